From an optimization exercise on the open Yosys and OpenROAD flow, aimed at small area and a short achievable clock period; shortcuts taken in it are not production practice. At most, simulation tests tie the RTL to the original design; equivalence was not proved. The runs stand in the order in which they began. Some may have run side by side, so a run need not build on the results above it, and the first need not be the original design. Not every run is shown, and edits may drop behaviour that the tests do not exercise. Only the layout flow was run in runs 1 to 4; the RTL was not checked for function there.

==> flow/design.v <==
module PPU (
    input clk,
    input rst,
    input i_en,
    input [32-1:0] data_in,
    input [11:0] scaling_factor,
    output logic[6:0] data_out,
    output logic valid,
    output logic [31:0] data_in_out
);
logic [32 - 1:0] relu_out;
logic [32:0] data_shift;
logic [7:0] data_quant;
logic [8:0] data_temp;
always @(*) begin
    relu_out = (data_in[32 - 1])? 32'd0 : data_in;
    /*verilator lint_off WIDTHEXPAND*/
    /*verilator lint_off WIDTHTRUNC*/
    data_shift = ({relu_out, 1'b0} / scaling_factor);
    /*verilator lint_on WIDTHTRUNC*/
    /*verilator lint_on WIDTHEXPAND*/
    data_temp = (data_shift > 127)? 254 : data_shift[8:0] + {8'b0, data_shift[0]};
end
always @(posedge clk) begin
    if(rst) begin
        valid <= 1'd0;
        data_out <= 7'd0;
        data_in_out <= 32'd0;
    end
    else begin
        valid <= i_en;
        data_out <= (i_en)? data_temp[7:1] : 7'd0;
        data_in_out <= data_in;
    end
end
endmodule
==> flow/run.sh <==
#!/bin/bash
# synth_recipe.tcl (not shown) runs the flow's synth.tcl, then flattens the netlist and writes it again
# the make line also repeats each setting of config.mk as NAME=value (left out here)
make -C /OpenROAD-flow-scripts/flow DESIGN_CONFIG=/design/flow/config.mk WORK_HOME=/design/flow/orfs CLKGATE_MAP_FILE= SYNTH_SCRIPT=/design/flow/synth_recipe.tcl finish
==> flow/config.mk <==
export PLATFORM = sky130hd
export DESIGN_NAME = PPU
export DESIGN_NICKNAME = PPU
export VERILOG_FILES = /design/flow/design.v
export SDC_FILE = /design/flow/constraint.sdc
export NUM_CORES = 4
export LEC_CHECK = 0
export CAP_MARGIN = 20
export CORE_MARGIN = 2
export CORE_UTILIZATION = 40
export SLEW_MARGIN = 20
==> flow/constraint.sdc <==
create_clock -name core_clock -period 120.0 [get_ports {clk}]
set_input_delay 24.0000 -clock core_clock [delete_from_list [all_inputs] [get_ports {clk}]]
set_output_delay 24.0000 -clock core_clock [all_outputs]
set_load 0.01 [all_outputs]
==> results of run 1 <==
-- cells in the final DEF (no fill, tap or decap), types with 53 or more instances in the layout --
cell             netlist  routed
clkdlybuf4s50_1        0      84
ha_1                 331     331
nand2_1              281     279
nor2b_1               94      91
buf_4                 13     130
xor2_1                77      77
o21a_1               206     205
nand4_1               53      53
nand3_1               69      69
xnor2_1              109     109
o21ai_0              157     149
o31ai_1               93      87
nor3_1               238     233
mux2_2                60      60
inv_1                 80      79
or2_2                 54      54
a21oi_1              201     184
nor2_1               324     314
a21o_1                91      90
-- what timing repair did --
action,CTS,global route
setup endpoints to repair,0,7
resized for setup,0,114
setup buffers,0,14
hold buffers,0,0
-- worst max-delay path, delay by kind of cell --
kind | cells | cell delay (ns)
and+or+nand+nor | 128 | 23.58
AOI/OAI and AO/OA | 254 | 48.96
muxes | 6 | 1.78
buffers and inverters | 31 | 5.41
adders and majority gates | 32 | 9.93
-- state kept, by name, indices dropped and copies added (netlist names) --
register     flops
data_in_out     32
valid            1
data_out         7
-- worst max-delay path by stage --
stage / to / depth (start not counted) / from / slack [ns]
5_1_grt: data_out[0] / 454 / data_in[30] / -0.21
6_report: data_out[1] / 451 / scaling_factor[11] / 6.29
3_3_place_gp: data_out[1] / 444 / scaling_factor[11] / 1.02
3_5_place_dp: data_out[1] / 447 / scaling_factor[0] / 0.31
4_1_cts: data_out[1] / 445 / scaling_factor[0] / 0.26
2_1_floorplan: data_out[0] / 474 / scaling_factor[0] / 1.26
-- routing by layer --
layer / up-vias / part of all wire, %
met5: - / 0
met4: 0 / 2.7
met3: 122 / 3.5
met2: 595 / 45
met1: 11900 / 49
li1: 13200 / -
-- layout make-up --
| class | instances | area, um^2 |
|---|---|---|
| fillers | 6071 | 32000 |
| multi-input cells | 3155 | 22700 |
| repair buffers | 222 | 1950 |
| well taps | 773 | 967 |
| flip-flops and latches | 40 | 801 |
| inverters | 82 | 308 |
| clock buffers | 5 | 125 |
| clock inverters | 2 | 60.1 |
-- stage by stage --
step                cells  setup WS (ns)  util (%)  cell area, um^2  hold WS, ns
floorplan            3358           1.26         -            23700        24.07
global placement     4258           1.02      44.3            26100        24.59
detailed placement   4258          0.308      44.3            26100        24.60
CTS                  4265          0.260      44.6            26300        24.28
global route         4279         -0.208      45.7            26900        24.29
finish               4279           6.29      45.7            26900        24.29
-- kinds of logic (layout without fill, tap and decap cells) --
family                     count (synthesis)  in the layout  synth area share, %
and+or+nand+nor                         1397           1397                 30.3
muxes                                     90             90                 4.15
DFF                                       40             40                 3.37
buffers and inverters                    163            311                 3.20
xor gates and xnor gates                 188            188                 7.00
other                                      1              1               0.0158
AOI/OAI and AO/OA                       1147           1147                 34.5
adders and majority gates                332            332                 17.5
==> flow_metrics.py, run 1 <==
metrics = {
    "drt": {
        "wl_um": 75100,
        "wl_per_cell_um": 17.5,
        "num_vias": 25900,
        "avgViaCountPerCell": 6.04,
        "ant_nets": 0,
        "drt_iter0_drc": 1389,
        "firstDrtPassIters": 5,
        "drcViolationCount": 0,
    },
    "cts": {
        "path_clk_slew_ns": 0.06,
        "numCtsBuffers": 5,
        "cts.htree.levels": 2,
        "cts_buffer_depth": 2,
        "cts_tree": "yes",
        "cts.sinks": 40,
        "clockRootBuffer": "clkbuf_16",
    },
    "synth": {
        "syn_avg_cell_area_um2": 7.07,
        "synth_top_cell_by_area": "ha_1",
        "ys_seq_elements": 40,
        "synth.most_common_cell": "ha_1",
        "synth-main-ff-cell": "dfxtp_1",
        "synth_edf_count": 0,
        "synth_area_um2": 23700,
        "syn_inst": 3358,
        "yosys.area.top_type_share_pct": 17.4,
        "yosysWarnings": 1,
        "synth_commonest_cells": "ha_1 (331), nor2_1 (324), nand2_1 (281), nor3_1 (238), o21a_1 (206)",
        "syn_nets": 3736,
        "synth_cell_types": 138,
        "async_flop_share_pct": 0,
        "yosysSeqAreaShare_pct": 3.37,
        "synth_area_leaders": "ha_1 (17%), o21a_1 (6.5%), nor2_1 (5.1%)",
    },
    "floorplan": {
        "boundaryPins": 87,
        "die_y_um": 248,
        "start_util_pct": 40.3,
        "die_area_um2": 61300,
        "rows": 89,
        "core_region_area_um2": 58900,
        "die_w_um": 248,
    },
    "min_path": {
        "hold_end": "data_in_out[23]",
        "hold_path_depth": 2,
        "min_path_type": "in -> reg",
        "hp-start": "data_in[23]",
    },
    "critical_path": {
        "worst-setup-path-type": "in -> reg",
        "cp_slowest_stage_delay_ns": 0.63,
        "critPathArrivalTime_ns": 113.93,
        "crit_required_ns": 120.22,
        "critPathSlowestCell": "clkdlybuf4s50_1",
        "worstPathMaxFanout": 30,
        "startpoint_type": "input pin",
        "crit_top_cell": "o21a_1",
        "endpoint_kind": "register",
    },
    "global_routing": {
        "antenna_found_initial": 0,
        "grt_usage_pct": 23.7,
        "first_global_vias": 23800,
        "grt_pass1_wl_um": 122000,
        "use_met3_pct": 1.51,
        "busiest_layer": "met2",
        "grt_max_degree": 34,
        "overflow": 0,
        "grtUsageMet2_pct": 39.9,
        "use_met1_pct": 32.6,
    },
    "sta": {
        "min_period_over_period_pct": 94.8,
        "hold_viol_final": 0,
        "tightest_slew_ns": 1.03,
        "layout_min_cycle_time_ns": 113.71,
        "max-slew-margin-rel_pct": 30.7,
        "setup_viol": 0,
        "max_freq_mhz": 8.79,
        "fin_tns_setup_ns": 0,
        "slew_violations": 0,
    },
    "finish": {
        "final_layout_size_suffix_gt1_share_pct": 12.9,
        "antennaDiodeCount": 0,
        "nNetsFinal": 3884,
        "area_growth_pct": 13.4,
    },
    "placement": {
        "dp_hpwl_um": 60200,
        "port_buffers": 86,
        "globalplace.congestion": 0.909,
    },
    "job": {
        "cap_violations": 0,
    },
    "status": {
        "status": "complete, no violations",
    },
}
Power of run 1 is left out: the tool's default activity adds up to more than one toggle a clock period on the data nets, which glitch-free logic cannot reach.
==> run 2: changes to the inputs <==
==> flow/design.v (replaced) <==
module PPU (
    input clk,
    input rst,
    input i_en,
    input [31:0] data_in,
    input [11:0] scaling_factor,
    output logic [6:0] data_out,
    output logic valid,
    output logic [31:0] data_in_out
);
logic        ovf;
logic [5:0]  qq;
logic        rnd;
logic [6:0]  fval;
logic [11:0] rem [0:6];
logic [12:0] diff [0:5];
always @(*) begin
    ovf = (|data_in[30:18]) | (data_in[17:6] >= scaling_factor);
    rem[6] = data_in[17:6];
    for (int k = 5; k >= 0; k--) begin
        diff[k] = {rem[k+1], data_in[k]} - {1'b0, scaling_factor};
        qq[k] = ~diff[k][12];
        rem[k] = qq[k] ? diff[k][11:0] : {rem[k+1][10:0], data_in[k]};
    end
    rnd = {rem[0], 1'b0} >= {1'b0, scaling_factor};
    fval = ovf ? 7'd127 : ({1'b0, qq} + {6'd0, rnd});
end
always @(posedge clk) begin
    if (rst) begin
        valid <= 1'b0;
        data_out <= 7'd0;
        data_in_out <= 32'd0;
    end else begin
        valid <= i_en;
        data_out <= (i_en & ~data_in[31]) ? fval : 7'd0;
        data_in_out <= data_in;
    end
end
endmodule
==> flow_metrics.py, run 2 <==
metrics = {
    "global_routing": {
        "grt_usage_pct": 20.8,
        "grt_pass1_wl_um": 25700,
        "overflow": 0,
        "grt_max_degree": 34,
        "antenna_found_initial": 0,
        "first_global_vias": 5407,
    },
    "synth": {
        "syn_nets": 876,
        "yosys.area.top_type_share_pct": 21.1,
        "synth_area_leaders": "ha_1 (21%), dfxtp_1 (14%), a21oi_1 (5.2%)",
        "synth_top_cell_by_area": "ha_1",
        "synth_edf_count": 0,
        "syn_avg_cell_area_um2": 7.91,
        "synth-main-ff-cell": "dfxtp_1",
        "synth.most_common_cell": "ha_1",
        "synth_cell_types": 70,
        "synth_commonest_cells": "ha_1 (97), nor2_1 (63), a21oi_1 (60), inv_1 (50), o21ai_0 (50)",
        "synth_area_um2": 5740,
        "syn_inst": 726,
        "yosysWarnings": 3,
        "async_flop_share_pct": 0,
        "ys_seq_elements": 40,
        "yosysSeqAreaShare_pct": 13.9,
    },
    "floorplan": {
        "die_y_um": 124,
        "die_w_um": 124,
        "die_area_um2": 15300,
        "boundaryPins": 87,
        "start_util_pct": 41.2,
        "core_region_area_um2": 13900,
        "rows": 43,
    },
    "cts": {
        "path_clk_slew_ns": 0.06,
        "clockRootBuffer": "clkbuf_16",
        "cts-hold-fix-buffers": 0,
        "cts.htree.levels": 2,
        "post-cts-setup-buffers": 0,
        "numCtsBuffers": 5,
        "cts_buffer_depth": 2,
        "cts_tree": "yes",
        "cts.sinks": 40,
        "cts_resized": 0,
    },
    "critical_path": {
        "critical_path.endpoint": "data_out[4]",
        "critPathArrivalTime_ns": 45.14,
        "critPathSlowestCell": "a21oi_1",
        "cp_slowest_stage_delay_ns": 0.83,
        "crit_cells": 92,
        "crit_top_cell": "a21oi_1",
        "endpoint_kind": "register",
        "crit_required_ns": 120.13,
        "startpoint_type": "input pin",
        "cp_top_family": "compound AO/OA/AOI/OAI gates",
        "worst-setup-path-type": "in -> reg",
        "worstPathMaxFanout": 22,
        "path_buf_inv": 4,
        "worstSetupStartpoint": "scaling_factor[0]",
    },
    "finish": {
        "regMostFlops": "data_in_out",
        "final_cells": 989,
        "top_regs": "data_in_out: 32 flops, data_out: 7 flops, valid: 1 flops",
        "nFillCells": 1320,
        "nNetsFinal": 958,
        "final_cell_mix": "ha_1 (97), clkdlybuf4s50_1 (86), nor2_1 (63), a21oi_1 (60)",
        "final_layout_size_suffix_gt1_share_pct": 8.41,
        "layout_commonest_cell": "ha_1",
        "area_growth_pct": 21.2,
        "stdcell_area_um2": 6960,
        "largest_reg_flops": 32,
        "antennaDiodeCount": 0,
    },
    "min_path": {
        "hp-start": "i_en",
        "min_path_type": "in -> reg",
    },
    "drt": {
        "avgViaCountPerCell": 5.58,
        "drt_iter0_drc": 331,
        "drcViolationCount": 0,
        "wl_per_cell_um": 15.9,
        "wl_um": 15800,
        "ant_nets": 0,
        "num_vias": 5521,
        "firstDrtPassIters": 5,
    },
    "sta": {
        "layout_min_cycle_time_ns": 45.00,
        "fin_tns_setup_ns": 0,
        "fin_ws_ns": 75.00,
        "setup_viol": 0,
        "max_freq_mhz": 22.2,
        "min_period_over_period_pct": 37.5,
        "hold_viol_final": 0,
        "tightest_slew_ns": 1.01,
        "max-slew-margin-rel_pct": 32.7,
        "slew_violations": 0,
        "rsz0062_at_grt": "no",
    },
    "job": {
        "cap_violations": 0,
    },
    "placement": {
        "globalplace.congestion": 0.923,
        "dp_hpwl_um": 13000,
        "placed_area_um2": 6790,
        "post-place-cells": 981,
        "port_buffers": 86,
        "post-place-ws_ns": 74.87,
    },
    "status": {
        "status": "complete, no violations",
    },
}
-- run 2: changes by cell type in the layout (fill, tap and decap cells not counted), moves of 61 or more --
cell,delta
o31ai_1,-85
a21o_1,-70
o21ai_0,-99
a21oi_1,-124
xor2_1,-61
xnor2_1,-76
ha_1,-234
nand2_1,-239
buf_4,-127
nor3_1,-217
nor2_1,-251
o21a_1,-191
-- run 2: worst min-delay path by stage --
stage,endpoint,slack [ns],depth (start not counted)
after floorplan,data_in_out[7],24.07,1
after global placement,valid,24.59,2
after detailed placement,valid,24.60,2
after CTS,valid,24.30,2
after global routing,data_in_out[31],24.31,2
final,valid,24.29,2
-- run 2: layer usage --
layer	vias up	share of wire, %	track usage [%]
met5	-	0	0
met4	0	1.8	5.61
met3	23	5.0	1.92
met2	151	48	37.6
met1	2596	45	26.3
li1	2751	-	-
-- run 2: cell families (layout without fill, tap and decap cells) --
group | Yosys count | count (layout) | synth area share (%)
AO/OA/AOI/OAI | 200 | 200 | 22.5
AND/OR/NAND/NOR | 231 | 231 | 20.3
XOR/XNOR | 49 | 49 | 7.47
multiplexers | 38 | 38 | 7.89
adder cells (fa/ha/maj) | 103 | 103 | 23.2
buffers and inverters | 65 | 148 | 4.60
flip-flops | 40 | 40 | 13.9
-- run 2: cell type report --
cell class / instances / area (um^2) / area share, %
Multi-Input combinational cell: 621 / 4680 / 67.3
Sequential cell: 40 / 801 / 11.5
Clock inverter: 2 / 38.8 / 0.557
Clock buffer: 6 / 139 / 1.99
Inverter: 51 / 191 / 2.75
Tap cell: 180 / 225 / 3.23
Timing Repair Buffer: 89 / 883 / 12.7
-- run 2: through the flow --
stage          utilization [%]  hold WS, ns
2_1_floorplan                -        24.07
3_3_place_gp              48.7        24.59
3_5_place_dp              48.7        24.60
4_1_cts                   50.0        24.30
5_1_grt                   50.0        24.31
6_report                  50.0        24.29
Power of run 2 is left out for the same reason.
==> run 3: changes to the inputs <==
==> flow/design.v (replaced) <==
module PPU (
    input clk,
    input rst,
    input i_en,
    input [31:0] data_in,
    input [11:0] scaling_factor,
    output logic [6:0] data_out,
    output logic valid,
    output logic [31:0] data_in_out
);
wire [11:0] s  = scaling_factor;
wire [11:0] sn = ~scaling_factor;
wire [12:0] oc;
assign oc[0] = 1'b1;
genvar i, k;
generate
    for (i = 0; i < 12; i = i + 1) begin : g_ov
        assign oc[i+1] = (data_in[6+i] & sn[i]) | (data_in[6+i] & oc[i]) | (sn[i] & oc[i]);
    end
endgenerate
wire ovf = (|data_in[30:18]) | oc[12];
wire [11:0] rem [0:6];
wire [5:0]  qq;
assign rem[6] = data_in[17:6];
generate
    for (k = 5; k >= 0; k = k - 1) begin : g_st
        wire [12:0] a = {rem[k+1], data_in[k]};
        wire [12:0] c;
        wire [11:0] d;
        assign c[0] = 1'b1;
        for (i = 0; i < 12; i = i + 1) begin : g_b
            assign d[i]   = a[i] ^ sn[i] ^ c[i];
            assign c[i+1] = (a[i] & sn[i]) | (a[i] & c[i]) | (sn[i] & c[i]);
        end
        assign qq[k] = a[12] | c[12];
        assign rem[k] = qq[k] ? d : a[11:0];
    end
endgenerate
wire [12:0] rc;
wire [12:0] a2 = {rem[0], 1'b0};
assign rc[0] = 1'b1;
generate
    for (i = 0; i < 12; i = i + 1) begin : g_rn
        assign rc[i+1] = (a2[i] & sn[i]) | (a2[i] & rc[i]) | (sn[i] & rc[i]);
    end
endgenerate
wire rnd = a2[12] | rc[12];
wire [6:0] fval = ovf ? 7'd127 : ({1'b0, qq} + {6'd0, rnd});
always @(posedge clk) begin
    if (rst) begin
        valid <= 1'b0;
        data_out <= 7'd0;
        data_in_out <= 32'd0;
    end else begin
        valid <= i_en;
        data_out <= (i_en & ~data_in[31]) ? fval : 7'd0;
        data_in_out <= data_in;
    end
end
endmodule
==> flow_metrics.py, run 3 <==
metrics = {
    "drt": {
        "drcViolationCount": 0,
        "ant_nets": 0,
        "drt_iter0_drc": 127,
        "num_vias": 3167,
        "wl_per_cell_um": 16.0,
        "firstDrtPassIters": 4,
        "wl_um": 9910,
        "avgViaCountPerCell": 5.12,
    },
    "floorplan": {
        "die_w_um": 106,
        "boundaryPins": 87,
        "die_y_um": 106,
        "rows": 37,
        "die_area_um2": 11300,
        "start_util_pct": 40.8,
        "core_region_area_um2": 10200,
    },
    "cts": {
        "path_clk_slew_ns": 0.09,
        "post-cts-setup-buffers": 0,
        "numCtsBuffers": 5,
        "cts-hold-fix-buffers": 0,
        "cts_buffer_depth": 2,
        "cts.sinks": 40,
        "cts.htree.levels": 2,
        "cts_tree": "yes",
        "cts_resized": 0,
        "clockRootBuffer": "clkbuf_8",
    },
    "critical_path": {
        "worst-setup-path-type": "in -> reg",
        "endpoint_kind": "register",
        "startpoint_type": "input pin",
        "cp_slowest_stage_delay_ns": 0.71,
        "critPathSlowestCell": "clkdlybuf4s50_1",
        "worstPathMaxFanout": 17,
        "crit_top_cell": "fa_1",
        "crit_required_ns": 120.24,
        "critPathArrivalTime_ns": 58.21,
    },
    "placement": {
        "dp_hpwl_um": 8550,
        "placed_area_um2": 5150,
        "globalplace.congestion": 0.857,
        "port_buffers": 86,
        "post-place-cells": 610,
    },
    "finish": {
        "regMostFlops": "data_in_out",
        "nNetsFinal": 604,
        "largest_reg_flops": 32,
        "area_growth_pct": 26.3,
        "final_cells": 619,
        "top_regs": "data_in_out: 32 flops, data_out: 7 flops, valid: 1 flops",
        "stdcell_area_um2": 5280,
        "final_cell_mix": "clkdlybuf4s50_1 (86), fa_1 (65), dfxtp_1 (40), inv_1 (37), nand2_1 (32)",
        "antennaDiodeCount": 0,
        "finalCoreUtilization_pct": 51.6,
        "layout_commonest_cell": "clkdlybuf4s50_1",
        "final_layout_size_suffix_gt1_share_pct": 12.0,
    },
    "synth": {
        "synth_top_family_by_area": "adder cells",
        "async_flop_share_pct": 0,
        "syn_inst": 395,
        "yosysWarnings": 1,
        "synth_xor_area_share_pct": 1.05,
        "synth_area_um2": 4180,
        "synth_commonest_cells": "fa_1 (65), dfxtp_1 (40), inv_1 (37), nand2_1 (32), nor2b_1 (27)",
        "synth_mux_area_share_pct": 12.2,
        "syn_avg_cell_area_um2": 10.6,
        "synth_cell_types": 64,
        "syn_nets": 517,
        "yosys.area.top_type_share_pct": 31.2,
        "synth_edf_count": 0,
        "ys_seq_elements": 40,
        "synth_compound_area_share_pct": 12.9,
        "yosysSeqAreaShare_pct": 19.2,
        "synth_area_leaders": "fa_1 (31%), dfxtp_1 (19%), mux2_2 (6.5%)",
        "synth_top_cell_by_area": "fa_1",
        "synth.most_common_cell": "fa_1",
        "synthAdderAreaFrac_pct": 36.1,
        "synth-main-ff-cell": "dfxtp_1",
        "synth_simple_gate_area_share_pct": 13.1,
    },
    "sta": {
        "layout_min_cycle_time_ns": 57.97,
        "min_period_over_period_pct": 48.3,
        "max_freq_mhz": 17.3,
        "slew_violations": 0,
        "rsz0062_at_grt": "no",
        "hold_viol_final": 0,
        "setup_viol": 0,
        "max-slew-margin-rel_pct": 43.1,
        "tightest_slew_ns": 0.854,
        "fin_tns_setup_ns": 0,
    },
    "global_routing": {
        "antenna_found_initial": 0,
        "overflow": 0,
        "first_global_vias": 3301,
        "grt_pass1_wl_um": 16900,
        "grt_usage_pct": 18.9,
        "grt_max_degree": 34,
    },
    "min_path": {
        "min_path_type": "in -> reg",
    },
    "status": {
        "status": "complete, no violations",
    },
    "job": {
        "cap_violations": 0,
    },
}
## run 3: cell types whose count changed after synthesis, moves of 14 or more
| cell | previous run | this run |
|---|---|---|
| a21o_1 | 20 | 4 |
| a21oi_1 | 60 | 13 |
| fa_1 | 6 | 65 |
| ha_1 | 97 | 10 |
| nand3_1 | 16 | 2 |
| nor2_1 | 63 | 23 |
| o21ai_0 | 50 | 7 |
| xnor2_1 | 33 | 4 |
| xor2_1 | 16 | 1 |
## run 3: path summary, 6_finish.rpt
check  cells after the start           to              start
min                        2        valid               i_en
max                      107  data_out[6]  scaling_factor[1]
## run 3: cell families (layout without fill, tap and decap cells)
group | Yosys count | count (layout)
simple gates | 107 | 107
fa+ha+maj | 83 | 83
compound gates | 67 | 67
buf+inv | 49 | 137
mux | 44 | 44
flops | 40 | 40
xor+xnor | 5 | 5
## run 3: cell type report
class,instances,area (um^2)
flip-flops and latches,40,801
inverters,37,139
clock buffers,5,68.8
repair buffers,92,906
clock inverters,3,46.3
fillers,968,4960
well taps,136,170
multi-input cells,306,3140
## run 3: metrics by stage
stage,hold slack (ns),setup slack [ns]
final,24.27,62.03
after global routing,24.27,60.38
after CTS,24.26,61.89
after detailed placement,24.58,61.62
after global placement,24.58,61.99
after floorplan,24.07,64.22
## run 3: routing by layer
| metal | part of all wire [%] | up-vias | wire (um) | GRT usage [%] |
|---|---|---|---|---|
| met5 | 0 | - | 0 | 0 |
| met4 | 2.1 | 0 | 206 | 5.08 |
| met3 | 4.1 | 15 | 410 | 2.51 |
| met2 | 49 | 72 | 4890 | 31.3 |
| met1 | 44 | 1553 | 4410 | 26.2 |
| li1 | - | 1527 | - | - |
## run 3: worst max-delay path, delay by kind of cell
kind	cells	cell delay [ns]
AO/OA/AOI/OAI	16	3.23
adder cells (fa/ha/maj)	68	26.13
AND/OR/NAND/NOR	6	0.94
buffers and inverters	12	2.13
multiplexers	5	1.70
Power of run 3 is left out for the same reason.
==> run 4: changes to the inputs <==
==> flow/flow/run.sh (new file) <==
#!/bin/bash
# Standard ORFS layout, with the port buffers made from the smallest buffer cell.
set -o pipefail
bash standard.sh BUFFER_PORTS_ARGS="-buffer_cell sky130_fd_sc_hd__buf_1" finish > standard_flow.log 2>&1
==> flow/standard.sh (new file) <==
#!/bin/bash
# synth_recipe.tcl (not shown) runs the flow's synth.tcl, then flattens the netlist and writes it again
# the make line also repeats each setting of config.mk as NAME=value (left out here)
make -C /OpenROAD-flow-scripts/flow DESIGN_CONFIG=/design/flow/config.mk WORK_HOME=/design/flow/orfs CLKGATE_MAP_FILE= SYNTH_SCRIPT=/design/flow/synth_recipe.tcl "${@:-finish}"
removed: flow/run.sh
==> flow_metrics.py, run 4 <==
metrics = {
    "status": {
        "status": "complete, no violations",
    },
    "critical_path": {
        "worst-setup-path-type": "in -> reg",
        "endpoint_kind": "register",
        "startpoint_type": "input pin",
        "critPathSlowestCell": "a21o_1",
        "crit_top_cell": "fa_1",
        "worstSetupStartpoint": "scaling_factor[1]",
        "cp_slowest_stage_delay_ns": 0.47,
        "crit_required_ns": 120.22,
        "cp_top_family": "adder cells",
        "worstPathMaxFanout": 17,
        "path_buf_inv": 10,
        "critPathArrivalTime_ns": 57.91,
    },
    "synth": {
        "synth-main-ff-cell": "dfxtp_1",
        "ys_seq_elements": 40,
        "synth.most_common_cell": "fa_1",
        "synth_cell_types": 64,
        "yosys.area.top_type_share_pct": 31.2,
        "synth_edf_count": 0,
        "yosysSeqAreaShare_pct": 19.2,
        "synth_top_cell_by_area": "fa_1",
        "yosysWarnings": 1,
        "syn_inst": 395,
        "async_flop_share_pct": 0,
        "syn_avg_cell_area_um2": 10.6,
        "syn_nets": 517,
        "synth_area_leaders": "fa_1 (31%), dfxtp_1 (19%), mux2_2 (6.5%)",
        "synth_area_um2": 4180,
        "synth_commonest_cells": "fa_1 (65), dfxtp_1 (40), inv_1 (37), nand2_1 (32), nor2b_1 (27)",
    },
    "drt": {
        "wl_per_cell_um": 15.7,
        "drcViolationCount": 0,
        "num_vias": 3231,
        "wl_um": 9690,
        "drt_iter0_drc": 100,
        "avgViaCountPerCell": 5.23,
        "ant_nets": 0,
        "firstDrtPassIters": 4,
    },
    "sta": {
        "rsz0062_at_grt": "no",
        "max-slew-margin-rel_pct": 34.0,
        "min_period_over_period_pct": 48.1,
        "layout_min_cycle_time_ns": 57.68,
        "max_freq_mhz": 17.3,
        "tightest_slew_ns": 0.989,
        "setup_viol": 0,
        "slew_violations": 0,
        "fin_tns_setup_ns": 0,
        "fin_ws_ns": 62.32,
        "hold_viol_final": 0,
    },
    "finish": {
        "stdcell_area_um2": 4730,
        "largest_reg_flops": 32,
        "regMostFlops": "data_in_out",
        "antennaDiodeCount": 0,
        "area_growth_pct": 13.2,
        "layout_commonest_cell": "buf_1",
        "final_layout_size_suffix_gt1_share_pct": 11.8,
        "nNetsFinal": 603,
        "final_cell_mix": "buf_1 (86), fa_1 (65), dfxtp_1 (40), inv_1 (37), nand2_1 (32)",
        "top_regs": "data_in_out: 32 flops, data_out: 7 flops, valid: 1 flops",
    },
    "min_path": {
        "hp-start": "data_in[31]",
        "min_path_type": "in -> reg",
    },
    "floorplan": {
        "die_w_um": 106,
        "start_util_pct": 40.8,
        "rows": 37,
        "core_region_area_um2": 10200,
        "die_y_um": 106,
        "die_area_um2": 11300,
        "boundaryPins": 87,
    },
    "cts": {
        "numCtsBuffers": 5,
        "clockRootBuffer": "clkbuf_8",
        "cts.htree.levels": 2,
        "cts_buffer_depth": 2,
        "cts-hold-fix-buffers": 0,
        "post-cts-setup-buffers": 0,
        "cts_tree": "yes",
        "path_clk_slew_ns": 0.08,
        "cts_resized": 0,
        "cts.sinks": 40,
    },
    "global_routing": {
        "grt_usage_pct": 18.2,
        "grt_max_degree": 34,
        "antenna_found_initial": 0,
        "grt_pass1_wl_um": 16400,
        "overflow": 0,
        "first_global_vias": 3300,
    },
    "placement": {
        "dp_hpwl_um": 8350,
        "port_buffers": 86,
        "placed_area_um2": 4610,
        "post-place-ws_ns": 61.90,
        "globalplace.congestion": 0.930,
    },
    "job": {
        "cap_violations": 0,
    },
}
==> run 4: changes by cell type in the layout (fill, tap and decap cells not counted), sizes merged <==
cell,delta
clkdlybuf4s50,-86
buf,+85
clkinv,+1
inv,-1
==> run 4: layout make-up <==
cell class                 instances  area (um^2)
timing repair buffer              91          360
inverter                          37          139
tap                              136          170
sequential                        40          801
clock buffer                       5         68.8
multi-input combinational        306         3140
fill                            1007         5510
clock inverter                     3         42.5
==> run 4: cells by family after synthesis <==
family / share of synthesized area, %
buffers and inverters: 5.54
XOR/XNOR: 1.05
adder cells (fa/ha/maj): 36.1
AND/OR/NAND/NOR: 13.1
AO/OA/AOI/OAI: 12.9
flip-flops: 19.2
multiplexers: 12.2
==> run 4: per-stage QoR <==
step	cells	utilization, %	hold WS, ns
floorplan	395	-	24.07
global placement	610	45.1	24.23
detailed placement	610	45.1	24.24
CTS	618	46.2	23.93
global route	618	46.2	23.94
finish	618	46.2	23.93
==> run 4: final timing paths <==
check | to | slack (ns) | cells after the start
max | data_out[6] | 62.32 | 105
min | data_in_out[31] | 23.93 | 2
==> run 4: per-layer routing <==
layer  vias up  GRT usage [%]  routed length, um
met5         -              0                  0
met4         0           4.61                139
met3         8           2.51                414
met2        89           31.2               4910
met1      1607           24.3               4230
li1       1527              -                  -
Power of run 4 is left out for the same reason.
==> run 5: changes to the inputs <==
--- a/flow/design.v
+++ b/flow/design.v
@@ -16,5 +16,5 @@
 generate
     for (i = 0; i < 12; i = i + 1) begin : g_ov
-        assign oc[i+1] = (data_in[6+i] & sn[i]) | (data_in[6+i] & oc[i]) | (sn[i] & oc[i]);
+        assign oc[i+1] = (data_in[6+i] & sn[i]) | ((data_in[6+i] | sn[i]) & oc[i]);
     end
 endgenerate
@@ -27,12 +27,13 @@
         wire [12:0] a = {rem[k+1], data_in[k]};
         wire [12:0] c;
-        wire [11:0] d;
+        wire [11:0] g = a[11:0] & sn;
+        wire [11:0] p = a[11:0] | sn;
+        wire [11:0] x = a[11:0] ^ sn;
         assign c[0] = 1'b1;
         for (i = 0; i < 12; i = i + 1) begin : g_b
-            assign d[i]   = a[i] ^ sn[i] ^ c[i];
-            assign c[i+1] = (a[i] & sn[i]) | (a[i] & c[i]) | (sn[i] & c[i]);
+            assign c[i+1] = g[i] | (p[i] & c[i]);
         end
         assign qq[k] = a[12] | c[12];
-        assign rem[k] = qq[k] ? d : a[11:0];
+        assign rem[k] = a[11:0] ^ ({12{qq[k]}} & ~(s ^ c[11:0]));
     end
 endgenerate
@@ -42,5 +43,5 @@
 generate
     for (i = 0; i < 12; i = i + 1) begin : g_rn
-        assign rc[i+1] = (a2[i] & sn[i]) | (a2[i] & rc[i]) | (sn[i] & rc[i]);
+        assign rc[i+1] = (a2[i] & sn[i]) | ((a2[i] | sn[i]) & rc[i]);
     end
 endgenerate
--- a/flow/config.mk
+++ b/flow/config.mk
@@ -6,4 +6,5 @@
 export NUM_CORES = 4
 export LEC_CHECK = 0
+export ABC_AREA = 1
 export CAP_MARGIN = 20
 export CORE_MARGIN = 2
==> flow_metrics.py, run 5 <==
metrics = {
    "critical_path": {
        "critPathSlowestCell": "buf_1",
        "cp_slowest_stage_delay_ns": 0.55,
        "crit_top_cell": "nand3_2",
        "startpoint_type": "input pin",
        "endpoint_kind": "register",
        "critPathArrivalTime_ns": 35.07,
        "crit_required_ns": 120.18,
        "worst-setup-path-type": "in -> reg",
        "worstPathMaxFanout": 21,
    },
    "finish": {
        "final_cells": 1097,
        "final_layout_size_suffix_gt1_share_pct": 10.2,
        "antennaDiodeCount": 0,
        "nNetsFinal": 973,
        "largest_reg_flops": 32,
        "area_growth_pct": 10.6,
        "layout_commonest_cell": "nand2_1",
        "final_cell_mix": "nand2_1 (255), inv_1 (132), nand3_1 (108), buf_1 (86), nor2_1 (70)",
        "regMostFlops": "data_in_out",
        "finalCoreUtilization_pct": 45.0,
        "top_regs": "data_in_out: 32 flops, data_out: 7 flops, valid: 1 flops",
    },
    "cts": {
        "cts_resized": 0,
        "cts_tree": "yes",
        "post-cts-setup-buffers": 0,
        "cts-hold-fix-buffers": 0,
        "clockRootBuffer": "clkbuf_16",
        "cts.htree.levels": 2,
        "cts_buffer_depth": 2,
        "cts.sinks": 40,
        "numCtsBuffers": 5,
        "path_clk_slew_ns": 0.06,
    },
    "global_routing": {
        "grt_max_degree": 34,
        "grt_pass1_wl_um": 20600,
        "antenna_found_initial": 0,
        "grt_usage_pct": 18.1,
        "first_global_vias": 4722,
        "overflow": 0,
    },
    "synth": {
        "syn_inst": 863,
        "yosysSeqAreaShare_pct": 15.7,
        "synth_top_cell_by_area": "nand2_1",
        "syn_nets": 912,
        "yosys.area.top_type_share_pct": 18.8,
        "synth_edf_count": 0,
        "synth_area_leaders": "nand2_1 (19%), dfxtp_1 (16%), xor2_1 (11%)",
        "async_flop_share_pct": 0,
        "ys_seq_elements": 40,
        "synth_cell_types": 36,
        "synth-main-ff-cell": "dfxtp_1",
        "synth_commonest_cells": "nand2_1 (255), inv_1 (132), nand3_1 (108), nor2_1 (70), xor2_1 (62)",
        "syn_avg_cell_area_um2": 5.89,
        "synth.most_common_cell": "nand2_1",
        "synth_area_um2": 5090,
        "yosysWarnings": 1,
    },
    "sta": {
        "slew_violations": 0,
        "rsz0062_at_grt": "no",
        "fin_tns_setup_ns": 0,
        "setup_viol": 0,
        "layout_min_cycle_time_ns": 34.88,
        "tightest_slew_ns": 0.953,
        "fin_ws_ns": 85.12,
        "max_freq_mhz": 28.7,
        "max-slew-margin-rel_pct": 36.4,
        "hold_viol_final": 0,
        "min_period_over_period_pct": 29.1,
    },
    "drt": {
        "num_vias": 4999,
        "ant_nets": 0,
        "avgViaCountPerCell": 4.56,
        "wl_per_cell_um": 10.2,
        "drt_iter0_drc": 163,
        "drcViolationCount": 0,
        "wl_um": 11200,
        "firstDrtPassIters": 4,
    },
    "floorplan": {
        "start_util_pct": 40.6,
        "boundaryPins": 87,
        "die_area_um2": 13600,
        "rows": 41,
        "die_w_um": 117,
        "die_y_um": 117,
        "core_region_area_um2": 12500,
    },
    "placement": {
        "post-place-cells": 1089,
        "port_buffers": 86,
        "dp_hpwl_um": 9350,
        "post-place-ws_ns": 84.74,
        "globalplace.congestion": 0.798,
    },
    "status": {
        "status": "complete, no violations",
    },
    "job": {
        "cap_violations": 0,
    },
    "min_path": {
        "min_path_type": "in -> reg",
    },
}
==> run 5: cell count changes after synthesis, sizes merged, moves of 27 or more <==
| cell | before | now |
|---|---|---|
| mux2 | 32 | 0 |
| nor2 | 23 | 70 |
| nor2b | 27 | 0 |
| fa | 65 | 0 |
| nand3 | 2 | 160 |
| nand2 | 32 | 275 |
| inv | 37 | 138 |
| xor2 | 1 | 65 |
==> run 5: worst max-delay path: cells and delay by family <==
| family | cells | cell delay, ns |
|---|---|---|
| compound gates | 1 | 0.14 |
| xor+xnor | 5 | 0.96 |
| fa+ha+maj | 2 | 0.43 |
| buf+inv | 2 | 0.60 |
| simple gates | 90 | 8.87 |
==> run 5: final timing paths <==
path	start	end	slack, ns	cells after the start
setup / recovery	scaling_factor[0]	data_out[4]	85.12	100
hold / removal	i_en	valid	23.90	3
==> run 5: final cells by class <==
type	instances	area, um^2
clock inverter	3	46.3
inverter	142	533
tap	172	215
clock buffer	5	125
sequential	40	801
fill	1416	6890
multi-input combinational	647	3570
timing repair buffer	88	338
==> run 5: metrics by stage <==
step / hold slack, ns / instance area, um^2
2_1_floorplan: 24.12 / 5090
3_3_place_gp: 24.21 / 5460
3_5_place_dp: 24.20 / 5460
4_1_cts: 23.90 / 5630
5_1_grt: 23.92 / 5630
6_report: 23.90 / 5630
==> run 5: kinds of logic (layout without fill, tap and decap cells) <==
kind of cell / after synthesis / count (layout) / synth area share [%]
fa+ha+maj: 2 / 2 / 0.492
xor+xnor: 85 / 85 / 15.2
buf+inv: 176 / 238 / 14.1
compound gates: 37 / 37 / 4.43
flops: 40 / 40 / 15.7
simple gates: 522 / 522 / 49.9
mux: 1 / 1 / 0.197
==> run 5: routing by layer <==
| metal | GRT usage (%) | routed length, um |
|---|---|---|
| met1 | 21.8 | 5330 |
| met5 | 0 | 0 |
| met2 | 34.2 | 5520 |
| met4 | 2.98 | 83 |
| met3 | 2.78 | 292 |
Power of run 5 is left out for the same reason.
==> run 6: changes to the inputs <==
==> flow/design.v (replaced) <==
module ppu_pg_n (input na, input s, output g, output p);
    assign g = ~(na | s);
    assign p = ~(na & s);
endmodule
module ppu_pg_t (input a, input sn, output g, output p);
    assign g = a & sn;
    assign p = a | sn;
endmodule
module ppu_ngp_t (input a, input sn, output ng, output np);
    assign ng = ~(a & sn);
    assign np = ~(a | sn);
endmodule
module ppu_cy_ti (input g, input p, input c, output nco);
    assign nco = ~(g | (p & c));
endmodule
module ppu_cy_it (input ng, input np, input nc, output co);
    assign co = ~((ng & nc) | np);
endmodule
module ppu_rem_iti (input na, input s, input c, input q, output nr);
    assign nr = ~(~na ^ (q & ~(s ^ c)));
endmodule
module ppu_rem_itt (input na, input s, input c, input q, output r);
    assign r = ~na ^ (q & ~(s ^ c));
endmodule
module ppu_rem_tii (input a, input s, input nc, input q, output nr);
    assign nr = ~(a ^ (q & (s ^ nc)));
endmodule
module ppu_rem_tti (input a, input s, input c, input q, output nr);
    assign nr = ~(a ^ (q & ~(s ^ c)));
endmodule
module ppu_rem_ttt (input a, input s, input c, input q, output r);
    assign r = a ^ (q & ~(s ^ c));
endmodule
module ppu_q (input a12, input nc12, output q);
    assign q = a12 | ~nc12;
endmodule
module ppu_maj (input a, input b, input c, output y);
    assign y = (a & b) | (a & c) | (b & c);
endmodule
module ppu_ge12 (input [11:0] a, input [11:0] sn, output ge);
    wire [12:0] c;
    assign c[1] = a[0] | sn[0];
    genvar i;
    generate
        for (i = 1; i < 12; i = i + 1) begin : g_b
            ppu_maj u_m (.a(a[i]), .b(sn[i]), .c(c[i]), .y(c[i+1]));
        end
    endgenerate
    assign ge = c[12];
endmodule
module ppu_rem0 (input a, input s, input q, output nr);
    assign nr = ~(a ^ (q & s));
endmodule
module ppu_stage_first (input [12:0] a, input [11:0] s, input [11:0] sn, output q, output [11:0] r);
    wire [12:0] cy;   
    assign cy[1] = a[0] | sn[0];
    ppu_rem0 u_r0 (.a(a[0]), .s(s[0]), .q(q), .nr(r[0]));
    wire g1, p1;
    ppu_pg_t u_pg1 (.a(a[1]), .sn(sn[1]), .g(g1), .p(p1));
    ppu_cy_ti u_cy1 (.g(g1), .p(p1), .c(cy[1]), .nco(cy[2]));
    ppu_rem_ttt u_r1 (.a(a[1]), .s(s[1]), .c(cy[1]), .q(q), .r(r[1]));
    wire ng2, np2;
    ppu_ngp_t u_pg2 (.a(a[2]), .sn(sn[2]), .ng(ng2), .np(np2));
    ppu_cy_it u_cy2 (.ng(ng2), .np(np2), .nc(cy[2]), .co(cy[3]));
    ppu_rem_tii u_r2 (.a(a[2]), .s(s[2]), .nc(cy[2]), .q(q), .nr(r[2]));
    wire g3, p3;
    ppu_pg_t u_pg3 (.a(a[3]), .sn(sn[3]), .g(g3), .p(p3));
    ppu_cy_ti u_cy3 (.g(g3), .p(p3), .c(cy[3]), .nco(cy[4]));
    ppu_rem_ttt u_r3 (.a(a[3]), .s(s[3]), .c(cy[3]), .q(q), .r(r[3]));
    wire ng4, np4;
    ppu_ngp_t u_pg4 (.a(a[4]), .sn(sn[4]), .ng(ng4), .np(np4));
    ppu_cy_it u_cy4 (.ng(ng4), .np(np4), .nc(cy[4]), .co(cy[5]));
    ppu_rem_tii u_r4 (.a(a[4]), .s(s[4]), .nc(cy[4]), .q(q), .nr(r[4]));
    wire g5, p5;
    ppu_pg_t u_pg5 (.a(a[5]), .sn(sn[5]), .g(g5), .p(p5));
    ppu_cy_ti u_cy5 (.g(g5), .p(p5), .c(cy[5]), .nco(cy[6]));
    ppu_rem_ttt u_r5 (.a(a[5]), .s(s[5]), .c(cy[5]), .q(q), .r(r[5]));
    wire ng6, np6;
    ppu_ngp_t u_pg6 (.a(a[6]), .sn(sn[6]), .ng(ng6), .np(np6));
    ppu_cy_it u_cy6 (.ng(ng6), .np(np6), .nc(cy[6]), .co(cy[7]));
    ppu_rem_tii u_r6 (.a(a[6]), .s(s[6]), .nc(cy[6]), .q(q), .nr(r[6]));
    wire g7, p7;
    ppu_pg_t u_pg7 (.a(a[7]), .sn(sn[7]), .g(g7), .p(p7));
    ppu_cy_ti u_cy7 (.g(g7), .p(p7), .c(cy[7]), .nco(cy[8]));
    ppu_rem_ttt u_r7 (.a(a[7]), .s(s[7]), .c(cy[7]), .q(q), .r(r[7]));
    wire ng8, np8;
    ppu_ngp_t u_pg8 (.a(a[8]), .sn(sn[8]), .ng(ng8), .np(np8));
    ppu_cy_it u_cy8 (.ng(ng8), .np(np8), .nc(cy[8]), .co(cy[9]));
    ppu_rem_tii u_r8 (.a(a[8]), .s(s[8]), .nc(cy[8]), .q(q), .nr(r[8]));
    wire g9, p9;
    ppu_pg_t u_pg9 (.a(a[9]), .sn(sn[9]), .g(g9), .p(p9));
    ppu_cy_ti u_cy9 (.g(g9), .p(p9), .c(cy[9]), .nco(cy[10]));
    ppu_rem_ttt u_r9 (.a(a[9]), .s(s[9]), .c(cy[9]), .q(q), .r(r[9]));
    wire ng10, np10;
    ppu_ngp_t u_pg10 (.a(a[10]), .sn(sn[10]), .ng(ng10), .np(np10));
    ppu_cy_it u_cy10 (.ng(ng10), .np(np10), .nc(cy[10]), .co(cy[11]));
    ppu_rem_tii u_r10 (.a(a[10]), .s(s[10]), .nc(cy[10]), .q(q), .nr(r[10]));
    wire g11, p11;
    ppu_pg_t u_pg11 (.a(a[11]), .sn(sn[11]), .g(g11), .p(p11));
    ppu_cy_ti u_cy11 (.g(g11), .p(p11), .c(cy[11]), .nco(cy[12]));
    ppu_rem_ttt u_r11 (.a(a[11]), .s(s[11]), .c(cy[11]), .q(q), .r(r[11]));
    ppu_q u_q (.a12(a[12]), .nc12(cy[12]), .q(q));
endmodule
module ppu_stage (input [12:0] a, input [11:0] s, input [11:0] sn, output q, output [11:0] r);
    wire [12:0] cy;   
    assign cy[1] = a[0] | sn[0];
    ppu_rem0 u_r0 (.a(a[0]), .s(s[0]), .q(q), .nr(r[0]));
    wire g1, p1;
    ppu_pg_n u_pg1 (.na(a[1]), .s(s[1]), .g(g1), .p(p1));
    ppu_cy_ti u_cy1 (.g(g1), .p(p1), .c(cy[1]), .nco(cy[2]));
    ppu_rem_itt u_r1 (.na(a[1]), .s(s[1]), .c(cy[1]), .q(q), .r(r[1]));
    wire ng2, np2;
    ppu_ngp_t u_pg2 (.a(a[2]), .sn(sn[2]), .ng(ng2), .np(np2));
    ppu_cy_it u_cy2 (.ng(ng2), .np(np2), .nc(cy[2]), .co(cy[3]));
    ppu_rem_tii u_r2 (.a(a[2]), .s(s[2]), .nc(cy[2]), .q(q), .nr(r[2]));
    wire g3, p3;
    ppu_pg_n u_pg3 (.na(a[3]), .s(s[3]), .g(g3), .p(p3));
    ppu_cy_ti u_cy3 (.g(g3), .p(p3), .c(cy[3]), .nco(cy[4]));
    ppu_rem_itt u_r3 (.na(a[3]), .s(s[3]), .c(cy[3]), .q(q), .r(r[3]));
    wire ng4, np4;
    ppu_ngp_t u_pg4 (.a(a[4]), .sn(sn[4]), .ng(ng4), .np(np4));
    ppu_cy_it u_cy4 (.ng(ng4), .np(np4), .nc(cy[4]), .co(cy[5]));
    ppu_rem_tii u_r4 (.a(a[4]), .s(s[4]), .nc(cy[4]), .q(q), .nr(r[4]));
    wire g5, p5;
    ppu_pg_n u_pg5 (.na(a[5]), .s(s[5]), .g(g5), .p(p5));
    ppu_cy_ti u_cy5 (.g(g5), .p(p5), .c(cy[5]), .nco(cy[6]));
    ppu_rem_itt u_r5 (.na(a[5]), .s(s[5]), .c(cy[5]), .q(q), .r(r[5]));
    wire ng6, np6;
    ppu_ngp_t u_pg6 (.a(a[6]), .sn(sn[6]), .ng(ng6), .np(np6));
    ppu_cy_it u_cy6 (.ng(ng6), .np(np6), .nc(cy[6]), .co(cy[7]));
    ppu_rem_tii u_r6 (.a(a[6]), .s(s[6]), .nc(cy[6]), .q(q), .nr(r[6]));
    wire g7, p7;
    ppu_pg_n u_pg7 (.na(a[7]), .s(s[7]), .g(g7), .p(p7));
    ppu_cy_ti u_cy7 (.g(g7), .p(p7), .c(cy[7]), .nco(cy[8]));
    ppu_rem_itt u_r7 (.na(a[7]), .s(s[7]), .c(cy[7]), .q(q), .r(r[7]));
    wire ng8, np8;
    ppu_ngp_t u_pg8 (.a(a[8]), .sn(sn[8]), .ng(ng8), .np(np8));
    ppu_cy_it u_cy8 (.ng(ng8), .np(np8), .nc(cy[8]), .co(cy[9]));
    ppu_rem_tii u_r8 (.a(a[8]), .s(s[8]), .nc(cy[8]), .q(q), .nr(r[8]));
    wire g9, p9;
    ppu_pg_n u_pg9 (.na(a[9]), .s(s[9]), .g(g9), .p(p9));
    ppu_cy_ti u_cy9 (.g(g9), .p(p9), .c(cy[9]), .nco(cy[10]));
    ppu_rem_itt u_r9 (.na(a[9]), .s(s[9]), .c(cy[9]), .q(q), .r(r[9]));
    wire ng10, np10;
    ppu_ngp_t u_pg10 (.a(a[10]), .sn(sn[10]), .ng(ng10), .np(np10));
    ppu_cy_it u_cy10 (.ng(ng10), .np(np10), .nc(cy[10]), .co(cy[11]));
    ppu_rem_tii u_r10 (.a(a[10]), .s(s[10]), .nc(cy[10]), .q(q), .nr(r[10]));
    wire g11, p11;
    ppu_pg_n u_pg11 (.na(a[11]), .s(s[11]), .g(g11), .p(p11));
    ppu_cy_ti u_cy11 (.g(g11), .p(p11), .c(cy[11]), .nco(cy[12]));
    ppu_rem_itt u_r11 (.na(a[11]), .s(s[11]), .c(cy[11]), .q(q), .r(r[11]));
    ppu_q u_q (.a12(a[12]), .nc12(cy[12]), .q(q));
endmodule
module ppu_round (input [12:0] a, input [11:0] s, input [11:0] sn, output q);
    wire [12:0] cy;   
    assign cy[1] = sn[0];
    wire g1, p1;
    ppu_pg_n u_pg1 (.na(a[1]), .s(s[1]), .g(g1), .p(p1));
    ppu_cy_ti u_cy1 (.g(g1), .p(p1), .c(cy[1]), .nco(cy[2]));
    wire ng2, np2;
    ppu_ngp_t u_pg2 (.a(a[2]), .sn(sn[2]), .ng(ng2), .np(np2));
    ppu_cy_it u_cy2 (.ng(ng2), .np(np2), .nc(cy[2]), .co(cy[3]));
    wire g3, p3;
    ppu_pg_n u_pg3 (.na(a[3]), .s(s[3]), .g(g3), .p(p3));
    ppu_cy_ti u_cy3 (.g(g3), .p(p3), .c(cy[3]), .nco(cy[4]));
    wire ng4, np4;
    ppu_ngp_t u_pg4 (.a(a[4]), .sn(sn[4]), .ng(ng4), .np(np4));
    ppu_cy_it u_cy4 (.ng(ng4), .np(np4), .nc(cy[4]), .co(cy[5]));
    wire g5, p5;
    ppu_pg_n u_pg5 (.na(a[5]), .s(s[5]), .g(g5), .p(p5));
    ppu_cy_ti u_cy5 (.g(g5), .p(p5), .c(cy[5]), .nco(cy[6]));
    wire ng6, np6;
    ppu_ngp_t u_pg6 (.a(a[6]), .sn(sn[6]), .ng(ng6), .np(np6));
    ppu_cy_it u_cy6 (.ng(ng6), .np(np6), .nc(cy[6]), .co(cy[7]));
    wire g7, p7;
    ppu_pg_n u_pg7 (.na(a[7]), .s(s[7]), .g(g7), .p(p7));
    ppu_cy_ti u_cy7 (.g(g7), .p(p7), .c(cy[7]), .nco(cy[8]));
    wire ng8, np8;
    ppu_ngp_t u_pg8 (.a(a[8]), .sn(sn[8]), .ng(ng8), .np(np8));
    ppu_cy_it u_cy8 (.ng(ng8), .np(np8), .nc(cy[8]), .co(cy[9]));
    wire g9, p9;
    ppu_pg_n u_pg9 (.na(a[9]), .s(s[9]), .g(g9), .p(p9));
    ppu_cy_ti u_cy9 (.g(g9), .p(p9), .c(cy[9]), .nco(cy[10]));
    wire ng10, np10;
    ppu_ngp_t u_pg10 (.a(a[10]), .sn(sn[10]), .ng(ng10), .np(np10));
    ppu_cy_it u_cy10 (.ng(ng10), .np(np10), .nc(cy[10]), .co(cy[11]));
    wire g11, p11;
    ppu_pg_n u_pg11 (.na(a[11]), .s(s[11]), .g(g11), .p(p11));
    ppu_cy_ti u_cy11 (.g(g11), .p(p11), .c(cy[11]), .nco(cy[12]));
    ppu_q u_q (.a12(a[12]), .nc12(cy[12]), .q(q));
endmodule
module PPU (
    input clk,
    input rst,
    input i_en,
    input [31:0] data_in,
    input [11:0] scaling_factor,
    output logic [6:0] data_out,
    output logic valid,
    output logic [31:0] data_in_out
);
wire [11:0] s  = scaling_factor;
wire [11:0] sn = ~scaling_factor;
wire ge_hi;
ppu_ge12 u_ov (.a(data_in[17:6]), .sn(sn), .ge(ge_hi));
wire ovf = (|data_in[30:18]) | ge_hi;
wire [11:0] rem [0:5];
wire [5:0]  qq;
ppu_stage_first u_st5 (.a(data_in[17:5]), .s(s), .sn(sn), .q(qq[5]), .r(rem[5]));
ppu_stage u_st4 (.a({rem[5], data_in[4]}), .s(s), .sn(sn), .q(qq[4]), .r(rem[4]));
ppu_stage u_st3 (.a({rem[4], data_in[3]}), .s(s), .sn(sn), .q(qq[3]), .r(rem[3]));
ppu_stage u_st2 (.a({rem[3], data_in[2]}), .s(s), .sn(sn), .q(qq[2]), .r(rem[2]));
ppu_stage u_st1 (.a({rem[2], data_in[1]}), .s(s), .sn(sn), .q(qq[1]), .r(rem[1]));
ppu_stage u_st0 (.a({rem[1], data_in[0]}), .s(s), .sn(sn), .q(qq[0]), .r(rem[0]));
wire rnd;
ppu_round u_rn (.a({rem[0], 1'b0}), .s(s), .sn(sn), .q(rnd));
wire [6:0] fval = ovf ? 7'd127 : ({1'b0, qq} + {6'd0, rnd});
always @(posedge clk) begin
    if (rst) begin
        valid <= 1'b0;
        data_out <= 7'd0;
        data_in_out <= 32'd0;
    end else begin
        valid <= i_en;
        data_out <= (i_en & ~data_in[31]) ? fval : 7'd0;
        data_in_out <= data_in;
    end
end
endmodule
--- a/flow/config.mk
+++ b/flow/config.mk
@@ -6,7 +6,8 @@
 export NUM_CORES = 4
 export LEC_CHECK = 0
-export ABC_AREA = 1
 export CAP_MARGIN = 20
 export CORE_MARGIN = 2
 export CORE_UTILIZATION = 40
 export SLEW_MARGIN = 20
+export SYNTH_HIERARCHICAL = 1
+export SYNTH_MINIMUM_KEEP_SIZE = 0
==> flow_metrics.py, run 6 <==
metrics = {
    "drt": {
        "avgViaCountPerCell": 4.66,
        "wl_per_cell_um": 11.2,
        "firstDrtPassIters": 4,
        "ant_nets": 0,
        "drcViolationCount": 0,
        "num_vias": 3781,
        "drt_iter0_drc": 85,
        "wl_um": 9130,
    },
    "placement": {
        "port_buffers": 86,
        "globalplace.congestion": 0.788,
        "dp_hpwl_um": 7550,
    },
    "cts": {
        "cts.sinks": 40,
        "clockRootBuffer": "clkbuf_8",
        "cts_tree": "yes",
        "numCtsBuffers": 5,
        "cts.htree.levels": 2,
        "cts-hold-fix-buffers": 0,
        "path_clk_slew_ns": 0.09,
        "post-cts-setup-buffers": 0,
        "cts_buffer_depth": 2,
        "cts_resized": 0,
    },
    "sta": {
        "max_freq_mhz": 23.9,
        "rsz0062_at_grt": "no",
        "min_period_over_period_pct": 34.9,
        "layout_min_cycle_time_ns": 41.91,
        "whs_ns": 23.94,
        "fin_tns_setup_ns": 0,
        "tightest_slew_ns": 0.946,
        "hold_viol_final": 0,
        "max-slew-margin-rel_pct": 36.9,
        "slew_violations": 0,
        "setup_viol": 0,
    },
    "critical_path": {
        "worstSetupStartpoint": "scaling_factor[1]",
        "crit_required_ns": 120.17,
        "critPathArrivalTime_ns": 42.08,
        "cp_slowest_stage_delay_ns": 0.69,
        "startpoint_type": "input pin",
        "critPathSlowestCell": "buf_1",
        "worst-setup-path-type": "in -> reg",
        "worstPathMaxFanout": 19,
        "crit_top_cell": "a21oi_2",
        "endpoint_kind": "register",
    },
    "synth": {
        "syn_avg_cell_area_um2": 7.30,
        "yosysWarnings": 7,
        "syn_nets": 631,
        "syn_inst": 582,
        "synth_area_um2": 4250,
    },
    "min_path": {
        "hp-start": "data_in[27]",
        "min_path_type": "in -> reg",
        "hold_end": "data_in_out[27]",
        "hold_path_depth": 2,
    },
    "floorplan": {
        "die_w_um": 107,
        "die_y_um": 107,
        "core_region_area_um2": 10300,
        "rows": 37,
        "boundaryPins": 87,
        "die_area_um2": 11500,
        "start_util_pct": 41.1,
    },
    "finish": {
        "nNetsFinal": 724,
        "final_cell_mix": "nand2_1 (143), xor2_1 (98), buf_1 (86), a21oi_2 (77), nor2_1 (72)",
        "regMostFlops": "data_in_out",
        "layout_commonest_cell": "nand2_1",
        "final_layout_size_suffix_gt1_share_pct": 16.4,
        "top_regs": "data_in_out: 32 flops, data_out: 7 flops, valid: 1 flops",
        "largest_reg_flops": 32,
        "area_growth_pct": 14.5,
        "antennaDiodeCount": 0,
    },
    "global_routing": {
        "first_global_vias": 3590,
        "overflow": 0,
        "antenna_found_initial": 0,
        "grt_pass1_wl_um": 15800,
        "grt_max_degree": 34,
        "grt_usage_pct": 16.2,
    },
    "status": {
        "status": "complete, no violations",
    },
    "job": {
        "cap_violations": 0,
    },
}
[run 6: worst max-delay path, delay by kind of cell]
family,cells,cell delay (ns)
AOI/OAI and AO/OA,78,10.59
and+or+nand+nor,21,4.35
adders and majority gates,2,0.49
xor gates and xnor gates,7,1.73
buffers and inverters,2,0.86
[run 6: how the worst max path moves through the flow]
stage / to / slack [ns]
after detailed placement: data_out[4] / 77.68
after global routing: data_out[4] / 76.19
after CTS: data_out[4] / 77.97
after floorplan: data_out[4] / 81.20
final: data_out[4] / 78.09
after global placement: data_out[4] / 78.20
[run 6: cell type report]
class                      count  area (um^2)
clock buffer                   5         68.8
clock inverter                 3         46.3
fill                        1077         5460
inverter                      15         56.3
multi-input combinational    523         3370
sequential                    40          801
tap                          136          170
timing repair buffer          90          353
[run 6: per-layer routing]
layer | global-route usage [%] | part of all wire [%]
met1 | 19.5 | 46
met3 | 2.92 | 3.5
met4 | 2.13 | 0.77
met5 | 0 | 0
met2 | 30.3 | 50
[run 6: stage by stage]
step	std cells	util (%)	cell area (um^2)	setup slack, ns
after floorplan	582	-	4250	81.20
after global placement	804	46.0	4750	78.20
after detailed placement	804	46.0	4750	77.68
after CTS	812	47.1	4860	77.97
after global routing	812	47.1	4860	76.19
final	812	47.1	4860	78.09
Power of run 6 is left out for the same reason.
==> run 7: changes to the inputs <==
==> flow/design.v (replaced) <==
module PPU (
    input clk,
    input rst,
    input i_en,
    input [31:0] data_in,
    input [11:0] scaling_factor,
    output logic [6:0] data_out,
    output logic valid,
    output logic [31:0] data_in_out
);
wire [11:0] s  = scaling_factor;
wire [11:0] sn = ~scaling_factor;
wire [12:0] oc;
assign oc[0] = 1'b1;
genvar i, k;
generate
    for (i = 0; i < 12; i = i + 1) begin : g_ov
        assign oc[i+1] = (data_in[6+i] & sn[i]) | ((data_in[6+i] | sn[i]) & oc[i]);
    end
endgenerate
wire ovf = (|data_in[30:18]) | oc[12];
wire [11:0] rem [0:6];
wire [5:0]  qq;
assign rem[6] = data_in[17:6];
generate
    for (k = 5; k >= 0; k = k - 1) begin : g_st
        wire [12:0] a = {rem[k+1], data_in[k]};
        wire [12:0] c;
        wire [11:0] g = a[11:0] & sn;
        wire [11:0] p = a[11:0] | sn;
        wire [11:0] x = a[11:0] ^ sn;
        assign c[0] = 1'b1;
        for (i = 0; i < 12; i = i + 1) begin : g_b
            assign c[i+1] = g[i] | (p[i] & c[i]);
        end
        assign qq[k] = a[12] | c[12];
        assign rem[k] = a[11:0] ^ ({12{qq[k]}} & ~(s ^ c[11:0]));
    end
endgenerate
wire [12:0] rc;
wire [12:0] a2 = {rem[0], 1'b0};
assign rc[0] = 1'b1;
generate
    for (i = 0; i < 12; i = i + 1) begin : g_rn
        assign rc[i+1] = (a2[i] & sn[i]) | ((a2[i] | sn[i]) & rc[i]);
    end
endgenerate
wire rnd = a2[12] | rc[12];
wire [6:0] fval = ovf ? 7'd127 : ({1'b0, qq} + {6'd0, rnd});
always @(posedge clk) begin
    if (rst) begin
        valid <= 1'b0;
        data_out <= 7'd0;
        data_in_out <= 32'd0;
    end else begin
        valid <= i_en;
        data_out <= (i_en & ~data_in[31]) ? fval : 7'd0;
        data_in_out <= data_in;
    end
end
endmodule
==> flow/flow/run.sh (replaced) <==
#!/bin/bash
# Standard ORFS layout, with the port buffers made from the smallest buffer cell, and timing
# repair aiming at a setup slack of 90 ns so that it speeds up the critical paths.
set -o pipefail
bash standard.sh BUFFER_PORTS_ARGS="-buffer_cell sky130_fd_sc_hd__buf_1" SETUP_SLACK_MARGIN=90 finish > standard_flow.log 2>&1
--- a/flow/config.mk
+++ b/flow/config.mk
@@ -6,8 +6,7 @@
 export NUM_CORES = 4
 export LEC_CHECK = 0
+export ABC_AREA = 1
 export CAP_MARGIN = 20
 export CORE_MARGIN = 2
 export CORE_UTILIZATION = 40
 export SLEW_MARGIN = 20
-export SYNTH_HIERARCHICAL = 1
-export SYNTH_MINIMUM_KEEP_SIZE = 0
==> flow_metrics.py, run 7 <==
metrics = {
    "placement": {
        "post-place-ws_ns": 84.98,
        "port_buffers": 86,
        "globalplace.congestion": 0.796,
        "dp_hpwl_um": 9360,
    },
    "drt": {
        "firstDrtPassIters": 4,
        "ant_nets": 0,
        "drcViolationCount": 0,
        "avgViaCountPerCell": 4.71,
        "wl_per_cell_um": 12.6,
        "wl_um": 15500,
        "num_vias": 5822,
        "drt_iter0_drc": 212,
    },
    "sta": {
        "rsz0062_at_grt": "yes",
        "min_period_over_period_pct": 27.8,
        "whs_ns": 23.91,
        "layout_min_cycle_time_ns": 33.37,
        "slew_violations": 0,
        "max-slew-margin-rel_pct": 63.4,
        "hold_viol_final": 0,
        "max_freq_mhz": 30.0,
        "setup_viol": 0,
        "fin_ws_ns": 86.63,
        "tightest_slew_ns": 0.549,
        "fin_tns_setup_ns": 0,
    },
    "synth": {
        "async_flop_share_pct": 0,
        "synth_edf_count": 0,
        "synth_top_cell_by_area": "nand2_1",
        "syn_avg_cell_area_um2": 5.89,
        "synth-main-ff-cell": "dfxtp_1",
        "synth_area_leaders": "nand2_1 (19%), dfxtp_1 (16%), xor2_1 (11%)",
        "synth_area_um2": 5090,
        "syn_nets": 912,
        "synth.most_common_cell": "nand2_1",
        "ys_seq_elements": 40,
        "syn_inst": 863,
        "yosysWarnings": 1,
        "yosys.area.top_type_share_pct": 18.8,
        "synth_cell_types": 36,
        "synth_commonest_cells": "nand2_1 (255), inv_1 (132), nand3_1 (108), nor2_1 (70), xor2_1 (62)",
        "yosysSeqAreaShare_pct": 15.7,
    },
    "finish": {
        "final_cell_mix": "nand2_1 (206), buf_4 (133), inv_1 (124), nand3_2 (73), nand3_1 (73)",
        "antennaDiodeCount": 0,
        "layout_commonest_cell": "nand2_1",
        "top_regs": "data_in_out: 32 flops, data_out: 7 flops, valid: 1 flops",
        "largest_reg_flops": 32,
        "area_growth_pct": 51.3,
        "regMostFlops": "data_in_out",
        "nNetsFinal": 1113,
        "final_layout_size_suffix_gt1_share_pct": 34.5,
    },
    "critical_path": {
        "crit_required_ns": 120.19,
        "cp_slowest_stage_delay_ns": 0.24,
        "worstPathMaxFanout": 8,
        "crit_top_cell": "nand3_2",
        "worst-setup-path-type": "in -> reg",
        "cp_top_family": "simple AND/OR/NAND/NOR gates",
        "worstSetupStartpoint": "scaling_factor[1]",
        "endpoint_kind": "register",
        "startpoint_type": "input pin",
        "critPathArrivalTime_ns": 33.56,
        "critPathSlowestCell": "or2_1",
        "path_buf_inv": 18,
    },
    "floorplan": {
        "die_w_um": 117,
        "boundaryPins": 87,
        "core_region_area_um2": 12500,
        "die_area_um2": 13600,
        "die_y_um": 117,
        "rows": 41,
        "start_util_pct": 40.6,
    },
    "min_path": {
        "min_path_type": "in -> reg",
        "hp-start": "i_en",
    },
    "global_routing": {
        "overflow": 0,
        "antenna_found_initial": 0,
        "grt_max_degree": 34,
        "first_global_vias": 5328,
        "grt_pass1_wl_um": 23500,
        "grt_usage_pct": 21.4,
    },
    "cts": {
        "cts_buffer_depth": 2,
        "cts.sinks": 40,
        "cts_tree": "yes",
        "numCtsBuffers": 5,
        "clockRootBuffer": "clkbuf_16",
        "path_clk_slew_ns": 0.07,
        "cts.htree.levels": 2,
    },
    "status": {
        "status": "complete, no violations",
    },
    "job": {
        "cap_violations": 0,
    },
}
[run 7: metal layers]
metal	up-vias	wire [um]	global-route usage, %
li1	3054	-	-
met1	2652	6560	25.3
met2	97	8090	41.4
met3	19	611	2.57
met4	0	272	3.92
met5	-	0	0
[run 7: tightest hold or removal path, cell delays in order]
cell and delay, ns:
buf_1 0.07, inv_1 0.04, nor2_1 0.04
[run 7: final cells by class]
cell class | count | area [um^2]
clock buffer | 5 | 125
multi-input combinational | 651 | 4450
fill | 1187 | 4820
sequential | 40 | 801
timing repair buffer | 224 | 1490
tap | 172 | 215
inverter | 142 | 564
clock inverter | 3 | 46.3
[run 7: cell families (layout without fill, tap and decap cells)]
| group | after synthesis | count (layout) | share of synthesized area (%) |
|---|---|---|---|
| compound gates | 37 | 37 | 4.43 |
| xor+xnor | 85 | 85 | 15.2 |
| fa+ha+maj | 2 | 2 | 0.492 |
| buf+inv | 176 | 374 | 14.1 |
| flops | 40 | 40 | 15.7 |
| mux | 1 | 1 | 0.197 |
| simple gates | 522 | 526 | 49.9 |
[run 7: per-stage QoR]
stage	instance area [um^2]	utilization, %	std cells
after floorplan	5180	-	863
after global placement	5550	44.3	1090
after detailed placement	5550	44.3	1090
after CTS	7040	56.3	1212
after global routing	7700	61.5	1237
final	7700	61.5	1237
[run 7: repair_timing]
action | 4_1_cts | 5_1_grt
hold buffers | 0 | 0
resized for setup | 113 | 88
gates cloned | 4 | 1
setup endpoints to repair | 7 | 7
pin swaps | 80 | 84
setup buffers | 110 | 24
[run 7: path summary, 6_finish.rpt]
check                     end  slack [ns]  cells after the start
hold / removal          valid       23.91                      3
setup / recovery  data_out[4]       86.63                     97
Power of run 7 is left out for the same reason.
==> run 8: changes to the inputs <==
==> flow/design.v: back to that of run 6 <==
==> flow/flow/run.sh (replaced) <==
#!/bin/bash
# Standard ORFS layout, with the port buffers made from the smallest buffer cell, and timing
# repair aiming at a setup slack of 85 ns so that it speeds up the critical paths.
set -o pipefail
bash standard.sh BUFFER_PORTS_ARGS="-buffer_cell sky130_fd_sc_hd__buf_1" SETUP_SLACK_MARGIN=85 finish > standard_flow.log 2>&1
--- a/flow/config.mk
+++ b/flow/config.mk
@@ -6,7 +6,8 @@
 export NUM_CORES = 4
 export LEC_CHECK = 0
-export ABC_AREA = 1
 export CAP_MARGIN = 20
 export CORE_MARGIN = 2
 export CORE_UTILIZATION = 40
 export SLEW_MARGIN = 20
+export SYNTH_HIERARCHICAL = 1
+export SYNTH_MINIMUM_KEEP_SIZE = 0
==> flow_metrics.py, run 8 <==
metrics = {
    "cts": {
        "cts_tree": "yes",
        "numCtsBuffers": 5,
        "clockRootBuffer": "clkbuf_8",
        "cts-hold-fix-buffers": 0,
        "cts.sinks": 40,
        "path_clk_slew_ns": 0.08,
        "cts.htree.levels": 2,
        "cts_buffer_depth": 2,
    },
    "critical_path": {
        "endpoint_kind": "register",
        "crit_required_ns": 120.17,
        "critPathSlowestCell": "or2_4",
        "cp_slowest_stage_delay_ns": 0.25,
        "crit_top_cell": "a21oi_2",
        "startpoint_type": "input pin",
        "worst-setup-path-type": "in -> reg",
        "worstPathMaxFanout": 13,
        "critPathArrivalTime_ns": 38.01,
    },
    "floorplan": {
        "boundaryPins": 87,
        "core_region_area_um2": 10300,
        "die_y_um": 107,
        "die_w_um": 107,
        "die_area_um2": 11500,
        "start_util_pct": 41.1,
        "rows": 37,
    },
    "finish": {
        "top_regs": "data_in_out: 32 flops, data_out: 7 flops, valid: 1 flops",
        "nNetsFinal": 843,
        "layout_commonest_cell": "nand2_1",
        "final_layout_size_suffix_gt1_share_pct": 35.7,
        "regMostFlops": "data_in_out",
        "antennaDiodeCount": 0,
        "area_growth_pct": 45.8,
        "final_cell_mix": "nand2_1 (133), buf_4 (123), xor2_1 (82), buf_1 (78), a21oi_2 (73)",
        "stdcell_area_um2": 6190,
        "nFillCells": 944,
        "largest_reg_flops": 32,
        "multi_input_area_um2": 3730,
        "register_area_um2": 801,
        "finalCoreUtilization_pct": 60.0,
    },
    "sta": {
        "rsz0062_at_grt": "yes",
        "hold_viol_final": 0,
        "setup_viol": 0,
        "whs_ns": 23.93,
        "max_freq_mhz": 26.4,
        "fin_tns_setup_ns": 0,
        "max-slew-margin-rel_pct": 65.6,
        "min_period_over_period_pct": 31.5,
        "slew_violations": 0,
        "layout_min_cycle_time_ns": 37.84,
        "tightest_slew_ns": 0.516,
    },
    "synth": {
        "synth_area_um2": 4250,
        "syn_nets": 631,
        "syn_inst": 582,
        "syn_avg_cell_area_um2": 7.30,
        "yosysWarnings": 7,
    },
    "global_routing": {
        "grt_max_degree": 34,
        "first_global_vias": 4112,
        "overflow": 0,
        "grt_usage_pct": 20.3,
        "antenna_found_initial": 0,
        "grt_pass1_wl_um": 18800,
    },
    "drt": {
        "ant_nets": 0,
        "num_vias": 4398,
        "drt_iter0_drc": 143,
        "firstDrtPassIters": 4,
        "wl_um": 12300,
        "wl_per_cell_um": 13.2,
        "drcViolationCount": 0,
        "avgViaCountPerCell": 4.72,
    },
    "placement": {
        "dp_hpwl_um": 7850,
        "port_buffers": 86,
        "globalplace.congestion": 0.784,
        "placed_area_um2": 4890,
    },
    "min_path": {
        "hold_path_depth": 2,
        "min_path_type": "in -> reg",
        "hold_end": "data_in_out[6]",
        "hp-start": "data_in[6]",
    },
    "job": {
        "cap_violations": 0,
    },
    "status": {
        "status": "complete, no violations",
    },
}
-- run 8: cell types whose count changed in the layout (fill, tap and decap cells not counted), moves of 29 or more --
cell	delta
xor2_1	+34
a21oi_2	+71
nand2_1	-73
nand3_1	-73
nand3_2	-71
inv_1	-114
xnor2_1	+29
nor2b_1	+31
nand2_2	-37
-- run 8: what timing repair did --
action                                  4_1_cts  5_1_grt
resized for setup                            45       29
buffers inserted                             88       31
pin swaps                                   100       87
endpoints found under the setup margin        7        7
-- run 8: metrics by stage --
| step | cells | setup WS, ns |
|---|---|---|
| 5_1_grt | 931 | 81.23 |
| 4_1_cts | 900 | 81.92 |
| 2_1_floorplan | 582 | 82.37 |
| 3_3_place_gp | 804 | 79.91 |
| 3_5_place_dp | 804 | 79.45 |
| 6_report | 931 | 82.16 |
-- run 8: worst max-delay path: cells and delay by family --
family          cells  cell delay, ns
fa+ha+maj           2            0.38
compound gates     75            9.66
buf+inv             3            0.47
simple gates       21            2.18
xor+xnor            7            1.24
-- run 8: how the worst max path moves through the flow --
| stage | from | end | slack, ns | depth (start not counted) |
|---|---|---|---|---|
| floorplan | scaling_factor[0] | data_out[4] | 82.37 | 109 |
| global placement | scaling_factor[1] | data_out[4] | 79.91 | 110 |
| detailed placement | scaling_factor[1] | data_out[4] | 79.45 | 110 |
| CTS | data_in[5] | data_out[4] | 81.92 | 109 |
| global route | scaling_factor[2] | data_out[4] | 81.23 | 109 |
| finish | data_in[6] | data_out[4] | 82.16 | 108 |
-- run 8: metal layers --
metal	part of all wire [%]	routed length (um)	global-route usage, %	up-vias
li1	-	-	-	2259
met1	44	5440	25.2	2067
met2	52	6450	37.8	59
met3	2.5	308	2.86	13
met4	0.91	112	2.78	0
met5	0	0	0	-
-- run 8: cell type report --
type	instances	share of cell area, %
timing repair buffer	209	21.4
multi-input combinational	523	60.2
clock buffer	5	1.11
clock inverter	3	0.303
tap	136	2.75
sequential	40	12.9
inverter	15	1.27
Power of run 8 is left out for the same reason.
==> run 9: changes to the inputs <==
==> flow/flow/run.sh (replaced) <==
#!/bin/bash
# Standard ORFS layout, with the port buffers made from the smallest buffer cell.
set -o pipefail
bash standard.sh BUFFER_PORTS_ARGS="-buffer_cell sky130_fd_sc_hd__buf_1" finish > standard_flow.log 2>&1
--- a/flow/config.mk
+++ b/flow/config.mk
@@ -8,5 +8,5 @@
 export CAP_MARGIN = 20
 export CORE_MARGIN = 2
-export CORE_UTILIZATION = 40
+export CORE_UTILIZATION = 70
 export SLEW_MARGIN = 20
 export SYNTH_HIERARCHICAL = 1
==> flow_metrics.py, run 9 <==
metrics = {
    "synth": {
        "syn_avg_cell_area_um2": 7.30,
        "synth_area_um2": 4250,
        "syn_nets": 631,
        "yosysWarnings": 7,
        "syn_inst": 582,
    },
    "floorplan": {
        "die_area_um2": 6710,
        "boundaryPins": 87,
        "rows": 28,
        "start_util_pct": 72.2,
        "die_w_um": 81.9,
        "core_region_area_um2": 5890,
        "die_y_um": 81.9,
    },
    "cts": {
        "cts_resized": 0,
        "clockRootBuffer": "clkbuf_8",
        "cts.htree.levels": 2,
        "cts_buffer_depth": 2,
        "cts-hold-fix-buffers": 0,
        "numCtsBuffers": 5,
        "cts.sinks": 40,
        "cts_tree": "yes",
        "post-cts-setup-buffers": 0,
        "path_clk_slew_ns": 0.08,
    },
    "drt": {
        "firstDrtPassIters": 4,
        "wl_per_cell_um": 12.1,
        "drcViolationCount": 0,
        "ant_nets": 0,
        "drt_iter0_drc": 161,
        "wl_um": 9090,
        "num_vias": 4006,
        "avgViaCountPerCell": 5.33,
    },
    "finish": {
        "antennaDiodeCount": 0,
        "regMostFlops": "data_in_out",
        "top_regs": "data_in_out: 32 flops, data_out: 7 flops, valid: 1 flops",
        "final_layout_size_suffix_gt1_share_pct": 16.4,
        "largest_reg_flops": 32,
        "nNetsFinal": 724,
        "layout_commonest_cell": "nand2_1",
        "finalCoreUtilization_pct": 80.9,
        "final_cell_mix": "nand2_1 (143), xor2_1 (98), buf_1 (86), a21oi_2 (77), nor2_1 (72)",
        "area_growth_pct": 12.0,
    },
    "critical_path": {
        "cp_top_family": "compound AO/OA/AOI/OAI gates",
        "cp_slowest_stage_delay_ns": 0.62,
        "crit_required_ns": 120.16,
        "path_buf_inv": 2,
        "startpoint_type": "input pin",
        "critPathSlowestCell": "buf_1",
        "worstPathMaxFanout": 19,
        "worst-setup-path-type": "in -> reg",
        "critPathArrivalTime_ns": 42.61,
        "crit_top_cell": "a21oi_2",
        "endpoint_kind": "register",
    },
    "sta": {
        "max_freq_mhz": 23.6,
        "whs_ns": 23.95,
        "fin_ws_ns": 77.55,
        "rsz0062_at_grt": "no",
        "slew_violations": 0,
        "layout_min_cycle_time_ns": 42.45,
        "tightest_slew_ns": 0.893,
        "setup_viol": 0,
        "hold_viol_final": 0,
        "fin_tns_setup_ns": 0,
        "min_period_over_period_pct": 35.4,
        "max-slew-margin-rel_pct": 40.5,
    },
    "min_path": {
        "hold_end": "valid",
        "hold_path_depth": 2,
        "hp-start": "i_en",
        "min_path_type": "in -> reg",
    },
    "global_routing": {
        "antenna_found_initial": 0,
        "grt_usage_pct": 26.7,
        "first_global_vias": 3515,
        "grt_pass1_wl_um": 14500,
        "overflow": 0,
        "grt_max_degree": 34,
    },
    "placement": {
        "globalplace.congestion": 0.808,
        "dp_hpwl_um": 7220,
        "port_buffers": 86,
        "post-place-ws_ns": 77.34,
    },
    "job": {
        "cap_violations": 0,
    },
    "status": {
        "status": "complete, no violations",
    },
}
## run 9: metal layers
layer  track usage [%]  vias up  routed length [um]
met5                 0        -                   0
met4              6.50        0                 144
met3              4.73       18                 366
met2              53.3       85                4790
met1              28.4     1865                3790
li1                  -     2038                   -
## run 9: how the worst max path moves through the flow
stage,cells past startpoint,endpoint,start
detailed placement,110,data_out[4],scaling_factor[1]
global placement,110,data_out[4],scaling_factor[1]
global route,110,data_out[4],scaling_factor[1]
finish,110,data_out[4],scaling_factor[1]
CTS,110,data_out[4],scaling_factor[1]
floorplan,109,data_out[4],scaling_factor[0]
## run 9: through the flow
stage               std cells  area [um^2]
floorplan                 582         4250
finish                    751         4760
global route              751         4760
global placement          743         4670
detailed placement        743         4670
CTS                       751         4760
## run 9: area by class of cell
cell class,count,area [um^2]
sequential,40,801
clock inverter,3,18.8
fill,450,1130
multi-input combinational,523,3370
inverter,15,56.3
clock buffer,5,68.8
tap,75,93.8
timing repair buffer,90,353
Power of run 9 is left out for the same reason.
==> run 10: changes to the inputs <==
==> flow/design.v (replaced) <==
module PPU (
    input clk,
    input rst,
    input i_en,
    input [31:0] data_in,
    input [11:0] scaling_factor,
    output logic [6:0] data_out,
    output logic valid,
    output logic [31:0] data_in_out
);
wire [11:0] s  = scaling_factor;
wire [11:0] sn = ~scaling_factor;
wire [12:0] oc;
assign oc[0] = 1'b1;
genvar i, k;
generate
    for (i = 0; i < 12; i = i + 1) begin : g_ov
        assign oc[i+1] = (data_in[6+i] & sn[i]) | ((data_in[6+i] | sn[i]) & oc[i]);
    end
endgenerate
wire ovf = (|data_in[30:18]) | oc[12];
wire [11:0] rem [0:6];
wire [5:0]  qq;
assign rem[6] = data_in[17:6];
generate
    for (k = 5; k >= 0; k = k - 1) begin : g_st
        wire [12:0] a = {rem[k+1], data_in[k]};
        wire [12:0] c;
        wire [11:0] g = a[11:0] & sn;
        wire [11:0] p = a[11:0] | sn;
        wire [11:0] x = a[11:0] ^ sn;
        assign c[0] = 1'b1;
        for (i = 0; i < 12; i = i + 1) begin : g_b
            assign c[i+1] = g[i] | (p[i] & c[i]);
        end
        assign qq[k] = a[12] | c[12];
        assign rem[k] = a[11:0] ^ ({12{qq[k]}} & ~(s ^ c[11:0]));
    end
endgenerate
wire [12:0] rc;
wire [12:0] a2 = {rem[0], 1'b0};
assign rc[0] = 1'b1;
generate
    for (i = 0; i < 12; i = i + 1) begin : g_rn
        assign rc[i+1] = (a2[i] & sn[i]) | ((a2[i] | sn[i]) & rc[i]);
    end
endgenerate
wire rnd = a2[12] | rc[12];
wire [6:0] fval = ovf ? 7'd127 : ({1'b0, qq} + {6'd0, rnd});
always @(posedge clk) begin
    if (rst) begin
        valid <= 1'b0;
        data_out <= 7'd0;
        data_in_out <= 32'd0;
    end else begin
        valid <= i_en;
        data_out <= (i_en & ~data_in[31]) ? fval : 7'd0;
        data_in_out <= data_in;
    end
end
endmodule
--- a/flow/config.mk
+++ b/flow/config.mk
@@ -6,8 +6,7 @@
 export NUM_CORES = 4
 export LEC_CHECK = 0
+export ABC_AREA = 1
 export CAP_MARGIN = 20
 export CORE_MARGIN = 2
 export CORE_UTILIZATION = 70
 export SLEW_MARGIN = 20
-export SYNTH_HIERARCHICAL = 1
-export SYNTH_MINIMUM_KEEP_SIZE = 0
==> flow_metrics.py, run 10 <==
metrics = {
    "sta": {
        "layout_min_cycle_time_ns": 35.55,
        "max_freq_mhz": 28.1,
        "max-slew-margin-rel_pct": 45.9,
        "hold_viol_final": 0,
        "fin_ws_ns": 84.45,
        "min_period_over_period_pct": 29.6,
        "tightest_slew_ns": 0.811,
        "rsz0062_at_grt": "no",
        "setup_viol": 0,
        "fin_tns_setup_ns": 0,
        "slew_violations": 0,
    },
    "finish": {
        "antennaDiodeCount": 0,
        "final_layout_size_suffix_gt1_share_pct": 10.3,
        "layout_commonest_cell": "nand2_1",
        "final_cell_mix": "nand2_1 (255), inv_1 (132), nand3_1 (108), buf_1 (86), nor2_1 (70)",
        "regMostFlops": "data_in_out",
        "largest_reg_flops": 32,
        "area_growth_pct": 8.04,
        "nNetsFinal": 976,
        "stdcell_area_um2": 5500,
        "top_regs": "data_in_out: 32 flops, data_out: 7 flops, valid: 1 flops",
    },
    "floorplan": {
        "start_util_pct": 71.3,
        "core_region_area_um2": 7140,
        "rows": 31,
        "boundaryPins": 87,
        "die_y_um": 89.3,
        "die_area_um2": 7970,
        "die_w_um": 89.3,
    },
    "synth": {
        "async_flop_share_pct": 0,
        "synth_commonest_cells": "nand2_1 (255), inv_1 (132), nand3_1 (108), nor2_1 (70), xor2_1 (62)",
        "synth_area_um2": 5090,
        "yosysSeqAreaShare_pct": 15.7,
        "ys_seq_elements": 40,
        "syn_inst": 863,
        "syn_nets": 912,
        "syn_avg_cell_area_um2": 5.89,
        "synth_edf_count": 0,
        "synth_top_cell_by_area": "nand2_1",
        "synth.most_common_cell": "nand2_1",
        "yosys.area.top_type_share_pct": 18.8,
        "synth_cell_types": 36,
        "synth_area_leaders": "nand2_1 (19%), dfxtp_1 (16%), xor2_1 (11%)",
        "synth-main-ff-cell": "dfxtp_1",
        "yosysWarnings": 1,
    },
    "placement": {
        "dp_hpwl_um": 9620,
        "post-place-ws_ns": 84.31,
        "globalplace.congestion": 0.902,
        "port_buffers": 86,
        "placed_area_um2": 5390,
    },
    "drt": {
        "drcViolationCount": 0,
        "ant_nets": 0,
        "num_vias": 5416,
        "drt_iter0_drc": 275,
        "firstDrtPassIters": 5,
        "avgViaCountPerCell": 5.27,
        "wl_per_cell_um": 11.8,
        "wl_um": 12100,
    },
    "global_routing": {
        "antenna_found_initial": 0,
        "overflow": 0,
        "grt_max_degree": 34,
        "grt_usage_pct": 30.3,
        "first_global_vias": 4801,
        "grt_pass1_wl_um": 19800,
    },
    "cts": {
        "numCtsBuffers": 5,
        "cts.htree.levels": 2,
        "cts_resized": 0,
        "post-cts-setup-buffers": 0,
        "clockRootBuffer": "clkbuf_8",
        "cts-hold-fix-buffers": 0,
        "cts.sinks": 40,
        "cts_buffer_depth": 2,
        "cts_tree": "yes",
        "path_clk_slew_ns": 0.08,
    },
    "critical_path": {
        "crit_cells": 99,
        "critPathArrivalTime_ns": 35.73,
        "critPathSlowestCell": "buf_1",
        "worst-setup-path-type": "in -> reg",
        "crit_top_cell": "nand3_2",
        "cp_top_family": "simple AND/OR/NAND/NOR gates",
        "worstPathMaxFanout": 21,
        "cp_slowest_stage_delay_ns": 0.59,
        "startpoint_type": "input pin",
        "path_buf_inv": 3,
        "crit_required_ns": 120.18,
        "endpoint_kind": "register",
    },
    "min_path": {
        "hold_path_depth": 3,
        "min_path_type": "in -> reg",
    },
    "job": {
        "cap_violations": 0,
    },
    "status": {
        "status": "complete, no violations",
    },
}
==> run 10: kinds of logic (layout without fill, tap and decap cells) <==
family          after synthesis  after routing  share of synthesized area, %
compound gates               37             37                          4.43
xor+xnor                     85             85                          15.2
fa+ha+maj                     2              2                         0.492
buf+inv                     176            241                          14.1
flops                        40             40                          15.7
mux                           1              1                         0.197
simple gates                522            522                          49.9
==> run 10: worst paths after layout <==
kind,start,endpoint
setup / recovery,scaling_factor[0],data_out[4]
hold / removal,data_in[28],data_in_out[28]
==> run 10: layer usage <==
layer | vias to the layer above | share of wire [%] | GRT usage, %
li1 | 2787 | - | -
met1 | 2449 | 43 | 35.8
met2 | 159 | 49 | 55.6
met3 | 21 | 5.7 | 4.34
met5 | - | 0 | 0
met4 | 0 | 2.1 | 10.7
==> run 10: worst min-delay path: stages <==
cell	delay [ns]
buf_1	0.07
inv_1	0.06
nor2_1	0.04
==> run 10: area by class of cell <==
type | count | area [um^2]
multi-input combinational | 647 | 3570
fill | 614 | 1640
sequential | 40 | 801
inverter | 142 | 533
timing repair buffer | 91 | 360
tap | 99 | 124
clock buffer | 6 | 72.6
clock inverter | 2 | 35.0
==> run 10: per-stage QoR <==
stage                     utilization [%]  hold slack [ns]  cells
after floorplan                         -            24.12    863
after global placement               75.5            24.21   1019
after detailed placement             75.5            24.22   1019
after CTS                            77.0            23.91   1027
after global routing                 77.0            23.92   1027
final                                77.0            23.91   1027
Power of run 10 is left out for the same reason.
==> run 11: changes to the inputs <==
--- a/flow/config.mk
+++ b/flow/config.mk
@@ -9,4 +9,5 @@
 export CAP_MARGIN = 20
 export CORE_MARGIN = 2
-export CORE_UTILIZATION = 70
+export CORE_UTILIZATION = 40
+export CTS_BUF_LIST = sky130_fd_sc_hd__clkbuf_8
 export SLEW_MARGIN = 20
==> flow_metrics.py, run 11 <==
metrics = {
    "finish": {
        "finalCoreUtilization_pct": 44.5,
        "stdcell_area_um2": 5570,
        "top_regs": "data_in_out: 32 flops, data_out: 7 flops, valid: 1 flops",
        "nFillCells": 1423,
        "final_layout_size_suffix_gt1_share_pct": 10.2,
        "area_growth_pct": 9.54,
        "regMostFlops": "data_in_out",
        "nNetsFinal": 973,
        "final_cell_mix": "nand2_1 (255), inv_1 (132), nand3_1 (108), buf_1 (86), nor2_1 (70)",
        "antennaDiodeCount": 0,
        "largest_reg_flops": 32,
        "layout_commonest_cell": "nand2_1",
        "multi_input_area_um2": 3570,
        "register_area_um2": 801,
    },
    "cts": {
        "cts_resized": 0,
        "post-cts-setup-buffers": 0,
        "clockRootBuffer": "clkbuf_8",
        "cts.sinks": 40,
        "cts-hold-fix-buffers": 0,
        "cts.htree.levels": 2,
        "cts_buffer_depth": 2,
        "path_clk_slew_ns": 0.08,
        "cts_tree": "yes",
        "numCtsBuffers": 5,
    },
    "synth": {
        "synth.most_common_cell": "nand2_1",
        "synth_area_um2": 5090,
        "syn_inst": 863,
        "synth_top_cell_by_area": "nand2_1",
        "async_flop_share_pct": 0,
        "syn_avg_cell_area_um2": 5.89,
        "yosysSeqAreaShare_pct": 15.7,
        "yosys.area.top_type_share_pct": 18.8,
        "ys_seq_elements": 40,
        "synth_area_leaders": "nand2_1 (19%), dfxtp_1 (16%), xor2_1 (11%)",
        "synth_edf_count": 0,
        "synth_commonest_cells": "nand2_1 (255), inv_1 (132), nand3_1 (108), nor2_1 (70), xor2_1 (62)",
        "synth-main-ff-cell": "dfxtp_1",
        "syn_nets": 912,
        "yosysWarnings": 1,
        "synth_cell_types": 36,
    },
    "global_routing": {
        "grt_usage_pct": 18.1,
        "first_global_vias": 4752,
        "grt_max_degree": 34,
        "grt_pass1_wl_um": 20700,
        "antenna_found_initial": 0,
        "overflow": 0,
    },
    "floorplan": {
        "die_y_um": 117,
        "die_area_um2": 13600,
        "die_w_um": 117,
        "core_region_area_um2": 12500,
        "boundaryPins": 87,
        "start_util_pct": 40.6,
        "rows": 41,
    },
    "critical_path": {
        "crit_top_cell": "nand3_2",
        "endpoint_kind": "register",
        "worstPathMaxFanout": 21,
        "startpoint_type": "input pin",
        "worst-setup-path-type": "in -> reg",
        "critPathArrivalTime_ns": 35.07,
        "critPathSlowestCell": "buf_1",
        "cp_slowest_stage_delay_ns": 0.55,
        "crit_required_ns": 120.20,
    },
    "placement": {
        "port_buffers": 86,
        "dp_hpwl_um": 9350,
        "globalplace.congestion": 0.798,
        "placed_area_um2": 5460,
    },
    "job": {
        "cap_violations": 0,
    },
    "min_path": {
        "min_path_type": "in -> reg",
    },
    "sta": {
        "tightest_slew_ns": 0.955,
        "min_period_over_period_pct": 29.1,
        "slew_violations": 0,
        "whs_ns": 23.89,
        "max_freq_mhz": 28.7,
        "layout_min_cycle_time_ns": 34.86,
        "fin_tns_setup_ns": 0,
        "hold_viol_final": 0,
        "setup_viol": 0,
        "rsz0062_at_grt": "no",
        "max-slew-margin-rel_pct": 36.3,
    },
    "drt": {
        "ant_nets": 0,
        "num_vias": 5005,
        "firstDrtPassIters": 4,
        "drt_iter0_drc": 182,
        "wl_per_cell_um": 10.3,
        "wl_um": 11300,
        "drcViolationCount": 0,
        "avgViaCountPerCell": 4.56,
    },
    "status": {
        "status": "complete, no violations",
    },
}
==> run 11: cell counts after synthesis <==
Identical to the previous run, type by type.
==> run 11: kinds of logic (layout without fill, tap and decap cells) <==
kind of cell | count (synthesis) | count (layout) | synth area share [%]
and+or+nand+nor | 522 | 522 | 49.9
buffers and inverters | 176 | 238 | 14.1
xor gates and xnor gates | 85 | 85 | 15.2
DFF | 40 | 40 | 15.7
AOI/OAI and AO/OA | 37 | 37 | 4.43
adders and majority gates | 2 | 2 | 0.492
muxes | 1 | 1 | 0.197
==> run 11: critical path: cells and delay by family <==
kind / cells / cell delay (ns)
AO/OA/AOI/OAI: 1 / 0.14
buffers and inverters: 2 / 0.60
AND/OR/NAND/NOR: 90 / 8.87
XOR/XNOR: 5 / 0.95
adder cells (fa/ha/maj): 2 / 0.43
==> run 11: final cells by class <==
type,instances,area share (%)
Timing Repair Buffer,88,6.06
Clock inverter,3,0.831
Multi-Input combinational cell,647,64.1
Sequential cell,40,14.4
Tap cell,172,3.86
Clock buffer,5,1.23
Inverter,142,9.56
==> run 11: routing by layer <==
metal	wire length [um]	vias to the layer above	track usage [%]	share of wire, %
met5	0	-	0	0
met4	78	0	2.51	0.69
met3	328	10	2.78	2.9
met2	5550	61	34.5	49
met1	5300	2156	21.8	47
li1	-	2778	-	-
==> run 11: path summary, 6_finish.rpt <==
check                 depth (start not counted)               from          end
worst max-delay path                        100  scaling_factor[0]  data_out[4]
worst min-delay path                          3               i_en        valid
==> run 11: stage by stage <==
| stage | worst slack [ns] | std cells |
|---|---|---|
| after floorplan | 87.16 | 863 |
| after global placement | 84.99 | 1089 |
| after detailed placement | 84.74 | 1089 |
| after CTS | 85.09 | 1097 |
| after global routing | 83.37 | 1097 |
| final | 85.14 | 1097 |
Power of run 11 is left out for the same reason.
==> run 12: changes to the inputs <==
--- a/flow/design.v
+++ b/flow/design.v
@@ -11,7 +11,7 @@
 wire [11:0] s  = scaling_factor;
 wire [11:0] sn = ~scaling_factor;
+genvar i, k;
 wire [12:0] oc;
 assign oc[0] = 1'b1;
-genvar i, k;
 generate
     for (i = 0; i < 12; i = i + 1) begin : g_ov
@@ -27,10 +27,7 @@
         wire [12:0] a = {rem[k+1], data_in[k]};
         wire [12:0] c;
-        wire [11:0] g = a[11:0] & sn;
-        wire [11:0] p = a[11:0] | sn;
-        wire [11:0] x = a[11:0] ^ sn;
         assign c[0] = 1'b1;
         for (i = 0; i < 12; i = i + 1) begin : g_b
-            assign c[i+1] = g[i] | (p[i] & c[i]);
+            assign c[i+1] = (a[i] & sn[i]) | ((a[i] | sn[i]) & c[i]);
         end
         assign qq[k] = a[12] | c[12];
==> flow/flow/run.sh (replaced) <==
#!/bin/bash
# ORFS layout with two changes: synthesis maps the logic with our own ABC script
# (flow/abc_area.script, no gate sizing or buffering inside ABC), and the port buffers are
# made from the smallest buffer cell. Each step's full output goes to its own log file here.
set -o pipefail
mkdir -p synth_scripts
cp -r "$FLOW_HOME/scripts/." synth_scripts/
cp flow/abc_area.script synth_scripts/abc_area.script
bash standard.sh SCRIPTS_DIR="$PWD/synth_scripts" synth > synth_flow.log 2>&1 || exit 1
bash standard.sh BUFFER_PORTS_ARGS="-buffer_cell sky130_fd_sc_hd__buf_1" finish > layout_flow.log 2>&1
==> flow/flow/abc_area.script (new file) <==
strash
dc2
dch
map -B 0.9
==> flow_metrics.py, run 12 <==
metrics = {
    "drt": {
        "drt_iter0_drc": 197,
        "drcViolationCount": 0,
        "num_vias": 4609,
        "firstDrtPassIters": 5,
        "wl_um": 10200,
        "ant_nets": 0,
        "avgViaCountPerCell": 5.05,
        "wl_per_cell_um": 11.2,
    },
    "cts": {
        "cts_resized": 0,
        "cts.sinks": 40,
        "cts_buffer_depth": 2,
        "path_clk_slew_ns": 0.08,
        "post-cts-setup-buffers": 0,
        "numCtsBuffers": 5,
        "clockRootBuffer": "clkbuf_8",
        "cts-hold-fix-buffers": 0,
        "cts.htree.levels": 2,
        "cts_tree": "yes",
    },
    "sta": {
        "tightest_slew_ns": 0.773,
        "min_period_over_period_pct": 35.3,
        "rsz0062_at_grt": "no",
        "hold_viol_final": 0,
        "max-slew-margin-rel_pct": 48.4,
        "slew_violations": 0,
        "setup_viol": 0,
        "fin_tns_setup_ns": 0,
        "max_freq_mhz": 23.6,
        "layout_min_cycle_time_ns": 42.42,
    },
    "critical_path": {
        "startpoint_type": "input pin",
        "cp_slowest_stage_delay_ns": 0.57,
        "worstPathMaxFanout": 20,
        "crit_required_ns": 120.18,
        "crit_top_cell": "nand2_1",
        "critPathArrivalTime_ns": 42.60,
        "endpoint_kind": "register",
        "critPathSlowestCell": "buf_1",
        "worst-setup-path-type": "in -> reg",
    },
    "min_path": {
        "min_path_type": "in -> reg",
    },
    "floorplan": {
        "die_y_um": 102,
        "start_util_pct": 41.6,
        "rows": 35,
        "die_area_um2": 10500,
        "core_region_area_um2": 9330,
        "die_w_um": 102,
        "boundaryPins": 87,
    },
    "finish": {
        "nFillCells": 1057,
        "antennaDiodeCount": 0,
        "regMostFlops": "data_in_out",
        "nNetsFinal": 832,
        "largest_reg_flops": 32,
        "finalCoreUtilization_pct": 48.0,
        "final_cell_mix": "nand2_1 (235), nand3_1 (153), clkinv_1 (101), buf_1 (86), xor2_1 (54)",
        "area_growth_pct": 15.5,
        "top_regs": "data_in_out: 32 flops, data_out: 7 flops, valid: 1 flops",
        "final_layout_size_suffix_gt1_share_pct": 1.91,
        "layout_commonest_cell": "nand2_1",
    },
    "synth": {
        "synth_edf_count": 0,
        "ys_seq_elements": 40,
        "syn_nets": 738,
        "synth.most_common_cell": "nand2_1",
        "synth_xor_area_share_pct": 13.5,
        "synth_top_family_by_area": "simple AND/OR/NAND/NOR gates",
        "synth_cell_types": 23,
        "synth_area_um2": 3880,
        "yosys.area.top_type_share_pct": 22.7,
        "synth_simple_gate_area_share_pct": 48.9,
        "yosysSeqAreaShare_pct": 20.6,
        "synth_mux_area_share_pct": 0,
        "syn_avg_cell_area_um2": 5.63,
        "synth_area_leaders": "nand2_1 (23%), dfxtp_1 (21%), nand3_1 (20%)",
        "synthAdderAreaFrac_pct": 0.645,
        "synth-main-ff-cell": "dfxtp_1",
        "yosysWarnings": 1,
        "synth_compound_area_share_pct": 6.45,
        "synth_top_cell_by_area": "nand2_1",
        "async_flop_share_pct": 0,
        "syn_inst": 689,
        "synth_commonest_cells": "nand2_1 (235), nand3_1 (153), clkinv_1 (101), xor2_1 (54), dfxtp_1 (40)",
    },
    "placement": {
        "globalplace.congestion": 0.835,
        "dp_hpwl_um": 8500,
        "port_buffers": 86,
    },
    "status": {
        "status": "complete, no violations",
    },
    "global_routing": {
        "grt_max_degree": 34,
        "antenna_found_initial": 0,
        "grt_usage_pct": 20.3,
        "overflow": 0,
        "first_global_vias": 4285,
        "grt_pass1_wl_um": 17800,
    },
    "job": {
        "cap_violations": 0,
    },
}
==> run 12: cell count changes after synthesis, sizes merged, moves of 5 or more <==
cell	previous run	this run
clkbuf	20	0
nor3	1	8
nand2	275	235
buf	14	0
inv	138	0
nand3	160	153
xor2	65	54
xnor2	20	6
nor2	70	38
or2	8	3
a21oi	9	15
clkinv	4	101
==> run 12: final cells by class <==
class                      count  area (um^2)  share of cell area (%)
multi-input combinational    548         2700                    60.2
sequential                    40          801                    17.9
inverter                     101          379                    8.46
timing repair buffer          87          330                    7.37
tap                          129          161                    3.60
clock buffer                   5         68.8                    1.54
clock inverter                 3         42.5                   0.949
==> run 12: path summary, 6_finish.rpt <==
kind,start,end,slack (ns),cells past startpoint
setup / recovery,scaling_factor[0],data_out[4],77.58,161
hold / removal,i_en,valid,23.89,3
==> run 12: stage by stage <==
step / hold slack [ns] / cells / worst slack, ns / area, um^2
finish: 23.89 / 913 / 77.58 / 4480
global route: 23.89 / 913 / 74.47 / 4480
CTS: 23.88 / 913 / 77.58 / 4480
detailed placement: 24.20 / 905 / 77.34 / 4370
global placement: 24.19 / 905 / 77.82 / 4370
floorplan: 24.07 / 689 / 81.60 / 3880
==> run 12: cells by family after synthesis <==
group	after synthesis
fa+ha+maj	2
flops	40
simple gates	444
buf+inv	101
xor+xnor	60
compound gates	42
==> run 12: worst max-delay path, delay by kind of cell <==
| family | cells | cell delay (ns) |
|---|---|---|
| adders and majority gates | 2 | 0.42 |
| buffers and inverters | 9 | 1.20 |
| AOI/OAI and AO/OA | 2 | 0.26 |
| and+or+nand+nor | 145 | 15.77 |
| xor gates and xnor gates | 3 | 0.80 |
==> run 12: routing by layer <==
layer / wire (um) / share of wire [%] / track usage (%) / up-vias
met4: 45 / 0.44 / 4.00 / 0
met2: 4710 / 46 / 37.2 / 100
met1: 5000 / 49 / 25.5 / 2092
met3: 472 / 4.6 / 2.67 / 4
li1: - / - / - / 2413
met5: 0 / 0 / 0 / -
Power of run 12 is left out for the same reason.
==> run 13: changes to the inputs <==
==> flow/flow/abc_area.script (replaced) <==
strash
dc2
dch
map -B 0.3
==> flow_metrics.py, run 13 <==
metrics = {
    "status": {
        "status": "complete, no violations",
    },
    "finish": {
        "area_growth_pct": 15.2,
        "regMostFlops": "data_in_out",
        "largest_reg_flops": 32,
        "nNetsFinal": 840,
        "final_layout_size_suffix_gt1_share_pct": 2.53,
        "stdcell_area_um2": 4630,
        "top_regs": "data_in_out: 32 flops, data_out: 7 flops, valid: 1 flops",
        "antennaDiodeCount": 0,
        "layout_commonest_cell": "nand3_1",
        "final_cell_mix": "nand3_1 (202), nand2_1 (180), clkinv_1 (98), buf_1 (86), xor2_1 (59)",
    },
    "global_routing": {
        "antenna_found_initial": 0,
        "grt_max_degree": 34,
        "grt_usage_pct": 21.4,
        "first_global_vias": 4628,
        "overflow": 0,
        "grt_pass1_wl_um": 19900,
    },
    "critical_path": {
        "cp_slowest_stage_delay_ns": 0.55,
        "crit_required_ns": 120.22,
        "worstSetupStartpoint": "scaling_factor[1]",
        "critPathArrivalTime_ns": 44.06,
        "worstPathMaxFanout": 17,
        "crit_top_cell": "nand2_1",
        "startpoint_type": "input pin",
        "worst-setup-path-type": "in -> reg",
        "endpoint_kind": "register",
        "critPathSlowestCell": "nand2_1",
    },
    "sta": {
        "whs_ns": 23.90,
        "fin_tns_setup_ns": 0,
        "rsz0062_at_grt": "no",
        "tightest_slew_ns": 0.715,
        "slew_violations": 0,
        "max_freq_mhz": 22.8,
        "setup_viol": 0,
        "max-slew-margin-rel_pct": 52.0,
        "layout_min_cycle_time_ns": 43.84,
        "hold_viol_final": 0,
        "min_period_over_period_pct": 36.5,
    },
    "synth": {
        "syn_nets": 744,
        "synth_area_um2": 4020,
        "synth_commonest_cells": "nand3_1 (202), nand2_1 (180), clkinv_1 (98), xor2_1 (59), nor2_1 (43)",
        "synth_mux_area_share_pct": 0,
        "syn_avg_cell_area_um2": 5.78,
        "syn_inst": 695,
        "synth_compound_area_share_pct": 8.19,
        "synth_top_cell_by_area": "nand3_1",
        "synth_edf_count": 0,
        "synth_area_leaders": "nand3_1 (25%), dfxtp_1 (20%), nand2_1 (17%)",
        "async_flop_share_pct": 0,
        "synth_xor_area_share_pct": 13.9,
        "synth_top_family_by_area": "simple AND/OR/NAND/NOR gates",
        "synthAdderAreaFrac_pct": 0.623,
        "synth_simple_gate_area_share_pct": 48.2,
        "synth.most_common_cell": "nand3_1",
        "yosysSeqAreaShare_pct": 19.9,
        "yosysWarnings": 1,
        "synth-main-ff-cell": "dfxtp_1",
        "yosys.area.top_type_share_pct": 25.2,
        "ys_seq_elements": 40,
        "synth_cell_types": 28,
    },
    "floorplan": {
        "die_w_um": 104,
        "die_area_um2": 10900,
        "start_util_pct": 41.1,
        "die_y_um": 104,
        "boundaryPins": 87,
        "rows": 36,
        "core_region_area_um2": 9770,
    },
    "drt": {
        "wl_per_cell_um": 12.4,
        "drcViolationCount": 0,
        "firstDrtPassIters": 4,
        "wl_um": 11500,
        "num_vias": 4816,
        "avgViaCountPerCell": 5.21,
        "drt_iter0_drc": 164,
        "ant_nets": 0,
    },
    "cts": {
        "path_clk_slew_ns": 0.08,
        "cts-hold-fix-buffers": 0,
        "cts_resized": 0,
        "cts_buffer_depth": 2,
        "clockRootBuffer": "clkbuf_8",
        "cts.sinks": 40,
        "cts.htree.levels": 2,
        "numCtsBuffers": 5,
        "post-cts-setup-buffers": 0,
        "cts_tree": "yes",
    },
    "job": {
        "cap_violations": 0,
    },
    "min_path": {
        "hp-start": "data_in[31]",
        "min_path_type": "in -> reg",
    },
    "placement": {
        "globalplace.congestion": 0.829,
        "port_buffers": 86,
        "placed_area_um2": 4530,
        "dp_hpwl_um": 9330,
    },
}
==> run 13: cell count changes after synthesis, moves of 3 or more <==
cell | previous run | this run
a31oi_1 | 1 | 9
nand2_1 | 235 | 180
nor3_1 | 8 | 4
o21ai_0 | 12 | 4
nor2_1 | 38 | 43
nor4_1 | 3 | 0
nand3_1 | 153 | 202
xor2_1 | 54 | 59
a21oi_1 | 15 | 20
clkinv_1 | 101 | 98
==> run 13: final cells by class <==
cell class | count | area, um^2
clock buffer | 6 | 82.6
clock inverter | 2 | 15.0
fill | 1081 | 5150
inverter | 98 | 368
multi-input combinational | 557 | 2850
sequential | 40 | 801
tap | 133 | 166
timing repair buffer | 89 | 345
==> run 13: cell families after synthesis <==
kind of cell	count (synthesis)
simple gates	439
compound gates	52
flops	40
xor+xnor	64
buf+inv	98
fa+ha+maj	2
==> run 13: through the flow <==
| stage | setup WS (ns) | util (%) | cells |
|---|---|---|---|
| floorplan | 81.59 | - | 695 |
| global route | 73.28 | 47.4 | 925 |
| finish | 76.16 | 47.4 | 925 |
| CTS | 76.36 | 47.4 | 925 |
| detailed placement | 76.11 | 46.4 | 917 |
| global placement | 76.68 | 46.4 | 917 |
==> run 13: final timing paths <==
path                              end  slack (ns)  cells past startpoint
worst min-delay path  data_in_out[31]       23.90                      3
worst max-delay path      data_out[5]       76.16                    154
==> run 13: per-layer routing <==
metal | up-vias | global-route usage [%] | routed length (um)
met1 | 2181 | 25.2 | 5210
met5 | - | 0 | 0
met2 | 111 | 38.4 | 5430
li1 | 2500 | - | -
met4 | 0 | 9.17 | 418
met3 | 24 | 3.01 | 432
==> run 13: critical path, delay by kind of cell <==
kind | cells | cell delay [ns]
XOR/XNOR | 1 | 0.29
adder cells (fa/ha/maj) | 1 | 0.20
AND/OR/NAND/NOR | 143 | 17.43
AO/OA/AOI/OAI | 6 | 1.36
buffers and inverters | 3 | 0.69
Power of run 13 is left out for the same reason.
==> run 14: changes to the inputs <==
==> flow/flow/abc_area.script (replaced) <==
strash
dch
map -B 0.3
==> flow_metrics.py, run 14 <==
metrics = {
    "status": {
        "status": "complete, no violations",
    },
    "critical_path": {
        "cp_top_family": "simple AND/OR/NAND/NOR gates",
        "worstPathMaxFanout": 17,
        "worst-setup-path-type": "in -> reg",
        "crit_required_ns": 120.23,
        "critPathSlowestCell": "a21oi_1",
        "path_buf_inv": 3,
        "crit_top_cell": "nand3_1",
        "critPathArrivalTime_ns": 38.41,
        "endpoint_kind": "register",
        "startpoint_type": "input pin",
        "cp_slowest_stage_delay_ns": 0.62,
    },
    "drt": {
        "drcViolationCount": 0,
        "num_vias": 4980,
        "avgViaCountPerCell": 4.79,
        "wl_um": 12500,
        "drt_iter0_drc": 241,
        "wl_per_cell_um": 12.0,
        "firstDrtPassIters": 4,
        "ant_nets": 0,
    },
    "floorplan": {
        "rows": 38,
        "start_util_pct": 41.5,
        "die_w_um": 110,
        "die_area_um2": 12200,
        "die_y_um": 110,
        "core_region_area_um2": 10900,
        "boundaryPins": 87,
    },
    "synth": {
        "synth.most_common_cell": "nand2_1",
        "synth-main-ff-cell": "dfxtp_1",
        "ys_seq_elements": 40,
        "synth_cell_types": 25,
        "synthAdderAreaFrac_pct": 0.552,
        "synth_compound_area_share_pct": 9.33,
        "synth_mux_area_share_pct": 0,
        "syn_avg_cell_area_um2": 5.65,
        "yosys.area.top_type_share_pct": 21.1,
        "yosysSeqAreaShare_pct": 17.7,
        "synth_edf_count": 0,
        "async_flop_share_pct": 0,
        "yosysWarnings": 1,
        "syn_nets": 851,
        "synth_area_um2": 4530,
        "synth_commonest_cells": "nand2_1 (255), clkinv_1 (126), nand3_1 (108), xor2_1 (93), nor2_1 (74)",
        "synth_xor_area_share_pct": 20.5,
        "synth_simple_gate_area_share_pct": 41.6,
        "syn_inst": 802,
        "synth_area_leaders": "nand2_1 (21%), xor2_1 (18%), dfxtp_1 (18%)",
        "synth_top_cell_by_area": "nand2_1",
        "synth_top_family_by_area": "simple AND/OR/NAND/NOR gates",
    },
    "cts": {
        "cts_resized": 0,
        "numCtsBuffers": 5,
        "cts-hold-fix-buffers": 0,
        "cts_tree": "yes",
        "post-cts-setup-buffers": 0,
        "cts.htree.levels": 2,
        "cts.sinks": 40,
        "path_clk_slew_ns": 0.08,
        "clockRootBuffer": "clkbuf_8",
        "cts_buffer_depth": 2,
    },
    "global_routing": {
        "first_global_vias": 4451,
        "antenna_found_initial": 0,
        "grtUsageMet2_pct": 34.9,
        "use_met3_pct": 2.74,
        "busiest_layer": "met2",
        "grt_usage_pct": 20.4,
        "use_met1_pct": 27.0,
        "grt_max_degree": 34,
        "overflow": 0,
        "grt_pass1_wl_um": 21000,
    },
    "finish": {
        "finalCoreUtilization_pct": 47.2,
        "area_growth_pct": 13.9,
        "layout_commonest_cell": "nand2_1",
        "nNetsFinal": 948,
        "final_cells": 1040,
        "antennaDiodeCount": 0,
        "final_layout_size_suffix_gt1_share_pct": 2.44,
        "final_cell_mix": "nand2_1 (255), clkinv_1 (126), nand3_1 (108), xor2_1 (93), buf_1 (86)",
        "top_regs": "data_in_out: 32 flops, data_out: 7 flops, valid: 1 flops",
        "regMostFlops": "data_in_out",
        "largest_reg_flops": 32,
    },
    "sta": {
        "fin_tns_setup_ns": 0,
        "whs_ns": 23.89,
        "slew_violations": 0,
        "min_period_over_period_pct": 31.8,
        "layout_min_cycle_time_ns": 38.18,
        "max-slew-margin-rel_pct": 33.4,
        "setup_viol": 0,
        "tightest_slew_ns": 0.999,
        "max_freq_mhz": 26.2,
        "rsz0062_at_grt": "no",
        "hold_viol_final": 0,
    },
    "placement": {
        "port_buffers": 86,
        "post-place-cells": 1032,
        "globalplace.congestion": 0.886,
        "dp_hpwl_um": 9880,
    },
    "min_path": {
        "min_path_type": "in -> reg",
    },
    "job": {
        "cap_violations": 0,
    },
}
[run 14: area by class of cell]
type / instances / area (um^2)
Fill cell: 1253 / 5770
Timing Repair Buffer: 90 / 353
Multi-Input combinational cell: 636 / 3270
Sequential cell: 40 / 801
Tap cell: 140 / 175
Clock inverter: 2 / 15.0
Inverter: 126 / 473
Clock buffer: 6 / 82.6
[run 14: metal layers]
| metal | wire (um) | vias up |
|---|---|---|
| li1 | - | 2721 |
| met1 | 5730 | 2134 |
| met2 | 5880 | 115 |
| met3 | 739 | 10 |
| met4 | 170 | 0 |
| met5 | 0 | - |
[run 14: worst paths after layout]
kind / startpoint / to / slack, ns / depth (start not counted)
worst max-delay path: scaling_factor[2] / data_out[6] / 81.82 / 93
worst min-delay path: data_in[27] / data_in_out[27] / 23.89 / 3
[run 14: worst min-delay path: stages]
cell and delay [ns]:
buf_1 0.08, clkinv_1 0.04, nor2_1 0.03
[run 14: metrics by stage]
stage / area (um^2) / setup WS (ns)
global route: 5170 / 79.71
global placement: 5060 / 81.67
finish: 5170 / 81.82
CTS: 5160 / 81.84
floorplan: 4530 / 85.75
detailed placement: 5060 / 81.56
[run 14: kinds of logic (layout without fill, tap and decap cells)]
kind of cell    Yosys count  in the layout
simple gates            454            454
buf+inv                 126            224
xor+xnor                106            106
compound gates           74             74
flops                    40             40
fa+ha+maj                 2              2
Power of run 14 is left out for the same reason.
==> run 15: changes to the inputs <==
--- a/flow/flow/run.sh
+++ b/flow/flow/run.sh
@@ -8,3 +8,3 @@
 cp flow/abc_area.script synth_scripts/abc_area.script
 bash standard.sh SCRIPTS_DIR="$PWD/synth_scripts" synth > synth_flow.log 2>&1 || exit 1
-bash standard.sh BUFFER_PORTS_ARGS="-buffer_cell sky130_fd_sc_hd__buf_1" finish > layout_flow.log 2>&1
+bash standard.sh BUFFER_PORTS_ARGS="-buffer_cell sky130_fd_sc_hd__buf_1" SETUP_SLACK_MARGIN=79 finish > layout_flow.log 2>&1
==> flow/flow/abc_area.script (replaced) <==
strash
dc2
dch
map -B 0.9
==> flow_metrics.py, run 15 <==
metrics = {
    "status": {
        "status": "complete, no violations",
    },
    "sta": {
        "max_freq_mhz": 25.4,
        "fin_ws_ns": 80.55,
        "layout_min_cycle_time_ns": 39.45,
        "fin_tns_setup_ns": 0,
        "min_period_over_period_pct": 32.9,
        "slew_violations": 0,
        "max-slew-margin-rel_pct": 56.5,
        "tightest_slew_ns": 0.652,
        "hold_viol_final": 0,
        "rsz0062_at_grt": "no",
        "setup_viol": 0,
    },
    "placement": {
        "port_buffers": 86,
        "globalplace.congestion": 0.835,
        "dp_hpwl_um": 8500,
        "post-place-ws_ns": 77.34,
    },
    "finish": {
        "regMostFlops": "data_in_out",
        "final_layout_size_suffix_gt1_share_pct": 25.7,
        "nNetsFinal": 870,
        "layout_commonest_cell": "nand2_1",
        "register_area_um2": 801,
        "final_cell_mix": "nand2_1 (156), nand3_1 (99), clkinv_1 (90), buf_1 (81), nand2_2 (78)",
        "finalCoreUtilization_pct": 57.5,
        "top_regs": "data_in_out: 32 flops, data_out: 7 flops, valid: 1 flops",
        "antennaDiodeCount": 0,
        "largest_reg_flops": 32,
        "area_growth_pct": 38.4,
        "nFillCells": 945,
        "multi_input_area_um2": 3310,
    },
    "critical_path": {
        "crit_top_cell": "nand2_1",
        "critPathSlowestCell": "clkinv_1",
        "endpoint_kind": "register",
        "startpoint_type": "input pin",
        "cp_slowest_stage_delay_ns": 0.46,
        "worstPathMaxFanout": 10,
        "worst-setup-path-type": "in -> reg",
        "crit_required_ns": 120.22,
        "critPathArrivalTime_ns": 39.66,
    },
    "synth": {
        "yosys.area.top_type_share_pct": 22.7,
        "syn_avg_cell_area_um2": 5.63,
        "synth_cell_types": 23,
        "synth_edf_count": 0,
        "synth_area_leaders": "nand2_1 (23%), dfxtp_1 (21%), nand3_1 (20%)",
        "synth_commonest_cells": "nand2_1 (235), nand3_1 (153), clkinv_1 (101), xor2_1 (54), dfxtp_1 (40)",
        "synth.most_common_cell": "nand2_1",
        "yosysWarnings": 1,
        "syn_inst": 689,
        "synth_area_um2": 3880,
        "synth-main-ff-cell": "dfxtp_1",
        "synth_top_cell_by_area": "nand2_1",
        "yosysSeqAreaShare_pct": 20.6,
        "ys_seq_elements": 40,
        "async_flop_share_pct": 0,
        "syn_nets": 738,
    },
    "global_routing": {
        "grt_pass1_wl_um": 17800,
        "first_global_vias": 4297,
        "antenna_found_initial": 0,
        "grt_max_degree": 34,
        "overflow": 0,
        "grt_usage_pct": 20.4,
    },
    "floorplan": {
        "rows": 35,
        "die_w_um": 102,
        "die_y_um": 102,
        "core_region_area_um2": 9330,
        "start_util_pct": 41.6,
        "die_area_um2": 10500,
        "boundaryPins": 87,
    },
    "cts": {
        "cts-hold-fix-buffers": 0,
        "cts.htree.levels": 2,
        "cts_buffer_depth": 2,
        "numCtsBuffers": 5,
        "clockRootBuffer": "clkbuf_8",
        "cts_tree": "yes",
        "cts.sinks": 40,
        "path_clk_slew_ns": 0.08,
    },
    "drt": {
        "avgViaCountPerCell": 5.16,
        "wl_um": 12000,
        "wl_per_cell_um": 12.6,
        "drt_iter0_drc": 178,
        "drcViolationCount": 0,
        "ant_nets": 0,
        "num_vias": 4907,
        "firstDrtPassIters": 4,
    },
    "min_path": {
        "hold_path_depth": 3,
        "hold_end": "valid",
        "hp-start": "i_en",
        "min_path_type": "in -> reg",
    },
    "job": {
        "cap_violations": 0,
    },
}
## run 15: cell count changes after synthesis, moves of 18 or more
cell,delta
nor2_1,-36
o21ai_0,-18
xor2_1,-39
clkinv_1,-25
nand3_1,+45
nand2_1,-20
## run 15: kinds of logic (layout without fill, tap and decap cells)
logic type | count (synthesis) | in the layout | synth area share, %
fa+ha+maj | 2 | 2 | 0.645
flops | 40 | 40 | 20.6
compound gates | 42 | 42 | 6.45
buf+inv | 101 | 228 | 9.77
xor+xnor | 60 | 60 | 13.5
simple gates | 444 | 450 | 48.9
## run 15: layout make-up
cell class                 instances  area share (%)
sequential                        40            14.9
clock inverter                     3           0.793
timing repair buffer             119            11.1
inverter                         101            7.30
multi-input combinational        554            61.6
clock buffer                       5            1.28
tap                              129            3.01
## run 15: worst max path at each step
stage	slack (ns)	depth (start not counted)	end	startpoint
floorplan	81.60	161	data_out[4]	scaling_factor[1]
global placement	77.82	158	data_out[4]	scaling_factor[0]
detailed placement	77.34	161	data_out[4]	scaling_factor[0]
CTS	79.03	160	data_out[4]	scaling_factor[1]
global route	78.71	165	data_out[4]	data_in[5]
finish	80.55	154	data_out[5]	scaling_factor[5]
## run 15: critical path: cells and delay by family
family / cells / cell delay [ns]
buffers and inverters: 9 / 1.62
xor gates and xnor gates: 3 / 0.60
adders and majority gates: 1 / 0.20
AOI/OAI and AO/OA: 1 / 0.13
and+or+nand+nor: 140 / 13.04
## run 15: layer usage
metal  track usage [%]  share of wire (%)
met1              25.5                 45
met2              37.4                 49
met3              2.67                5.0
met4              4.00               0.92
met5                 0                  0
## run 15: repair_timing
action / CTS / global route
setup endpoints to repair: 7 / 7
setup buffers: 0 / 32
resized for setup: 10 / 165
pin swaps: 0 / 61
gates cloned: 0 / 6
## run 15: stage by stage
stage / instance area (um^2) / hold WS [ns] / std cells
after floorplan: 3880 / 24.07 / 689
after global placement: 4370 / 24.19 / 905
after detailed placement: 4370 / 24.20 / 905
after CTS: 4500 / 23.88 / 913
after global routing: 5370 / 23.89 / 951
final: 5370 / 23.89 / 951
Power of run 15 is left out for the same reason.
==> run 16: changes to the inputs <==
--- a/flow/design.v
+++ b/flow/design.v
@@ -11,7 +11,7 @@
 wire [11:0] s  = scaling_factor;
 wire [11:0] sn = ~scaling_factor;
-genvar i, k;
 wire [12:0] oc;
 assign oc[0] = 1'b1;
+genvar i, k;
 generate
     for (i = 0; i < 12; i = i + 1) begin : g_ov
@@ -27,7 +27,10 @@
         wire [12:0] a = {rem[k+1], data_in[k]};
         wire [12:0] c;
+        wire [11:0] g = a[11:0] & sn;
+        wire [11:0] p = a[11:0] | sn;
+        wire [11:0] x = a[11:0] ^ sn;
         assign c[0] = 1'b1;
         for (i = 0; i < 12; i = i + 1) begin : g_b
-            assign c[i+1] = (a[i] & sn[i]) | ((a[i] | sn[i]) & c[i]);
+            assign c[i+1] = g[i] | (p[i] & c[i]);
         end
         assign qq[k] = a[12] | c[12];
==> flow/flow/run.sh (replaced) <==
#!/bin/bash
# Standard ORFS layout, with the port buffers made from the smallest buffer cell.
set -o pipefail
bash standard.sh BUFFER_PORTS_ARGS="-buffer_cell sky130_fd_sc_hd__buf_1" SETUP_SLACK_MARGIN=86.5 finish > standard_flow.log 2>&1
removed: flow/flow/abc_area.script
==> flow_metrics.py, run 16 <==
metrics = {
    "drt": {
        "drt_iter0_drc": 233,
        "firstDrtPassIters": 5,
        "avgViaCountPerCell": 4.76,
        "num_vias": 5519,
        "ant_nets": 0,
        "wl_um": 14100,
        "drcViolationCount": 0,
        "wl_per_cell_um": 12.1,
    },
    "sta": {
        "min_period_over_period_pct": 28.0,
        "fin_tns_setup_ns": 0,
        "tightest_slew_ns": 0.510,
        "max-slew-margin-rel_pct": 66.0,
        "hold_viol_final": 0,
        "max_freq_mhz": 29.8,
        "slew_violations": 0,
        "layout_min_cycle_time_ns": 33.58,
        "rsz0062_at_grt": "yes",
        "setup_viol": 0,
    },
    "synth": {
        "synth_simple_gate_area_share_pct": 49.9,
        "synth-main-ff-cell": "dfxtp_1",
        "yosysWarnings": 1,
        "syn_inst": 863,
        "syn_avg_cell_area_um2": 5.89,
        "synth_xor_area_share_pct": 15.2,
        "synth_top_cell_by_area": "nand2_1",
        "synth.most_common_cell": "nand2_1",
        "synthAdderAreaFrac_pct": 0.492,
        "yosysSeqAreaShare_pct": 15.7,
        "synth_edf_count": 0,
        "synth_mux_area_share_pct": 0.197,
        "synth_compound_area_share_pct": 4.43,
        "synth_area_leaders": "nand2_1 (19%), dfxtp_1 (16%), xor2_1 (11%)",
        "synth_area_um2": 5090,
        "ys_seq_elements": 40,
        "syn_nets": 912,
        "async_flop_share_pct": 0,
        "synth_commonest_cells": "nand2_1 (255), inv_1 (132), nand3_1 (108), nor2_1 (70), xor2_1 (62)",
        "synth_top_family_by_area": "simple AND/OR/NAND/NOR gates",
        "synth_cell_types": 36,
        "yosys.area.top_type_share_pct": 18.8,
    },
    "finish": {
        "top_regs": "data_in_out: 32 flops, data_out: 7 flops, valid: 1 flops",
        "antennaDiodeCount": 0,
        "regMostFlops": "data_in_out",
        "final_cell_mix": "nand2_1 (211), inv_1 (125), buf_1 (71), nand3_1 (70), nor2_1 (69)",
        "largest_reg_flops": 32,
        "layout_commonest_cell": "nand2_1",
        "register_area_um2": 801,
        "multi_input_area_um2": 4470,
        "area_growth_pct": 39.3,
        "nFillCells": 1234,
        "nNetsFinal": 1036,
        "final_layout_size_suffix_gt1_share_pct": 28.5,
    },
    "global_routing": {
        "first_global_vias": 4893,
        "grt_pass1_wl_um": 21600,
        "grt_max_degree": 34,
        "antenna_found_initial": 0,
        "overflow": 0,
        "grt_usage_pct": 19.2,
    },
    "critical_path": {
        "worst-setup-path-type": "in -> reg",
        "path_buf_inv": 3,
        "endpoint_kind": "register",
        "cp_slowest_stage_delay_ns": 0.29,
        "startpoint_type": "input pin",
        "critPathSlowestCell": "or2_2",
        "crit_required_ns": 120.21,
        "worstPathMaxFanout": 8,
        "critPathArrivalTime_ns": 33.79,
        "crit_top_cell": "nand3_2",
        "cp_top_family": "simple AND/OR/NAND/NOR gates",
    },
    "placement": {
        "dp_hpwl_um": 9350,
        "globalplace.congestion": 0.798,
        "port_buffers": 86,
    },
    "status": {
        "status": "complete, no violations",
    },
    "cts": {
        "clockRootBuffer": "clkbuf_8",
        "path_clk_slew_ns": 0.08,
        "cts-hold-fix-buffers": 0,
        "cts_buffer_depth": 2,
        "cts_tree": "yes",
        "cts.htree.levels": 2,
        "cts.sinks": 40,
        "numCtsBuffers": 5,
    },
    "floorplan": {
        "die_w_um": 117,
        "die_y_um": 117,
        "core_region_area_um2": 12500,
        "start_util_pct": 40.6,
        "die_area_um2": 13600,
        "boundaryPins": 87,
        "rows": 41,
    },
    "job": {
        "cap_violations": 0,
    },
    "min_path": {
        "min_path_type": "in -> reg",
    },
}
[run 16: cell families after synthesis]
kind of cell,count (synthesis)
mux,1
xor+xnor,85
simple gates,522
fa+ha+maj,2
flops,40
buf+inv,176
compound gates,37
[run 16: through the flow]
step	instance area, um^2	hold WS [ns]	cells	setup slack, ns	util [%]
after floorplan	5090	24.12	863	87.16	-
after global placement	5460	24.21	1089	84.99	43.6
after detailed placement	5460	24.20	1089	84.74	43.6
after CTS	5950	23.88	1121	86.51	47.5
after global routing	7080	23.89	1160	85.61	56.6
final	7080	23.88	1160	86.42	56.6
[run 16: final cells by class]
class	instances	share of cell area, %
Tap cell	172	3.04
Timing Repair Buffer	147	13.0
Multi-Input combinational cell	651	63.1
Inverter	142	7.95
Clock inverter	3	0.653
Sequential cell	40	11.3
Clock buffer	5	0.971
[run 16: layer usage]
layer | track usage, % | wire length, um
met5 | 0 | 0
met4 | 3.53 | 210
met3 | 2.78 | 558
met2 | 36.0 | 7200
met1 | 23.4 | 6130
[run 16: path summary, 6_finish.rpt]
| path | from | to | slack [ns] | cells past startpoint |
|---|---|---|---|---|
| max | data_in[5] | data_out[4] | 86.42 | 103 |
| min | i_en | valid | 23.88 | 3 |
[run 16: timing repair]
action / in CTS / in global routing
pin swaps: 12 / 75
endpoints found under the setup margin: 7 / 7
gates cloned: 1 / 4
gates resized for setup: 52 / 177
buffers inserted: 23 / 35
Power of run 16 is left out for the same reason.
==> run 17: changes to the inputs <==
--- a/flow/design.v
+++ b/flow/design.v
@@ -11,7 +11,7 @@
 wire [11:0] s  = scaling_factor;
 wire [11:0] sn = ~scaling_factor;
+genvar i, k;
 wire [12:0] oc;
 assign oc[0] = 1'b1;
-genvar i, k;
 generate
     for (i = 0; i < 12; i = i + 1) begin : g_ov
@@ -27,10 +27,7 @@
         wire [12:0] a = {rem[k+1], data_in[k]};
         wire [12:0] c;
-        wire [11:0] g = a[11:0] & sn;
-        wire [11:0] p = a[11:0] | sn;
-        wire [11:0] x = a[11:0] ^ sn;
         assign c[0] = 1'b1;
         for (i = 0; i < 12; i = i + 1) begin : g_b
-            assign c[i+1] = g[i] | (p[i] & c[i]);
+            assign c[i+1] = (a[i] & sn[i]) | ((a[i] | sn[i]) & c[i]);
         end
         assign qq[k] = a[12] | c[12];
==> flow/flow/run.sh (replaced) <==
#!/bin/bash
# ORFS layout with two changes: synthesis maps the logic with our own ABC script
# (flow/abc_area.script, no gate sizing or buffering inside ABC), and the port buffers are
# made from the smallest buffer cell. Each step's full output goes to its own log file here.
set -o pipefail
mkdir -p synth_scripts
cp -r "$FLOW_HOME/scripts/." synth_scripts/
cp flow/abc_area.script synth_scripts/abc_area.script
bash standard.sh SCRIPTS_DIR="$PWD/synth_scripts" synth > synth_flow.log 2>&1 || exit 1
bash standard.sh BUFFER_PORTS_ARGS="-buffer_cell sky130_fd_sc_hd__buf_1" finish > layout_flow.log 2>&1
==> flow/flow/abc_area.script (new file) <==
strash
dch
map -B 0.5
topo
stime -c
buffer -c
upsize -c
dnsize -c
==> flow_metrics.py, run 17 <==
metrics = {
    "critical_path": {
        "startpoint_type": "input pin",
        "cp_slowest_stage_delay_ns": 0.64,
        "endpoint_kind": "register",
        "crit_top_cell": "nand3_2",
        "worstPathMaxFanout": 22,
        "critPathArrivalTime_ns": 34.61,
        "worst-setup-path-type": "in -> reg",
        "crit_required_ns": 120.17,
        "critPathSlowestCell": "buf_1",
    },
    "placement": {
        "post-place-ws_ns": 85.24,
        "placed_area_um2": 5410,
        "dp_hpwl_um": 10000,
        "post-place-cells": 1062,
        "port_buffers": 86,
        "globalplace.congestion": 0.828,
    },
    "sta": {
        "tightest_slew_ns": 0.927,
        "setup_viol": 0,
        "hold_viol_final": 0,
        "rsz0062_at_grt": "no",
        "max-slew-margin-rel_pct": 38.2,
        "layout_min_cycle_time_ns": 34.44,
        "max_freq_mhz": 29.0,
        "fin_tns_setup_ns": 0,
        "min_period_over_period_pct": 28.7,
        "fin_ws_ns": 85.56,
        "slew_violations": 0,
    },
    "cts": {
        "cts.sinks": 40,
        "numCtsBuffers": 5,
        "post-cts-setup-buffers": 0,
        "cts_resized": 0,
        "cts.htree.levels": 2,
        "cts_tree": "yes",
        "clockRootBuffer": "clkbuf_8",
        "cts_buffer_depth": 2,
        "cts-hold-fix-buffers": 0,
        "path_clk_slew_ns": 0.09,
    },
    "job": {
        "cap_violations": 0,
    },
    "floorplan": {
        "die_area_um2": 13600,
        "die_w_um": 117,
        "core_region_area_um2": 12500,
        "boundaryPins": 87,
        "rows": 41,
        "start_util_pct": 40.6,
        "die_y_um": 117,
    },
    "synth": {
        "yosys.area.top_type_share_pct": 18.7,
        "synth-main-ff-cell": "dfxtp_1",
        "yosysWarnings": 1,
        "synth_edf_count": 0,
        "yosysSeqAreaShare_pct": 15.8,
        "syn_inst": 829,
        "synth_top_cell_by_area": "nand2_1",
        "syn_nets": 878,
        "synth_cell_types": 40,
        "syn_avg_cell_area_um2": 6.13,
        "synth_area_um2": 5080,
        "synth_commonest_cells": "nand2_1 (253), inv_1 (113), xor2_1 (95), nand3_1 (68), nor2_1 (66)",
        "async_flop_share_pct": 0,
        "synth.most_common_cell": "nand2_1",
        "ys_seq_elements": 40,
        "synth_area_leaders": "nand2_1 (19%), xor2_1 (16%), dfxtp_1 (16%)",
    },
    "global_routing": {
        "antenna_found_initial": 0,
        "overflow": 0,
        "grt_max_degree": 34,
        "grt_usage_pct": 18.5,
        "first_global_vias": 4549,
        "grt_pass1_wl_um": 20900,
    },
    "finish": {
        "final_cells": 1070,
        "final_layout_size_suffix_gt1_share_pct": 10.4,
        "final_cell_mix": "nand2_1 (253), inv_1 (113), xor2_1 (95), buf_1 (86), nand3_1 (68)",
        "area_growth_pct": 8.82,
        "largest_reg_flops": 32,
        "regMostFlops": "data_in_out",
        "nNetsFinal": 946,
        "top_regs": "data_in_out: 32 flops, data_out: 7 flops, valid: 1 flops",
        "layout_commonest_cell": "nand2_1",
        "stdcell_area_um2": 5530,
        "antennaDiodeCount": 0,
    },
    "drt": {
        "wl_per_cell_um": 11.5,
        "num_vias": 4980,
        "wl_um": 12300,
        "drt_iter0_drc": 280,
        "firstDrtPassIters": 5,
        "drcViolationCount": 0,
        "avgViaCountPerCell": 4.65,
        "ant_nets": 0,
    },
    "min_path": {
        "min_path_type": "in -> reg",
    },
    "status": {
        "status": "complete, no violations",
    },
}
==> run 17: changes by cell type in the layout (fill, tap and decap cells not counted), moves of 10 or more <==
cell	change
a21oi_1	+10
buf_1	+15
buf_4	-52
inv_1	-12
nand2_1	+42
nand2_2	-24
nand2_4	-15
nand3_2	-16
nand3_4	-28
xor2_1	+42
xor2_2	-10
==> run 17: metal layers <==
metal / global-route usage (%) / vias up / wire, um
met1: 25.3 / 2201 / 6120
met3: 1.82 / 7 / 581
li1: - / 2672 / -
met2: 32.3 / 100 / 5570
met5: 0 / - / 0
met4: 2.27 / 0 / 67
==> run 17: path summary, 6_finish.rpt <==
check                              to  depth (start not counted)               from  slack (ns)
worst max-delay path      data_out[4]                        102  scaling_factor[0]       85.56
worst min-delay path  data_in_out[29]                          3        data_in[29]       23.90
==> run 17: critical path, delay by kind of cell <==
kind / cells / cell delay [ns]
fa+ha+maj: 2 / 0.45
simple gates: 96 / 9.17
buf+inv: 2 / 0.70
compound gates: 1 / 0.07
xor+xnor: 1 / 0.15
==> run 17: cell families after synthesis <==
logic type	Yosys count	synth area share, %
AO/OA/AOI/OAI	49	5.44
XOR/XNOR	107	18.6
adder cells (fa/ha/maj)	2	0.492
buffers and inverters	152	14.0
flip-flops	40	15.8
AND/OR/NAND/NOR	479	45.7
==> run 17: stage by stage <==
step | hold slack (ns) | util, %
2_1_floorplan | 24.11 | -
5_1_grt | 23.90 | 44.2
3_3_place_gp | 24.20 | 43.2
6_report | 23.90 | 44.2
4_1_cts | 23.89 | 44.2
3_5_place_dp | 24.20 | 43.2
==> run 17: cell type report <==
| cell class | instances | area (um^2) |
|---|---|---|
| inverters | 121 | 459 |
| flip-flops and latches | 40 | 801 |
| repair buffers | 92 | 368 |
| clock buffers | 5 | 68.8 |
| multi-input cells | 637 | 3570 |
| well taps | 172 | 215 |
| fillers | 1401 | 6990 |
| clock inverters | 3 | 47.5 |
Power of run 17 is left out for the same reason.
==> run 18: changes to the inputs <==
==> flow/flow/abc_area.script (replaced) <==
strash
dc2
dch
map -B 0.9
topo
stime -c
buffer -c
upsize -c
dnsize -c
==> flow_metrics.py, run 18 <==
metrics = {
    "status": {
        "status": "complete, no violations",
    },
    "synth": {
        "syn_inst": 712,
        "ys_seq_elements": 40,
        "yosysSeqAreaShare_pct": 19.1,
        "synth_area_leaders": "nand2_1 (20%), dfxtp_1 (19%), nand3_1 (17%)",
        "syn_nets": 761,
        "yosys.area.top_type_share_pct": 19.5,
        "synth_edf_count": 0,
        "synth_top_cell_by_area": "nand2_1",
        "synth-main-ff-cell": "dfxtp_1",
        "synth_area_um2": 4190,
        "synth_cell_types": 38,
        "synth_commonest_cells": "nand2_1 (218), nand3_1 (146), inv_1 (84), xor2_1 (54), dfxtp_1 (40)",
        "async_flop_share_pct": 0,
        "synth.most_common_cell": "nand2_1",
        "yosysWarnings": 1,
        "syn_avg_cell_area_um2": 5.89,
    },
    "drt": {
        "num_vias": 4655,
        "firstDrtPassIters": 5,
        "wl_um": 10800,
        "wl_per_cell_um": 11.8,
        "ant_nets": 0,
        "drcViolationCount": 0,
        "avgViaCountPerCell": 5.06,
        "drt_iter0_drc": 237,
    },
    "cts": {
        "cts_resized": 0,
        "cts_buffer_depth": 2,
        "clockRootBuffer": "clkbuf_8",
        "numCtsBuffers": 5,
        "cts-hold-fix-buffers": 0,
        "post-cts-setup-buffers": 0,
        "cts_tree": "yes",
        "cts.sinks": 40,
        "path_clk_slew_ns": 0.09,
        "cts.htree.levels": 2,
    },
    "floorplan": {
        "start_util_pct": 41.0,
        "rows": 37,
        "boundaryPins": 87,
        "core_region_area_um2": 10200,
        "die_w_um": 106,
        "die_y_um": 106,
        "die_area_um2": 11300,
    },
    "finish": {
        "final_cell_mix": "nand2_1 (218), nand3_1 (146), buf_1 (86), inv_1 (84), xor2_1 (54)",
        "antennaDiodeCount": 0,
        "top_regs": "data_in_out: 32 flops, data_out: 7 flops, valid: 1 flops",
        "final_layout_size_suffix_gt1_share_pct": 6.51,
        "nNetsFinal": 832,
        "layout_commonest_cell": "nand2_1",
        "largest_reg_flops": 32,
        "area_growth_pct": 9.82,
        "regMostFlops": "data_in_out",
    },
    "sta": {
        "setup_viol": 0,
        "min_period_over_period_pct": 33.8,
        "max-slew-margin-rel_pct": 45.6,
        "rsz0062_at_grt": "no",
        "hold_viol_final": 0,
        "slew_violations": 0,
        "fin_tns_setup_ns": 0,
        "tightest_slew_ns": 0.816,
        "max_freq_mhz": 24.7,
        "layout_min_cycle_time_ns": 40.52,
    },
    "placement": {
        "dp_hpwl_um": 8860,
        "port_buffers": 86,
        "globalplace.congestion": 0.873,
    },
    "critical_path": {
        "startpoint_type": "input pin",
        "worstSetupStartpoint": "scaling_factor[0]",
        "worst-setup-path-type": "in -> reg",
        "critPathArrivalTime_ns": 40.71,
        "cp_slowest_stage_delay_ns": 0.60,
        "endpoint_kind": "register",
        "crit_required_ns": 120.19,
        "worstPathMaxFanout": 20,
        "crit_top_cell": "nand2_1",
        "cp_top_family": "simple AND/OR/NAND/NOR gates",
        "path_buf_inv": 5,
        "critPathSlowestCell": "buf_1",
    },
    "min_path": {
        "min_path_type": "in -> reg",
        "hp-start": "data_in[18]",
    },
    "global_routing": {
        "antenna_found_initial": 0,
        "grt_usage_pct": 19.2,
        "grt_max_degree": 34,
        "first_global_vias": 4397,
        "grt_pass1_wl_um": 18300,
        "overflow": 0,
    },
    "job": {
        "cap_violations": 0,
    },
}
## run 18: worst min-delay path: stages
cell,delay (ns)
buf_1,0.07
inv_1,0.06
nor2_1,0.04
## run 18: path summary, 6_finish.rpt
path                     endpoint  cells past startpoint
hold / removal    data_in_out[18]                      3
setup / recovery      data_out[4]                    166
## run 18: per-layer routing
| metal | vias to the layer above | wire length, um | global-route usage (%) |
|---|---|---|---|
| met5 | - | 0 | 0 |
| met4 | 0 | 153 | 6.02 |
| met3 | 10 | 578 | 2.02 |
| met2 | 118 | 4890 | 33.7 |
| met1 | 2127 | 5180 | 24.5 |
| li1 | 2400 | - | - |
## run 18: layout make-up
cell class	count	area, um^2
multi-input combinational	548	2790
tap	136	170
fill	1103	5630
clock inverter	3	47.5
sequential	40	801
timing repair buffer	87	330
clock buffer	5	68.8
inverter	101	400
## run 18: cell families after synthesis
| kind of cell | Yosys count | share of synthesized area [%] |
|---|---|---|
| buffers and inverters | 124 | 14.4 |
| AND/OR/NAND/NOR | 444 | 47.5 |
| adder cells (fa/ha/maj) | 2 | 0.597 |
| flip-flops | 40 | 19.1 |
| AO/OA/AOI/OAI | 42 | 5.88 |
| XOR/XNOR | 60 | 12.5 |
## run 18: stage by stage
step	instances	area, um^2	util (%)	hold WS, ns	setup slack (ns)
3_3_place_gp	912	4490	43.9	24.21	79.78
5_1_grt	920	4610	45.0	23.91	76.57
6_report	920	4610	45.0	23.91	79.48
4_1_cts	920	4610	45.0	23.90	79.55
3_5_place_dp	912	4490	43.9	24.21	79.34
2_1_floorplan	712	4190	-	24.11	83.17
Power of run 18 is left out for the same reason.
==> run 19: changes to the inputs <==
==> flow/flow/abc_area.script (replaced) <==
strash
dc2
dch
map -B 0.9
topo
buffer -c
==> flow_metrics.py, run 19 <==
metrics = {
    "floorplan": {
        "die_y_um": 107,
        "start_util_pct": 41.1,
        "die_area_um2": 11500,
        "die_w_um": 107,
        "core_region_area_um2": 10300,
        "rows": 37,
        "boundaryPins": 87,
    },
    "placement": {
        "port_buffers": 86,
        "globalplace.congestion": 0.877,
        "dp_hpwl_um": 8810,
    },
    "min_path": {
        "min_path_type": "in -> reg",
        "hold_path_depth": 3,
    },
    "global_routing": {
        "grt_max_degree": 34,
        "use_met3_pct": 2.13,
        "overflow": 0,
        "grtUsageMet2_pct": 33.0,
        "grt_pass1_wl_um": 18100,
        "grt_usage_pct": 18.7,
        "use_met1_pct": 24.1,
        "antenna_found_initial": 0,
        "busiest_layer": "met2",
        "first_global_vias": 4244,
    },
    "synth": {
        "synth_top_cell_by_area": "nand2_1",
        "synth_area_um2": 4250,
        "synthAdderAreaFrac_pct": 0.589,
        "synth_commonest_cells": "nand2_1 (235), nand3_1 (153), inv_1 (98), xor2_1 (54), dfxtp_1 (40)",
        "synth.most_common_cell": "nand2_1",
        "synth_xor_area_share_pct": 12.4,
        "synth_area_leaders": "nand2_1 (21%), dfxtp_1 (19%), nand3_1 (18%)",
        "synth_mux_area_share_pct": 0,
        "syn_inst": 712,
        "synth_simple_gate_area_share_pct": 44.7,
        "synth-main-ff-cell": "dfxtp_1",
        "syn_nets": 761,
        "synth_edf_count": 0,
        "yosysSeqAreaShare_pct": 18.9,
        "synth_top_family_by_area": "simple AND/OR/NAND/NOR gates",
        "ys_seq_elements": 40,
        "async_flop_share_pct": 0,
        "synth_cell_types": 27,
        "yosysWarnings": 1,
        "yosys.area.top_type_share_pct": 20.8,
        "syn_avg_cell_area_um2": 5.96,
        "synth_compound_area_share_pct": 5.89,
    },
    "finish": {
        "largest_reg_flops": 32,
        "area_growth_pct": 5.86,
        "top_regs": "data_in_out: 32 flops, data_out: 7 flops, valid: 1 flops",
        "final_cell_mix": "nand2_1 (235), nand3_1 (153), inv_1 (98), buf_1 (86), xor2_1 (54)",
        "nNetsFinal": 832,
        "antennaDiodeCount": 0,
        "final_layout_size_suffix_gt1_share_pct": 1.91,
        "layout_commonest_cell": "nand2_1",
        "nFillCells": 1161,
        "regMostFlops": "data_in_out",
    },
    "cts": {
        "cts.sinks": 40,
        "numCtsBuffers": 5,
        "cts_resized": 0,
        "cts.htree.levels": 2,
        "post-cts-setup-buffers": 0,
        "path_clk_slew_ns": 0.08,
        "cts_buffer_depth": 2,
        "cts_tree": "yes",
        "clockRootBuffer": "clkbuf_8",
        "cts-hold-fix-buffers": 0,
    },
    "sta": {
        "hold_viol_final": 0,
        "max-slew-margin-rel_pct": 49.0,
        "fin_tns_setup_ns": 0,
        "min_period_over_period_pct": 35.2,
        "tightest_slew_ns": 0.765,
        "rsz0062_at_grt": "no",
        "layout_min_cycle_time_ns": 42.22,
        "setup_viol": 0,
        "slew_violations": 0,
        "max_freq_mhz": 23.7,
    },
    "job": {
        "cap_violations": 0,
    },
    "drt": {
        "wl_per_cell_um": 11.6,
        "drcViolationCount": 0,
        "wl_um": 10700,
        "drt_iter0_drc": 247,
        "ant_nets": 0,
        "num_vias": 4638,
        "avgViaCountPerCell": 5.04,
        "firstDrtPassIters": 5,
    },
    "critical_path": {
        "cp_slowest_stage_delay_ns": 0.56,
        "crit_required_ns": 120.22,
        "startpoint_type": "input pin",
        "endpoint_kind": "register",
        "worst-setup-path-type": "in -> reg",
        "critPathSlowestCell": "buf_1",
        "critPathArrivalTime_ns": 42.45,
        "crit_top_cell": "nand2_1",
        "worstPathMaxFanout": 20,
    },
    "status": {
        "status": "complete, no violations",
    },
}
## run 19: changes by cell type in the layout (fill, tap and decap cells not counted), moves of 2 or more
cell / delta
clkinv_2: -2
nand2_4: -3
inv_2: -12
nand3_2: -7
clkinv_1: +2
nand2_1: +17
inv_1: +14
nand2_2: -14
nand3_1: +7
clkinv_4: -2
## run 19: stage by stage
step	cells	instance area [um^2]	worst slack, ns	utilization [%]	hold WS (ns)
floorplan	712	4250	82.70	-	24.11
global placement	912	4380	78.15	42.4	24.21
finish	920	4490	77.78	43.5	23.90
CTS	920	4490	77.89	43.5	23.89
global route	920	4490	74.57	43.5	23.90
detailed placement	912	4380	77.62	42.4	24.21
## run 19: layer usage
layer / wire (um) / vias up
met4: 153 / 0
met1: 5140 / 2109
met2: 4890 / 109
li1: - / 2408
met5: 0 / -
met3: 473 / 12
## run 19: cell type report
cell class / count / area, um^2 / share of cell area [%]
clock inverters: 3 / 46.3 / 1.03
inverters: 101 / 379 / 8.44
clock buffers: 5 / 68.8 / 1.53
repair buffers: 87 / 330 / 7.35
well taps: 136 / 170 / 3.79
multi-input cells: 548 / 2700 / 60.1
flip-flops and latches: 40 / 801 / 17.8
## run 19: critical path, delay by kind of cell
| family | cells | cell delay, ns |
|---|---|---|
| buffers and inverters | 3 | 0.64 |
| AOI/OAI and AO/OA | 1 | 0.14 |
| and+or+nand+nor | 154 | 17.24 |
| adders and majority gates | 1 | 0.17 |
| xor gates and xnor gates | 1 | 0.17 |
## run 19: cells by family after synthesis
logic type               count (synthesis)
flip-flops                              40
AND/OR/NAND/NOR                        444
buffers and inverters                  124
adder cells (fa/ha/maj)                  2
XOR/XNOR                                60
AO/OA/AOI/OAI                           42
## run 19: path summary, 6_finish.rpt
kind                           from           to  slack (ns)
hold / removal                 i_en        valid       23.90
setup / recovery  scaling_factor[0]  data_out[5]       77.78
Power of run 19 is left out for the same reason.
==> run 20: changes to the inputs <==
==> flow/flow/abc_area.script (replaced) <==
strash
dc2
dch
map -B 0.9
topo
upsize -c
dnsize -c
==> flow_metrics.py, run 20 <==
metrics = {
    "cts": {
        "cts_resized": 0,
        "post-cts-setup-buffers": 0,
        "clockRootBuffer": "clkbuf_8",
        "numCtsBuffers": 5,
        "cts.htree.levels": 2,
        "cts.sinks": 40,
        "cts_tree": "yes",
        "cts-hold-fix-buffers": 0,
        "cts_buffer_depth": 2,
        "path_clk_slew_ns": 0.07,
    },
    "drt": {
        "avgViaCountPerCell": 5.03,
        "wl_um": 10500,
        "ant_nets": 0,
        "firstDrtPassIters": 4,
        "drcViolationCount": 0,
        "num_vias": 4625,
        "drt_iter0_drc": 207,
        "wl_per_cell_um": 11.4,
    },
    "critical_path": {
        "cp_slowest_stage_delay_ns": 0.62,
        "critPathArrivalTime_ns": 40.50,
        "startpoint_type": "input pin",
        "critPathSlowestCell": "buf_1",
        "crit_required_ns": 120.18,
        "worst-setup-path-type": "in -> reg",
        "endpoint_kind": "register",
        "worstPathMaxFanout": 20,
        "crit_top_cell": "nand2_1",
    },
    "floorplan": {
        "core_region_area_um2": 10200,
        "die_y_um": 106,
        "rows": 37,
        "boundaryPins": 87,
        "die_area_um2": 11200,
        "die_w_um": 106,
        "start_util_pct": 40.6,
    },
    "synth": {
        "yosysWarnings": 1,
        "synth_area_leaders": "nand2_1 (20%), dfxtp_1 (19%), nand3_1 (18%)",
        "synth_cell_types": 36,
        "syn_inst": 689,
        "synth.most_common_cell": "nand2_1",
        "synth_area_um2": 4140,
        "syn_nets": 738,
        "yosys.area.top_type_share_pct": 20.2,
        "synth_top_cell_by_area": "nand2_1",
        "yosysSeqAreaShare_pct": 19.4,
        "synth_edf_count": 0,
        "synth_commonest_cells": "nand2_1 (222), nand3_1 (145), clkinv_1 (56), xor2_1 (52), dfxtp_1 (40)",
        "synth-main-ff-cell": "dfxtp_1",
        "syn_avg_cell_area_um2": 6.00,
        "async_flop_share_pct": 0,
        "ys_seq_elements": 40,
    },
    "finish": {
        "final_cell_mix": "nand2_1 (222), nand3_1 (145), buf_1 (86), clkinv_1 (56), xor2_1 (52)",
        "nNetsFinal": 832,
        "largest_reg_flops": 32,
        "final_layout_size_suffix_gt1_share_pct": 7.40,
        "nFillCells": 1136,
        "antennaDiodeCount": 0,
        "regMostFlops": "data_in_out",
        "top_regs": "data_in_out: 32 flops, data_out: 7 flops, valid: 1 flops",
        "area_growth_pct": 14.7,
        "layout_commonest_cell": "nand2_1",
    },
    "sta": {
        "tightest_slew_ns": 0.857,
        "fin_tns_setup_ns": 0,
        "setup_viol": 0,
        "rsz0062_at_grt": "no",
        "max-slew-margin-rel_pct": 42.9,
        "layout_min_cycle_time_ns": 40.32,
        "max_freq_mhz": 24.8,
        "hold_viol_final": 0,
        "min_period_over_period_pct": 33.6,
        "slew_violations": 0,
    },
    "placement": {
        "port_buffers": 86,
        "globalplace.congestion": 0.833,
        "dp_hpwl_um": 8800,
    },
    "global_routing": {
        "grt_pass1_wl_um": 18700,
        "first_global_vias": 4426,
        "grt_max_degree": 34,
        "overflow": 0,
        "grt_usage_pct": 19.5,
        "antenna_found_initial": 0,
    },
    "job": {
        "cap_violations": 0,
    },
    "status": {
        "status": "complete, no violations",
    },
    "min_path": {
        "min_path_type": "in -> reg",
    },
}
-- run 20: cell types whose count changed in the layout (fill, tap and decap cells not counted), moves of 7 or more --
| cell | before | now |
|---|---|---|
| clkinv_1 | 3 | 56 |
| inv_1 | 98 | 19 |
| nand3_2 | 0 | 7 |
| nand3_1 | 153 | 145 |
| inv_2 | 0 | 17 |
| nand2_1 | 235 | 222 |
-- run 20: layout make-up --
| class | instances | area, um^2 | share of cell area, % |
|---|---|---|---|
| timing repair buffer | 87 | 330 | 6.96 |
| clock inverter | 3 | 38.8 | 0.818 |
| sequential | 40 | 801 | 16.9 |
| tap | 136 | 170 | 3.59 |
| inverter | 101 | 454 | 9.58 |
| clock buffer | 5 | 68.8 | 1.45 |
| multi-input combinational | 548 | 2880 | 60.7 |
-- run 20: worst max-delay path, delay by kind of cell --
family	cells	cell delay (ns)
adder cells (fa/ha/maj)	2	0.42
buffers and inverters	7	1.19
AO/OA/AOI/OAI	2	0.26
XOR/XNOR	5	1.26
AND/OR/NAND/NOR	143	13.36
-- run 20: cell families (layout without fill, tap and decap cells) --
| family | count (synthesis) | in the layout | synth area share (%) |
|---|---|---|---|
| compound gates | 42 | 42 | 5.96 |
| xor+xnor | 60 | 60 | 13.3 |
| fa+ha+maj | 2 | 2 | 0.605 |
| buf+inv | 101 | 196 | 11.0 |
| flops | 40 | 40 | 19.4 |
| simple gates | 444 | 444 | 49.7 |
-- run 20: per-layer routing --
layer / up-vias / routed length, um / GRT usage [%]
met2: 103 / 4840 / 35.1
met1: 2091 / 5090 / 24.9
li1: 2421 / - / -
met3: 10 / 489 / 2.54
met4: 0 / 92 / 3.67
met5: - / 0 / 0
-- run 20: through the flow --
stage	cell area [um^2]	util (%)	instances	setup WS (ns)	hold WS, ns
CTS	4740	46.6	920	79.79	23.90
detailed placement	4640	45.5	912	79.57	24.20
floorplan	4140	-	689	82.96	24.07
global route	4740	46.6	920	76.70	23.90
finish	4740	46.6	920	79.68	23.90
global placement	4640	45.5	912	79.94	24.19
-- run 20: worst paths after layout --
check	from	to	slack [ns]	depth (start not counted)
max	scaling_factor[0]	data_out[4]	79.68	159
min	i_en	valid	23.90	3
Power of run 20 is left out for the same reason.
==> run 21: changes to the inputs <==
--- a/flow/design.v
+++ b/flow/design.v
@@ -11,7 +11,7 @@
 wire [11:0] s  = scaling_factor;
 wire [11:0] sn = ~scaling_factor;
-genvar i, k;
 wire [12:0] oc;
 assign oc[0] = 1'b1;
+genvar i, k;
 generate
     for (i = 0; i < 12; i = i + 1) begin : g_ov
@@ -27,7 +27,10 @@
         wire [12:0] a = {rem[k+1], data_in[k]};
         wire [12:0] c;
+        wire [11:0] g = a[11:0] & sn;
+        wire [11:0] p = a[11:0] | sn;
+        wire [11:0] x = a[11:0] ^ sn;
         assign c[0] = 1'b1;
         for (i = 0; i < 12; i = i + 1) begin : g_b
-            assign c[i+1] = (a[i] & sn[i]) | ((a[i] | sn[i]) & c[i]);
+            assign c[i+1] = g[i] | (p[i] & c[i]);
         end
         assign qq[k] = a[12] | c[12];
==> flow/flow/run.sh (replaced) <==
#!/bin/bash
# Standard ORFS layout, with the port buffers made from the smallest buffer cell.
set -o pipefail
bash standard.sh BUFFER_PORTS_ARGS="-buffer_cell sky130_fd_sc_hd__buf_1" finish > standard_flow.log 2>&1
--- a/flow/config.mk
+++ b/flow/config.mk
@@ -10,4 +10,6 @@
 export CORE_MARGIN = 2
 export CORE_UTILIZATION = 40
-export CTS_BUF_LIST = sky130_fd_sc_hd__clkbuf_8
+export CTS_BUF_LIST = sky130_fd_sc_hd__clkbuf_16
+export CTS_CLUSTER_DIAMETER = 500
+export CTS_CLUSTER_SIZE = 40
 export SLEW_MARGIN = 20
removed: flow/flow/abc_area.script
==> flow_metrics.py, run 21 <==
metrics = {
    "floorplan": {
        "rows": 41,
        "die_y_um": 117,
        "core_region_area_um2": 12500,
        "boundaryPins": 87,
        "die_area_um2": 13600,
        "start_util_pct": 40.6,
        "die_w_um": 117,
    },
    "finish": {
        "antennaDiodeCount": 0,
        "nFillCells": 1416,
        "layout_commonest_cell": "nand2_1",
        "final_layout_size_suffix_gt1_share_pct": 10.2,
        "final_cell_mix": "nand2_1 (255), inv_1 (132), nand3_1 (108), buf_1 (86), nor2_1 (70)",
        "area_growth_pct": 10.6,
        "largest_reg_flops": 32,
        "regMostFlops": "data_in_out",
        "top_regs": "data_in_out: 32 flops, data_out: 7 flops, valid: 1 flops",
        "nNetsFinal": 973,
    },
    "cts": {
        "cts_resized": 0,
        "cts.htree.levels": 2,
        "cts-hold-fix-buffers": 0,
        "numCtsBuffers": 5,
        "cts_buffer_depth": 2,
        "path_clk_slew_ns": 0.06,
        "cts_tree": "yes",
        "cts.sinks": 40,
        "clockRootBuffer": "clkbuf_16",
        "post-cts-setup-buffers": 0,
    },
    "synth": {
        "synth_area_leaders": "nand2_1 (19%), dfxtp_1 (16%), xor2_1 (11%)",
        "synth_area_um2": 5090,
        "synth_edf_count": 0,
        "ys_seq_elements": 40,
        "yosys.area.top_type_share_pct": 18.8,
        "yosysSeqAreaShare_pct": 15.7,
        "synth_top_cell_by_area": "nand2_1",
        "syn_nets": 912,
        "syn_inst": 863,
        "syn_avg_cell_area_um2": 5.89,
        "synth_cell_types": 36,
        "async_flop_share_pct": 0,
        "synth_commonest_cells": "nand2_1 (255), inv_1 (132), nand3_1 (108), nor2_1 (70), xor2_1 (62)",
        "synth.most_common_cell": "nand2_1",
        "synth-main-ff-cell": "dfxtp_1",
        "yosysWarnings": 1,
    },
    "placement": {
        "globalplace.congestion": 0.798,
        "post-place-ws_ns": 84.74,
        "port_buffers": 86,
        "dp_hpwl_um": 9350,
    },
    "sta": {
        "rsz0062_at_grt": "no",
        "setup_viol": 0,
        "min_period_over_period_pct": 29.1,
        "max_freq_mhz": 28.7,
        "fin_ws_ns": 85.12,
        "layout_min_cycle_time_ns": 34.88,
        "hold_viol_final": 0,
        "tightest_slew_ns": 0.953,
        "fin_tns_setup_ns": 0,
        "whs_ns": 23.90,
        "max-slew-margin-rel_pct": 36.4,
        "slew_violations": 0,
    },
    "drt": {
        "ant_nets": 0,
        "firstDrtPassIters": 4,
        "wl_um": 11200,
        "drcViolationCount": 0,
        "avgViaCountPerCell": 4.56,
        "wl_per_cell_um": 10.2,
        "drt_iter0_drc": 163,
        "num_vias": 4999,
    },
    "min_path": {
        "min_path_type": "in -> reg",
        "hold_path_depth": 3,
        "hold_end": "valid",
        "hp-start": "i_en",
    },
    "job": {
        "cap_violations": 0,
    },
    "global_routing": {
        "grt_max_degree": 34,
        "antenna_found_initial": 0,
        "grt_pass1_wl_um": 20600,
        "overflow": 0,
        "first_global_vias": 4722,
        "grt_usage_pct": 18.1,
    },
    "critical_path": {
        "critPathSlowestCell": "buf_1",
        "worst-setup-path-type": "in -> reg",
        "worstSetupStartpoint": "scaling_factor[0]",
        "startpoint_type": "input pin",
        "worstPathMaxFanout": 21,
        "crit_required_ns": 120.18,
        "cp_slowest_stage_delay_ns": 0.55,
        "endpoint_kind": "register",
        "critPathArrivalTime_ns": 35.07,
        "crit_top_cell": "nand3_2",
    },
    "status": {
        "status": "complete, no violations",
    },
}
run 21: cell types whose count changed after synthesis, sizes merged, moves of 7 or more:
cell / previous run / this run
clkbuf: 0 / 20
nand3: 153 / 160
nor3: 8 / 1
buf: 0 / 14
xor2: 54 / 65
inv: 41 / 138
nand2: 235 / 275
nor2: 38 / 70
xnor2: 6 / 20
clkinv: 56 / 4
run 21: how the worst max path moves through the flow:
stage                  end  depth (start not counted)  slack (ns)
2_1_floorplan  data_out[4]                        102       87.16
3_3_place_gp   data_out[4]                        103       84.99
3_5_place_dp   data_out[4]                        100       84.74
4_1_cts        data_out[4]                        100       85.06
5_1_grt        data_out[4]                        104       83.35
6_report       data_out[4]                        100       85.12
run 21: cell type report:
cell class / instances / area [um^2] / share of cell area (%)
Inverter: 142 / 533 / 9.47
Sequential cell: 40 / 801 / 14.2
Tap cell: 172 / 215 / 3.82
Timing Repair Buffer: 88 / 338 / 6.00
Multi-Input combinational cell: 647 / 3570 / 63.4
Clock inverter: 3 / 46.3 / 0.822
Clock buffer: 5 / 125 / 2.22
run 21: cell families after synthesis:
family,count (synthesis),share of synthesized area [%]
fa+ha+maj,2,0.492
xor+xnor,85,15.2
mux,1,0.197
buf+inv,176,14.1
compound gates,37,4.43
flops,40,15.7
simple gates,522,49.9
run 21: worst max-delay path, delay by kind of cell:
kind            cells  cell delay (ns)
compound gates      1             0.14
xor+xnor            5             0.96
fa+ha+maj           2             0.43
buf+inv             2             0.60
simple gates       90             8.87
run 21: metal layers:
metal	vias up	part of all wire, %	GRT usage, %
li1	2779	-	-
met1	2152	47	21.8
met2	57	49	34.2
met3	11	2.6	2.78
met4	0	0.74	2.98
met5	-	0	0
run 21: metrics by stage:
stage	util [%]	area, um^2	instances
floorplan	-	5090	863
global placement	43.6	5460	1089
detailed placement	43.6	5460	1089
CTS	45.0	5630	1097
global route	45.0	5630	1097
finish	45.0	5630	1097
Power of run 21 is left out for the same reason.

==> static timing again, ports no longer ideal <==
No port has a modelled driver above. Below, the same layouts with a new extraction and two added sets of constraints. Step 1 assumes that a clkbuf_16 drives the clock port and a buf_2 every other input. Step 2, shift: input delay + t, output delay - t, t = (earliest + latest rising clock arrival at the registers) / 2. This alone moves slack from input paths to output paths. Three values: ideal, step 1, step 2; two values: the first two.
run | shift t [ns] | slack for setup (ns) | hold slack, ns | worst register clock-pin slew, ns | worst slew at a driven data input, ns
run 1 | 0.333 | 6.288 / 6.287 / 5.954 | 24.289 / 24.279 / 24.612 | 0.07 / 0.07 | 0.05
run 2 | 0.309 | 74.996 / 75.008 / 74.699 | 24.294 / 24.285 / 24.594 | 0.06 / 0.06 | 0.04
run 3 | 0.328 | 62.034 / 62.030 / 61.703 | 24.267 / 24.261 / 24.589 | 0.09 / 0.09 | 0.05
run 4 | 0.322 | 62.317 / 62.324 / 62.002 | 23.934 / 23.928 / 24.250 | 0.08 / 0.08 | 0.04
run 5 | 0.322 | 85.115 / 85.091 / 84.769 | 23.905 / 23.893 / 24.215 | 0.06 / 0.06 | 0.07
run 6 | 0.314 | 78.089 / 78.090 / 77.777 | 23.939 / 23.934 / 24.248 | 0.09 / 0.09 | 0.04
run 7 | 0.325 | 86.628 / 86.595 / 86.271 | 23.906 / 23.889 / 24.214 | 0.07 / 0.07 | 0.13
run 8 | 0.316 | 82.162 / 82.120 / 81.804 | 23.929 / 23.932 / 24.248 | 0.08 / 0.08 | 0.08
run 9 | 0.308 | 77.552 / 77.551 / 77.243 | 23.945 / 23.947 / 24.255 | 0.08 / 0.08 | 0.04
run 10 | 0.312 | 84.454 / 84.455 / 84.142 | 23.915 / 23.910 / 24.222 | 0.08 / 0.08 | 0.04
run 11 | 0.334 | 85.137 / 85.126 / 84.792 | 23.885 / 23.878 / 24.212 | 0.08 / 0.08 | 0.07
run 12 | 0.312 | 77.581 / 77.580 / 77.268 | 23.894 / 23.886 / 24.198 | 0.08 / 0.08 | 0.04
run 13 | 0.311 | 76.163 / 76.162 / 75.851 | 23.902 / 23.895 / 24.206 | 0.08 / 0.08 | 0.04
run 14 | 0.331 | 81.817 / 81.824 / 81.493 | 23.886 / 23.875 / 24.205 | 0.09 / 0.09 | 0.04
run 15 | 0.312 | 80.554 / 80.558 / 80.246 | 23.894 / 23.885 / 24.197 | 0.08 / 0.08 | 0.05
run 16 | 0.339 | 86.416 / 86.374 / 86.035 | 23.880 / 23.873 / 24.211 | 0.08 / 0.08 | 0.14
run 17 | 0.319 | 85.563 / 85.562 / 85.243 | 23.902 / 23.895 / 24.214 | 0.09 / 0.09 | 0.04
run 18 | 0.324 | 79.477 / 79.478 / 79.154 | 23.908 / 23.898 / 24.222 | 0.09 / 0.09 | 0.05
run 19 | 0.318 | 77.776 / 77.776 / 77.458 | 23.897 / 23.890 / 24.208 | 0.09 / 0.09 | 0.04
run 20 | 0.312 | 79.679 / 79.681 / 79.369 | 23.897 / 23.886 / 24.198 | 0.07 / 0.07 | 0.06
run 21 | 0.322 | 85.115 / 85.091 / 84.769 | 23.905 / 23.893 / 24.215 | 0.06 / 0.06 | 0.07
After both steps setup and hold are still met in every run listed. For run 16, which loses most, drivers alone change the setup slack by -0.042 ns; drivers and shift together by -0.381 ns.
